Background: an optimization exercise with open tools, aiming at small area, a short achievable clock period and few clock cycles. Do not read the settings as production practice. In this exercise RTL edits were held to simulation tests only and were not proved equivalent to the original. The runs stand in the order in which they began. Some may have run side by side, so a run need not build on the results above it, and the first need not be the original design. Not every run is shown, and edits may drop behaviour that the tests do not exercise.

<file path="design/flow/config.mk">
export PLATFORM = sky130hd
export DESIGN_NAME = move_generator
export DESIGN_NICKNAME = move_generator
export VERILOG_FILES = /design/flow/design.v
export SDC_FILE = /design/flow/constraint.sdc
export NUM_CORES = 4
export LEC_CHECK = 0
export CAP_MARGIN = 30
export CORE_MARGIN = 2
export CORE_UTILIZATION = 40
export SETUP_SLACK_MARGIN = 0.3
export SLEW_MARGIN = 30
</file>
<file path="design/flow/constraint.sdc">
create_clock -name core_clock -period 11.0 [get_ports {clk_in}]
set_input_delay 2.2000 -clock core_clock [delete_from_list [all_inputs] [get_ports {clk_in}]]
set_output_delay 2.2000 -clock core_clock [all_outputs]
set_load 0.01 [all_outputs]
</file>
<file path="design/flow/design.v">
typedef enum logic[2:0] {
    SPECIAL_NONE = 3'b000,
    SPECIAL_EN_PASSANT = 3'b001,
    SPECIAL_CASTLE = 3'b010,
    SPECIAL_UNKNOWN = 3'b011,
    SPECIAL_PROMOTE_KNIGHT = 3'b100,
    SPECIAL_PROMOTE_BISHOP = 3'b101,
    SPECIAL_PROMOTE_ROOK = 3'b110,
    SPECIAL_PROMOTE_QUEEN = 3'b111
} move_special_t;
typedef enum logic[2:0] {
    KNIGHT = 3'b000,
    BISHOP = 3'b001,
    ROOK = 3'b010,
    QUEEN = 3'b011,
    PAWN = 3'b100,
    KING = 3'b101
} piece_t;
typedef struct packed  {
    logic[2:0] rnk;
    logic[2:0] fil;
} coord_t;
typedef struct packed {
    logic [4:0][63:0] pieces;
    logic [63:0] pieces_w;
    coord_t[1:0] kings;
    logic[1:0] checkmate;
    logic[3:0] en_passant;
    logic[1:0][1:0] castle;
    logic[14:0] ply;
    logic[6:0] ply50;
} board_t;
typedef struct packed {
    coord_t src;
    coord_t dst;
    move_special_t special;
} move_t;
typedef logic [15:0] eval_t;
`timescale 1ns / 1ps
`default_nettype none
module king_moves(
    input coord_t sq_in,
    output logic [63:0] mask_out
);
    logic [99:0] full_mask;
    always_comb begin
        logic [7:0] shift_amt;
        shift_amt = sq_in.rnk * 7'd10 + sq_in.fil;
        full_mask = (100'h701C07 << shift_amt);
    end
    generate
        for (genvar rnk = 0; rnk < 8; rnk = rnk + 1) begin
            assign mask_out[rnk * 8 + 7:rnk * 8] = full_mask[rnk * 10 + 18:rnk * 10 + 11];
        end
    endgenerate
endmodule
module knight_moves(
    input coord_t sq_in,
    output logic [63:0] mask_out
);
    logic [143:0] full_mask;
    always_comb begin
        logic [7:0] shift_amt;
        shift_amt = sq_in.rnk * 7'd12 + sq_in.fil;
        full_mask = (144'ha01100001100a << shift_amt);
    end
    generate
        for (genvar rnk = 0; rnk < 8; rnk = rnk + 1) begin
            assign mask_out[rnk * 8 + 7:rnk * 8] = full_mask[rnk * 12 + 33:rnk * 12 + 26];
        end
    endgenerate
endmodule
module rook_moves(
    input coord_t sq_in,
    input wire [63:0] occ_in,
    output logic [63:0] mask_out
);
    function [7:0] rev8(logic [7:0] data);
        logic [7:0] out;
        out[0] = data[7];
        out[1] = data[6];
        out[2] = data[5];
        out[3] = data[4];
        out[4] = data[3];
        out[5] = data[2];
        out[6] = data[1];
        out[7] = data[0];
        rev8 = out;
    endfunction
    logic [63:0] gen_result;
    always_comb begin
        logic [5:0] src;
        logic [63:0] other_occ;
        logic [63:0] rnk_shift;
        logic [63:0] fil_shift;
        logic [7:0] rnk_occ;
        logic [7:0] fil_occ;
        logic [63:0] diag_mask;
        logic [63:0] antidiag_mask;
        logic [7:0] e_atk;
        logic [7:0] w_atk;
        logic [7:0] n_atk;
        logic [7:0] s_atk;
        logic [7:0] rnk_atk;
        logic [7:0] fil_atk;
        src = {sq_in.rnk, sq_in.fil};
        other_occ = occ_in & ~(64'b1 << src);
        rnk_shift = other_occ >> (src & 6'h38);
        rnk_occ = rnk_shift[7:0];
        fil_shift = other_occ >> (src & 6'h07);
        fil_occ = {fil_shift[56], fil_shift[48], fil_shift[40], fil_shift[32], fil_shift[24], fil_shift[16], fil_shift[8], fil_shift[0]};
        e_atk = rnk_occ - (8'b1 << (src & 6'h07));
        w_atk = rev8(rnk_occ) - rev8(8'b1 << (src & 6'h07));
        n_atk = fil_occ - (8'b1 << (src >> 3'h3));
        s_atk = rev8(fil_occ) - rev8(8'b1 << (src >> 3'h3));
        rnk_atk = e_atk ^ rev8(w_atk);
        fil_atk = n_atk ^ rev8(s_atk);
        gen_result = ({56'b0, rnk_atk} << (src & 6'h38)) | ({7'b0, fil_atk[7], 7'b0, fil_atk[6], 7'b0, fil_atk[5], 7'b0, fil_atk[4], 7'b0, fil_atk[3], 7'b0, fil_atk[2], 7'b0, fil_atk[1], 7'b0, fil_atk[0]} << (src & 6'h07));
    end
    assign mask_out = gen_result;
endmodule
module bishop_moves(
    input coord_t sq_in,
    input wire [63:0] occ_in,
    output logic [63:0] mask_out
);
    function [63:0] bs64(logic [63:0] data);
        logic [63:0] out;
        out[7:0]   = data[63:56];
        out[15:8]  = data[55:48];
        out[23:16] = data[47:40];
        out[31:24] = data[39:32];
        out[39:32] = data[31:24];
        out[47:40] = data[23:16];
        out[55:48] = data[15:8];
        out[63:56] = data[7:0];
        bs64 = out;
    endfunction
    logic [63:0] gen_result;
    always_comb begin
        logic [5:0] src;
        logic [63:0] other_occ;
        logic [4:0] diag;
        logic [4:0] antidiag;
        logic [119:0] diag_im;
        logic [119:0] antidiag_im;
        logic [63:0] diag_mask;
        logic [63:0] antidiag_mask;
        logic [63:0] ne_atk;
        logic [63:0] sw_atk;
        logic [63:0] nw_atk;
        logic [63:0] se_atk;
        src = {sq_in.rnk, sq_in.fil};
        other_occ = occ_in & ~(64'b1 << src);
        diag = {1'b0, sq_in.rnk} + {1'b0, ~sq_in.fil};
        antidiag = {1'b0, sq_in.rnk} + {1'b0, sq_in.fil};
        diag_im = 120'h8040201008040201 << {diag, 3'b0};
        antidiag_im = 120'h0102040810204080 << {antidiag, 3'b0};
        diag_mask = diag_im[119:56];
        antidiag_mask = antidiag_im[119:56];
        ne_atk = (other_occ & diag_mask) - (64'b1 << src);
        sw_atk = bs64(other_occ & diag_mask) - bs64(64'b1 << src);
        nw_atk = (other_occ & antidiag_mask) - (64'b1 << src);
        se_atk = bs64(other_occ & antidiag_mask) - bs64(64'b1 << src);
        gen_result = ((ne_atk ^ bs64(sw_atk)) & diag_mask) | ((nw_atk ^ bs64(se_atk)) & antidiag_mask);
    end
    assign mask_out = gen_result;
endmodule
module move_generator(
    input wire    clk_in,
    input wire    rst_in,
    input wire [427:0] board_in,
    input wire    captures_only_in,
    input wire    valid_in,
    output logic [14:0] move_out,
    output logic  valid_out,
    output logic  ready_out
);
    logic [427:0] board_reg;
    logic [427:0] board;
    logic processing;
    assign ready_out = ~processing;
    assign board = valid_in ? board_in : board_reg;
    logic [63:0] occupied;
    logic [63:0] allies;
    logic [63:0] enemies;
    logic [63:0] dest_mask;
    logic caponly;
    logic [63:0] occupied_next;
    logic [63:0] allies_next;
    logic [63:0] enemies_next;
    logic [63:0] dest_mask_next;
    logic is_black;
    function [5:0] ctz64(logic [63:0] data);
        logic [5:0] tz;
        logic [63:0] onehot;
        tz = 6'b000000;
        onehot = data & -data;
        for (integer i = 0; i < 64; i = i + 1) begin
            tz = tz | ({6{onehot[i]}} & i);
        end
        ctz64 = tz;
    endfunction
    always_comb begin
        logic [63:0] ours;
        is_black = board[7];
        ours = is_black ? ~board[107:44] : board[107:44];
        occupied_next = 0;
        for (integer i = 0; i < 5; i = i + 1) begin
            occupied_next = occupied_next | board[108 + 64 * i +: 64];
        end
        occupied_next = occupied_next | (64'b1 << board[37:32]) | (64'b1 << board[43:38]);
        allies_next = occupied_next & ours;
        enemies_next = occupied_next & ~ours;
        dest_mask_next = captures_only_in ? enemies_next : ~allies_next;
    end
    coord_t king_sq;
    logic [63:0] king_all_dst;
    king_moves king_m(.sq_in(king_sq), .mask_out(king_all_dst));
    logic [63:0] king_pl_dst;
    logic [63:0] king_pl_dst_cur;
    logic [14:0] king_move;
    logic [1:0] king_castle;
    logic [1:0] king_castle_state;
    logic [1:0] king_castle_state_cur;
    logic [1:0] king_castle_state_next;
    logic king_move_valid;
    assign king_sq = is_black ? board[43:38] : board[37:32];
    assign king_castle = is_black ? board[25:24] : board[23:22];
    assign king_castle_state_cur = king_castle_state;
    assign king_pl_dst_cur = king_pl_dst;
    always_comb begin
        logic [7:0] king_rank_occ;
        king_move = '0;
        king_castle_state_next = king_castle_state_cur;
        king_rank_occ = is_black ? occupied[63:56] : occupied[7:0];
        if (king_pl_dst_cur != 0) begin
            king_move_valid = 1;
            king_move[14:9] = king_sq;
            king_move[8:3] = ctz64(king_pl_dst_cur);
            king_move[2:0] = SPECIAL_NONE;
        end else if (king_castle_state_cur == 2'b00 && king_castle[0] && king_rank_occ[6:5] == 2'b0) begin
            king_move_valid = 1;
            king_move[14:9] = king_sq;
            king_move[8:3] = (king_sq & 6'h38) | (6'h06);
            king_move[2:0] = SPECIAL_CASTLE;
            king_castle_state_next = 2'b1;
        end else if (king_castle_state_cur < 2'b10 && king_castle[1] && king_rank_occ[3:1] == 3'b0) begin
            king_move_valid = 1;
            king_move[14:9] = king_sq;
            king_move[8:3] = (king_sq & 6'h38) | (6'h02);
            king_move[2:0] = SPECIAL_CASTLE;
            king_castle_state_next = 2'b10;
        end else begin
            king_move_valid = 0;
        end
    end
    logic [5:0] knight_dst;
    logic [63:0] knight_avail;
    logic [63:0] knight_avail_cur;
    logic [5:0] knight_gen;
    logic [63:0] knight_all_dst;
    knight_moves knight_m(.sq_in(knight_gen), .mask_out(knight_all_dst));
    logic [63:0] knight_pl_dst;
    logic [63:0] knight_pl_dst_cur;
    logic [14:0] knight_move;
    logic knight_move_valid;
    logic knight_go_next;
    logic knight_new;
    assign knight_avail_cur = knight_avail;
    assign knight_gen = ctz64(knight_avail_cur);
    assign knight_pl_dst_cur = knight_pl_dst;
    always_comb begin
        knight_move = '0;
        knight_dst = '0;
        if (knight_avail_cur != 0 && knight_pl_dst_cur != 0) begin
            knight_dst = ctz64(knight_pl_dst_cur);
            knight_move_valid = 1;
            knight_move[14:9] = knight_gen;
            knight_move[8:3] = knight_dst;
            knight_move[2:0] = SPECIAL_NONE;
            knight_go_next = (knight_pl_dst_cur & (knight_pl_dst_cur - 64'b1)) == 0;
        end else begin
            knight_move_valid = 0;
            knight_go_next = 1;
        end
    end
    logic [5:0] bishop_dst;
    logic [63:0] bishop_avail;
    logic [63:0] bishop_avail_cur;
    logic [5:0] bishop_gen;
    logic [63:0] bishop_all_dst;
    bishop_moves bishop_m(.sq_in(bishop_gen), .occ_in(occupied), .mask_out(bishop_all_dst));
    logic [63:0] bishop_pl_dst;
    logic [63:0] bishop_pl_dst_cur;
    logic [14:0] bishop_move;
    logic bishop_move_valid;
    logic bishop_go_next;
    logic bishop_new;
    assign bishop_avail_cur = bishop_avail;
    assign bishop_gen = ctz64(bishop_avail_cur);
    assign bishop_pl_dst_cur = bishop_pl_dst;
    always_comb begin
        bishop_move = '0;
        bishop_dst = '0;
        if (bishop_avail_cur != 0 && bishop_pl_dst_cur != 0) begin
            bishop_dst = ctz64(bishop_pl_dst_cur);
            bishop_move_valid = 1;
            bishop_move[14:9] = bishop_gen;
            bishop_move[8:3] = bishop_dst;
            bishop_move[2:0] = SPECIAL_NONE;
            bishop_go_next = (bishop_pl_dst_cur & (bishop_pl_dst_cur - 64'b1)) == 0;
        end else begin
            bishop_move_valid = 0;
            bishop_go_next = 1;
        end
    end
    logic [5:0] rook_dst;
    logic [63:0] rook_avail;
    logic [63:0] rook_avail_cur;
    logic [5:0] rook_gen;
    logic [63:0] rook_all_dst;
    rook_moves rook_m(.sq_in(rook_gen), .occ_in(occupied), .mask_out(rook_all_dst));
    logic [63:0] rook_pl_dst;
    logic [63:0] rook_pl_dst_cur;
    logic [14:0] rook_move;
    logic rook_move_valid;
    logic rook_go_next;
    logic rook_new;
    assign rook_avail_cur = rook_avail;
    assign rook_gen = ctz64(rook_avail_cur);
    assign rook_pl_dst_cur = rook_pl_dst;
    always_comb begin
        rook_move = '0;
        rook_dst = '0;
        if (rook_avail_cur != 0 && rook_pl_dst_cur != 0) begin
            rook_dst = ctz64(rook_pl_dst_cur);
            rook_move_valid = 1;
            rook_move[14:9] = rook_gen;
            rook_move[8:3] = rook_dst;
            rook_move[8:3] = ctz64(rook_pl_dst_cur);
            rook_move[2:0] = SPECIAL_NONE;
            rook_go_next = (rook_pl_dst_cur & (rook_pl_dst_cur - 64'b1)) == 0;
        end else begin
            rook_move_valid = 0;
            rook_go_next = 1;
        end
    end
    logic [5:0] pawn_dst;
    logic [63:0] local_occ;
    logic [63:0] local_opp;
    logic [5:0] fw_inc;
    logic is_start_rank;
    logic can_ep;
    logic is_promote_rank;
    logic has_fw;
    logic has_fw2;
    logic has_lcap;
    logic has_rcap;
    logic [63:0] pawn_avail;
    logic [63:0] pawn_avail_cur;
    logic [5:0] pawn_gen;
    logic [3:0] pawn_move_state;
    logic [3:0] pawn_move_state_cur;
    logic [3:0] pawn_move_state_next;
    logic [14:0] pawn_move;
    logic pawn_move_valid;
    logic pawn_go_next;
    logic pawn_new;
    assign pawn_avail_cur = pawn_avail;
    assign pawn_gen = ctz64(pawn_avail_cur);
    assign pawn_move_state_cur = pawn_move_state;
    function [63:0] bs64(logic [63:0] data);
        logic [63:0] out;
        out[7:0]   = data[63:56];
        out[15:8]  = data[55:48];
        out[23:16] = data[47:40];
        out[31:24] = data[39:32];
        out[39:32] = data[31:24];
        out[47:40] = data[23:16];
        out[55:48] = data[15:8];
        out[63:56] = data[7:0];
        bs64 = out;
    endfunction
    always_comb begin
        pawn_move = '0;
        pawn_dst = '0;
        local_occ = '0;
        local_opp = '0;
        fw_inc = '0;
        is_start_rank = '0;
        can_ep = '0;
        is_promote_rank = '0;
        has_fw = '0;
        has_fw2 = '0;
        has_lcap = '0;
        has_rcap = '0;
        pawn_move_state_next = pawn_move_state_cur;
        if (pawn_avail_cur != 0) begin
            local_occ = is_black ? bs64(occupied) >> {~pawn_gen[5:3], pawn_gen[2:0]} : occupied >> pawn_gen;
            local_opp = is_black ? bs64(occupied & board[107:44]) >> {~pawn_gen[5:3], pawn_gen[2:0]} : (occupied & ~board[107:44]) >> pawn_gen;
            fw_inc = is_black ? 6'b111000 : 6'b001000;
            is_start_rank = pawn_gen[5:3] == (is_black ? 3'b110 : 3'b001);
            can_ep = (pawn_gen[5:3] == (is_black ? 3'b011 : 3'b100)) && board[29];
            is_promote_rank = pawn_gen[5:3] == (is_black ? 3'b001 : 3'b110);
            has_fw = ~local_occ[8];
            has_fw2 = has_fw && ~local_occ[16] && is_start_rank;
            has_lcap = (pawn_gen[2:0] != 3'b000) && (local_opp[7] || (pawn_gen[2:0] == board[28:26] + 3'b001 && can_ep));
            has_rcap = (pawn_gen[2:0] != 3'b111) && (local_opp[9] || (pawn_gen[2:0] == board[28:26] - 3'b001 && can_ep));
            if (pawn_move_state_cur <= 4'b0011 && has_fw) begin
                pawn_dst = pawn_gen + fw_inc;
                pawn_move_valid = 1;
                pawn_move[14:9] = pawn_gen;
                pawn_move[8:3] = pawn_dst;
                pawn_move[2:0] = is_promote_rank ? move_special_t'({1'b1, pawn_move_state_cur[1:0]}) : SPECIAL_NONE;
                pawn_move_state_next = is_promote_rank ? pawn_move_state_cur + 4'b1 : (has_fw2 ? 4'b1101 : 4'b0100);
                pawn_go_next = ~has_fw2 & ~has_lcap & ~has_rcap & (~is_promote_rank || pawn_move_state_cur == 4'b0011);
            end else if (pawn_move_state_cur == 4'b1101 && has_fw2) begin
                pawn_dst = pawn_gen + (fw_inc << 1);
                pawn_move_valid = 1;
                pawn_move[14:9] = pawn_gen;
                pawn_move[8:3] = pawn_dst;
                pawn_move[2:0] = SPECIAL_NONE;
                pawn_move_state_next = 4'b0100;
                pawn_go_next = ~has_lcap & ~has_rcap;
            end else if (pawn_move_state_cur <= 4'b0111 && has_lcap) begin
                pawn_dst = pawn_gen + fw_inc - 1;
                pawn_move_valid = 1;
                pawn_move[14:9] = pawn_gen;
                pawn_move[8:3] = pawn_dst;
                pawn_move[2:0] = is_promote_rank ? move_special_t'({1'b1, pawn_move_state_cur[1:0]}) : SPECIAL_NONE;
                pawn_move_state_next = is_promote_rank ? pawn_move_state_cur + 4'b1 : 4'b1000;
                pawn_go_next = ~has_rcap & (~is_promote_rank || pawn_move_state_cur == 4'b0111);
            end else if (pawn_move_state_cur <= 4'b1011 && has_rcap) begin
                pawn_dst = pawn_gen + fw_inc + 1;
                pawn_move_valid = 1;
                pawn_move[14:9] = pawn_gen;
                pawn_move[8:3] = pawn_dst;
                pawn_move[2:0] = is_promote_rank ? move_special_t'({1'b1, pawn_move_state_cur[1:0]}) : SPECIAL_NONE;
                pawn_move_state_next = is_promote_rank ? pawn_move_state_cur + 4'b1 : 4'b1100;
                pawn_go_next = ~is_promote_rank || pawn_move_state_cur == 4'b1011;
            end else begin
                pawn_move_state_next = pawn_move_state_cur;
                pawn_move_valid = 0;
                pawn_go_next = 1;
            end
        end else begin
            pawn_move_valid = 0;
            pawn_go_next = 1;
        end
    end
    logic king_castle_pending;
    always_comb begin
        logic [1:0] castle_r;
        logic [7:0] rank_occ_r;
        castle_r = board_reg[7] ? board_reg[25:24] : board_reg[23:22];
        rank_occ_r = board_reg[7] ? occupied[63:56] : occupied[7:0];
        king_castle_pending = (king_castle_state == 2'b00 && castle_r[0] && rank_occ_r[6:5] == 2'b0) ||
            (king_castle_state < 2'b10 && castle_r[1] && rank_occ_r[3:1] == 3'b0);
    end
    assign processing = (
        king_pl_dst_cur != 0 ||
        king_castle_pending ||
        knight_avail_cur != 0 ||
        bishop_avail_cur != 0 ||
        rook_avail_cur != 0 ||
        pawn_avail_cur != 0
    );
    logic skip_king;
    logic skip_knight;
    logic skip_bishop;
    logic skip_rook;
    logic skip_pawn;
    assign skip_king = 0;
    assign skip_knight = skip_king | king_move_valid;
    assign skip_bishop = skip_knight | (~knight_new & knight_move_valid);
    assign skip_rook = skip_bishop | (~bishop_new & bishop_move_valid);
    assign skip_pawn = skip_rook | (~rook_new & rook_move_valid);
    always_ff @(posedge clk_in) begin
        if (rst_in) begin
            king_pl_dst <= 0;
            king_castle_state <= 2'b11;
            knight_avail <= 0;
            bishop_avail <= 0;
            rook_avail <= 0;
            pawn_avail <= 0;
            valid_out <= 1'b0;
        end else begin
            if (valid_in) begin
                board_reg <= board_in;
                occupied <= occupied_next;
                allies <= allies_next;
                enemies <= enemies_next;
                dest_mask <= dest_mask_next;
                caponly <= captures_only_in;
                king_pl_dst <= king_all_dst & dest_mask_next;
                knight_avail <= board[171:108] & allies_next;
                bishop_avail <= (board[235:172] | board[363:300]) & allies_next;
                rook_avail <= (board[299:236] | board[363:300]) & allies_next;
                pawn_avail <= board[427:364] & allies_next;
                king_castle_state <= 0;
                knight_new <= 1;
                bishop_new <= 1;
                rook_new <= 1;
                pawn_new <= 1;
                valid_out <= 1'b0;
            end else begin
                valid_out <= 1'b0;
                knight_new <= 0;
                bishop_new <= 0;
                rook_new <= 0;
                pawn_new <= 0;
                if (king_move_valid && ~skip_king) begin
                    move_out <= king_move;
                    valid_out <= 1'b1;
                    king_pl_dst <= king_pl_dst & (king_pl_dst - 64'b1);
                    king_castle_state <= king_castle_state_next;
                end
                if (knight_new) begin
                    knight_pl_dst <= knight_all_dst & dest_mask;
                    knight_new <= 0;
                end else begin
                    if (knight_move_valid & ~skip_knight) begin
                        move_out <= knight_move;
                        valid_out <= 1'b1;
                        knight_pl_dst <= knight_pl_dst_cur & (knight_pl_dst_cur - 64'b1);
                    end
                    if (~(knight_move_valid & skip_knight) & knight_go_next) begin
                        knight_new <= 1;
                        knight_avail <= knight_avail_cur & (knight_avail_cur - 64'b1);
                    end
                end
                if (bishop_new) begin
                    bishop_pl_dst <= bishop_all_dst & dest_mask;
                    bishop_new <= 0;
                end else begin
                    if (bishop_move_valid & ~skip_bishop) begin
                        move_out <= bishop_move;
                        valid_out <= 1'b1;
                        bishop_pl_dst <= bishop_pl_dst_cur & (bishop_pl_dst_cur - 64'b1);
                    end
                    if (~(bishop_move_valid & skip_bishop) & bishop_go_next) begin
                        bishop_new <= 1;
                        bishop_avail <= bishop_avail_cur & (bishop_avail_cur - 64'b1);
                    end
                end
                if (rook_new) begin
                    rook_pl_dst <= rook_all_dst & dest_mask;
                    rook_new <= 0;
                end else begin
                    if (rook_move_valid & ~skip_rook) begin
                        move_out <= rook_move;
                        valid_out <= 1'b1;
                        rook_pl_dst <= rook_pl_dst_cur & (rook_pl_dst_cur - 64'b1);
                    end
                    if (~(rook_move_valid & skip_rook) & rook_go_next) begin
                        rook_new <= 1;
                        rook_avail <= rook_avail_cur & (rook_avail_cur - 64'b1);
                    end
                end
                if (pawn_new) begin
                    pawn_move_state <= caponly ? 4'b0100 : 4'b0000;
                    pawn_new <= 0;
                end else begin
                    if (pawn_move_valid & ~skip_pawn) begin
                        move_out <= pawn_move;
                        valid_out <= 1'b1;
                        pawn_move_state <= pawn_move_state_next;
                    end
                    if (~(pawn_move_valid & skip_pawn) &  & pawn_go_next) begin
                        pawn_new <= 1;
                        pawn_avail <= pawn_avail_cur & (pawn_avail_cur - 64'b1);
                    end
                end
            end
        end
    end
endmodule
`default_nettype wire
</file>
<file path="design/flow/run.sh">
#!/bin/bash
# synth_recipe.tcl (not shown) runs the flow's synth.tcl, then flattens the netlist and writes it again
# the make line also repeats each setting of config.mk as NAME=value (left out here)
make -C /OpenROAD-flow-scripts/flow DESIGN_CONFIG=/design/flow/config.mk WORK_HOME=/design/flow/orfs CLKGATE_MAP_FILE= SYNTH_SCRIPT=/design/flow/synth_recipe.tcl finish
</file>
==> flow_summary.toml, run 1 <==
[status]
run_status = "complete, no violations"

[finish]
drive_above_1_share_pct = 10.81
syn_to_final_growth_pct = 17.23
largest_reg_flops = 405
num-fill-cells = 19270
combined_area_of_the_multi_input_logic_cells_sq_um = 46840
regArea_sq_um = 28960
final_net_count = 10550

[yosys]
synthTopCellsByArea = "edfxtp_1 29%, dfxtp_1 8.3%, nand2_1 5.6%, mux2_2 4.8%, nor2_1 4.7%"
yosys.area_share.xor_xnor_pct = 1.500
yosys.cell_types.count = 105
largest_family_of_logic_cells_by_synthesized_area = "simple AND/OR/NAND/NOR gates"
postSynth.topFlopCell = "edfxtp_1"
synth_adder_area_share_pct = 3.509
yosys_register_bits = 1072
edff_count_synth = 749
netlist.area_leader.share_pct = 28.75
synth_area_in_compound_gates_pct = 22.04
ys_warn_count = 5
synth_area_sq_um = 78220
synth_mux_area_share_pct = 6.483
netlist_instances = 9488
post_synth_and_or_nand_nor_area_fraction_pct = 25.45
syn-mean-instance-area_sq_um = 8.244
postSynth.asyncResetShare_pct = 0
fraction_of_the_yosys_area_taken_by_sequential_cells_pct = 37.02
nets_in_the_synthesized_netlist = 10110
synthDominantAreaCellType = "edfxtp_1"

[clocking]
clock_insertion_delay_worst_skew_ns = 0.88
clk_pin_slew_worst_paths_ns = 0.06
htree_levels = 4
hold_buffer_count_at_cts = 0
maximum_number_of_buffers_from_clock_root_to_sink = 3
cts_tree = "yes"
clkSinkCount = 1072
clockRootBuffer = "clkbuf_16"
cts-buffers-inserted = 130

[floorplanning]
rows = 162
core_area_sq_um = 194600
die_y_um = 446.2
pin_count = 449
die_width_um = 446.2
initial_core_util_pct = 40.20
die_area_sq_um = 199100

[critical_path]
arrival_worst_endpoint_ns = 10.91
worstSetupEndpointType = "register"
critical_path.most_common_cell = "or3_1"
crit_path_max_incr_delay_ns = 0.63
critical_path_class = "register to register"
worstPathRequired_ns = 11.55
worst_path_fanout_max = 7
cpMaxStageDelayCell = "or4b_1"
worstSetupStartpointType = "register"

[detailed_routing]
route.vias.total = 88340
drcViolationCount = 0
drt-initial-drc-count = 14930
detail_route.first_pass.iterations = 9
viasPerCell = 6.991
avgRoutedWirePerCell_um = 39.42
totalWireLength_um = 498100
postRouteAntennaNets = 0

[hold_path]
hold_path.class = "register to register"

[grt]
via_count_of_the_first_global_routing_pass = 79650
grt_pass1_wl_um = 665000
gr-usage-all-layers_pct = 48.37
overflow = 0
antenna_found_initial = 75
maximum_number_of_pins_on_one_net_before_global_route_repair = 149

[sta]
period_needed_ns = 10.35
final_worst_setup_slack_ns = 0.6459
final_max_slew_viol_count = 0
hold-worst-slack_ns = 0.4840
final.period_utilization_pct = 94.13
slew_headroom_pct = 19.03
tightestPinTransition_ns = 1.212
final_report_hold_violation_count = 0
setup_viol_count_final = 0
grt_setup_unrepaired = "false"
max_freq_mhz = 96.58
timing.clock.skew_ns = 0.05112
tns_ns = 0

[placement]
dpl.hpwl_um = 396900
routability_congestion_estimate_from_global_placement = 1.145
dp_slack_ns = 0.1558
numPortBuffers = 425

[flow_run]
maxCapViolCount = 0
through the flow:
stage	utilization, %	area (sq um)	cells
6_report	47.12	91700	12640
5_1_grt	47.07	91600	12600
4_1_cts	46.87	91200	12560
3_5_place_dp	44.60	86790	12320
3_3_place_gp	44.50	86600	12310
2_1_floorplan	-	78220	9488
logic make-up after synthesis:
family                   count (synthesis)
AND/OR/NAND/NOR                       4130
AO/OA/AOI/OAI                         2659
flip-flops                            1072
buffers and inverters                  811
multiplexers                           465
adder cells (fa/ha/maj)                217
XOR/XNOR                               134
layout make-up:
cell class | instances | area share (%)
multi-input combinational | 7605 | 51.08
sequential | 1072 | 31.58
timing repair buffer | 752 | 7.397
clock buffer | 171 | 3.905
tap | 2542 | 3.469
inverter | 364 | 1.508
clock inverter | 69 | 0.8897
antenna | 62 | 0.1692
path summary, 6_finish.rpt:
kind / start / to / slack [ns] / depth (start not counted)
min: bishop_avail[10]$_SDFFE_PP0P_ / bishop_avail[10]$_SDFFE_PP0P_ / 0.48 / 2
max: bishop_avail[8]$_SDFFE_PP0P_ / bishop_pl_dst[23]$_DFFE_PP_ / 0.65 / 35
min reg2reg: bishop_avail[10]$_SDFFE_PP0P_ / bishop_avail[10]$_SDFFE_PP0P_ / 0.48 / 2
max reg2reg: bishop_avail[8]$_SDFFE_PP0P_ / bishop_pl_dst[23]$_DFFE_PP_ / 0.65 / 35
cells in the final DEF (no fill, tap or decap), drive strengths merged, types with 49 or more instances in the layout:
master	instances
a22oi	63
a21oi	625
buf	324
mux2	333
inv	366
a221oi	49
or2	65
nor4	211
nor2b	69
and3	181
nor3	380
nand3	487
or4	51
nand4	160
o22ai	223
or3	111
a31oi	124
xnor2	100
mux2i	132
a211oi	80
o21ai	603
dfxtp	323
clkbuf	177
o211ai	162
clkinv	51
clkdlybuf4s50	422
nand2	1166
nor2	990
ha	177
diode	62
a21o	149
nand2b	61
edfxtp	749
o311ai	66
timing repair:
action	CTS	global route
setup endpoints to repair	6	55
pin swaps	0	1
buffers inserted	0	2
gates resized for setup	2	17
routing by layer:
layer	up-vias	GRT usage, %	wire length (um)
li1	37060	-	-
met1	42800	59.51	179600
met2	6851	66.09	196600
met3	1591	16.05	65470
met4	36	44.63	55960
met5	-	0.7326	442
worst max-delay path: cells and delay by family (launching register included):
kind                     cells  cell delay, ns
XOR/XNOR                     1            0.34
AND/OR/NAND/NOR             20            5.67
flip-flops                   1            0.35
adder cells (fa/ha/maj)      3            1.05
AO/OA/AOI/OAI                9            2.29
buffers and inverters        2            0.38
cells in the mapped netlist (40+ instances only):
cell type  instances
o32ai_1           43
or3_1            109
edfxtp_1         749
a31oi_1          124
a211oi_1          80
a21oi_1          624
or2_2             60
nor2_1           988
or4_1             51
inv_1            351
o311ai_0          59
dfxtp_1          323
buf_1             40
ha_1             177
o21bai_1          44
mux2i_1          132
o22ai_1          223
mux2_2           333
nor4_1           200
clkbuf_1         357
o211ai_1         162
and2_1            44
nand2_1         1165
nor2b_1           69
o21ai_0          595
nor3_1           377
a22oi_1           63
a21o_1           149
buf_2             42
and3_1           181
nand4_1          159
nand2b_1          61
xnor2_1          100
a221oi_1          48
nand3_1          487
Testbench counts, summed over its fixed seeds: cycles 105,954.
Power of run 1 is not shown: the default activity estimate is doubtful for this run.
==> run 2, diff against run 1 <==
==> design/flow/design.v (replaced) <==
typedef enum logic[2:0] {
    SPECIAL_NONE = 3'b000,
    SPECIAL_EN_PASSANT = 3'b001,
    SPECIAL_CASTLE = 3'b010,
    SPECIAL_UNKNOWN = 3'b011,
    SPECIAL_PROMOTE_KNIGHT = 3'b100,
    SPECIAL_PROMOTE_BISHOP = 3'b101,
    SPECIAL_PROMOTE_ROOK = 3'b110,
    SPECIAL_PROMOTE_QUEEN = 3'b111
} move_special_t;
typedef enum logic[2:0] {
    KNIGHT = 3'b000,
    BISHOP = 3'b001,
    ROOK = 3'b010,
    QUEEN = 3'b011,
    PAWN = 3'b100,
    KING = 3'b101
} piece_t;
typedef struct packed  {
    logic[2:0] rnk;
    logic[2:0] fil;
} coord_t;
typedef struct packed {
    logic [4:0][63:0] pieces;
    logic [63:0] pieces_w;
    coord_t[1:0] kings;
    logic[1:0] checkmate;
    logic[3:0] en_passant;
    logic[1:0][1:0] castle;
    logic[14:0] ply;
    logic[6:0] ply50;
} board_t;
typedef struct packed {
    coord_t src;
    coord_t dst;
    move_special_t special;
} move_t;
typedef logic [15:0] eval_t;
`timescale 1ns / 1ps
`default_nettype none
module move_generator(
    input wire    clk_in,
    input wire    rst_in,
    input wire [427:0] board_in,
    input wire    captures_only_in,
    input wire    valid_in,
    output logic [14:0] move_out,
    output logic  valid_out,
    output logic  ready_out
);
    logic ready_q;
    logic first_q;
    logic [63:0] rN, rD, rO, rP, rW;
    logic [5:0] rK0, rK1;
    logic [3:0] rCastle;
    logic [3:0] rEp;
    logic rBlack, rCap;
    logic [63:0] occ_r;
    assign ready_out = ready_q;
    wire acc = valid_in & ready_q;
    wire [63:0] in_N = board_in[171:108];
    wire [63:0] in_B = board_in[235:172];
    wire [63:0] in_R = board_in[299:236];
    wire [63:0] in_Q = board_in[363:300];
    wire [63:0] in_P = board_in[427:364];
    wire [63:0] own = rW ^ {64{rBlack}};
    logic [63:0] k0_oh, k1_oh;
    always_comb begin
        k0_oh = 64'b0; k0_oh[rK0] = 1'b1;
        k1_oh = 64'b0; k1_oh[rK1] = 1'b1;
    end
    wire [63:0] occ_comb = rN | rD | rO | rP | k0_oh | k1_oh;
    wire [63:0] occ_use = first_q ? occ_comb : occ_r;
    wire [63:0] dm = rCap ? (occ_use & ~own) : ~(occ_use & own);
    wire [63:0] en_r = occ_r & ~own;
    wire [63:0] aN = rN & own;
    wire [63:0] aD = rD & own;
    wire [63:0] aO = rO & own;
    wire [63:0] aP = rP & own;
    wire anyN = |aN;
    wire anyD = |aD;
    wire anyO = |aO;
    wire anyP = |aP;
    wire sel_any = anyN | anyD | anyO | anyP;
    wire selN = anyN;
    wire selD = ~anyN & anyD;
    wire selO = ~anyN & ~anyD & anyO;
    wire selP = ~anyN & ~anyD & ~anyO & anyP;
    wire [63:0] sel_m = anyN ? aN : anyD ? aD : anyO ? aO : aP;
    wire [63:0] sel_low = sel_m & (~sel_m + 64'd1);
    logic [5:0] sel_src;
    always_comb begin
        sel_src = 6'd0;
        for (integer i = 0; i < 64; i = i + 1)
            if (sel_low[i]) sel_src = sel_src | i[5:0];
    end
    logic s1_v;
    logic tK, tC, tN, tD, tO, tP;
    logic [5:0] s1_src;
    wire [2:0] r = s1_src[5:3];
    wire [2:0] f = s1_src[2:0];
    logic [7:0] Rdec, Fdec;
    logic [14:0] Ddec, Adec;
    logic [63:0] oh;
    always_comb begin
        Rdec = 8'b0; Rdec[r] = 1'b1;
        Fdec = 8'b0; Fdec[f] = 1'b1;
        Ddec = 15'b0; Ddec[4'd7 + {1'b0, f} - {1'b0, r}] = 1'b1;
        Adec = 15'b0; Adec[{1'b0, r} + {1'b0, f}] = 1'b1;
        oh = 64'b0; oh[s1_src] = 1'b1;
    end
    wire enRF = s1_v & (tO | tK);
    wire enDA = s1_v & (tD | tK);
    wire [7:0] Rl = Rdec & {8{enRF}};
    wire [7:0] Fl = Fdec & {8{enRF}};
    wire [14:0] Dl = Ddec & {15{enDA}};
    wire [14:0] Al = Adec & {15{enDA}};
    function automatic [7:0] lineatk(input [7:0] o, input [2:0] p);
        logic [7:0] ph, up, dn;
        ph = 8'b0; ph[p] = 1'b1;
        up[0] = 1'b0;
        for (integer k = 1; k < 8; k = k + 1)
            up[k] = ph[k-1] | (up[k-1] & ~o[k-1]);
        dn[7] = 1'b0;
        for (integer k = 6; k >= 0; k = k - 1)
            dn[k] = ph[k+1] | (dn[k+1] & ~o[k+1]);
        lineatk = up | dn;
    endfunction
    logic [7:0] o_r, o_f, o_d, o_a;
    always_comb begin
        for (integer x = 0; x < 8; x = x + 1) begin
            o_r[x] = tK;
            o_f[x] = tK;
            o_d[x] = tK;
            o_a[x] = tK;
            for (integer y = 0; y < 8; y = y + 1) begin
                o_r[x] = o_r[x] | (occ_r[y*8 + x] & Rdec[y]);
                o_f[x] = o_f[x] | (occ_r[x*8 + y] & Fdec[y]);
                o_d[x] = o_d[x] | (occ_r[x*8 + y] & Ddec[y - x + 7]);
                o_a[x] = o_a[x] | (occ_r[x*8 + y] & Adec[x + y]);
            end
        end
    end
    wire [7:0] at_r = lineatk(o_r, f);
    wire [7:0] at_f = lineatk(o_f, r);
    wire [7:0] at_d = lineatk(o_d, r);
    wire [7:0] at_a = lineatk(o_a, r);
    logic [63:0] slide;
    logic [63:0] knight;
    always_comb begin
        for (integer i = 0; i < 8; i = i + 1)
            for (integer j = 0; j < 8; j = j + 1)
                slide[i*8 + j] = (Rl[i] & at_r[j]) | (Fl[j] & at_f[i]) |
                                 (Dl[j - i + 7] & at_d[i]) | (Al[i + j] & at_a[i]);
        for (integer t = 0; t < 64; t = t + 1) begin
            knight[t] = 1'b0;
            for (integer s = 0; s < 64; s = s + 1) begin
                if (((s/8 - t/8 == 1 || t/8 - s/8 == 1) && (s%8 - t%8 == 2 || t%8 - s%8 == 2)) ||
                    ((s/8 - t/8 == 2 || t/8 - s/8 == 2) && (s%8 - t%8 == 1 || t%8 - s%8 == 1)))
                    knight[t] = knight[t] | oh[s];
            end
        end
        knight = knight & {64{s1_v & tN}};
    end
    wire [63:0] ohP = oh & {64{s1_v & tP}};
    wire [63:0] fwd1 = rBlack ? (ohP >> 8) : (ohP << 8);
    wire [63:0] p_push = fwd1 & ~occ_r & {64{~rCap}};
    wire [63:0] fwd2 = rBlack ? (p_push >> 8) : (p_push << 8);
    wire [63:0] p_dbl = fwd2 & ~occ_r & (rBlack ? 64'h000000FF00000000 : 64'h00000000FF000000);
    logic [63:0] epsq;
    always_comb begin
        epsq = 64'b0;
        epsq[{rBlack ? 3'd2 : 3'd5, rEp[2:0]}] = rEp[3];
    end
    wire [63:0] capt = en_r | epsq;
    wire [63:0] p_lc = (fwd1 >> 1) & 64'h7F7F7F7F7F7F7F7F & capt;
    wire [63:0] p_rc = (fwd1 << 1) & 64'hFEFEFEFEFEFEFEFE & capt;
    wire [63:0] BACK = 64'hFF000000000000FF;
    wire p_fl = |(p_lc & BACK);
    wire p_fp = |(p_push & BACK);
    wire p_fr = |(p_rc & BACK);
    wire p_promo = s1_v & tP & (r == (rBlack ? 3'd1 : 3'd6));
    wire p_repl2 = ~rCap & ~p_fp;
    wire [1:0] p_repr = p_fl ? 2'd1 : ((p_fp | rCap) ? 2'd2 : 2'd3);
    wire [1:0] rights = rBlack ? rCastle[3:2] : rCastle[1:0];
    wire [7:0] back = rBlack ? occ_r[63:56] : occ_r[7:0];
    wire c_g = s1_v & tC & rights[0] & ~back[5] & ~back[6];
    wire c_c = s1_v & tC & rights[1] & ~back[1] & ~back[2] & ~back[3];
    logic [63:0] cbits;
    always_comb begin
        cbits = 64'b0;
        for (integer i = 0; i < 8; i = i + 1) begin
            cbits[i*8 + 6] = Rdec[i] & c_g;
            cbits[i*8 + 2] = Rdec[i] & c_c;
        end
    end
    wire [63:0] s2_dst = ((slide | knight) & dm) | p_push | p_dbl | p_lc | p_rc | cbits;
    logic [63:0] cur_dst, nxt_dst;
    logic [5:0] cur_src, nxt_src;
    logic cur_cs, nxt_cs;        
    logic cur_pr, nxt_pr;        
    logic cur_fl, nxt_fl, cur_fp, nxt_fp, cur_fr, nxt_fr;
    logic cur_rl, nxt_rl;
    logic [1:0] cur_rr, nxt_rr;
    logic [3:0] pcnt;
    wire cur_v = |cur_dst;
    wire nxt_v = |nxt_dst;
    wire [63:0] cur_low = cur_dst & (~cur_dst + 64'd1);
    wire cur_multi = |(cur_dst & ~cur_low);
    logic [5:0] cur_idx;
    always_comb begin
        cur_idx = 6'd0;
        for (integer i = 0; i < 64; i = i + 1)
            if (cur_low[i]) cur_idx = cur_idx | i[5:0];
    end
    wire [1:0] rep_m1 = cur_fl ? {1'b0, cur_rl} : (cur_fp ? 2'd0 : cur_rr - 2'd1);
    wire tdone = (pcnt[1:0] == 2'b11) && (pcnt[3:2] == rep_m1);
    wire hold = cur_pr & ~tdone;
    wire cur_last = cur_v & ~cur_multi & ~hold;
    wire cur_free = ~cur_v | cur_last | rst_in;
    wire nxt_take = nxt_v & ~rst_in;
    wire adv = cur_free | ~nxt_v;
    wire load_nxt = rst_in | (nxt_v ? cur_free : ~cur_free);
    wire done = cur_free & ~nxt_v & ~s1_v;
    logic [2:0] special;
    always_comb begin
        if (cur_cs) special = SPECIAL_CASTLE;
        else if (cur_pr) special = {1'b1, pcnt[1:0]};
        else special = SPECIAL_NONE;
    end
    wire [63:0] s2_g = s2_dst & {64{~rst_in}};
    always_ff @(posedge clk_in) begin
        move_out <= {cur_src, cur_idx, special};
        valid_out <= cur_v & ~rst_in;
        if (rst_in) begin
            ready_q <= 1'b1;
            first_q <= 1'b0;
        end else begin
            first_q <= acc;
            if (acc) ready_q <= 1'b0;
            else if (~ready_q & done) ready_q <= 1'b1;
        end
        if (ready_q) begin
            rN <= in_N;
            rD <= in_B | in_Q;
            rO <= in_R | in_Q;
            rP <= in_P;
            rW <= board_in[107:44];
            rK0 <= board_in[37:32];
            rK1 <= board_in[43:38];
            rEp <= board_in[29:26];
            rCastle <= board_in[25:22];
            rBlack <= board_in[7];
            rCap <= captures_only_in;
        end else if (adv & ~(s1_v & tK)) begin
            if (selN) rN <= rN & ~sel_low;
            if (selD) rD <= rD & ~sel_low;
            if (selO) rO <= rO & ~sel_low;
            if (selP) rP <= rP & ~sel_low;
        end
        if (first_q) occ_r <= occ_comb;
        if (rst_in) begin
            s1_v <= 1'b0;
        end else if (acc) begin
            s1_v <= 1'b1;
            {tK, tC, tN, tD, tO, tP} <= 6'b100000;
            s1_src <= board_in[7] ? board_in[43:38] : board_in[37:32];
        end else if (adv) begin
            if (s1_v & tK) begin
                {tK, tC, tN, tD, tO, tP} <= 6'b010000;
            end else begin
                s1_v <= sel_any & ~ready_q;
                {tK, tC, tN, tD, tO, tP} <= {2'b00, selN, selD, selO, selP};
                s1_src <= sel_src;
            end
        end
        if (cur_free) begin
            if (nxt_take) begin
                cur_dst <= nxt_dst; cur_src <= nxt_src; cur_cs <= nxt_cs; cur_pr <= nxt_pr;
                cur_fl <= nxt_fl; cur_fp <= nxt_fp; cur_fr <= nxt_fr; cur_rl <= nxt_rl; cur_rr <= nxt_rr;
            end else begin
                cur_dst <= s2_g; cur_src <= s1_src; cur_cs <= tC; cur_pr <= p_promo;
                cur_fl <= p_fl; cur_fp <= p_fp; cur_fr <= p_fr; cur_rl <= p_repl2; cur_rr <= p_repr;
            end
            pcnt <= 4'd0;
        end else if (hold) begin
            pcnt <= pcnt + 4'd1;
        end else begin
            cur_dst <= cur_dst & ~cur_low;
            pcnt <= 4'd0;
            if (cur_fl) cur_fl <= 1'b0;
            else if (cur_fp) cur_fp <= 1'b0;
            else cur_fr <= 1'b0;
        end
        if (load_nxt) begin
            nxt_dst <= s2_g; nxt_src <= s1_src; nxt_cs <= tC; nxt_pr <= p_promo;
            nxt_fl <= p_fl; nxt_fp <= p_fp; nxt_fr <= p_fr; nxt_rl <= p_repl2; nxt_rr <= p_repr;
        end
    end
endmodule
`default_nettype wire
==> run 2 against run 1 <==
Against the previous run:
- still clean
- critical path depth down 19
- global-route usage up 8.0 points
- fmax up 15%
- sequential share of layout area up 0.052 points
- synthesized cell count down 43%
- area after synthesis down 43%
- count of clock-buffer cells in the layout down 85
- critical endpoint is now s1_src[2]$_DFFE_PP_
==> flow_summary.toml, run 2 <==
[finish]
num-fill-cells = 10450
finish.utilization_pct = 48.71
final_common_cell = "nand2_1"
syn_to_final_growth_pct = 20.97
final_net_count = 6236
regArea_sq_um = 17010
drive_above_1_share_pct = 8.718
combined_area_of_the_multi_input_logic_cells_sq_um = 25700
layout_common_cells = "683 x nand2_1, 513 x nor2_1, 508 x edfxtp_1, 424 x clkdlybuf4s50_1, 409 x a21oi_1"

[floorplanning]
die_area_sq_um = 113800
core_area_sq_um = 110400
die_y_um = 337.3
rows = 122
pin_count = 449
die_width_um = 337.3
initial_core_util_pct = 40.27

[sta]
final_report_hold_violation_count = 0
period_needed_ns = 9.042
grt_setup_unrepaired = "false"
tns_ns = 0
final.period_utilization_pct = 82.20
final_max_slew_viol_count = 0
slew_headroom_pct = 16.42
setup_viol_count_final = 0
max_freq_mhz = 110.6
timing.clock.skew_ns = 0.04241
tightestPinTransition_ns = 1.245

[yosys]
synth.cells.most_frequent = "687 x nand2_1, 525 x nor2_1, 508 x edfxtp_1"
count_leader_synth = "nand2_1"
postSynth.topFlopCell = "edfxtp_1"
syn-mean-instance-area_sq_um = 8.202
synthDominantAreaCellType = "edfxtp_1"
yosys_register_bits = 595
yosys.cell_types.count = 97
netlist.area_leader.share_pct = 34.33
fraction_of_the_yosys_area_taken_by_sequential_cells_pct = 38.25
synthTopCellsByArea = "edfxtp_1 34%, nand2_1 5.8%, a21oi_1 4.6%, nor2_1 4.4%, o21ai_0 4.2%"
edff_count_synth = 508
nets_in_the_synthesized_netlist = 5880
netlist_instances = 5418
synth_area_sq_um = 44440
postSynth.asyncResetShare_pct = 0
ys_warn_count = 1

[grt]
grt_pass1_wl_um = 436400
gr-usage-all-layers_pct = 56.38
overflow = 0
antenna_found_initial = 50
maximum_number_of_pins_on_one_net_before_global_route_repair = 246
via_count_of_the_first_global_routing_pass = 50240

[critical_path]
start_point_of_the_critical_path = "rW[40]$_DFFE_PP_"
r2r_end = "s1_src[2]$_DFFE_PP_"
crit_path_end = "s1_src[2]$_DFFE_PP_"
critical_path_class = "register to register"
reg2reg_from = "rW[40]$_DFFE_PP_"
critical_path.most_common_cell = "buf_4"
worst_path_fanout_max = 14
worstSetupEndpointType = "register"
worstRegToRegCells = 16
cpMaxStageDelayCell = "a211oi_1"
crit_path_cell_trace = "buf_4, a221oi_4, nand4_1, or4_4, a211o_1, nor3_1, buf_4, a21o_1, o21ai_1, nand3_1, nor4b_1, buf_4, a211oi_1, nand4_1, nor3b_1, a31oi_2"
arrival_worst_endpoint_ns = 9.34
r2r_setup_slack_ns = 1.96
crit_path_max_incr_delay_ns = 0.98
instance_count_on_the_critical_path = 16
worstPathRequired_ns = 11.29
worstPathBufferInverterCount = 3
worstSetupStartpointType = "register"
crit_family = "simple AND/OR/NAND/NOR gates"

[placement]
numPortBuffers = 425
routability_congestion_estimate_from_global_placement = 1.224
dpl.hpwl_um = 252600

[clocking]
cts-buffers-inserted = 70
hold_buffer_count_at_cts = 0
postCtsSetupBuffers = 0
cts_tree = "yes"
postCtsResizedCells = 0
clkSinkCount = 595
maximum_number_of_buffers_from_clock_root_to_sink = 3
clockRootBuffer = "clkbuf_16"
htree_levels = 3
clk_pin_slew_worst_paths_ns = 0.06
clock_insertion_delay_worst_skew_ns = 0.70

[detailed_routing]
totalWireLength_um = 329000
viasPerCell = 7.526
drt-initial-drc-count = 10620
detail_route.first_pass.iterations = 10
route.vias.total = 55300
avgRoutedWirePerCell_um = 44.78
drcViolationCount = 0
postRouteAntennaNets = 0

[hold_path]
hold_start = "cur_src[2]$_DFFE_PN_"
hold_path.class = "register to register"

[status]
run_status = "complete, no violations"

[flow_run]
maxCapViolCount = 0
==> run 2: layer usage <==
| layer | up-vias | routed length [um] | global-route usage [%] |
|---|---|---|---|
| met4 | 34 | 43470 | 57.65 |
| met1 | 26300 | 105400 | 60.40 |
| li1 | 21530 | - | - |
| met3 | 1913 | 47870 | 26.15 |
| met2 | 5534 | 131900 | 79.65 |
| met5 | - | 322 | 1.191 |
==> run 2: how the worst min path moves through the flow <==
stage,end,slack [ns],depth (start not counted)
after floorplan,move_out[10]$_DFF_P_,0.32,0
after global placement,move_out[12]$_DFF_P_,0.33,0
after detailed placement,move_out[11]$_DFF_P_,0.35,0
after CTS,move_out[11]$_DFF_P_,0.36,0
after global routing,move_out[11]$_DFF_P_,0.36,0
final,move_out[11]$_DFF_P_,0.36,0
==> run 2: cell type report <==
type                    instances  share of cell area (%)
repair buffers                645                   11.13
inverters                     223                   1.562
clock inverters                39                  0.7634
well taps                    1488                   3.463
multi-input cells            4239                   47.81
flip-flops and latches        595                   31.63
diodes                         33                  0.1536
clock buffers                  86                   3.486
==> run 2: through the flow <==
step           area [sq um]  cells  hold WS, ns  worst slack, ns
3_5_place_dp          51150   7185       0.3478            2.965
6_report              53760   7348       0.3566            1.958
2_1_floorplan         44440   5418       0.3233            4.493
5_1_grt               53700   7323       0.3613            2.247
3_3_place_gp          50980   7182       0.3266            2.856
4_1_cts               53430   7310       0.3604            2.890
==> run 2: cell families after synthesis <==
logic type	count (synthesis)	share of synthesized area, %
mux	106	2.576
flops	595	38.25
simple gates	2169	23.41
buf+inv	584	5.158
xor+xnor	106	2.089
fa+ha+maj	32	0.9235
compound gates	1826	27.59
Testbench counts for the RTL of run 2, summed over its fixed seeds: cycles 103,264.
Power of run 2 is not shown: the default activity estimate is doubtful for this run.
==> run 3, diff against run 2 <==
==> design/flow/design.v (replaced) <==
typedef enum logic[2:0] {
    SPECIAL_NONE = 3'b000,
    SPECIAL_EN_PASSANT = 3'b001,
    SPECIAL_CASTLE = 3'b010,
    SPECIAL_UNKNOWN = 3'b011,
    SPECIAL_PROMOTE_KNIGHT = 3'b100,
    SPECIAL_PROMOTE_BISHOP = 3'b101,
    SPECIAL_PROMOTE_ROOK = 3'b110,
    SPECIAL_PROMOTE_QUEEN = 3'b111
} move_special_t;
typedef enum logic[2:0] {
    KNIGHT = 3'b000,
    BISHOP = 3'b001,
    ROOK = 3'b010,
    QUEEN = 3'b011,
    PAWN = 3'b100,
    KING = 3'b101
} piece_t;
typedef struct packed  {
    logic[2:0] rnk;
    logic[2:0] fil;
} coord_t;
typedef struct packed {
    logic [4:0][63:0] pieces;
    logic [63:0] pieces_w;
    coord_t[1:0] kings;
    logic[1:0] checkmate;
    logic[3:0] en_passant;
    logic[1:0][1:0] castle;
    logic[14:0] ply;
    logic[6:0] ply50;
} board_t;
typedef struct packed {
    coord_t src;
    coord_t dst;
    move_special_t special;
} move_t;
typedef logic [15:0] eval_t;
`timescale 1ns / 1ps
`default_nettype none
module move_generator(
    input wire    clk_in,
    input wire    rst_in,
    input wire [427:0] board_in,
    input wire    captures_only_in,
    input wire    valid_in,
    output logic [14:0] move_out,
    output logic  valid_out,
    output logic  ready_out
);
    function automatic [63:0] lowbit(input [63:0] x);
        logic [63:0] p;
        p = x;
        for (integer k = 1; k < 64; k = k * 2)
            p = p | (p << k);
        lowbit = x & ~(p << 1);
    endfunction
    function automatic atmost1(input [63:0] x);
        logic [63:0] a, t;
        a = x;
        t = 64'b0;
        for (integer k = 1; k < 64; k = k * 2)
            for (integer i = 0; i + k < 64; i = i + 2 * k) begin
                t[i] = t[i] | t[i + k] | (a[i] & a[i + k]);
                a[i] = a[i] | a[i + k];
            end
        atmost1 = ~t[0];
    endfunction
    function automatic [5:0] enc64(input [63:0] oh);
        enc64 = 6'd0;
        for (integer i = 0; i < 64; i = i + 1)
            if (oh[i]) enc64 = enc64 | i[5:0];
    endfunction
    function automatic [7:0] lineatk(input [7:0] o, input [2:0] p);
        logic [7:0] ph, up, dn;
        ph = 8'b0; ph[p] = 1'b1;
        up[0] = 1'b0;
        for (integer k = 1; k < 8; k = k + 1)
            up[k] = ph[k-1] | (up[k-1] & ~o[k-1]);
        dn[7] = 1'b0;
        for (integer k = 6; k >= 0; k = k - 1)
            dn[k] = ph[k+1] | (dn[k+1] & ~o[k+1]);
        lineatk = up | dn;
    endfunction
    logic ready_q;
    logic first_q;
    logic [63:0] occ_r, rW, rN, rP, PA, PB;
    logic [5:0] rK0, rK1;
    logic [3:0] rCastle;
    logic [3:0] rEp;
    logic rBlack, rCap;
    logic phaseB;
    assign ready_out = ready_q;
    wire acc = valid_in & ready_q;
    wire [63:0] in_N = board_in[171:108];
    wire [63:0] in_B = board_in[235:172];
    wire [63:0] in_R = board_in[299:236];
    wire [63:0] in_Q = board_in[363:300];
    wire [63:0] in_P = board_in[427:364];
    logic [63:0] koh;
    always_comb begin
        koh = 64'b0;
        koh[rK0] = 1'b1;
        koh[rK1] = 1'b1;
    end
    wire [63:0] own = rW;
    wire [63:0] occ_full = occ_r | koh;
    wire [63:0] dm = rCap ? (occ_full & ~own) : ~(occ_full & own);
    logic [63:0] cur_dst, nxt_dst;
    wire cur_v = |cur_dst;
    wire nxt_v = |nxt_dst;
    logic s1_v, s2a_v;
    wire [63:0] mA = PA & own;
    wire [63:0] mB = PB & own;
    wire [63:0] m = phaseB ? mB : mA;
    wire [63:0] sel_low = lowbit(m);
    wire [5:0] sel_src = enc64(sel_low);
    wire sel_found = |m;
    wire sel_N = ~phaseB & |(sel_low & rN);
    wire sel_P = ~phaseB & |(sel_low & rP);
    wire sel_D = ~phaseB & ~sel_N & ~sel_P;
    wire sel_O = phaseB;
    wire mA_last = atmost1(mA);
    wire moreB = |mB;
    wire sel_en = ~ready_q & (~s1_v | ~s2a_v | ~nxt_v | ~cur_v);
    logic s1N, s1D, s1O, s1P;
    logic [5:0] s1_src;
    wire [2:0] r1 = s1_src[5:3];
    wire [2:0] f1 = s1_src[2:0];
    logic [7:0] R1, F1;
    logic [14:0] D1, A1;
    always_comb begin
        R1 = 8'b0; R1[r1] = 1'b1;
        F1 = 8'b0; F1[f1] = 1'b1;
        D1 = 15'b0; D1[4'd7 + {1'b0, f1} - {1'b0, r1}] = 1'b1;
        A1 = 15'b0; A1[{1'b0, r1} + {1'b0, f1}] = 1'b1;
    end
    logic [7:0] o_r, o_f, o_d, o_a;
    always_comb begin
        for (integer x = 0; x < 8; x = x + 1) begin
            o_r[x] = 1'b0;
            o_f[x] = 1'b0;
            o_d[x] = 1'b0;
            o_a[x] = 1'b0;
            for (integer y = 0; y < 8; y = y + 1) begin
                o_r[x] = o_r[x] | (occ_r[y*8 + x] & R1[y]);
                o_f[x] = o_f[x] | (occ_r[x*8 + y] & F1[y]);
                o_d[x] = o_d[x] | (occ_r[x*8 + y] & D1[y - x + 7]);
                o_a[x] = o_a[x] | (occ_r[x*8 + y] & A1[x + y]);
            end
        end
    end
    logic tK, tC, tN, tD, tO, tP;
    logic [5:0] s2_src;
    logic [7:0] q_r, q_f, q_d, q_a;
    wire [2:0] r = s2_src[5:3];
    wire [2:0] f = s2_src[2:0];
    logic [7:0] Rdec, Fdec;
    logic [14:0] Ddec, Adec;
    logic [63:0] oh;
    always_comb begin
        Rdec = 8'b0; Rdec[r] = 1'b1;
        Fdec = 8'b0; Fdec[f] = 1'b1;
        Ddec = 15'b0; Ddec[4'd7 + {1'b0, f} - {1'b0, r}] = 1'b1;
        Adec = 15'b0; Adec[{1'b0, r} + {1'b0, f}] = 1'b1;
        oh = 64'b0; oh[s2_src] = 1'b1;
    end
    wire enRF = s2a_v & (tO | tK);
    wire enDA = s2a_v & (tD | tK);
    wire [7:0] Rl = Rdec & {8{enRF}};
    wire [7:0] Fl = Fdec & {8{enRF}};
    wire [14:0] Dl = Ddec & {15{enDA}};
    wire [14:0] Al = Adec & {15{enDA}};
    wire [7:0] at_r = lineatk(q_r, f);
    wire [7:0] at_f = lineatk(q_f, r);
    wire [7:0] at_d = lineatk(q_d, r);
    wire [7:0] at_a = lineatk(q_a, r);
    logic [63:0] slide;
    logic [63:0] knight;
    always_comb begin
        for (integer i = 0; i < 8; i = i + 1)
            for (integer j = 0; j < 8; j = j + 1)
                slide[i*8 + j] = (Rl[i] & at_r[j]) | (Fl[j] & at_f[i]) |
                                 (Dl[j - i + 7] & at_d[i]) | (Al[i + j] & at_a[i]);
        for (integer t = 0; t < 64; t = t + 1) begin
            knight[t] = 1'b0;
            for (integer s = 0; s < 64; s = s + 1) begin
                if (((s/8 - t/8 == 1 || t/8 - s/8 == 1) && (s%8 - t%8 == 2 || t%8 - s%8 == 2)) ||
                    ((s/8 - t/8 == 2 || t/8 - s/8 == 2) && (s%8 - t%8 == 1 || t%8 - s%8 == 1)))
                    knight[t] = knight[t] | oh[s];
            end
        end
        knight = knight & {64{s2a_v & tN}};
    end
    wire [5:0] fidx = s2_src + (rBlack ? 6'd56 : 6'd8);
    wire [5:0] fidx2 = s2_src + (rBlack ? 6'd48 : 6'd16);
    logic [63:0] ohF, ohF2;
    always_comb begin
        ohF = 64'b0; ohF[fidx] = s2a_v & tP;
        ohF2 = 64'b0; ohF2[fidx2] = s2a_v & tP & ~rCap & (r == (rBlack ? 3'd6 : 3'd1));
    end
    wire [63:0] p_push = ohF & ~occ_r & {64{~rCap}};
    wire push_ok = |p_push;
    wire [63:0] p_dbl = ohF2 & ~occ_r & {64{push_ok}};
    logic [63:0] epsq;
    always_comb begin
        epsq = 64'b0;
        epsq[{rBlack ? 3'd2 : 3'd5, rEp[2:0]}] = rEp[3];
    end
    wire [63:0] capt = (occ_r & ~own) | epsq;
    wire [63:0] p_lc = (ohF >> 1) & 64'h7F7F7F7F7F7F7F7F & capt;
    wire [63:0] p_rc = (ohF << 1) & 64'hFEFEFEFEFEFEFEFE & capt;
    wire [63:0] BACK = 64'hFF000000000000FF;
    wire p_fl = |(p_lc & BACK);
    wire p_fp = |(p_push & BACK);
    wire p_fr = |(p_rc & BACK);
    wire p_promo = s2a_v & tP & (r == (rBlack ? 3'd1 : 3'd6));
    wire p_repl2 = ~rCap & ~p_fp;
    wire [1:0] p_repr = p_fl ? 2'd1 : ((p_fp | rCap) ? 2'd2 : 2'd3);
    wire [1:0] rights = rBlack ? rCastle[3:2] : rCastle[1:0];
    wire [7:0] back = rBlack ? occ_r[63:56] : occ_r[7:0];
    wire c_g = s2a_v & tC & rights[0] & ~back[5] & ~back[6];
    wire c_c = s2a_v & tC & rights[1] & ~back[1] & ~back[2] & ~back[3];
    logic [63:0] cbits;
    always_comb begin
        cbits = 64'b0;
        for (integer i = 0; i < 8; i = i + 1) begin
            cbits[i*8 + 6] = Rdec[i] & c_g;
            cbits[i*8 + 2] = Rdec[i] & c_c;
        end
    end
    wire [63:0] s2_dst = ((slide | knight) & dm) | p_push | p_dbl | p_lc | p_rc | cbits;
    logic [5:0] cur_src, nxt_src;
    logic cur_cs, nxt_cs;        
    logic cur_pr, nxt_pr;        
    logic cur_fl, nxt_fl, cur_fp, nxt_fp, cur_fr, nxt_fr;
    logic cur_rl, nxt_rl;
    logic [1:0] cur_rr, nxt_rr;
    logic [3:0] pcnt;
    wire [63:0] cur_low = lowbit(cur_dst);
    wire cur_one = atmost1(cur_dst);
    wire [5:0] cur_idx = enc64(cur_low);
    wire [1:0] rep_m1 = cur_fl ? {1'b0, cur_rl} : (cur_fp ? 2'd0 : cur_rr - 2'd1);
    wire tdone = (pcnt[1:0] == 2'b11) && (pcnt[3:2] == rep_m1);
    wire hold = cur_pr & ~tdone;
    wire cur_free = ~cur_v | (cur_one & ~hold) | rst_in;
    wire nxt_take = nxt_v & ~rst_in;
    wire adv2 = cur_free | ~nxt_v;
    wire load_nxt = rst_in | (nxt_v ? cur_free : ~cur_free);
    wire done = cur_free & ~nxt_v & ~s2a_v & ~s1_v & phaseB & ~moreB;
    logic [2:0] special;
    always_comb begin
        if (cur_cs) special = SPECIAL_CASTLE;
        else if (cur_pr) special = {1'b1, pcnt[1:0]};
        else special = SPECIAL_NONE;
    end
    wire [63:0] s2_g = s2_dst & {64{~rst_in}};
    always_ff @(posedge clk_in) begin
        move_out <= {cur_src, cur_idx, special};
        valid_out <= cur_v & ~rst_in;
        if (rst_in) begin
            ready_q <= 1'b1;
            first_q <= 1'b0;
        end else begin
            first_q <= acc;
            if (acc) ready_q <= 1'b0;
            else if (~ready_q & done) ready_q <= 1'b1;
        end
        if (ready_q) begin
            occ_r <= in_N | in_B | in_R | in_Q | in_P;
            rW <= board_in[107:44] ^ {64{board_in[7]}};
            rN <= in_N;
            rP <= in_P;
            PA <= in_N | in_B | in_Q | in_P;
            PB <= in_R | in_Q;
            rK0 <= board_in[37:32];
            rK1 <= board_in[43:38];
            rEp <= board_in[29:26];
            rCastle <= board_in[25:22];
            rBlack <= board_in[7];
            rCap <= captures_only_in;
            phaseB <= 1'b0;
        end else begin
            occ_r <= occ_r | koh;
            if (sel_en) begin
                if (phaseB) PB <= PB & ~sel_low;
                else PA <= PA & ~sel_low;
                if (~phaseB & mA_last) phaseB <= 1'b1;
            end
        end
        if (rst_in | ready_q) begin
            s1_v <= 1'b0;
        end else if (sel_en) begin
            s1_v <= sel_found;
            s1_src <= sel_src;
            {s1N, s1D, s1O, s1P} <= {sel_N, sel_D, sel_O, sel_P};
        end else if (adv2 & ~first_q) begin
            s1_v <= 1'b0;
        end
        if (rst_in) begin
            s2a_v <= 1'b0;
        end else if (acc) begin
            s2a_v <= 1'b1;
            {tK, tC, tN, tD, tO, tP} <= 6'b100000;
            s2_src <= board_in[7] ? board_in[43:38] : board_in[37:32];
            {q_r, q_f, q_d, q_a} <= 32'hFFFFFFFF;
        end else if (first_q) begin
            {tK, tC, tN, tD, tO, tP} <= 6'b010000;
        end else if (adv2 | ~s2a_v) begin
            s2a_v <= s1_v;
            {tK, tC, tN, tD, tO, tP} <= {2'b00, s1N, s1D, s1O, s1P};
            s2_src <= s1_src;
            {q_r, q_f, q_d, q_a} <= {o_r, o_f, o_d, o_a};
        end
        if (cur_free) begin
            if (nxt_take) begin
                cur_dst <= nxt_dst; cur_src <= nxt_src; cur_cs <= nxt_cs; cur_pr <= nxt_pr;
                cur_fl <= nxt_fl; cur_fp <= nxt_fp; cur_fr <= nxt_fr; cur_rl <= nxt_rl; cur_rr <= nxt_rr;
            end else begin
                cur_dst <= s2_g; cur_src <= s2_src; cur_cs <= tC; cur_pr <= p_promo;
                cur_fl <= p_fl; cur_fp <= p_fp; cur_fr <= p_fr; cur_rl <= p_repl2; cur_rr <= p_repr;
            end
            pcnt <= 4'd0;
        end else if (hold) begin
            pcnt <= pcnt + 4'd1;
        end else begin
            cur_dst <= cur_dst & ~cur_low;
            pcnt <= 4'd0;
            if (cur_fl) cur_fl <= 1'b0;
            else if (cur_fp) cur_fp <= 1'b0;
            else cur_fr <= 1'b0;
        end
        if (load_nxt) begin
            nxt_dst <= s2_g; nxt_src <= s2_src; nxt_cs <= tC; nxt_pr <= p_promo;
            nxt_fl <= p_fl; nxt_fp <= p_fp; nxt_fr <= p_fr; nxt_rl <= p_repl2; nxt_rr <= p_repr;
        end
    end
endmodule
`default_nettype wire
==> design/flow/flow/run.sh (new file) <==
#!/bin/bash
# Standard ORFS layout (standard.sh, standard synthesis unchanged) with a larger
# setup-slack margin for repair_timing, so that timing repair keeps shortening the critical
# paths below the 11 ns clock period. The SDC, clock period and all other settings are the standard flow's.
set -euo pipefail
MARGIN=6.5
sed -E "s/SETUP_SLACK_MARGIN=[-0-9.]+/SETUP_SLACK_MARGIN=${MARGIN}/" standard.sh > standard_margin.sh
grep -q "SETUP_SLACK_MARGIN=${MARGIN}" standard_margin.sh
bash standard_margin.sh > flow_make.log 2>&1
==> design/flow/standard.sh (new file) <==
#!/bin/bash
# synth_recipe.tcl (not shown) runs the flow's synth.tcl, then flattens the netlist and writes it again
# the make line also repeats each setting of config.mk as NAME=value (left out here)
make -C /OpenROAD-flow-scripts/flow DESIGN_CONFIG=/design/flow/config.mk WORK_HOME=/design/flow/orfs CLKGATE_MAP_FILE= SYNTH_SCRIPT=/design/flow/synth_recipe.tcl "${@:-finish}"
removed: design/flow/run.sh
==> run 3 against run 2 <==
Against the previous run:
- clock skew rose by 0.0054 ns
- final cell count fell by 5.5%
- first-iteration DRC count fell by 9.7%
- still clean
- critical path type unchanged
- count of clock-buffer cells in the layout rose by 10
- non-clock buffer count rose by 79
- final area rose by 3.1%
- worst hold slack got worse by 0.047 ns
- setup slack improved by 4.3 ns
- highest routed layer unchanged
- synthesized cell count fell by 8.9%
==> flow_summary.toml, run 3 <==
[critical_path]
worstSetupStartpointType = "register"
cpMaxStageDelayCell = "a2111oi_2"
r2r_end = "s1P$_DFFE_PP_"
crit_family = "compound AO/OA/AOI/OAI gates"
worstPathRequired_ns = 11.39
worstRegToRegCells = 11
worstSetupEndpointType = "register"
crit_path_max_incr_delay_ns = 0.99
arrival_worst_endpoint_ns = 5.13
r2r_setup_slack_ns = 6.26
start_point_of_the_critical_path = "rW[0]$_DFFE_PP_"
critical_path_class = "register to register"
reg2reg_from = "rW[0]$_DFFE_PP_"
worst_path_fanout_max = 14
worstPathBufferInverterCount = 2
crit_path_cell_trace = "a222oi_1, buf_4, and4_4, and4_1, buf_4, and4_1, a2111oi_2, nand4_1, a2111o_1, a211oi_1, nor2_1"

[sta]
grt_setup_unrepaired = "true"
hold-worst-slack_ns = 0.3100
setup_viol_count_final = 0
final.period_utilization_pct = 43.07
tns_ns = 0
tightestPinTransition_ns = 1.212
final_report_hold_violation_count = 0
slew_headroom_pct = 18.34
period_needed_ns = 4.738
final_max_slew_viol_count = 0
final_worst_setup_slack_ns = 6.262
max_freq_mhz = 211.1
timing.clock.skew_ns = 0.04777

[yosys]
yosys_register_bits = 631
postSynth.asyncResetShare_pct = 0
synthDominantAreaCellType = "edfxtp_1"
netlist_instances = 4935
synthTopCellsByArea = "edfxtp_1 37%, nand2_1 4.5%, nor2_1 4.3%, a21oi_1 4.1%, dfxtp_1 4.1%"
netlist.area_leader.share_pct = 37.34
fraction_of_the_yosys_area_taken_by_sequential_cells_pct = 41.43
postSynth.topFlopCell = "edfxtp_1"
ys_warn_count = 1
syn-mean-instance-area_sq_um = 8.832
edff_count_synth = 542
yosys.cell_types.count = 110
nets_in_the_synthesized_netlist = 5419
synth_area_sq_um = 43590
synth.cells.most_frequent = "542 x edfxtp_1, 520 x nand2_1, 496 x nor2_1"
count_leader_synth = "edfxtp_1"

[floorplanning]
initial_core_util_pct = 40.21
die_area_sq_um = 111600
die_y_um = 334.1
core_area_sq_um = 108400
die_width_um = 334.1
pin_count = 449
rows = 121

[finish]
num-fill-cells = 10160
final_common_cell = "edfxtp_1"
layout_common_cells = "542 x edfxtp_1, 501 x nand2_1, 484 x nor2_1, 423 x clkdlybuf4s50_1, 349 x a21oi_1"
drive_above_1_share_pct = 15.02
syn_to_final_growth_pct = 27.11
regArea_sq_um = 18060
combined_area_of_the_multi_input_logic_cells_sq_um = 25730
final_net_count = 5938
layout.cell_area.non_filler_sq_um = 55400

[detailed_routing]
route.vias.total = 50350
postRouteAntennaNets = 0
avgRoutedWirePerCell_um = 41.52
detail_route.first_pass.iterations = 9
drcViolationCount = 0
drt-initial-drc-count = 9583
totalWireLength_um = 288300
viasPerCell = 7.250

[placement]
dp_slack_ns = 4.717
routability_congestion_estimate_from_global_placement = 1.127
placed_cell_area_sq_um = 49990
dpl.hpwl_um = 222600
numPortBuffers = 425

[clocking]
cts_tree = "yes"
clock_insertion_delay_worst_skew_ns = 0.70
maximum_number_of_buffers_from_clock_root_to_sink = 3
clkSinkCount = 631
cts-buffers-inserted = 74
htree_levels = 3
clockRootBuffer = "clkbuf_16"
clk_pin_slew_worst_paths_ns = 0.10
hold_buffer_count_at_cts = 0

[flow_run]
maxCapViolCount = 0

[grt]
gr-usage-all-layers_pct = 50.01
grt_pass1_wl_um = 385200
via_count_of_the_first_global_routing_pass = 45990
maximum_number_of_pins_on_one_net_before_global_route_repair = 83
overflow = 0
antenna_found_initial = 21

[hold_path]
min_to = "move_out[12]$_DFF_P_"
worst_hold_path.num_cells = 0
hold_path.class = "register to register"
hold_start = "cur_src[3]$_DFFE_PN_"

[status]
run_status = "complete, no violations"
==> run 3: changes by cell type in the layout (fill, tap and decap cells not counted), sizes merged, moves of 70 or more <==
cell / delta
nand2: -165
inv: -99
a221oi: -79
buf: +77
nand2b: -74
o31ai: -70
or4: +70
==> run 3: worst max path at each step <==
stage,end,slack (ns),cells past startpoint
6_report,s1P$_DFFE_PP_,6.26,11
5_1_grt,cur_dst[52]$_DFFE_PP_,6.42,10
4_1_cts,cur_dst[28]$_DFFE_PP_,6.48,16
3_5_place_dp,nxt_src[4]$_DFFE_PP_,4.72,14
3_3_place_gp,nxt_src[1]$_DFFE_PP_,4.69,14
2_1_floorplan,PB[0]$_DFFE_PP_,5.46,8
==> run 3: routing by layer <==
layer  vias up  global-route usage [%]  share of wire [%]
met4        14                   40.92                 11
li1      20260                       -                  -
met5         -                       0              0.045
met3      1198                   16.23                 13
met2      4743                   73.82                 42
met1     24130                   59.42                 34
==> run 3: worst register-to-register path, stage by stage, from the launching register on <==
cell,delay (ns)
edfxtp_1,0.98
a222oi_1,0.27
buf_4,0.22
and4_4,0.24
and4_1,0.21
buf_4,0.20
and4_1,0.20
a2111oi_2,0.99
nand4_1,0.17
a2111o_1,0.34
a211oi_1,0.54
nor2_1,0.11
==> run 3: layout make-up <==
| type | instances | share of cell area [%] |
|---|---|---|
| Antenna cell | 17 | 0.07678 |
| Multi-Input combinational cell | 3890 | 46.45 |
| Timing Repair Buffer | 724 | 12.26 |
| Clock inverter | 39 | 0.7091 |
| Clock buffer | 96 | 3.774 |
| Sequential cell | 631 | 32.61 |
| Inverter | 133 | 0.9327 |
| Tap cell | 1414 | 3.193 |
==> run 3: cells by family after synthesis <==
family,count (synthesis),synth area share (%)
muxes,166,4.203
AOI/OAI and AO/OA,1579,24.21
and+or+nand+nor,1978,22.49
DFF,631,41.43
xor gates and xnor gates,108,2.239
adders and majority gates,56,1.671
buffers and inverters,417,3.758
==> run 3: per-stage QoR <==
stage,instances,util [%]
after floorplan,4935,-
after global placement,6656,46.00
after detailed placement,6659,46.12
after CTS,6876,50.06
after global routing,6928,51.07
final,6944,51.11
==> run 3: what timing repair did <==
action / in CTS / in global routing
setup buffers: 77 / 46
pin swaps: 35 / 19
gates resized for setup: 224 / 125
setup endpoints to repair: 486 / 225
hold endpoints to repair: 0 / 0
cloned: 5 / 1
Testbench counts for the RTL of run 3, summed over its fixed seeds: cycles 104,166.
Power of run 3 is not shown: the default activity estimate is doubtful for this run.
==> run 4, diff against run 3 <==
--- a/design/flow/design.v
+++ b/design/flow/design.v
@@ -72,24 +72,37 @@
             if (oh[i]) enc64 = enc64 | i[5:0];
     endfunction
     function automatic [7:0] lineatk(input [7:0] o, input [2:0] p);
-        logic [7:0] ph, up, dn;
+        logic [7:0] ph, gu, pu, gd, pd;
         ph = 8'b0; ph[p] = 1'b1;
-        up[0] = 1'b0;
-        for (integer k = 1; k < 8; k = k + 1)
-            up[k] = ph[k-1] | (up[k-1] & ~o[k-1]);
-        dn[7] = 1'b0;
-        for (integer k = 6; k >= 0; k = k - 1)
-            dn[k] = ph[k+1] | (dn[k+1] & ~o[k+1]);
-        lineatk = up | dn;
+        gu[0] = 1'b0; pu[0] = 1'b0;
+        for (integer k = 1; k < 8; k = k + 1) begin
+            gu[k] = ph[k-1];
+            pu[k] = ~o[k-1];
+        end
+        for (integer s = 1; s < 8; s = s * 2)
+            for (integer k = 7; k >= s; k = k - 1) begin
+                gu[k] = gu[k] | (pu[k] & gu[k-s]);
+                pu[k] = pu[k] & pu[k-s];
+            end
+        gd[7] = 1'b0; pd[7] = 1'b0;
+        for (integer k = 0; k < 7; k = k + 1) begin
+            gd[k] = ph[k+1];
+            pd[k] = ~o[k+1];
+        end
+        for (integer s = 1; s < 8; s = s * 2)
+            for (integer k = 0; k + s < 8; k = k + 1) begin
+                gd[k] = gd[k] | (pd[k] & gd[k+s]);
+                pd[k] = pd[k] & pd[k+s];
+            end
+        lineatk = gu | gd;
     endfunction
     logic ready_q;
     logic first_q;
-    logic [63:0] occ_r, rW, rN, rP, PA, PB;
+    logic [63:0] c0, c1, c2, rOwn;
     logic [5:0] rK0, rK1;
     logic [3:0] rCastle;
     logic [3:0] rEp;
     logic rBlack, rCap;
-    logic phaseB;
     assign ready_out = ready_q;
     wire acc = valid_in & ready_q;
     wire [63:0] in_N = board_in[171:108];
@@ -103,37 +116,36 @@
         koh[rK0] = 1'b1;
         koh[rK1] = 1'b1;
     end
-    wire [63:0] own = rW;
-    wire [63:0] occ_full = occ_r | koh;
-    wire [63:0] dm = rCap ? (occ_full & ~own) : ~(occ_full & own);
+    wire [63:0] own = rOwn;
+    wire [63:0] occ = c0 | c1 | c2 | koh;
+    wire [63:0] dm = rCap ? (occ & ~own) : ~(occ & own);
     logic [63:0] cur_dst, nxt_dst;
     wire cur_v = |cur_dst;
     wire nxt_v = |nxt_dst;
     logic s1_v, s2a_v;
-    wire [63:0] mA = PA & own;
-    wire [63:0] mB = PB & own;
-    wire [63:0] m = phaseB ? mB : mA;
+    wire [63:0] m = own & (c0 | c1 | c2) & ~(c2 & c1);
     wire [63:0] sel_low = lowbit(m);
     wire [5:0] sel_src = enc64(sel_low);
     wire sel_found = |m;
-    wire sel_N = ~phaseB & |(sel_low & rN);
-    wire sel_P = ~phaseB & |(sel_low & rP);
-    wire sel_D = ~phaseB & ~sel_N & ~sel_P;
-    wire sel_O = phaseB;
-    wire mA_last = atmost1(mA);
-    wire moreB = |mB;
+    wire [2:0] sel_code = {|(sel_low & c2), |(sel_low & c1), |(sel_low & c0)};
+    wire sel_N = sel_code == 3'd1;
+    wire sel_D = sel_code == 3'd2 || sel_code == 3'd4;
+    wire sel_O = sel_code == 3'd3;
+    wire sel_P = sel_code == 3'd5;
     wire sel_en = ~ready_q & (~s1_v | ~s2a_v | ~nxt_v | ~cur_v);
     logic s1N, s1D, s1O, s1P;
     logic [5:0] s1_src;
     wire [2:0] r1 = s1_src[5:3];
     wire [2:0] f1 = s1_src[2:0];
+    wire [3:0] dsum1 = 4'd7 + {1'b0, f1} - {1'b0, r1};
+    wire [3:0] asum1 = {1'b0, r1} + {1'b0, f1};
     logic [7:0] R1, F1;
     logic [14:0] D1, A1;
     always_comb begin
         R1 = 8'b0; R1[r1] = 1'b1;
         F1 = 8'b0; F1[f1] = 1'b1;
-        D1 = 15'b0; D1[4'd7 + {1'b0, f1} - {1'b0, r1}] = 1'b1;
-        A1 = 15'b0; A1[{1'b0, r1} + {1'b0, f1}] = 1'b1;
+        D1 = 15'b0; D1[dsum1] = 1'b1;
+        A1 = 15'b0; A1[asum1] = 1'b1;
     end
     logic [7:0] o_r, o_f, o_d, o_a;
     always_comb begin
@@ -143,15 +155,20 @@
             o_d[x] = 1'b0;
             o_a[x] = 1'b0;
             for (integer y = 0; y < 8; y = y + 1) begin
-                o_r[x] = o_r[x] | (occ_r[y*8 + x] & R1[y]);
-                o_f[x] = o_f[x] | (occ_r[x*8 + y] & F1[y]);
-                o_d[x] = o_d[x] | (occ_r[x*8 + y] & D1[y - x + 7]);
-                o_a[x] = o_a[x] | (occ_r[x*8 + y] & A1[x + y]);
+                o_r[x] = o_r[x] | (occ[y*8 + x] & R1[y]);
+                o_f[x] = o_f[x] | (occ[x*8 + y] & F1[y]);
+                o_d[x] = o_d[x] | (occ[x*8 + y] & D1[y - x + 7]);
+                o_a[x] = o_a[x] | (occ[x*8 + y] & A1[x + y]);
             end
         end
     end
+    wire [7:0] a1_r = lineatk(o_r, f1);
+    wire [7:0] a1_f = lineatk(o_f, r1);
+    wire [7:0] a1_d = lineatk(o_d, r1);
+    wire [7:0] a1_a = lineatk(o_a, r1);
     logic tK, tC, tN, tD, tO, tP;
     logic [5:0] s2_src;
+    logic [3:0] dsum, asum;
     logic [7:0] q_r, q_f, q_d, q_a;
     wire [2:0] r = s2_src[5:3];
     wire [2:0] f = s2_src[2:0];
@@ -161,27 +178,35 @@
     always_comb begin
         Rdec = 8'b0; Rdec[r] = 1'b1;
         Fdec = 8'b0; Fdec[f] = 1'b1;
-        Ddec = 15'b0; Ddec[4'd7 + {1'b0, f} - {1'b0, r}] = 1'b1;
-        Adec = 15'b0; Adec[{1'b0, r} + {1'b0, f}] = 1'b1;
+        Ddec = 15'b0; Ddec[dsum] = 1'b1;
+        Adec = 15'b0; Adec[asum] = 1'b1;
         oh = 64'b0; oh[s2_src] = 1'b1;
     end
+    logic [7:0] nb_f, nb_r;
+    always_comb begin
+        for (integer k = 0; k < 8; k = k + 1) begin
+            nb_f[k] = (k > 0 ? Fdec[k-1] : 1'b0) | (k < 7 ? Fdec[k+1] : 1'b0);
+            nb_r[k] = (k > 0 ? Rdec[k-1] : 1'b0) | (k < 7 ? Rdec[k+1] : 1'b0);
+        end
+    end
+    wire [7:0] at_r = tK ? nb_f : q_r;
+    wire [7:0] at_f = tK ? nb_r : q_f;
+    wire [7:0] at_d = q_d;
+    wire [7:0] at_a = q_a;
+    wire [7:0] Kd = nb_r & {8{s2a_v & tK}};
     wire enRF = s2a_v & (tO | tK);
-    wire enDA = s2a_v & (tD | tK);
+    wire enDA = s2a_v & tD;
     wire [7:0] Rl = Rdec & {8{enRF}};
     wire [7:0] Fl = Fdec & {8{enRF}};
     wire [14:0] Dl = Ddec & {15{enDA}};
     wire [14:0] Al = Adec & {15{enDA}};
-    wire [7:0] at_r = lineatk(q_r, f);
-    wire [7:0] at_f = lineatk(q_f, r);
-    wire [7:0] at_d = lineatk(q_d, r);
-    wire [7:0] at_a = lineatk(q_a, r);
     logic [63:0] slide;
     logic [63:0] knight;
     always_comb begin
         for (integer i = 0; i < 8; i = i + 1)
             for (integer j = 0; j < 8; j = j + 1)
                 slide[i*8 + j] = (Rl[i] & at_r[j]) | (Fl[j] & at_f[i]) |
-                                 (Dl[j - i + 7] & at_d[i]) | (Al[i + j] & at_a[i]);
+                                 (Dl[j - i + 7] & at_d[i]) | (Al[i + j] & at_a[i]) | (Kd[i] & nb_f[j]);
         for (integer t = 0; t < 64; t = t + 1) begin
             knight[t] = 1'b0;
             for (integer s = 0; s < 64; s = s + 1) begin
@@ -199,15 +224,14 @@
         ohF = 64'b0; ohF[fidx] = s2a_v & tP;
         ohF2 = 64'b0; ohF2[fidx2] = s2a_v & tP & ~rCap & (r == (rBlack ? 3'd6 : 3'd1));
     end
-    wire [63:0] p_push = ohF & ~occ_r & {64{~rCap}};
-    wire push_ok = |p_push;
-    wire [63:0] p_dbl = ohF2 & ~occ_r & {64{push_ok}};
+    wire [63:0] p_push = ohF & ~occ & {64{~rCap}};
+    wire [63:0] p_dbl = ohF2 & ~occ & (rBlack ? ~(occ >> 8) : ~(occ << 8));
     logic [63:0] epsq;
     always_comb begin
         epsq = 64'b0;
         epsq[{rBlack ? 3'd2 : 3'd5, rEp[2:0]}] = rEp[3];
     end
-    wire [63:0] capt = (occ_r & ~own) | epsq;
+    wire [63:0] capt = (occ & ~own) | epsq;
     wire [63:0] p_lc = (ohF >> 1) & 64'h7F7F7F7F7F7F7F7F & capt;
     wire [63:0] p_rc = (ohF << 1) & 64'hFEFEFEFEFEFEFEFE & capt;
     wire [63:0] BACK = 64'hFF000000000000FF;
@@ -218,7 +242,7 @@
     wire p_repl2 = ~rCap & ~p_fp;
     wire [1:0] p_repr = p_fl ? 2'd1 : ((p_fp | rCap) ? 2'd2 : 2'd3);
     wire [1:0] rights = rBlack ? rCastle[3:2] : rCastle[1:0];
-    wire [7:0] back = rBlack ? occ_r[63:56] : occ_r[7:0];
+    wire [7:0] back = rBlack ? occ[63:56] : occ[7:0];
     wire c_g = s2a_v & tC & rights[0] & ~back[5] & ~back[6];
     wire c_c = s2a_v & tC & rights[1] & ~back[1] & ~back[2] & ~back[3];
     logic [63:0] cbits;
@@ -247,7 +271,7 @@
     wire nxt_take = nxt_v & ~rst_in;
     wire adv2 = cur_free | ~nxt_v;
     wire load_nxt = rst_in | (nxt_v ? cur_free : ~cur_free);
-    wire done = cur_free & ~nxt_v & ~s2a_v & ~s1_v & phaseB & ~moreB;
+    wire done = cur_free & ~nxt_v & ~s2a_v & ~s1_v & ~sel_found;
     logic [2:0] special;
     always_comb begin
         if (cur_cs) special = SPECIAL_CASTLE;
@@ -255,6 +279,8 @@
         else special = SPECIAL_NONE;
     end
     wire [63:0] s2_g = s2_dst & {64{~rst_in}};
+    wire [63:0] take = sel_low & {64{sel_en}};
+    wire [63:0] was_q = c2 & ~c0;
     always_ff @(posedge clk_in) begin
         move_out <= {cur_src, cur_idx, special};
         valid_out <= cur_v & ~rst_in;
@@ -267,26 +293,23 @@
             else if (~ready_q & done) ready_q <= 1'b1;
         end
         if (ready_q) begin
-            occ_r <= in_N | in_B | in_R | in_Q | in_P;
-            rW <= board_in[107:44] ^ {64{board_in[7]}};
-            rN <= in_N;
-            rP <= in_P;
-            PA <= in_N | in_B | in_Q | in_P;
-            PB <= in_R | in_Q;
+            c0 <= in_N | in_R | in_P;
+            c1 <= in_B | in_R;
+            c2 <= in_Q | in_P;
+            rOwn <= board_in[107:44] ^ {64{board_in[7]}};
             rK0 <= board_in[37:32];
             rK1 <= board_in[43:38];
             rEp <= board_in[29:26];
             rCastle <= board_in[25:22];
             rBlack <= board_in[7];
             rCap <= captures_only_in;
-            phaseB <= 1'b0;
         end else begin
-            occ_r <= occ_r | koh;
-            if (sel_en) begin
-                if (phaseB) PB <= PB & ~sel_low;
-                else PA <= PA & ~sel_low;
-                if (~phaseB & mA_last) phaseB <= 1'b1;
-            end
+            for (integer i = 0; i < 64; i = i + 1)
+                if (take[i]) begin
+                    c0[i] <= was_q[i];
+                    c1[i] <= 1'b1;
+                    c2[i] <= ~was_q[i];
+                end
         end
         if (rst_in | ready_q) begin
             s1_v <= 1'b0;
@@ -299,18 +322,22 @@
         end
         if (rst_in) begin
             s2a_v <= 1'b0;
-        end else if (acc) begin
-            s2a_v <= 1'b1;
+        end else if (ready_q) begin
+            s2a_v <= valid_in;
+        end else if (adv2 | ~s2a_v) begin
+            s2a_v <= s1_v | first_q;
+        end
+        if (ready_q) begin
             {tK, tC, tN, tD, tO, tP} <= 6'b100000;
             s2_src <= board_in[7] ? board_in[43:38] : board_in[37:32];
-            {q_r, q_f, q_d, q_a} <= 32'hFFFFFFFF;
         end else if (first_q) begin
             {tK, tC, tN, tD, tO, tP} <= 6'b010000;
         end else if (adv2 | ~s2a_v) begin
-            s2a_v <= s1_v;
             {tK, tC, tN, tD, tO, tP} <= {2'b00, s1N, s1D, s1O, s1P};
             s2_src <= s1_src;
-            {q_r, q_f, q_d, q_a} <= {o_r, o_f, o_d, o_a};
+            dsum <= dsum1;
+            asum <= asum1;
+            {q_r, q_f, q_d, q_a} <= {a1_r, a1_f, a1_d, a1_a};
         end
         if (cur_free) begin
             if (nxt_take) begin
==> run 4 against run 3 <==
Against the previous run:
- register-to-register slack hardly changed
- sequential share of layout area fell by 2.6 points
- fmax is essentially flat
- critical path depth grew 1
- worst hold slack better by 0.033 ns
- flip-flop and latch count is 113 lower
- non-clock buffer count down 91
- final cell count fell by 4.6%
- die area decreased by 6.5%
- global-route usage decreased by 5.7 points
- routed wire length decreased by 17%
- synthesized cell count decreased by 3.7%
- critical endpoint is now cur_dst[28]$_DFFE_PP_
- largest cell class unchanged
==> flow_summary.toml, run 4 <==
[detailed_routing]
totalWireLength_um = 239700
detail_route.first_pass.iterations = 10
viasPerCell = 7.047
avgRoutedWirePerCell_um = 36.19
drcViolationCount = 0
drt-initial-drc-count = 7444
postRouteAntennaNets = 0
route.vias.total = 46670

[clocking]
clk_pin_slew_worst_paths_ns = 0.06
clock_insertion_delay_worst_skew_ns = 0.70
cts-buffers-inserted = 56
clkSinkCount = 518
cts_tree = "yes"
clockRootBuffer = "clkbuf_16"
hold_buffer_count_at_cts = 0
maximum_number_of_buffers_from_clock_root_to_sink = 3
htree_levels = 2

[critical_path]
worstPathRequired_ns = 11.54
arrival_worst_endpoint_ns = 5.28
crit_path_cell_trace = "clkbuf_8, clkinvlp_4, ha_2, nor2_1, and2_1, nand2_1, nor2_1, nand3_1, nand3_1, o221ai_1, a21oi_1, o2bb2ai_1"
worstSetupEndpointType = "register"
critical_path_class = "register to register"
cpMaxStageDelayCell = "a21oi_1"
worstSetupStartpointType = "register"
worst_path_fanout_max = 31
crit_path_max_incr_delay_ns = 0.59

[yosys]
synthDominantAreaCellType = "edfxtp_1"
yosys.cell_types.count = 107
nets_in_the_synthesized_netlist = 5244
count_leader_synth = "nand2_1"
yosys_register_bits = 518
synthTopCellsByArea = "edfxtp_1 36%, nand2_1 5.2%, nor2_1 4.4%, a21oi_1 4.0%, nand3_1 2.3%"
ys_warn_count = 1
synth.cells.most_frequent = "568 x nand2_1, 488 x edfxtp_1, 472 x nor2_1"
postSynth.asyncResetShare_pct = 0
netlist_instances = 4754
fraction_of_the_yosys_area_taken_by_sequential_cells_pct = 37.47
netlist.area_leader.share_pct = 36.00
synth_area_sq_um = 40710
edff_count_synth = 488
syn-mean-instance-area_sq_um = 8.563
postSynth.topFlopCell = "edfxtp_1"

[sta]
final_max_slew_viol_count = 0
setup_viol_count_final = 0
final_report_hold_violation_count = 0
tns_ns = 0
slew_headroom_pct = 25.07
grt_setup_unrepaired = "true"
period_needed_ns = 4.736
max_freq_mhz = 211.2
final.period_utilization_pct = 43.05
tightestPinTransition_ns = 1.120
timing.clock.skew_ns = 0.01931

[floorplanning]
die_area_sq_um = 104300
rows = 117
die_width_um = 323.0
core_area_sq_um = 101300
die_y_um = 323.0
pin_count = 449
initial_core_util_pct = 40.19

[grt]
antenna_found_initial = 21
maximum_number_of_pins_on_one_net_before_global_route_repair = 188
grt_pass1_wl_um = 327500
via_count_of_the_first_global_routing_pass = 42850
overflow = 0
gr-usage-all-layers_pct = 44.30

[status]
run_status = "complete, no violations"

[finish]
layout_common_cells = "563 x nand2_1, 488 x edfxtp_1, 458 x nor2_1, 423 x clkdlybuf4s50_1, 309 x a21oi_1"
syn_to_final_growth_pct = 24.80
final_net_count = 5681
layout.cell_area.non_filler_sq_um = 50800
final_common_cell = "nand2_1"
num-fill-cells = 9788
drive_above_1_share_pct = 11.59

[hold_path]
hold_path.class = "register to register"

[placement]
numPortBuffers = 425
placed_cell_area_sq_um = 46940
dpl.hpwl_um = 188100
routability_congestion_estimate_from_global_placement = 1.137

[flow_run]
maxCapViolCount = 0
run 4: critical path, delay by kind of cell (launching register included):
family / cells / cell delay, ns
AO/OA/AOI/OAI: 3 / 0.95
adder cells (fa/ha/maj): 1 / 0.45
buffers and inverters: 2 / 0.52
flip-flops: 1 / 0.36
AND/OR/NAND/NOR: 6 / 2.27
run 4: cells by family after synthesis:
| kind of cell | synth area share, % |
|---|---|
| AND/OR/NAND/NOR | 25.77 |
| AO/OA/AOI/OAI | 27.96 |
| flip-flops | 37.47 |
| buffers and inverters | 3.350 |
| XOR/XNOR | 2.250 |
| adder cells (fa/ha/maj) | 1.863 |
| multiplexers | 1.343 |
run 4: worst paths after layout:
path / startpoint / end / slack [ns] / depth (start not counted)
max: s2_src[0]$_DFFE_PP_ / cur_dst[28]$_DFFE_PP_ / 6.26 / 12
min: cur_src[3]$_DFFE_PN_ / move_out[12]$_DFF_P_ / 0.34 / 0
max reg2reg: s2_src[0]$_DFFE_PP_ / cur_dst[28]$_DFFE_PP_ / 6.26 / 12
min reg2reg: cur_src[3]$_DFFE_PN_ / move_out[12]$_DFF_P_ / 0.34 / 0
run 4: metal layers:
layer	global-route usage (%)	wire length [um]
met4	29.50	20990
met5	0	11
met2	66.81	101600
met1	54.42	87060
met3	13.72	30050
run 4: stage by stage:
step / std cells / utilization (%) / worst slack (ns) / hold WS, ns
after floorplan: 4754 / - / 6.450 / 0.3233
after global placement: 6419 / 46.20 / 5.284 / 0.3300
after detailed placement: 6425 / 46.33 / 5.366 / 0.3291
after CTS: 6572 / 49.20 / 6.496 / 0.3478
after global routing: 6608 / 50.11 / 6.354 / 0.3549
final: 6623 / 50.15 / 6.264 / 0.3433
run 4: final cells by class:
type | instances | area, sq um | area share (%)
Multi-Input combinational cell | 3888 | 25580 | 50.34
Clock inverter | 41 | 422.9 | 0.8324
Sequential cell | 518 | 15260 | 30.03
Clock buffer | 65 | 1435 | 2.825
Tap cell | 1368 | 1712 | 3.369
Timing Repair Buffer | 633 | 5992 | 11.79
Antenna cell | 16 | 40.04 | 0.07881
Inverter | 94 | 367.9 | 0.7241
run 4: timing repair:
action | 4_1_cts | 5_1_grt
gates resized for setup | 136 | 108
endpoints found under the setup margin | 350 | 309
pin swaps | 13 | 15
setup buffers | 40 | 32
cloned | 1 | 2
Testbench counts for the RTL of run 4, summed over its fixed seeds: cycles 103,931.
Power of run 4 is not shown: the default activity estimate is doubtful for this run.
==> run 5, diff against run 4 <==
--- a/design/flow/design.v
+++ b/design/flow/design.v
@@ -98,8 +98,7 @@
     endfunction
     logic ready_q;
     logic first_q;
-    logic [63:0] c0, c1, c2, rOwn;
-    logic [5:0] rK0, rK1;
+    logic [63:0] c0, c1, c2;
     logic [3:0] rCastle;
     logic [3:0] rEp;
     logic rBlack, rCap;
@@ -110,35 +109,49 @@
     wire [63:0] in_R = board_in[299:236];
     wire [63:0] in_Q = board_in[363:300];
     wire [63:0] in_P = board_in[427:364];
-    logic [63:0] koh;
+    wire [63:0] in_pc = in_N | in_B | in_R | in_Q | in_P;
+    wire [63:0] in_own = board_in[107:44] ^ {64{board_in[7]}};
+    logic [5:0] rKe;
+    logic [63:0] ekoh, okoh;
     always_comb begin
-        koh = 64'b0;
-        koh[rK0] = 1'b1;
-        koh[rK1] = 1'b1;
-    end
-    wire [63:0] own = rOwn;
-    wire [63:0] occ = c0 | c1 | c2 | koh;
-    wire [63:0] dm = rCap ? (occ & ~own) : ~(occ & own);
+        ekoh = 64'b0;
+        ekoh[rKe] = 1'b1;
+        okoh = 64'b0;
+        okoh[s2_src] = 1'b1;
+    end
+    wire [63:0] occ = c0 | c1 | c2;
+    wire [63:0] ally = c1 | c2;
+    wire [63:0] en = c0 & ~ally;
+    wire [63:0] dm = rCap ? (en | ekoh) : ~ally;
     logic [63:0] cur_dst, nxt_dst;
     wire cur_v = |cur_dst;
     wire nxt_v = |nxt_dst;
     logic s1_v, s2a_v;
-    wire [63:0] m = own & (c0 | c1 | c2) & ~(c2 & c1);
+    wire [63:0] m = c2 | (c1 & c0);
     wire [63:0] sel_low = lowbit(m);
     wire [5:0] sel_src = enc64(sel_low);
+    logic [3:0] sel_dsum, sel_asum;
+    always_comb begin
+        sel_dsum = 4'd0;
+        sel_asum = 4'd0;
+        for (integer i = 0; i < 64; i = i + 1)
+            if (sel_low[i]) begin
+                sel_dsum = sel_dsum | 4'(7 + i % 8 - i / 8);
+                sel_asum = sel_asum | 4'(i / 8 + i % 8);
+            end
+    end
     wire sel_found = |m;
     wire [2:0] sel_code = {|(sel_low & c2), |(sel_low & c1), |(sel_low & c0)};
-    wire sel_N = sel_code == 3'd1;
-    wire sel_D = sel_code == 3'd2 || sel_code == 3'd4;
-    wire sel_O = sel_code == 3'd3;
-    wire sel_P = sel_code == 3'd5;
+    wire sel_N = sel_code == 3'd3;
+    wire sel_D = sel_code == 3'd4 || sel_code == 3'd6;
+    wire sel_O = sel_code == 3'd5;
+    wire sel_P = sel_code == 3'd7;
     wire sel_en = ~ready_q & (~s1_v | ~s2a_v | ~nxt_v | ~cur_v);
     logic s1N, s1D, s1O, s1P;
     logic [5:0] s1_src;
     wire [2:0] r1 = s1_src[5:3];
     wire [2:0] f1 = s1_src[2:0];
-    wire [3:0] dsum1 = 4'd7 + {1'b0, f1} - {1'b0, r1};
-    wire [3:0] asum1 = {1'b0, r1} + {1'b0, f1};
+    logic [3:0] dsum1, asum1;
     logic [7:0] R1, F1;
     logic [14:0] D1, A1;
     always_comb begin
@@ -147,18 +160,22 @@
         D1 = 15'b0; D1[dsum1] = 1'b1;
         A1 = 15'b0; A1[asum1] = 1'b1;
     end
-    logic [7:0] o_r, o_f, o_d, o_a;
+    logic [7:0] o_r, o_f, o_d, o_a, e_d, e_a;
     always_comb begin
         for (integer x = 0; x < 8; x = x + 1) begin
             o_r[x] = 1'b0;
             o_f[x] = 1'b0;
             o_d[x] = 1'b0;
             o_a[x] = 1'b0;
+            e_d[x] = 1'b0;
+            e_a[x] = 1'b0;
             for (integer y = 0; y < 8; y = y + 1) begin
                 o_r[x] = o_r[x] | (occ[y*8 + x] & R1[y]);
                 o_f[x] = o_f[x] | (occ[x*8 + y] & F1[y]);
                 o_d[x] = o_d[x] | (occ[x*8 + y] & D1[y - x + 7]);
+                e_d[x] = e_d[x] | (en[x*8 + y] & D1[y - x + 7]);
                 o_a[x] = o_a[x] | (occ[x*8 + y] & A1[x + y]);
+                e_a[x] = e_a[x] | (en[x*8 + y] & A1[x + y]);
             end
         end
     end
@@ -166,94 +183,76 @@
     wire [7:0] a1_f = lineatk(o_f, r1);
     wire [7:0] a1_d = lineatk(o_d, r1);
     wire [7:0] a1_a = lineatk(o_a, r1);
+    wire [2:0] rp1 = rBlack ? r1 - 3'd1 : r1 + 3'd1;
+    wire [2:0] rp2 = rBlack ? r1 - 3'd2 : r1 + 3'd2;
+    wire pw_push = ~rCap & ~o_f[rp1];
+    wire pw_dbl = pw_push & (r1 == (rBlack ? 3'd6 : 3'd1)) & ~o_f[rp2];
+    wire ep_row = rEp[3] & (rp1 == (rBlack ? 3'd2 : 3'd5));
+    wire pw_lc = (f1 != 3'd0) & ((rBlack ? e_d[rp1] : e_a[rp1]) | (ep_row & (f1 - 3'd1 == rEp[2:0])));
+    wire pw_rc = (f1 != 3'd7) & ((rBlack ? e_a[rp1] : e_d[rp1]) | (ep_row & (f1 + 3'd1 == rEp[2:0])));
+    logic [7:0] pv_f, pv_d, pv_a;
+    always_comb begin
+        pv_f = 8'b0; pv_f[rp1] = pw_push; pv_f[rp2] = pw_dbl;
+        pv_d = 8'b0; pv_d[rp1] = rBlack ? pw_lc : pw_rc;
+        pv_a = 8'b0; pv_a[rp1] = rBlack ? pw_rc : pw_lc;
+    end
+    wire pw_promo = r1 == (rBlack ? 3'd1 : 3'd6);
     logic tK, tC, tN, tD, tO, tP;
     logic [5:0] s2_src;
     logic [3:0] dsum, asum;
     logic [7:0] q_r, q_f, q_d, q_a;
+    logic s2_promo, s2_fl, s2_fp, s2_fr;
     wire [2:0] r = s2_src[5:3];
     wire [2:0] f = s2_src[2:0];
     logic [7:0] Rdec, Fdec;
     logic [14:0] Ddec, Adec;
-    logic [63:0] oh;
     always_comb begin
         Rdec = 8'b0; Rdec[r] = 1'b1;
         Fdec = 8'b0; Fdec[f] = 1'b1;
         Ddec = 15'b0; Ddec[dsum] = 1'b1;
         Adec = 15'b0; Adec[asum] = 1'b1;
-        oh = 64'b0; oh[s2_src] = 1'b1;
     end
-    logic [7:0] nb_f, nb_r;
+    logic [7:0] nb_f, nb_r, nb2_f, nb2_r;
     always_comb begin
         for (integer k = 0; k < 8; k = k + 1) begin
             nb_f[k] = (k > 0 ? Fdec[k-1] : 1'b0) | (k < 7 ? Fdec[k+1] : 1'b0);
             nb_r[k] = (k > 0 ? Rdec[k-1] : 1'b0) | (k < 7 ? Rdec[k+1] : 1'b0);
+            nb2_f[k] = (k > 1 ? Fdec[k-2] : 1'b0) | (k < 6 ? Fdec[k+2] : 1'b0);
+            nb2_r[k] = (k > 1 ? Rdec[k-2] : 1'b0) | (k < 6 ? Rdec[k+2] : 1'b0);
         end
     end
-    wire [7:0] at_r = tK ? nb_f : q_r;
+    wire [1:0] rights = rBlack ? rCastle[3:2] : rCastle[1:0];
+    wire [7:0] back = rBlack ? occ[63:56] : occ[7:0];
+    wire c_g = rights[0] & ~back[5] & ~back[6];
+    wire c_c = rights[1] & ~back[1] & ~back[2] & ~back[3];
+    wire [7:0] cvec = {1'b0, c_g, 3'b000, c_c, 2'b00};
+    wire vK = s2a_v & tK;
+    wire vN = s2a_v & tN;
+    wire [7:0] at_r = tK ? nb_f : (tC ? cvec : q_r);
     wire [7:0] at_f = tK ? nb_r : q_f;
-    wire [7:0] at_d = q_d;
-    wire [7:0] at_a = q_a;
-    wire [7:0] Kd = nb_r & {8{s2a_v & tK}};
-    wire enRF = s2a_v & (tO | tK);
-    wire enDA = s2a_v & tD;
-    wire [7:0] Rl = Rdec & {8{enRF}};
-    wire [7:0] Fl = Fdec & {8{enRF}};
-    wire [14:0] Dl = Ddec & {15{enDA}};
-    wire [14:0] Al = Adec & {15{enDA}};
-    logic [63:0] slide;
-    logic [63:0] knight;
+    wire [7:0] Rl = Rdec & {8{s2a_v & (tO | tK | tC)}};
+    wire [7:0] Fl = Fdec & {8{s2a_v & (tO | tK | tP)}};
+    wire [14:0] Dl = Ddec & {15{s2a_v & (tD | tP)}};
+    wire [14:0] Al = Adec & {15{s2a_v & (tD | tP)}};
+    wire [7:0] X1 = nb_r & {8{vK | vN}};
+    wire [7:0] Y1 = tK ? nb_f : nb2_f;
+    wire [7:0] X2 = nb2_r & {8{vN}};
+    wire [7:0] Y2 = nb_f;
+    logic [63:0] s2_raw;
     always_comb begin
         for (integer i = 0; i < 8; i = i + 1)
             for (integer j = 0; j < 8; j = j + 1)
-                slide[i*8 + j] = (Rl[i] & at_r[j]) | (Fl[j] & at_f[i]) |
-                                 (Dl[j - i + 7] & at_d[i]) | (Al[i + j] & at_a[i]) | (Kd[i] & nb_f[j]);
-        for (integer t = 0; t < 64; t = t + 1) begin
-            knight[t] = 1'b0;
-            for (integer s = 0; s < 64; s = s + 1) begin
-                if (((s/8 - t/8 == 1 || t/8 - s/8 == 1) && (s%8 - t%8 == 2 || t%8 - s%8 == 2)) ||
-                    ((s/8 - t/8 == 2 || t/8 - s/8 == 2) && (s%8 - t%8 == 1 || t%8 - s%8 == 1)))
-                    knight[t] = knight[t] | oh[s];
-            end
-        end
-        knight = knight & {64{s2a_v & tN}};
+                s2_raw[i*8 + j] = (Rl[i] & at_r[j]) | (Fl[j] & at_f[i]) |
+                                  (Dl[j - i + 7] & q_d[i]) | (Al[i + j] & q_a[i]) |
+                                  (X1[i] & Y1[j]) | (X2[i] & Y2[j]);
     end
-    wire [5:0] fidx = s2_src + (rBlack ? 6'd56 : 6'd8);
-    wire [5:0] fidx2 = s2_src + (rBlack ? 6'd48 : 6'd16);
-    logic [63:0] ohF, ohF2;
-    always_comb begin
-        ohF = 64'b0; ohF[fidx] = s2a_v & tP;
-        ohF2 = 64'b0; ohF2[fidx2] = s2a_v & tP & ~rCap & (r == (rBlack ? 3'd6 : 3'd1));
-    end
-    wire [63:0] p_push = ohF & ~occ & {64{~rCap}};
-    wire [63:0] p_dbl = ohF2 & ~occ & (rBlack ? ~(occ >> 8) : ~(occ << 8));
-    logic [63:0] epsq;
-    always_comb begin
-        epsq = 64'b0;
-        epsq[{rBlack ? 3'd2 : 3'd5, rEp[2:0]}] = rEp[3];
-    end
-    wire [63:0] capt = (occ & ~own) | epsq;
-    wire [63:0] p_lc = (ohF >> 1) & 64'h7F7F7F7F7F7F7F7F & capt;
-    wire [63:0] p_rc = (ohF << 1) & 64'hFEFEFEFEFEFEFEFE & capt;
-    wire [63:0] BACK = 64'hFF000000000000FF;
-    wire p_fl = |(p_lc & BACK);
-    wire p_fp = |(p_push & BACK);
-    wire p_fr = |(p_rc & BACK);
-    wire p_promo = s2a_v & tP & (r == (rBlack ? 3'd1 : 3'd6));
+    wire [63:0] s2_dst = s2_raw & (dm | {64{tP | tC}});
+    wire p_promo = s2a_v & tP & s2_promo;
+    wire p_fl = s2_fl;
+    wire p_fp = s2_fp;
+    wire p_fr = s2_fr;
     wire p_repl2 = ~rCap & ~p_fp;
     wire [1:0] p_repr = p_fl ? 2'd1 : ((p_fp | rCap) ? 2'd2 : 2'd3);
-    wire [1:0] rights = rBlack ? rCastle[3:2] : rCastle[1:0];
-    wire [7:0] back = rBlack ? occ[63:56] : occ[7:0];
-    wire c_g = s2a_v & tC & rights[0] & ~back[5] & ~back[6];
-    wire c_c = s2a_v & tC & rights[1] & ~back[1] & ~back[2] & ~back[3];
-    logic [63:0] cbits;
-    always_comb begin
-        cbits = 64'b0;
-        for (integer i = 0; i < 8; i = i + 1) begin
-            cbits[i*8 + 6] = Rdec[i] & c_g;
-            cbits[i*8 + 2] = Rdec[i] & c_c;
-        end
-    end
-    wire [63:0] s2_dst = ((slide | knight) & dm) | p_push | p_dbl | p_lc | p_rc | cbits;
     logic [5:0] cur_src, nxt_src;
     logic cur_cs, nxt_cs;        
     logic cur_pr, nxt_pr;        
@@ -280,7 +279,9 @@
     end
     wire [63:0] s2_g = s2_dst & {64{~rst_in}};
     wire [63:0] take = sel_low & {64{sel_en}};
-    wire [63:0] was_q = c2 & ~c0;
+    wire [63:0] was_q = c2 & c1 & ~c0;
+    wire [63:0] kset_o = okoh & {64{first_q}};
+    wire [63:0] kset_e = ekoh & {64{first_q}};
     always_ff @(posedge clk_in) begin
         move_out <= {cur_src, cur_idx, special};
         valid_out <= cur_v & ~rst_in;
@@ -293,22 +294,28 @@
             else if (~ready_q & done) ready_q <= 1'b1;
         end
         if (ready_q) begin
-            c0 <= in_N | in_R | in_P;
-            c1 <= in_B | in_R;
-            c2 <= in_Q | in_P;
-            rOwn <= board_in[107:44] ^ {64{board_in[7]}};
-            rK0 <= board_in[37:32];
-            rK1 <= board_in[43:38];
+            c0 <= in_pc & (~in_own | in_N | in_R | in_P);
+            c1 <= in_own & (in_N | in_Q | in_P);
+            c2 <= in_own & (in_B | in_R | in_Q | in_P);
+            rKe <= board_in[7] ? board_in[37:32] : board_in[43:38];
             rEp <= board_in[29:26];
             rCastle <= board_in[25:22];
             rBlack <= board_in[7];
             rCap <= captures_only_in;
         end else begin
             for (integer i = 0; i < 64; i = i + 1)
-                if (take[i]) begin
-                    c0[i] <= was_q[i];
+                if (kset_o[i]) begin
+                    c0[i] <= 1'b0;
                     c1[i] <= 1'b1;
-                    c2[i] <= ~was_q[i];
+                    c2[i] <= 1'b0;
+                end else if (kset_e[i]) begin
+                    c0[i] <= 1'b1;
+                    c1[i] <= 1'b0;
+                    c2[i] <= 1'b0;
+                end else if (take[i]) begin
+                    c0[i] <= was_q[i];
+                    c1[i] <= ~was_q[i];
+                    c2[i] <= was_q[i];
                 end
         end
         if (rst_in | ready_q) begin
@@ -316,6 +323,8 @@
         end else if (sel_en) begin
             s1_v <= sel_found;
             s1_src <= sel_src;
+            dsum1 <= sel_dsum;
+            asum1 <= sel_asum;
             {s1N, s1D, s1O, s1P} <= {sel_N, sel_D, sel_O, sel_P};
         end else if (adv2 & ~first_q) begin
             s1_v <= 1'b0;
@@ -337,7 +346,12 @@
             s2_src <= s1_src;
             dsum <= dsum1;
             asum <= asum1;
-            {q_r, q_f, q_d, q_a} <= {a1_r, a1_f, a1_d, a1_a};
+            if (s1P) {q_r, q_f, q_d, q_a} <= {8'b0, pv_f, pv_d, pv_a};
+            else {q_r, q_f, q_d, q_a} <= {a1_r, a1_f, a1_d, a1_a};
+            s2_promo <= pw_promo;
+            s2_fl <= pw_lc;
+            s2_fp <= pw_push;
+            s2_fr <= pw_rc;
         end
         if (cur_free) begin
             if (nxt_take) begin
==> design/flow/flow/run.sh (replaced) <==
#!/bin/bash
# Standard ORFS layout (standard.sh, standard synthesis unchanged) with a larger
# setup-slack margin for repair_timing, so that timing repair keeps shortening the critical
# paths below the 11 ns clock period. The SDC, clock period and all other settings are the standard flow's.
set -euo pipefail
MARGIN=7.0
sed -E "s/SETUP_SLACK_MARGIN=[-0-9.]+/SETUP_SLACK_MARGIN=${MARGIN}/" standard.sh > standard_margin.sh
grep -q "SETUP_SLACK_MARGIN=${MARGIN}" standard_margin.sh
bash standard_margin.sh > flow_make.log 2>&1
==> run 5 against run 4 <==
Against the previous run:
- fmax grew 12%
- largest cell class unchanged
- critical path depth unchanged
- critical endpoint is now q_d[7]$_DFFE_PP_
- still clean on timing, DRC and antenna
- flip-flop and latch count down 59
- highest routed layer unchanged
- first-iteration DRC count is 11% higher
- core utilization up 1.5 points
- synthesized cell count increased by 3.6%
==> flow_summary.toml, run 5 <==
[finish]
layout.cell_area.non_filler_sq_um = 50990
final_net_count = 5905
layout_common_cells = "483 x nand2_1, 429 x edfxtp_1, 425 x nor2_1, 423 x clkdlybuf4s50_1, 287 x o21ai_0"
finish.utilization_pct = 51.66
final_common_cell = "nand2_1"
drive_above_1_share_pct = 13.79
syn_to_final_growth_pct = 27.66

[grt]
overflow = 0
antenna_found_initial = 12
via_count_of_the_first_global_routing_pass = 46330
grt_pass1_wl_um = 348700
gr-usage-all-layers_pct = 47.63
maximum_number_of_pins_on_one_net_before_global_route_repair = 88

[clocking]
hold_buffer_count_at_cts = 0
clock_insertion_delay_worst_skew_ns = 0.71
maximum_number_of_buffers_from_clock_root_to_sink = 3
clk_pin_slew_worst_paths_ns = 0.07
cts-buffers-inserted = 53
clockRootBuffer = "clkbuf_16"
htree_levels = 2
clkSinkCount = 459
cts_tree = "yes"

[yosys]
nets_in_the_synthesized_netlist = 5410
largest_family_of_logic_cells_by_synthesized_area = "compound AO/OA/AOI/OAI gates"
synth_adder_area_share_pct = 1.666
edff_count_synth = 429
post_synth_and_or_nand_nor_area_fraction_pct = 27.20
postSynth.topFlopCell = "edfxtp_1"
synth_area_in_compound_gates_pct = 30.16
syn-mean-instance-area_sq_um = 8.107
postSynth.asyncResetShare_pct = 0
yosys_register_bits = 459
synthDominantAreaCellType = "edfxtp_1"
yosys.cell_types.count = 100
ys_warn_count = 1
synth_area_sq_um = 39940
synth.cells.most_frequent = "491 x nand2_1, 443 x nor2_1, 429 x edfxtp_1"
synth_mux_area_share_pct = 1.115
netlist.area_leader.share_pct = 32.25
netlist_instances = 4927
synthTopCellsByArea = "edfxtp_1 32%, nand2_1 4.6%, nor2_1 4.2%, a221oi_1 3.9%, a21oi_1 3.9%"
yosys.area_share.xor_xnor_pct = 2.258
count_leader_synth = "nand2_1"
fraction_of_the_yosys_area_taken_by_sequential_cells_pct = 33.75

[sta]
tightestPinTransition_ns = 1.230
final.period_utilization_pct = 38.43
final_max_slew_viol_count = 0
grt_setup_unrepaired = "true"
period_needed_ns = 4.227
setup_viol_count_final = 0
final_report_hold_violation_count = 0
slew_headroom_pct = 17.78
max_freq_mhz = 236.6
timing.clock.skew_ns = 0.06005
tns_ns = 0

[detailed_routing]
viasPerCell = 7.373
wl_met1_um = 89280
postRouteAntennaNets = 0
dr_wl_met2_um = 107800
drcViolationCount = 0
detail_route.first_pass.iterations = 12
totalWireLength_um = 255500
highest_layer = "met5"
drt-initial-drc-count = 8271
met3RoutedLength_um = 32510
route.vias.total = 49830
avgRoutedWirePerCell_um = 37.81

[hold_path]
hold_path.class = "register to register"
hold_start = "cur_src[5]$_DFFE_PN_"

[critical_path]
worstPathRequired_ns = 11.50
critical_path_class = "register to register"
worstSetupStartpointType = "register"
worst_path_fanout_max = 29
start_point_of_the_critical_path = "dsum1[1]$_SDFFCE_PP1P_"
arrival_worst_endpoint_ns = 4.73
reg2reg_from = "dsum1[1]$_SDFFCE_PP1P_"
worstSetupEndpointType = "register"

[floorplanning]
pin_count = 449
die_y_um = 320.0
die_width_um = 320.0
initial_core_util_pct = 40.47
core_area_sq_um = 98710
rows = 115
die_area_sq_um = 102400

[status]
run_status = "complete, no violations"

[placement]
routability_congestion_estimate_from_global_placement = 1.132
numPortBuffers = 425
placed_cell_area_sq_um = 46170
dpl.hpwl_um = 197000

[flow_run]
maxCapViolCount = 0
==> run 5: kinds of logic after synthesis <==
family	after synthesis
flops	459
compound gates	1745
xor+xnor	103
simple gates	2128
buf+inv	400
mux	39
fa+ha+maj	53
==> run 5: layout make-up <==
type                            instances  area [sq um]
Fill cell                            9432         47710
Multi-Input combinational cell       4068         26870
Sequential cell                       459         13490
Timing Repair Buffer                  743          6872
Tap cell                             1287          1610
Clock buffer                           69          1426
Inverter                               97         387.9
Clock inverter                         31         332.8
Antenna cell                            4         10.01
==> run 5: timing repair <==
action	4_1_cts	5_1_grt
setup buffers	62	81
gates resized for setup	207	126
pin swaps	12	22
gates cloned	2	3
endpoints found under the setup margin	608	381
==> run 5: worst paths after layout <==
check	to	slack (ns)	cells after the start
setup / recovery	q_d[7]$_DFFE_PP_	6.77	12
hold / removal	move_out[14]$_DFF_P_	0.34	0
setup reg to reg	q_d[7]$_DFFE_PP_	6.77	12
hold reg to reg	move_out[14]$_DFF_P_	0.34	0
==> run 5: worst max-delay path: stages (launching register included) <==
cell	delay (ns)
edfxtp_1	0.49
inv_1	0.13
ha_1	0.24
buf_12	0.18
nor4b_1	0.61
o31a_1	0.53
a311oi_1	0.24
a31oi_2	0.43
a32oi_2	0.22
a311oi_1	0.39
a21oi_2	0.09
buf_12	0.19
o22ai_1	0.25
==> run 5: through the flow <==
step                      hold slack (ns)  setup slack (ns)  cells
after floorplan                    0.3233             6.271   4927
after global placement             0.3245             5.319   6483
after detailed placement           0.3286             5.313   6502
after CTS                          0.3456             6.861   6666
after global routing               0.3556             6.934   6754
final                              0.3432             6.773   6758
==> run 5: layer usage <==
metal	GRT usage, %	vias to the layer above
met3	15.74	1116
met5	0	-
met2	71.64	4118
met1	55.76	23970
li1	-	20610
met4	37.50	14
Testbench counts for the RTL of run 5, summed over its fixed seeds: cycles 103,931.
Power of run 5 is not shown: the default activity estimate is doubtful for this run.
==> run 6, diff against run 5 <==
==> design/flow/flow/run.sh (replaced) <==
#!/bin/bash
# Standard ORFS layout (standard.sh, standard synthesis unchanged) with a larger
# setup-slack margin for repair_timing, so that timing repair keeps shortening the critical
# paths below the 11 ns clock period. The SDC, clock period and all other settings are the standard flow's.
set -euo pipefail
MARGIN=7.5
sed -E "s/SETUP_SLACK_MARGIN=[-0-9.]+/SETUP_SLACK_MARGIN=${MARGIN}/" standard.sh > standard_margin.sh
grep -q "SETUP_SLACK_MARGIN=${MARGIN}" standard_margin.sh
bash standard_margin.sh > flow_make.log 2>&1
==> run 6 against run 5 <==
Against the previous run:
- first-iteration DRC count increased by 6.3%
- final cell count increased by 4.7%
- worst hold slack got worse by 0.0010 ns
- setup slack improved by 0.25 ns
- register-to-register slack improved by 0.25 ns
- global-route usage increased by 2.9 points
- routed wire length increased by 8.9%
- core utilization increased by 6.7 points
==> flow_summary.toml, run 6 <==
[hold_path]
hold_path.class = "register to register"

[sta]
grt_setup_unrepaired = "true"
final_max_slew_viol_count = 0
tns_ns = 0
setup_viol_count_final = 0
timing.clock.skew_ns = 0.03811
period_needed_ns = 3.975
final.period_utilization_pct = 36.14
tightestPinTransition_ns = 1.231
slew_headroom_pct = 17.95
max_freq_mhz = 251.6
final_report_hold_violation_count = 0

[grt]
antenna_found_initial = 20
gr-usage-all-layers_pct = 50.50
via_count_of_the_first_global_routing_pass = 48700
maximum_number_of_pins_on_one_net_before_global_route_repair = 93
grt_pass1_wl_um = 368500
overflow = 0

[detailed_routing]
detail_route.first_pass.iterations = 9
drcViolationCount = 0
drt-initial-drc-count = 8792
avgRoutedWirePerCell_um = 39.30
route.vias.total = 53460
totalWireLength_um = 278200
viasPerCell = 7.553
postRouteAntennaNets = 0

[clocking]
hold_buffer_count_at_cts = 0
clock_insertion_delay_worst_skew_ns = 0.71
clkSinkCount = 459
cts_tree = "yes"
maximum_number_of_buffers_from_clock_root_to_sink = 3
clk_pin_slew_worst_paths_ns = 0.07
cts-buffers-inserted = 52
clockRootBuffer = "clkbuf_16"
htree_levels = 2

[floorplanning]
die_y_um = 320.0
initial_core_util_pct = 40.47
rows = 115
die_area_sq_um = 102400
core_area_sq_um = 98710
die_width_um = 320.0
pin_count = 449

[flow_run]
maxCapViolCount = 0

[critical_path]
crit_path_end = "q_f[3]$_DFFE_PP_"
r2r_setup_slack_ns = 7.03
r2r_end = "q_f[3]$_DFFE_PP_"
start_point_of_the_critical_path = "s1_src[0]$_SDFFCE_PP1P_"
critical_path_class = "register to register"
worstSetupStartpointType = "register"
worst_path_fanout_max = 3
worstPathRequired_ns = 11.50
arrival_worst_endpoint_ns = 4.47
reg2reg_from = "s1_src[0]$_SDFFCE_PP1P_"
worstSetupEndpointType = "register"
worstRegToRegCells = 14

[status]
run_status = "complete, no violations"

[finish]
syn_to_final_growth_pct = 44.28
final_common_cell = "buf_4"
combined_area_of_the_multi_input_logic_cells_sq_um = 30050
regArea_sq_um = 13490
num-fill-cells = 8546
final_net_count = 6209
layout_common_cells = "477 x buf_4, 474 x nand2_1, 429 x edfxtp_1, 406 x clkdlybuf4s50_1, 402 x nor2_1"
drive_above_1_share_pct = 24.20

[yosys]
edff_count_synth = 429
postSynth.topFlopCell = "edfxtp_1"
yosys.cell_types.count = 100
syn-mean-instance-area_sq_um = 8.107
synthDominantAreaCellType = "edfxtp_1"
count_leader_synth = "nand2_1"
netlist.area_leader.share_pct = 32.25
postSynth.asyncResetShare_pct = 0
netlist_instances = 4927
synth_area_sq_um = 39940
synthTopCellsByArea = "edfxtp_1 32%, nand2_1 4.6%, nor2_1 4.2%, a221oi_1 3.9%, a21oi_1 3.9%"
nets_in_the_synthesized_netlist = 5410
fraction_of_the_yosys_area_taken_by_sequential_cells_pct = 33.75
ys_warn_count = 1
yosys_register_bits = 459
synth.cells.most_frequent = "491 x nand2_1, 443 x nor2_1, 429 x edfxtp_1"

[placement]
routability_congestion_estimate_from_global_placement = 1.130
numPortBuffers = 425
dpl.hpwl_um = 200000
run 6: cell counts after synthesis:
No cell type changed its count.
run 6: layout make-up:
type	instances	share of cell area [%]
multi-input combinational	4070	52.14
sequential	459	23.40
timing repair buffer	1046	17.79
tap	1287	2.794
clock buffer	60	2.310
clock inverter	37	0.7620
inverter	97	0.7012
antenna	22	0.09553
run 6: cells by family after synthesis:
family / after synthesis / synth area share (%)
xor+xnor: 103 / 2.258
compound gates: 1745 / 30.16
flops: 459 / 33.75
buf+inv: 400 / 3.837
simple gates: 2128 / 27.20
mux: 39 / 1.115
fa+ha+maj: 53 / 1.666
run 6: worst min path at each step:
stage                                 to  cells past startpoint                  from  slack [ns]
finish               move_out[9]$_DFF_P_                      0  cur_src[0]$_DFFE_PN_        0.34
detailed placement   move_out[9]$_DFF_P_                      0  cur_src[0]$_DFFE_PN_        0.33
global route         move_out[9]$_DFF_P_                      0  cur_src[0]$_DFFE_PN_        0.35
CTS                  move_out[9]$_DFF_P_                      0  cur_src[0]$_DFFE_PN_        0.34
global placement    move_out[14]$_DFF_P_                      0  cur_src[5]$_DFFE_PN_        0.32
floorplan           move_out[10]$_DFF_P_                      0  cur_src[1]$_DFFE_PN_        0.32
run 6: through the flow:
stage	util (%)	area (sq um)	cells	worst slack, ns	hold slack [ns]
3_5_place_dp	46.81	46200	6501	5.629	0.3278
3_3_place_gp	46.61	46010	6488	5.603	0.3249
6_report	58.39	57630	7078	7.025	0.3422
2_1_floorplan	-	40140	4927	6.271	0.3233
5_1_grt	58.34	57590	7061	7.089	0.3457
4_1_cts	53.95	53250	6878	7.151	0.3420
run 6: repair_timing:
| item | CTS | global route |
|---|---|---|
| pin swaps | 83 | 128 |
| endpoints found under the setup margin | 825 | 491 |
| setup buffers | 270 | 145 |
| gates resized for setup | 588 | 431 |
| gates cloned | 10 | 30 |
run 6: critical path: stages, from the launching register on:
cell       delay [ns]
edfxtp_1         0.51
inv_2            0.08
ha_4             0.17
ha_4             0.25
buf_12           0.16
or4_4            0.51
o211ai_1         0.19
o221ai_4         0.19
a2111oi_4        0.38
o41ai_2          0.14
buf_4            0.16
or3_4            0.33
a211oi_4         0.25
a32oi_1          0.16
a21oi_1          0.26
run 6: per-layer routing:
metal | wire length [um] | vias to the layer above | global-route usage (%)
met5 | 458 | - | 2.411
met4 | 32190 | 12 | 42.86
met3 | 39300 | 1646 | 20.16
met2 | 114000 | 5146 | 74.02
met1 | 92200 | 25380 | 57.14
li1 | - | 21280 | -
Power of run 6 is not shown: the default activity estimate is doubtful for this run.
==> run 7, diff against run 6 <==
==> design/flow/flow/run.sh (replaced) <==
#!/bin/bash
# Standard ORFS layout (standard.sh, standard synthesis unchanged) with a larger
# setup-slack margin for repair_timing, so that timing repair keeps shortening the critical
# paths below the 11 ns clock period. The SDC, clock period and all other settings are the standard flow's.
set -euo pipefail
MARGIN=6.75
sed -E "s/SETUP_SLACK_MARGIN=[-0-9.]+/SETUP_SLACK_MARGIN=${MARGIN}/" standard.sh > standard_margin.sh
grep -q "SETUP_SLACK_MARGIN=${MARGIN}" standard_margin.sh
bash standard_margin.sh > flow_make.log 2>&1
==> run 7 against run 6 <==
Against the previous run:
- register-to-register slack worse by 0.39 ns
- fmax is 8.9% lower
- global-route usage shrank 2.6 points
- worst hold slack improved by 0.0032 ns
- flip-flop and latch count stayed put
- final area fell by 13%
- still clean
- final cell count shrank 5.2%
- via count is 6.5% lower
- setup slack got worse by 0.39 ns
- core utilization shrank 7.9 points
- count of clock-buffer cells in the layout rose by 7
- synthesized cell count unchanged
- critical endpoint is now asum1[2]$_SDFFCE_PP1P_
==> flow_summary.toml, run 7 <==
[placement]
routability_congestion_estimate_from_global_placement = 1.116
dpl.hpwl_um = 199700
numPortBuffers = 425
dp_slack_ns = 5.282

[floorplanning]
core_area_sq_um = 98710
pin_count = 449
die_area_sq_um = 102400
initial_core_util_pct = 40.47
rows = 115
die_y_um = 320.0
die_width_um = 320.0

[critical_path]
worstSetupStartpointType = "register"
worstSetupEndpointType = "register"
worst_path_fanout_max = 10
worstPathBufferInverterCount = 1
cpMaxStageDelayCell = "a41oi_1"
r2r_setup_slack_ns = 6.64
crit_path_cell_trace = "a21oi_1, nand4_1, nor4_1, buf_4, a41oi_1, nand4_1, nor2_1, nand3_1, or3_1, or4_1"
critical_path_class = "register to register"
crit_family = "simple AND/OR/NAND/NOR gates"
crit_path_max_incr_delay_ns = 0.75
critical_path.most_common_cell = "nand4_1"
arrival_worst_endpoint_ns = 4.77
worstPathRequired_ns = 11.41

[sta]
setup_viol_count_final = 0
final_report_hold_violation_count = 0
tightestPinTransition_ns = 1.222
slew_headroom_pct = 18.53
final_worst_setup_slack_ns = 6.636
tns_ns = 0
final.period_utilization_pct = 39.67
max_freq_mhz = 229.1
grt_setup_unrepaired = "true"
timing.clock.skew_ns = 0.06821
final_max_slew_viol_count = 0
period_needed_ns = 4.364

[detailed_routing]
met3RoutedLength_um = 32480
postRouteAntennaNets = 0
route.vias.total = 49970
drcViolationCount = 0
wl_met1_um = 90240
dr_wl_met2_um = 109400
avgRoutedWirePerCell_um = 38.43
detail_route.first_pass.iterations = 9
highest_layer = "met5"
drt-initial-drc-count = 8368
viasPerCell = 7.444
totalWireLength_um = 258000

[yosys]
count_leader_synth = "nand2_1"
postSynth.topFlopCell = "edfxtp_1"
yosys_register_bits = 459
yosys.cell_types.count = 100
fraction_of_the_yosys_area_taken_by_sequential_cells_pct = 33.75
synthTopCellsByArea = "edfxtp_1 32%, nand2_1 4.6%, nor2_1 4.2%, a221oi_1 3.9%, a21oi_1 3.9%"
synth_area_sq_um = 39940
postSynth.asyncResetShare_pct = 0
synth.cells.most_frequent = "491 x nand2_1, 443 x nor2_1, 429 x edfxtp_1"
edff_count_synth = 429
synthDominantAreaCellType = "edfxtp_1"
nets_in_the_synthesized_netlist = 5410
syn-mean-instance-area_sq_um = 8.107
ys_warn_count = 1
netlist.area_leader.share_pct = 32.25
netlist_instances = 4927

[clocking]
clk_pin_slew_worst_paths_ns = 0.07
htree_levels = 2
clockRootBuffer = "clkbuf_16"
clkSinkCount = 459
cts-buffers-inserted = 53
clock_insertion_delay_worst_skew_ns = 0.72
maximum_number_of_buffers_from_clock_root_to_sink = 3
cts_tree = "yes"

[finish]
layout_common_cells = "487 x nand2_1, 429 x edfxtp_1, 428 x nor2_1, 423 x clkdlybuf4s50_1, 297 x a21oi_1"
final_common_cell = "nand2_1"
syn_to_final_growth_pct = 24.86
final_net_count = 5855
drive_above_1_share_pct = 11.15

[grt]
antenna_found_initial = 11
maximum_number_of_pins_on_one_net_before_global_route_repair = 93
gr-usage-all-layers_pct = 47.90
overflow = 0
grt_pass1_wl_um = 349700
via_count_of_the_first_global_routing_pass = 46490

[hold_path]
hold_path.class = "register to register"

[status]
run_status = "complete, no violations"

[flow_run]
maxCapViolCount = 0
[run 7: what timing repair did]
| action | 4_1_cts | 5_1_grt |
|---|---|---|
| pin swaps | 7 | 13 |
| endpoints found under the setup margin | 526 | 257 |
| hold buffers | 0 | 0 |
| resized for setup | 93 | 84 |
| buffers inserted | 34 | 54 |
| cloned | 1 | 2 |
[run 7: stage by stage]
| stage | std cells | util, % | hold WS (ns) | area, sq um |
|---|---|---|---|---|
| after floorplan | 4927 | - | 0.3233 | 40050 |
| after global placement | 6492 | 46.63 | 0.3239 | 46020 |
| after global routing | 6704 | 50.50 | 0.3530 | 49850 |
| after CTS | 6640 | 49.47 | 0.3454 | 48830 |
| after detailed placement | 6506 | 46.77 | 0.3291 | 46160 |
| final | 6713 | 50.53 | 0.3454 | 49870 |
[run 7: cell type report]
class / count / area, sq um
clock inverters: 32 / 486.7
fillers: 9422 / 48830
well taps: 1287 / 1610
diodes: 10 / 25.02
flip-flops and latches: 459 / 13490
repair buffers: 692 / 6365
multi-input cells: 4069 / 26100
inverters: 97 / 379.1
clock buffers: 67 / 1419
[run 7: final timing paths]
kind | startpoint | to | cells after the start
worst min-delay path | cur_src[0]$_DFFE_PN_ | move_out[9]$_DFF_P_ | 0
worst max-delay path | c0[10]$_DFFE_PP_ | asum1[2]$_SDFFCE_PP1P_ | 10
worst min register to register | cur_src[0]$_DFFE_PN_ | move_out[9]$_DFF_P_ | 0
worst max register to register | c0[10]$_DFFE_PP_ | asum1[2]$_SDFFCE_PP1P_ | 10
[run 7: logic make-up after synthesis]
kind of cell | after synthesis | share of synthesized area, %
and+or+nand+nor | 2128 | 27.20
AOI/OAI and AO/OA | 1745 | 30.16
DFF | 459 | 33.75
buffers and inverters | 400 | 3.837
xor gates and xnor gates | 103 | 2.258
adders and majority gates | 53 | 1.666
muxes | 39 | 1.115
[run 7: metal layers]
metal,GRT usage [%],up-vias
met3,14.87,1125
li1,-,20540
met4,38.25,8
met5,0,-
met1,56.42,24060
met2,72.12,4233
Power of run 7 is not shown: the default activity estimate is doubtful for this run.
==> run 8, diff against run 7 <==
--- a/design/flow/design.v
+++ b/design/flow/design.v
@@ -98,7 +98,7 @@
     endfunction
     logic ready_q;
     logic first_q;
-    logic [63:0] c0, c1, c2;
+    logic [63:0] c0, c1, c2, rOwn;
     logic [3:0] rCastle;
     logic [3:0] rEp;
     logic rBlack, rCap;
@@ -109,8 +109,6 @@
     wire [63:0] in_R = board_in[299:236];
     wire [63:0] in_Q = board_in[363:300];
     wire [63:0] in_P = board_in[427:364];
-    wire [63:0] in_pc = in_N | in_B | in_R | in_Q | in_P;
-    wire [63:0] in_own = board_in[107:44] ^ {64{board_in[7]}};
     logic [5:0] rKe;
     logic [63:0] ekoh, okoh;
     always_comb begin
@@ -119,39 +117,29 @@
         okoh = 64'b0;
         okoh[s2_src] = 1'b1;
     end
+    wire [63:0] own = rOwn;
     wire [63:0] occ = c0 | c1 | c2;
-    wire [63:0] ally = c1 | c2;
-    wire [63:0] en = c0 & ~ally;
-    wire [63:0] dm = rCap ? (en | ekoh) : ~ally;
+    wire [63:0] dm = rCap ? ((occ | ekoh) & ~own) : ~(occ & own);
     logic [63:0] cur_dst, nxt_dst;
     wire cur_v = |cur_dst;
     wire nxt_v = |nxt_dst;
     logic s1_v, s2a_v;
-    wire [63:0] m = c2 | (c1 & c0);
+    wire [63:0] m = own & (c0 | c1 | c2) & ~(c2 & c1);
     wire [63:0] sel_low = lowbit(m);
     wire [5:0] sel_src = enc64(sel_low);
-    logic [3:0] sel_dsum, sel_asum;
-    always_comb begin
-        sel_dsum = 4'd0;
-        sel_asum = 4'd0;
-        for (integer i = 0; i < 64; i = i + 1)
-            if (sel_low[i]) begin
-                sel_dsum = sel_dsum | 4'(7 + i % 8 - i / 8);
-                sel_asum = sel_asum | 4'(i / 8 + i % 8);
-            end
-    end
     wire sel_found = |m;
     wire [2:0] sel_code = {|(sel_low & c2), |(sel_low & c1), |(sel_low & c0)};
-    wire sel_N = sel_code == 3'd3;
-    wire sel_D = sel_code == 3'd4 || sel_code == 3'd6;
-    wire sel_O = sel_code == 3'd5;
-    wire sel_P = sel_code == 3'd7;
+    wire sel_N = sel_code == 3'd1;
+    wire sel_D = sel_code == 3'd2 || sel_code == 3'd4;
+    wire sel_O = sel_code == 3'd3;
+    wire sel_P = sel_code == 3'd5;
     wire sel_en = ~ready_q & (~s1_v | ~s2a_v | ~nxt_v | ~cur_v);
     logic s1N, s1D, s1O, s1P;
     logic [5:0] s1_src;
     wire [2:0] r1 = s1_src[5:3];
     wire [2:0] f1 = s1_src[2:0];
-    logic [3:0] dsum1, asum1;
+    wire [3:0] dsum1 = 4'd7 + {1'b0, f1} - {1'b0, r1};
+    wire [3:0] asum1 = {1'b0, r1} + {1'b0, f1};
     logic [7:0] R1, F1;
     logic [14:0] D1, A1;
     always_comb begin
@@ -160,6 +148,7 @@
         D1 = 15'b0; D1[dsum1] = 1'b1;
         A1 = 15'b0; A1[asum1] = 1'b1;
     end
+    wire [63:0] en = occ & ~own;
     logic [7:0] o_r, o_f, o_d, o_a, e_d, e_a;
     always_comb begin
         for (integer x = 0; x < 8; x = x + 1) begin
@@ -279,9 +268,8 @@
     end
     wire [63:0] s2_g = s2_dst & {64{~rst_in}};
     wire [63:0] take = sel_low & {64{sel_en}};
-    wire [63:0] was_q = c2 & c1 & ~c0;
-    wire [63:0] kset_o = okoh & {64{first_q}};
-    wire [63:0] kset_e = ekoh & {64{first_q}};
+    wire [63:0] was_q = c2 & ~c0;
+    wire [63:0] kset = (okoh | ekoh) & {64{first_q}};
     always_ff @(posedge clk_in) begin
         move_out <= {cur_src, cur_idx, special};
         valid_out <= cur_v & ~rst_in;
@@ -294,28 +282,25 @@
             else if (~ready_q & done) ready_q <= 1'b1;
         end
         if (ready_q) begin
-            c0 <= in_pc & (~in_own | in_N | in_R | in_P);
-            c1 <= in_own & (in_N | in_Q | in_P);
-            c2 <= in_own & (in_B | in_R | in_Q | in_P);
+            c0 <= in_N | in_R | in_P;
+            c1 <= in_B | in_R;
+            c2 <= in_Q | in_P;
             rKe <= board_in[7] ? board_in[37:32] : board_in[43:38];
+            rOwn <= board_in[107:44] ^ {64{board_in[7]}};
             rEp <= board_in[29:26];
             rCastle <= board_in[25:22];
             rBlack <= board_in[7];
             rCap <= captures_only_in;
         end else begin
             for (integer i = 0; i < 64; i = i + 1)
-                if (kset_o[i]) begin
+                if (kset[i]) begin
                     c0[i] <= 1'b0;
                     c1[i] <= 1'b1;
-                    c2[i] <= 1'b0;
-                end else if (kset_e[i]) begin
-                    c0[i] <= 1'b1;
-                    c1[i] <= 1'b0;
-                    c2[i] <= 1'b0;
+                    c2[i] <= 1'b1;
                 end else if (take[i]) begin
                     c0[i] <= was_q[i];
-                    c1[i] <= ~was_q[i];
-                    c2[i] <= was_q[i];
+                    c1[i] <= 1'b1;
+                    c2[i] <= ~was_q[i];
                 end
         end
         if (rst_in | ready_q) begin
@@ -323,8 +308,6 @@
         end else if (sel_en) begin
             s1_v <= sel_found;
             s1_src <= sel_src;
-            dsum1 <= sel_dsum;
-            asum1 <= sel_asum;
             {s1N, s1D, s1O, s1P} <= {sel_N, sel_D, sel_O, sel_P};
         end else if (adv2 & ~first_q) begin
             s1_v <= 1'b0;
==> design/flow/flow/run.sh (replaced) <==
#!/bin/bash
# Standard ORFS layout (standard.sh, standard synthesis unchanged) with a larger
# setup-slack margin for repair_timing, so that timing repair keeps shortening the critical
# paths below the 11 ns clock period. The SDC, clock period and all other settings are the standard flow's.
set -euo pipefail
MARGIN=7.0
sed -E "s/SETUP_SLACK_MARGIN=[-0-9.]+/SETUP_SLACK_MARGIN=${MARGIN}/" standard.sh > standard_margin.sh
grep -q "SETUP_SLACK_MARGIN=${MARGIN}" standard_margin.sh
bash standard_margin.sh > flow_make.log 2>&1
==> run 8 against run 7 <==
Against the previous run:
- register-to-register slack gained 0.02 ns
- critical path depth grew 7
- non-clock buffer count shrank 19
- via count shrank 13%
- final area shrank 0.72%
- final cell count shrank 8.6%
- critical path type unchanged
- routed wire length shrank 16%
- core utilization grew 1.4 points
- die area shrank 3.5%
==> flow_summary.toml, run 8 <==
[hold_path]
hold_path.class = "register to register"
worst_hold_path.num_cells = 0

[clocking]
clk_pin_slew_worst_paths_ns = 0.07
clock_insertion_delay_worst_skew_ns = 0.73
clockRootBuffer = "clkbuf_16"
maximum_number_of_buffers_from_clock_root_to_sink = 3
clkSinkCount = 515
htree_levels = 2
cts_tree = "yes"
cts-buffers-inserted = 60

[sta]
period_needed_ns = 4.349
max_freq_mhz = 229.9
tightestPinTransition_ns = 1.159
grt_setup_unrepaired = "true"
setup_viol_count_final = 0
final.period_utilization_pct = 39.54
final_max_slew_viol_count = 0
tns_ns = 0
slew_headroom_pct = 22.13
timing.clock.skew_ns = 0.03540
final_report_hold_violation_count = 0

[grt]
grt_pass1_wl_um = 297700
via_count_of_the_first_global_routing_pass = 40340
maximum_number_of_pins_on_one_net_before_global_route_repair = 102
gr-usage-all-layers_pct = 41.95
antenna_found_initial = 18
overflow = 0

[detailed_routing]
detail_route.first_pass.iterations = 9
route.vias.total = 43420
drt-initial-drc-count = 6904
postRouteAntennaNets = 0
met3RoutedLength_um = 25190
drcViolationCount = 0
avgRoutedWirePerCell_um = 35.25
viasPerCell = 7.073
totalWireLength_um = 216300
highest_layer = "met5"
wl_met1_um = 78740
dr_wl_met2_um = 93720

[finish]
final_common_cell = "edfxtp_1"
drive_above_1_share_pct = 14.46
syn_to_final_growth_pct = 28.46
combined_area_of_the_multi_input_logic_cells_sq_um = 23370
final_net_count = 5303
regArea_sq_um = 15170
num-fill-cells = 9086
layout_common_cells = "485 x edfxtp_1, 423 x clkdlybuf4s50_1, 418 x nand2_1, 322 x nor2_1, 266 x a21oi_1"

[critical_path]
critical_path_class = "register to register"
worstSetupEndpointType = "register"
worstSetupStartpointType = "register"
arrival_worst_endpoint_ns = 4.91
worstPathRequired_ns = 11.56
worstRegToRegCells = 17
worst_path_fanout_max = 5

[yosys]
edff_count_synth = 485
fraction_of_the_yosys_area_taken_by_sequential_cells_pct = 39.34
netlist_instances = 4380
synth_area_sq_um = 38550
synthDominantAreaCellType = "edfxtp_1"
yosys.cell_types.count = 99
nets_in_the_synthesized_netlist = 4873
count_leader_synth = "edfxtp_1"
postSynth.asyncResetShare_pct = 0
synth.cells.most_frequent = "485 x edfxtp_1, 440 x nand2_1, 337 x nor2_1"
syn-mean-instance-area_sq_um = 8.801
ys_warn_count = 1
netlist.area_leader.share_pct = 37.78
yosys_register_bits = 515
postSynth.topFlopCell = "edfxtp_1"
synthTopCellsByArea = "edfxtp_1 38%, nand2_1 4.3%, a21oi_1 3.6%, or3_1 3.4%, nor2_1 3.3%"

[flow_run]
maxCapViolCount = 0

[floorplanning]
die_area_sq_um = 98870
initial_core_util_pct = 40.45
core_area_sq_um = 95290
rows = 113
die_y_um = 314.4
pin_count = 449
die_width_um = 314.4

[placement]
dpl.hpwl_um = 162800
routability_congestion_estimate_from_global_placement = 1.093
numPortBuffers = 425

[status]
run_status = "complete, no violations"
==> run 8: changes by cell type in the layout (fill, tap and decap cells not counted), sizes merged, moves of 75 or more <==
cell / previous run / this run
or3: 66 / 208
o21ai: 313 / 201
nor2: 445 / 337
nor4: 163 / 59
nor3: 258 / 178
a221oi: 180 / 105
==> run 8: cell families (layout without fill, tap and decap cells) <==
group                      count (synthesis)  count (layout)  synth area share [%]
muxes                                     53              53                 1.558
adders and majority gates                 62              62                 2.064
and+or+nand+nor                         1765            1765                 23.29
xor gates and xnor gates                 106             106                 2.522
buffers and inverters                    445             927                 4.388
AOI/OAI and AO/OA                       1434            1434                 26.84
other                                      0              11                     0
DFF                                      515             515                 39.34
==> run 8: metrics by stage <==
stage	hold slack [ns]	instances	setup slack (ns)	utilization, %	instance area [sq um]
after floorplan	0.3233	4380	6.370	-	38700
final	0.3386	6138	6.651	51.96	49520
after global placement	0.3281	5866	5.157	46.35	44170
after CTS	0.3417	6089	6.598	50.96	48560
after detailed placement	0.3296	5867	5.152	46.41	44220
after global routing	0.3445	6131	6.630	51.94	49500
==> run 8: worst paths after layout <==
path,from,to,slack (ns)
min reg2reg,cur_src[0]$_DFFE_PN_,move_out[9]$_DFF_P_,0.34
max reg2reg,s1_src[3]$_SDFFCE_PP1P_,q_a[6]$_DFFE_PP_,6.65
max,s1_src[3]$_SDFFCE_PP1P_,q_a[6]$_DFFE_PP_,6.65
min,cur_src[0]$_DFFE_PN_,move_out[9]$_DFF_P_,0.34
==> run 8: repair_timing <==
item,in CTS,in global routing
pin swaps,40,40
hold buffers,0,0
gates resized for setup,283,114
setup endpoints to repair,551,417
cloned,9,4
buffers inserted,99,34
==> run 8: worst max-delay path: stages (launching register included) <==
cell	delay (ns)
edfxtp_1	0.44
buf_12	0.16
ha_4	0.15
fa_2	0.55
inv_2	0.06
ha_4	0.15
xor3_2	0.26
buf_12	0.17
mux2i_1	0.11
a222oi_1	0.53
a21oi_1	0.09
a221o_1	0.37
o2111a_1	0.27
a221o_1	0.33
a21oi_2	0.20
buf_4	0.14
a21oi_2	0.05
o22ai_1	0.13
==> run 8: per-layer routing <==
metal / vias to the layer above / GRT usage [%]
met5: - / 0.9671
met4: 14 / 28.63
met3: 870 / 12.48
met2: 3135 / 64.13
met1: 21130 / 50.87
li1: 18260 / -
==> run 8: final cells by class <==
class,count,area share [%]
multi-input cells,3420,47.19
flip-flops and latches,515,30.64
repair buffers,673,13.38
well taps,1265,3.196
clock buffers,65,3.070
clock inverters,49,1.276
inverters,138,1.160
diodes,11,0.05559
repair inverters,2,0.03285
Testbench counts for the RTL of run 8, summed over its fixed seeds: cycles 103,931.
Power of run 8 is not shown: the default activity estimate is doubtful for this run.

==> what the ideal ports hide <==
In the flow no input, the clock included, has a driving cell. The finished layouts below were timed again as built, in two steps. Step 1, drivers: a clkbuf_16 drives clk_in and a buf_2 each remaining input, both assumed. Step 2 moves the port delays by t, midway between the first and last clock arrival at a register: inputs arrive t later, outputs are due t later. That takes back most of the time a late clock gives input paths. Three values: ideal ports, drivers, drivers and shift; two values: the first two.
run | t, ns | slack for setup (ns) | slew at the worst register clock pin (ns) | cell pins on the clock port's net
run 1 | 0.960 | 0.646 / 0.646 / 0.646 | 0.07 / 0.07 | 1
run 2 | 0.767 | 1.958 / 1.958 / 1.958 | 0.07 / 0.07 | 1
run 3 | 0.756 | 6.262 / 6.262 / 6.239 | 0.10 / 0.10 | 1
run 4 | 0.772 | 6.264 / 6.264 / 6.100 | 0.07 / 0.07 | 1
run 5 | 0.766 | 6.773 / 6.773 / 6.373 | 0.08 / 0.08 | 1
run 6 | 0.777 | 7.025 / 7.025 / 6.640 | 0.07 / 0.07 | 1
run 7 | 0.770 | 6.636 / 6.636 / 6.350 | 0.07 / 0.07 | 1
run 8 | 0.794 | 6.651 / 6.651 / 6.321 | 0.07 / 0.07 | 1
After both steps setup and hold are still met in every run listed. For run 5, which loses most, drivers alone change the setup slack by 0.000 ns; drivers and shift together by -0.400 ns.
